This design comes from an exercise in tuning for small area on the open sky130 flow, not from production work. At most, simulation tests tie the RTL to the original design; equivalence was not proved. Order is by start time. A run may have started before the one above it ended, and the first run may already hold edits. Some runs may be left out. An edit can pass the tests and still lose a function that they never use. Only the layout flow was run in runs 1 and 3; the RTL was not checked for function there. In runs 16 to 18 the design's own scripts or RTL, not TritonCTS, make the clock network. No driver is modelled on the clock port, so clock power and skew are understated where the tree is cut down; a real chip needs a root buffer or a tree. Power is estimated from default activity; no workload was simulated.

===== run.sh =====
#!/bin/bash
# synth_recipe.tcl (not shown) runs the flow's synth.tcl, then flattens the netlist and writes it again
# the make line also repeats each setting of config.mk as NAME=value (left out here)
make -C /OpenROAD-flow-scripts/flow DESIGN_CONFIG=/design/flow/config.mk WORK_HOME=/design/flow/orfs CLKGATE_MAP_FILE= SYNTH_SCRIPT=/design/flow/synth_recipe.tcl finish

===== config.mk =====
export PLATFORM = sky130hd
export DESIGN_NAME = rom_module
export DESIGN_NICKNAME = rom_module
export VERILOG_FILES = /design/flow/design.v
export SDC_FILE = /design/flow/constraint.sdc
export NUM_CORES = 4
export LEC_CHECK = 0
export ABC_AREA = 1
export CAP_MARGIN = 20
export CORE_MARGIN = 2
export CORE_UTILIZATION = 40
export SLEW_MARGIN = 20

===== constraint.sdc =====
create_clock -name core_clock -period 8.0 [get_ports {clk}]
set_input_delay 1.6000 -clock core_clock [delete_from_list [all_inputs] [get_ports {clk}]]
set_output_delay 1.6000 -clock core_clock [all_outputs]
set_load 0.01 [all_outputs]

===== design.v =====
`timescale 1ns / 1ps
module divFreq(clk, rst, clk_out, tick);  
input clk;
input rst;
output reg clk_out;
output tick;
parameter freq = 100000000;
parameter freq_out = 30;
localparam max_count = freq/(2*freq_out);
reg [$clog2(max_count+1)-1:0] count;  
assign tick = (count == (max_count)) && !clk_out;
always @(posedge clk) begin
	if (rst) begin
		count = 'd0;
		clk_out = 0;
	end
	else if(count == (max_count)) begin
		clk_out = ~clk_out;
		count = 0;
	end
	else
	count=count+1;
end
endmodule
`timescale 1ns / 1ps
module rom_module(clk, rst, data, enable, sel, selec);
input clk;
input rst;
input [1:0] sel;
input selec;
wire [8:0] dataM;
wire [8:0] dataF;
output[8:0] data;
output enable;
reg [8:0] data0;
reg [8:0] data1;
reg [8:0] data2;
reg [8:0] data3;
reg [8:0] data4;
reg [8:0] data5;
reg [5:0] init; 
reg [5:0] init1;
reg [5:0] init2;
reg [4:0] char;
reg [4:0] char1;
reg [4:0] char2;
reg [4:0] char3;
reg [4:0] char4;
reg [4:0] char5;
wire tick;
divFreq #(.freq(240), .freq_out(30)) d1(clk, rst, enable, tick);
parameter A = 9'b101000001;  parameter B = 9'b101000010;  parameter C = 9'b101000011;  parameter D = 9'b101000100;
parameter E = 9'b101000101;  parameter F = 9'b101000110;  parameter G = 9'b101000111;  parameter H = 9'b101001000;
parameter I = 9'b101001001;  parameter J = 9'b101001010;  parameter K = 9'b101001011;  parameter L = 9'b101001100;
parameter M = 9'b101001101;  parameter N = 9'b101001110;  parameter O = 9'b101001111;  parameter P = 9'b101010000;
parameter Q = 9'b101010001;  parameter R = 9'b101010010;  parameter S = 9'b101010011;  parameter T = 9'b101010100;
parameter U = 9'b101010101;  parameter V = 9'b101010110;  parameter W = 9'b101010111;  parameter X = 9'b101011000;
parameter Y = 9'b101011001;  parameter Z = 9'b101011010;
parameter a = 9'b101100001;  parameter b = 9'b101100010;  parameter c = 9'b101100011;  parameter d = 9'b101100100;
parameter e = 9'b101100101;  parameter f = 9'b101100110;  parameter g = 9'b101100111;  parameter h = 9'b101101000;
parameter i = 9'b101101001;  parameter j = 9'b101101010;  parameter k = 9'b101101011;  parameter l = 9'b101101100;
parameter m = 9'b101101101;  parameter n = 9'b101101110;  parameter o = 9'b101101111;  parameter p = 9'b101110000;
parameter q = 9'b101110001;  parameter r = 9'b101110010;  parameter s = 9'b101110011;  parameter t = 9'b101110100;
parameter u = 9'b101110101;  parameter v = 9'b101110110;  parameter w = 9'b101110111;  parameter x = 9'b101111000;
parameter y = 9'b101111001;  parameter z = 9'b101111010;
parameter alpha = 9'b111100000; parameter omega = 9'b111110100; parameter theta = 9'b111110010; parameter hashtag = 9'b100100011;
parameter pi = 9'b111110111; parameter kanji = 9'b110110111; parameter emoji = 9'b111101111;
parameter es = 9'b100100000; parameter c1 = 9'b000111000;
parameter c2 = 9'b000001110; parameter clear = 9'b000000001; parameter enter = 9'b011000000;
wire [5:0] rom_addr = init+char;
reg [8:0] rom_q;
always @* begin
	case (rom_addr)
		6'd0: rom_q = c1;
		6'd1: rom_q = c2;
		6'd2: rom_q = clear;
		6'd3: rom_q = es;
		6'd4: rom_q = es;
		6'd5: rom_q = es;
		6'd6: rom_q = es;
		6'd7: rom_q = es;
		6'd8: rom_q = es;
		6'd9: rom_q = es;
		6'd10: rom_q = es;
		6'd11: rom_q = P;
		6'd12: rom_q = r;
		6'd13: rom_q = i;
		6'd14: rom_q = m;
		6'd15: rom_q = e;
		6'd16: rom_q = r;
		6'd17: rom_q = o;
		6'd18: rom_q = es;
		6'd19: rom_q = S;
		6'd20: rom_q = e;
		6'd21: rom_q = g;
		6'd22: rom_q = u;
		6'd23: rom_q = n;
		6'd24: rom_q = d;
		6'd25: rom_q = o;
		6'd26: rom_q = es;
		6'd27: rom_q = T;
		6'd28: rom_q = e;
		6'd29: rom_q = r;
		6'd30: rom_q = c;
		6'd31: rom_q = e;
		6'd32: rom_q = r;
		6'd33: rom_q = o;
		6'd34: rom_q = es;
		6'd35: rom_q = hashtag;
		6'd36: rom_q = hashtag;
		6'd37: rom_q = hashtag;
		6'd38: rom_q = hashtag;
		6'd39: rom_q = es;
		6'd40: rom_q = es;
		6'd41: rom_q = es;
		6'd42: rom_q = es;
		6'd43: rom_q = es;
		6'd44: rom_q = es;
		6'd45: rom_q = es;
		6'd46: rom_q = es;
		default: rom_q = 9'd0;
	endcase
end
always @(posedge clk)begin
	if (rst) begin
		init = 0;
		char = 0;
		data0 <= 0;
	end
	else if (tick) begin
	data0 <= rom_q;
	if (init<'d46)begin
		if (char<'d18)begin
			char = char + 1;
		end 
		else begin
			char = 0;
			init = init + 1;
			data0 <= clear;
		end
	end
	else begin
		init = 0;
	end
end
	end
wire [5:0] rom1_addr = init1+char1;
reg [8:0] rom1_q;
always @* begin
	case (rom1_addr)
		6'd0: rom1_q = c1;
		6'd1: rom1_q = c2;
		6'd2: rom1_q = clear;
		6'd3: rom1_q = es;
		6'd4: rom1_q = es;
		6'd5: rom1_q = es;
		6'd6: rom1_q = es;
		6'd7: rom1_q = es;
		6'd8: rom1_q = es;
		6'd9: rom1_q = es;
		6'd10: rom1_q = es;
		6'd11: rom1_q = P;
		6'd12: rom1_q = r;
		6'd13: rom1_q = i;
		6'd14: rom1_q = m;
		6'd15: rom1_q = e;
		6'd16: rom1_q = r;
		6'd17: rom1_q = o;
		6'd18: rom1_q = es;
		6'd19: rom1_q = S;
		6'd20: rom1_q = e;
		6'd21: rom1_q = g;
		6'd22: rom1_q = u;
		6'd23: rom1_q = n;
		6'd24: rom1_q = d;
		6'd25: rom1_q = o;
		6'd26: rom1_q = es;
		6'd27: rom1_q = T;
		6'd28: rom1_q = e;
		6'd29: rom1_q = r;
		6'd30: rom1_q = c;
		6'd31: rom1_q = e;
		6'd32: rom1_q = r;
		6'd33: rom1_q = o;
		6'd34: rom1_q = es;
		6'd35: rom1_q = hashtag;
		6'd36: rom1_q = hashtag;
		6'd37: rom1_q = hashtag;
		6'd38: rom1_q = hashtag;
		6'd39: rom1_q = hashtag;
		6'd40: rom1_q = es;
		6'd41: rom1_q = es;
		6'd42: rom1_q = es;
		6'd43: rom1_q = es;
		6'd44: rom1_q = es;
		6'd45: rom1_q = es;
		6'd46: rom1_q = es;
		6'd47: rom1_q = es;
		default: rom1_q = 9'd0;
	endcase
end
always @(posedge clk)begin
	if (rst) begin
		init1 = 0;
		char1 = 0;
		data1 <= 0;
	end
	else if (tick) begin
	data1 <= rom1_q;
	if (init1<'d40)begin
		if (char1<'d18)begin
			char1 = char1 + 1;
		end 
		else begin
			char1 = 0;
			init1 = init1 + 1;
			data1 <= clear;
		end
	end
	else begin
		init1 = 0;
	end
end
	end
wire [5:0] rom2_addr = init2+char2;
reg [8:0] rom2_q;
always @* begin
	case (rom2_addr)
		6'd0: rom2_q = c1;
		6'd1: rom2_q = c2;
		6'd2: rom2_q = clear;
		6'd3: rom2_q = es;
		6'd4: rom2_q = es;
		6'd5: rom2_q = es;
		6'd6: rom2_q = es;
		6'd7: rom2_q = es;
		6'd8: rom2_q = es;
		6'd9: rom2_q = es;
		6'd10: rom2_q = es;
		6'd11: rom2_q = P;
		6'd12: rom2_q = r;
		6'd13: rom2_q = i;
		6'd14: rom2_q = m;
		6'd15: rom2_q = e;
		6'd16: rom2_q = r;
		6'd17: rom2_q = o;
		6'd18: rom2_q = es;
		6'd19: rom2_q = S;
		6'd20: rom2_q = e;
		6'd21: rom2_q = g;
		6'd22: rom2_q = u;
		6'd23: rom2_q = n;
		6'd24: rom2_q = d;
		6'd25: rom2_q = o;
		6'd26: rom2_q = es;
		6'd27: rom2_q = T;
		6'd28: rom2_q = e;
		6'd29: rom2_q = r;
		6'd30: rom2_q = c;
		6'd31: rom2_q = e;
		6'd32: rom2_q = r;
		6'd33: rom2_q = o;
		6'd34: rom2_q = es;
		6'd35: rom2_q = hashtag;
		6'd36: rom2_q = hashtag;
		6'd37: rom2_q = hashtag;
		6'd38: rom2_q = hashtag;
		6'd39: rom2_q = es;
		6'd40: rom2_q = es;
		6'd41: rom2_q = es;
		6'd42: rom2_q = es;
		6'd43: rom2_q = es;
		6'd44: rom2_q = es;
		6'd45: rom2_q = es;
		6'd46: rom2_q = es;
		default: rom2_q = 9'd0;
	endcase
end
always @(posedge clk)begin
	if (rst) begin
		init2 = 0;
		char2 = 0;
		data2 <= 0;
	end
	else if (tick) begin
	data2 <= rom2_q;
	if (init2<'d46)begin
		if (char2<'d18)begin
			char2 = char2 + 1;
		end 
		else begin
			char2 = 0;
			init2 = init2 + 1;
			data2<=clear;
		end
	end
	else begin
		init2 = 0;
	end
end
	end
wire [4:0] rom3_addr = char3;
reg [8:0] rom3_q;
always @* begin
	case (rom3_addr)
		5'd0: rom3_q = c1;
		5'd1: rom3_q = c2;
		5'd2: rom3_q = clear;
		5'd3: rom3_q = A;
		5'd4: rom3_q = r;
		5'd5: rom3_q = r;
		5'd6: rom3_q = i;
		5'd7: rom3_q = b;
		5'd8: rom3_q = a;
		5'd9: rom3_q = es;
		5'd10: rom3_q = enter;
		5'd11: rom3_q = A;
		5'd12: rom3_q = b;
		5'd13: rom3_q = a;
		5'd14: rom3_q = j;
		5'd15: rom3_q = o;
		5'd16: rom3_q = es;
		5'd17: rom3_q = hashtag;
		5'd18: rom3_q = hashtag;
		5'd19: rom3_q = hashtag;
		5'd20: rom3_q = hashtag;
		default: rom3_q = 9'd0;
	endcase
end
always @(posedge clk)begin
	if (rst) begin
		char3 = 0;
		data3 <= 0;
	end
	else if (tick) begin
	data3 <= rom3_q;
		if (char3<'d20)begin
			char3 = char3 + 1;
		end 
		else begin
			char3 = 0;
			data3<=clear;
		end
	end
	end
wire [4:0] rom4_addr = char4;
reg [8:0] rom4_q;
always @* begin
	case (rom4_addr)
		5'd0: rom4_q = c1;
		5'd1: rom4_q = c2;
		5'd2: rom4_q = clear;
		5'd3: rom4_q = A;
		5'd4: rom4_q = r;
		5'd5: rom4_q = r;
		5'd6: rom4_q = i;
		5'd7: rom4_q = b;
		5'd8: rom4_q = a;
		5'd9: rom4_q = es;
		5'd10: rom4_q = enter;
		5'd11: rom4_q = A;
		5'd12: rom4_q = b;
		5'd13: rom4_q = a;
		5'd14: rom4_q = j;
		5'd15: rom4_q = o;
		5'd16: rom4_q = es;
		5'd17: rom4_q = hashtag;
		5'd18: rom4_q = hashtag;
		default: rom4_q = 9'd0;
	endcase
end
always @(posedge clk)begin
	if (rst) begin
		char4 = 0;
		data4 <= 0;
	end
	else if (tick) begin
	data4 <= rom4_q;
		if (char4<'d18)begin
			char4 = char4 + 1;
		end 
		else begin
			char4 = 0;
			data4<=clear;
		end
	end
	end
wire [4:0] rom5_addr = char5;
reg [8:0] rom5_q;
always @* begin
	case (rom5_addr)
		5'd0: rom5_q = c1;
		5'd1: rom5_q = c2;
		5'd2: rom5_q = clear;
		5'd3: rom5_q = A;
		5'd4: rom5_q = r;
		5'd5: rom5_q = r;
		5'd6: rom5_q = i;
		5'd7: rom5_q = b;
		5'd8: rom5_q = a;
		5'd9: rom5_q = es;
		5'd10: rom5_q = enter;
		5'd11: rom5_q = A;
		5'd12: rom5_q = b;
		5'd13: rom5_q = a;
		5'd14: rom5_q = j;
		5'd15: rom5_q = o;
		5'd16: rom5_q = es;
		default: rom5_q = 9'd0;
	endcase
end
always @(posedge clk)begin
	if (rst) begin
		char5 = 0;
		data5 <= 0;
	end
	else if (tick) begin
	data5 <= rom5_q;
		if (char5<'d16)begin
			char5 = char5 + 1;
		end 
		else begin
			char5 = 0;
			data5<=clear;
		end
	end
	end
assign dataM = (sel == 2'b00) ? data0:
					(sel == 2'b01) ? data1:
					(sel == 2'b10) ? data2:
					data2;
assign dataF = (sel == 2'b00) ? data3:
					(sel == 2'b01) ? data4:
					(sel == 2'b10) ? data5:
					data5;
assign data = (selec == 1'b0) ? dataM:
					dataF;
endmodule 	

==> results of run 1 <==
==> cell usage after synthesis (2+ instances only) <==
cell / number / area share
a211oi_1: 2 / 0.0018
a21oi_1: 92 / 0.055
a221oi_1: 8 / 0.0084
a31oi_1: 6 / 0.0045
a32o_1: 8 / 0.0096
buf_1: 2 / 0.00090
buf_2: 16 / 0.0096
buf_4: 2 / 0.0018
clkbuf_1: 15 / 0.0068
clkinv_1: 2 / 0.00090
dfxtp_1: 130 / 0.31
fa_1: 3 / 0.0072
ha_1: 68 / 0.10
inv_1: 137 / 0.062
inv_2: 5 / 0.0023
nand2_1: 359 / 0.16
nand2_2: 5 / 0.0038
nand3_1: 125 / 0.075
nand3b_1: 2 / 0.0018
nand4_1: 11 / 0.0083
nor2_1: 117 / 0.053
nor2_2: 6 / 0.0045
nor2_4: 3 / 0.0041
nor3_1: 25 / 0.015
nor4_1: 2 / 0.0015
o211ai_1: 10 / 0.0090
o21ai_0: 62 / 0.037
o21ai_1: 3 / 0.0018
o21ai_2: 2 / 0.0021
or2_0: 2 / 0.0015
xnor2_1: 3 / 0.0032
xor2_1: 11 / 0.012
==> flip-flops by register name, indices dropped and copies added, names as in the netlist, 8 cells and up <==
register	cells
data3	9
data4	9
data5	9
rom3_q	9
rom4_q	9
rom5_q	9
data0	8
data1	8
data2	8
==> worst max-delay path: cells and delay by family <==
| family | cells | cell delay (ps) |
|---|---|---|
| AOI/OAI and AO/OA | 1 | 270 |
| buffers and inverters | 3 | 1380 |
| and+or+nand+nor | 2 | 1080 |
==> power breakdown <==
part	switching, mW	internal (mW)
logic	0.0768	0.0436
clock network	0.315	0.405
registers	0.0125	0.667
total	0.404	1.12
==> per-layer routing <==
metal | GRT usage | vias up | routed length (um)
met5 | 0 | - | 0
met4 | 0.06238 | 0 | 393
met3 | 0.02975 | 23 | 670
met2 | 0.3032 | 152 | 8974
met1 | 0.2469 | 3519 | 9649
li1 | - | 4111 | -
==> metrics by stage <==
step / hold slack [ps] / power [mW] / cells
final: 431.4 / 1.520 / 1541
after global routing: 459.1 / 1.581 / 1541
after CTS: 433.2 / 1.537 / 1541
after detailed placement: 428.4 / 0.8140 / 1509
after global placement: 422.0 / 0.8138 / 1509
after floorplan: 413.8 / 0.7810 / 1258
==> how the worst max path moves through the flow <==
stage,to,slack (ps),cells past startpoint
floorplan,data[2],3650,6
global placement,data[0],2150,6
detailed placement,data[0],2060,6
CTS,data[0],2060,6
global route,data[2],1850,6
finish,data[0],2070,6
==> layout make-up <==
cell class / instances / area, um^2
Clock buffer: 18 / 429.2
Clock inverter: 14 / 120.1
Inverter: 145 / 546.8
Sequential cell: 130 / 2603
Multi-Input combinational cell: 947 / 5012
Tap cell: 270 / 337.8
Timing Repair Buffer: 17 / 157.7
Fill cell: 2126 / 11160
==> cells by family after synthesis <==
kind of cell	count (synthesis)	share of synthesized area
AND/OR/NAND/NOR	663	0.3397
flip-flops	130	0.3124
XOR/XNOR	15	0.01667
AO/OA/AOI/OAI	198	0.1359
adder cells (fa/ha/maj)	71	0.1093
buffers and inverters	181	0.08605
==> flow_metrics.env, run 1 <==
export IMPL_status="complete, no violations"
export IMPL_arrival_ps=4330
export IMPL_cpMostUsedCell="clkdlybuf4s50_1"
export IMPL_min_period_ps=5925
export IMPL_crit_required_ps=6400
export IMPL_slowest_stage="nor2_1"
export IMPL_cts_sinks=130
export IMPL_start_kind="primary input"
export IMPL_r2r_setup_slack_ps=4870
export IMPL_diodes=0
export IMPL_maxCapViolations=0
export IMPL_wl_per_cell_um=12.78
export IMPL_ys_seq_elements=130
export IMPL_crit_path_max_incr_delay_ps=940
export IMPL_final_area_um2=9206
export IMPL_synth_edff_count=0
export IMPL_crit_type="in -> out"
export IMPL_r2r_end="rom4_q[0]"
export IMPL_coreArea_um2=20360
export IMPL_finalCritPeriodShare=0.7406
export IMPL_hp_start="rom3_q[0]"
export IMPL_grt_pass1_vias=7112
export IMPL_syn_nets=1334
export IMPL_setup_tns_ps=0
export IMPL_rsz0062_at_grt="false"
export IMPL_path_max_fanout=19
export IMPL_hold_viol_final=0
export IMPL_grt_max_degree=55
export IMPL_cts_htree_levels=4
export IMPL_crit_chain="clkdlybuf4s50_1 > nor2_1 > nand2_1 > a32o_1 > inv_1 > clkdlybuf4s50_1"
export IMPL_r2r_cells=14
export IMPL_area_growth_pct=10.50
export IMPL_grt_pass1_wl_um=33730
export IMPL_placed_area_um2=8657
export IMPL_routed_wl_um=19690
export IMPL_tightest_slew_ps=1040
export IMPL_grt_overflow=0
export IMPL_drcViolationCount=0
export IMPL_hpwl_um=14340
export IMPL_slew_violations=0
export IMPL_pin_count=15
export IMPL_utilization=0.4521
export IMPL_via_per_inst=5.065
export IMPL_final_setup_worst_slack_ps=2075
export IMPL_nNetsFinal=1334
export IMPL_cts_setup_buffers=0
export IMPL_place_ws_ps=2061
export IMPL_num_rows=52
export IMPL_max_freq_ghz=0.1688
export IMPL_gp_congestion=0.8506
export IMPL_clk_latency_ps=420
export IMPL_fp_dieH_um=148.3
export IMPL_drt_iter0_drc=392
export IMPL_avgSynthCellArea_um2=6.623
export IMPL_mostFrequentLayoutCell="nand2_1"
export IMPL_postCtsHoldBufs=0
export IMPL_synth_async_reset_ratio=0
export IMPL_drive_above_1_share=0.04957
export IMPL_clk_path_buf_depth=2
export IMPL_crit_start="sel[1]"
export IMPL_p_leak_nw=4.144
export IMPL_yosys_cell_types_count=46
export IMPL_min_delay_path_depth=2
export IMPL_yosys_most_used_dff="dfxtp_1"
export IMPL_antenna_found_initial=0
export IMPL_root_buffer="clkbuf_16"
export IMPL_powerDensity_nw_per_um2=165.1
export IMPL_track_usage=0.1844
export IMPL_antenna_left=0
export IMPL_crit_path_end_kind="primary output"
export IMPL_hp_class="reg -> reg"
export IMPL_setup_viol=0
export IMPL_cts_made_buffers=17
export IMPL_cts_tree="yes"
export IMPL_seq_area_frac_synth=0.3124
export IMPL_initial_core_util=0.4091
export IMPL_die_area_um2=22000
export IMPL_ys_warn_count=2
export IMPL_layout_common_cells="nand2_1 (359), inv_1 (137), dfxtp_1 (130), nand3_1 (125), nor2_1 (117)"
export IMPL_worst_ir_drop_vdd_mv=0.1406
export IMPL_hold_end="data3[0]"
export IMPL_finClkSkew_ps=14.68
export IMPL_drt_pass1_iter_count=5
export IMPL_fp_dieW_um=148.3
export IMPL_vias=7805
export IMPL_io_buffers=14
export IMPL_synth_cell_area_um2=8332
export IMPL_clkTransAtPathRegs_ps=60
export IMPL_worst_r2r_startpoint="d1.count[0]"
export IMPL_cts_resized=0
export IMPL_syn_inst=1258
export IMPL_slew_headroom=0.3043
==> run 2, diff against run 1 <==
==> design.v (replaced) <==
`timescale 1ns / 1ps
module divFreq(clk, rst, clk_out, tick);
input clk;
input rst;
output reg clk_out;
output tick;
parameter freq = 100000000;
parameter freq_out = 30;
localparam max_count = freq/(2*freq_out);
reg [$clog2(max_count+1)-1:0] count;
assign tick = (count == max_count) && !clk_out;
always @(posedge clk) begin
	if (rst) begin
		count <= 0;
		clk_out <= 1'b0;
	end else if (count == max_count) begin
		clk_out <= ~clk_out;
		count <= 0;
	end else
		count <= count + 1'b1;
end
endmodule
`timescale 1ns / 1ps
module rom_module(clk, rst, data, enable, sel, selec);
input clk;
input rst;
input [1:0] sel;
input selec;
output [8:0] data;
output enable;
wire tick;
divFreq #(.freq(240), .freq_out(30)) d1(clk, rst, enable, tick);
reg started;
always @(posedge clk)
	if (rst) started <= 1'b0;
	else if (tick) started <= 1'b1;
reg [5:0] aA, aB;
reg [4:0] cA, cB;
wire zA = (cA == 5'd0);
wire zB = (cB == 5'd0);
always @(posedge clk) begin
	if (rst) begin
		aA <= 6'd63; cA <= 5'd0;
	end else if (tick) begin
		if (zA && aA == 6'd45) aA <= 6'd63;
		else if (cA == 5'd18) begin aA <= aA - 6'd17; cA <= 5'd0; end
		else begin aA <= aA + 1'b1; cA <= cA + 1'b1; end
	end
end
always @(posedge clk) begin
	if (rst) begin
		aB <= 6'd63; cB <= 5'd0;
	end else if (tick) begin
		if (zB && aB == 6'd39) aB <= 6'd63;
		else if (cB == 5'd18) begin aB <= aB - 6'd17; cB <= 5'd0; end
		else begin aB <= aB + 1'b1; cB <= cB + 1'b1; end
	end
end
reg [4:0] f1, f2, f3;
always @(posedge clk) begin
	if (rst) begin
		f1 <= 5'd0; f2 <= 5'd0; f3 <= 5'd0;
	end else if (tick) begin
		f1 <= (f1 == 5'd20) ? 5'd0 : f1 + 1'b1;
		f2 <= (f2 == 5'd18) ? 5'd0 : f2 + 1'b1;
		f3 <= (f3 == 5'd16) ? 5'd0 : f3 + 1'b1;
	end
end
wire nB = (sel == 2'b01);
wire [5:0] ma = nB ? aB : aA;
wire mz = nB ? zB : zA;
reg [8:0] mq;
always @* begin
	case (ma)
		6'd0: mq = 9'h038;
		6'd1: mq = 9'h00E;
		6'd2: mq = 9'h001;
		6'd11: mq = 9'h150;  
		6'd12: mq = 9'h172;  
		6'd13: mq = 9'h169;  
		6'd14: mq = 9'h16D;  
		6'd15: mq = 9'h165;  
		6'd16: mq = 9'h172;  
		6'd17: mq = 9'h16F;  
		6'd19: mq = 9'h153;  
		6'd20: mq = 9'h165;  
		6'd21: mq = 9'h167;  
		6'd22: mq = 9'h175;  
		6'd23: mq = 9'h16E;  
		6'd24: mq = 9'h164;  
		6'd25: mq = 9'h16F;  
		6'd27: mq = 9'h154;  
		6'd28: mq = 9'h165;  
		6'd29: mq = 9'h172;  
		6'd30: mq = 9'h163;  
		6'd31: mq = 9'h165;  
		6'd32: mq = 9'h172;  
		6'd33: mq = 9'h16F;  
		6'd35, 6'd36, 6'd37, 6'd38: mq = 9'h123;  
		6'd39: mq = nB ? 9'h123 : 9'h120;
		6'd47: mq = nB ? 9'h120 : 9'h000;
		6'd3, 6'd4, 6'd5, 6'd6, 6'd7, 6'd8, 6'd9, 6'd10, 6'd18, 6'd26, 6'd34,
		6'd40, 6'd41, 6'd42, 6'd43, 6'd44, 6'd45, 6'd46: mq = 9'h120;
		default: mq = 9'h000;
	endcase
end
wire [8:0] mword = mz ? ((ma == 6'd63) ? 9'h120 : 9'h001) : mq;
wire [4:0] fc = (sel == 2'b00) ? f1 : (sel == 2'b01) ? f2 : f3;
reg [8:0] fq;
always @* begin
	case (fc)
		5'd0: fq = 9'h001;
		5'd1: fq = 9'h038;
		5'd2: fq = 9'h00E;
		5'd3: fq = 9'h001;
		5'd4: fq = 9'h141;  
		5'd5: fq = 9'h172;  
		5'd6: fq = 9'h172;  
		5'd7: fq = 9'h169;  
		5'd8: fq = 9'h162;  
		5'd9: fq = 9'h161;  
		5'd10: fq = 9'h120;
		5'd11: fq = 9'h0C0;
		5'd12: fq = 9'h141;  
		5'd13: fq = 9'h162;  
		5'd14: fq = 9'h161;  
		5'd15: fq = 9'h16A;  
		5'd16: fq = 9'h16F;  
		5'd17: fq = 9'h120;
		5'd18, 5'd19, 5'd20: fq = 9'h123;  
		default: fq = 9'h000;
	endcase
end
assign data = started ? (selec ? fq : mword) : 9'h000;
endmodule
==> run 2 against run 1 <==
Net effect: wire length shrank 58%; sequential share of layout area shrank 6.1 points; synthesized cell count is 57% lower; first-iteration DRC count is 60% lower; area after synthesis shrank 58%; power decreased by 68%; final area fell by 59%; via count shrank 57%; register-to-register slack improved by 360 ps; count of clock-buffer cells in the layout fell by 13; critical path type unchanged; highest routed layer unchanged.
==> flow_metrics.env, run 2 <==
export IMPL_status="complete, no violations"
export IMPL_power_mw=0.4869
export IMPL_utilization=0.4419
export IMPL_drt_iter0_drc=157
export IMPL_via_per_inst=5.116
export IMPL_wl_per_cell_um=12.56
export IMPL_slew_violations=0
export IMPL_grt_overflow=0
export IMPL_coreArea_um2=8593
export IMPL_synth_top_area_frac=0.2408
export IMPL_setup_viol=0
export IMPL_pwr_share_clk=0.300
export IMPL_finClkSkew_ps=9.032
export IMPL_hpwl_um=6535
export IMPL_path_delay_family="buffers and inverters"
export IMPL_initial_core_util=0.4064
export IMPL_cp_num_cells=15
export IMPL_diodes=0
export IMPL_max_freq_ghz=0.1628
export IMPL_intPower_mw=0.3195
export IMPL_syn_inst=544
export IMPL_r2r_setup_slack_ps=5230
export IMPL_seq_area_um2=840.8
export IMPL_mostFrequentLayoutCell="nand2_1"
export IMPL_root_buffer="clkbuf_8"
export IMPL_arrival_ps=4540
export IMPL_avgSynthCellArea_um2=6.419
export IMPL_wl_met2_um=3684
export IMPL_synth_async_reset_ratio=0
export IMPL_cts_resized=0
export IMPL_placed_area_um2=3705
export IMPL_crit_required_ps=6400
export IMPL_setup_tns_ps=0
export IMPL_multiInputGateArea_um2=2303
export IMPL_finalCritPeriodShare=0.7679
export IMPL_final_area_um2=3797
export IMPL_grt_max_degree=24
export IMPL_vias=3392
export IMPL_hold_viol_final=0
export IMPL_io_buffers=14
export IMPL_postCtsHoldBufs=0
export IMPL_drcViolationCount=0
export IMPL_r2r_end="cB[3]"
export IMPL_dr_wl_met3_um=236
export IMPL_antenna_left=0
export IMPL_met1_length_um=4297
export IMPL_drt_pass1_iter_count=5
export IMPL_synthTopCellsByCount="nand2_1 (122), inv_1 (67), nor2_1 (61), dfxtp_1 (42), nand3_1 (36)"
export IMPL_crit_path_end_kind="primary output"
export IMPL_critical_path_buf_inv_count=4
export IMPL_track_usage=0.1783
export IMPL_rsz0062_at_grt="false"
export IMPL_fp_dieW_um=97.44
export IMPL_ys_warn_count=2
export IMPL_p_switching_mw=0.1674
export IMPL_num_fill_cells=940
export IMPL_top_layer="met4"
export IMPL_hp_class="reg -> reg"
export IMPL_min_period_ps=6143
export IMPL_num_rows=34
export IMPL_yosys_area_top_type="dfxtp_1"
export IMPL_r2r_cells=11
export IMPL_clkTransAtPathRegs_ps=80
export IMPL_worst_ir_drop_vdd_mv=0.09758
export IMPL_slowest_stage="clkdlybuf4s50_1"
export IMPL_clk_path_buf_depth=2
export IMPL_powerDensity_nw_per_um2=128.2
export IMPL_cts_sinks=42
export IMPL_cp_endpoint="data[1]"
export IMPL_seq_area_frac_synth=0.2408
export IMPL_maxCapViolations=0
export IMPL_worst_r2r_startpoint="d1.count[0]"
export IMPL_crit_type="in -> out"
export IMPL_cts_htree_levels=2
export IMPL_pwr_share_comb=0.236
export IMPL_holdWs_ps=454.6
export IMPL_drive_above_1_share=0.1027
export IMPL_p_leak_nw=1.792
export IMPL_synth_edff_count=0
export IMPL_ys_seq_elements=42
export IMPL_slew_headroom=0.4792
export IMPL_tightest_slew_ps=771.2
export IMPL_yosys_cell_types_count=41
export IMPL_cts_made_buffers=5
export IMPL_crit_chain="clkdlybuf4s50_1 > nand2_4 > o221ai_2 > inv_1 > ha_1 > inv_1 > nor2_1 > nor2_1 > o21ai_0 > o211ai_1 > nand2_1 > nand2_1 > nand2_1 > nor2_1 > clkdlybuf4s50_1"
export IMPL_area_growth_pct=8.742
export IMPL_synth_area_leaders="dfxtp_1 (24%), nand2_1 (13%), ha_1 (9.0%)"
export IMPL_switching_share=0.3438
export IMPL_crit_start="sel[0]"
export IMPL_nNetsFinal=586
export IMPL_sequentialPowerShare=0.465
export IMPL_antenna_found_initial=0
export IMPL_path_max_fanout=19
export IMPL_routed_wl_um=8327
export IMPL_reg_top3="aA: 6 flops, aB: 6 flops"
export IMPL_cts_setup_buffers=0
export IMPL_clk_latency_ps=300
export IMPL_gp_congestion=0.9015
export IMPL_synth_most_common_cell="nand2_1"
export IMPL_layout_common_cells="nand2_1 (122), inv_1 (67), nor2_1 (61), dfxtp_1 (42), nand3_1 (36)"
export IMPL_grt_pass1_wl_um=14430
export IMPL_grt_pass1_vias=3181
export IMPL_pin_count=15
export IMPL_cts_tree="yes"
export IMPL_start_kind="primary input"
export IMPL_yosys_most_used_dff="dfxtp_1"
export IMPL_fp_dieH_um=97.44
export IMPL_crit_path_max_incr_delay_ps=790
export IMPL_syn_nets=576
export IMPL_synth_cell_area_um2=3492
export IMPL_die_area_um2=9494
==> run 2: cell count changes after synthesis, sizes merged, moves of 31 or more <==
cell   previous run  this run
a21oi            93        31
dfxtp           130        42
ha               68        25
inv             143        74
nand2           364       142
nand3           125        39
nor2            127        72
o21ai            67        36
==> run 2: power groups by stage <==
stage               clock (mW)  sequential, mW  combinational [mW]
finish                   0.146           0.226               0.115
global route             0.162           0.228               0.132
CTS                      0.154           0.226               0.115
detailed placement           0           0.231               0.114
global placement             0           0.231               0.112
floorplan                    0           0.228              0.0909
==> run 2: logic make-up (layout without fill, tap and decap cells) <==
logic type,Yosys count,in the layout,synth area share
simple gates,289,289,0.3819
compound gates,88,88,0.1462
buf+inv,86,97,0.09960
flops,42,42,0.2408
fa+ha+maj,27,27,0.1010
xor+xnor,11,11,0.02759
mux,1,1,0.002866
==> run 2: worst min-delay path by stage <==
| stage | startpoint | slack (ps) | depth (start not counted) | endpoint |
|---|---|---|---|---|
| global placement | d1.count[0] | 430 | 1 | d1.count[0] |
| finish | d1.count[0] | 450 | 1 | d1.count[0] |
| floorplan | d1.count[0] | 420 | 1 | d1.count[0] |
| detailed placement | d1.count[0] | 450 | 1 | d1.count[0] |
| CTS | d1.count[0] | 460 | 1 | d1.count[0] |
| global route | d1.count[0] | 480 | 1 | d1.count[0] |
==> run 2: per-stage QoR <==
step	cells	setup WS, ps
floorplan	544	3256
global placement	655	1935
detailed placement	655	1881
CTS	663	1872
global route	663	1591
finish	663	1857
==> run 2: area by class of cell <==
class / count / share of cell area
multi-input combinational: 416 / 0.6066
timing repair buffer: 15 / 0.03888
clock buffer: 5 / 0.01812
clock inverter: 3 / 0.006260
sequential: 42 / 0.2214
tap: 108 / 0.03558
inverter: 74 / 0.07315
==> run 2: routing by layer <==
layer | vias to the layer above | global-route usage
met1 | 1534 | 0.2491
met3 | 10 | 0.02158
met5 | - | 0
li1 | 1785 | -
met2 | 63 | 0.2928
met4 | 0 | 0.04487
==> run 3, diff against run 2 <==
==> design.v (replaced) <==
`timescale 1ns / 1ps
module divFreq(clk, rst, clk_out, tick);
input clk;
input rst;
output reg clk_out;
output tick;
parameter freq = 100000000;
parameter freq_out = 30;
localparam max_count = freq/(2*freq_out);
reg [$clog2(max_count+1)-1:0] count;
assign tick = (count == max_count) && !clk_out;
always @(posedge clk) begin
	if (rst) begin
		count <= 0;
		clk_out <= 1'b0;
	end else if (count == max_count) begin
		clk_out <= ~clk_out;
		count <= 0;
	end else
		count <= count + 1'b1;
end
endmodule
`timescale 1ns / 1ps
module rom_module(clk, rst, data, enable, sel, selec);
input clk;
input rst;
input [1:0] sel;
input selec;
output [8:0] data;
output enable;
wire tick;
divFreq #(.freq(240), .freq_out(30)) d1(clk, rst, enable, tick);
reg started;
always @(posedge clk)
	if (rst) started <= 1'b0;
	else if (tick) started <= 1'b1;
reg [5:0] aA;
reg [4:0] cA;
wire zA = (cA == 5'd0);
always @(posedge clk) begin
	if (rst) begin
		aA <= 6'd63; cA <= 5'd0;
	end else if (tick) begin
		if (zA && aA == 6'd45) aA <= 6'd63;
		else if (cA == 5'd30) begin aA <= aA - 6'd17; cA <= 5'd0; end
		else begin aA <= aA + 1'b1; cA <= {cA[3:0], ~(cA[4] ^ cA[2])}; end
	end
end
reg [5:0] aB;
reg [4:0] cB;
wire zB = (cB == 5'd0);
always @(posedge clk) begin
	if (rst) begin
		aB <= 6'd63; cB <= 5'd0;
	end else if (tick) begin
		if (zB && aB == 6'd39) aB <= 6'd63;
		else if (cB == 5'd30) begin aB <= aB - 6'd17; cB <= 5'd0; end
		else begin aB <= aB + 1'b1; cB <= {cB[3:0], ~(cB[4] ^ cB[2])}; end
	end
end
wire nB = (sel == 2'b01);
wire [5:0] ma = nB ? aB : aA;
wire mz = nB ? zB : zA;
wire m0 = (ma == 6'd63);
reg [4:0] f1, f2, f3;
always @(posedge clk) begin
	if (rst) begin
		f1 <= 5'd0; f2 <= 5'd0; f3 <= 5'd0;
	end else if (tick) begin
		f1 <= (f1 == 5'd27) ? 5'd0 : {f1[3:0], ~(f1[4] ^ f1[2])};
		f2 <= (f2 == 5'd30) ? 5'd0 : {f2[3:0], ~(f2[4] ^ f2[2])};
		f3 <= (f3 == 5'd23) ? 5'd0 : {f3[3:0], ~(f3[4] ^ f3[2])};
	end
end
wire [4:0] fc = (sel == 2'b00) ? f1 : (sel == 2'b01) ? f2 : f3;
wire [5:0] ad = selec ? {1'b0, fc} : ma;
reg [8:0] q;
always @* begin
	case ({selec, ad})
		7'd64: q = 9'h001;
		7'd65: q = 9'h038;
		7'd67: q = 9'h00E;
		7'd71: q = 9'h001;
		7'd78: q = 9'h141;
		7'd92: q = 9'h172;
		7'd89: q = 9'h172;
		7'd82: q = 9'h169;
		7'd68: q = 9'h162;
		7'd72: q = 9'h161;
		7'd81: q = 9'h120;
		7'd66: q = 9'h0C0;
		7'd69: q = 9'h141;
		7'd74: q = 9'h162;
		7'd85: q = 9'h161;
		7'd75: q = 9'h16A;
		7'd87: q = 9'h16F;
		7'd79: q = 9'h120;
		7'd94: q = 9'h123;
		7'd93: q = 9'h123;
		7'd91: q = 9'h123;
		7'd0: q = 9'h038;
		7'd1: q = 9'h00E;
		7'd2: q = 9'h001;
		7'd3: q = 9'h120;
		7'd4: q = 9'h120;
		7'd5: q = 9'h120;
		7'd6: q = 9'h120;
		7'd7: q = 9'h120;
		7'd8: q = 9'h120;
		7'd9: q = 9'h120;
		7'd10: q = 9'h120;
		7'd11: q = 9'h150;
		7'd12: q = 9'h172;
		7'd13: q = 9'h169;
		7'd14: q = 9'h16D;
		7'd15: q = 9'h165;
		7'd16: q = 9'h172;
		7'd17: q = 9'h16F;
		7'd18: q = 9'h120;
		7'd19: q = 9'h153;
		7'd20: q = 9'h165;
		7'd21: q = 9'h167;
		7'd22: q = 9'h175;
		7'd23: q = 9'h16E;
		7'd24: q = 9'h164;
		7'd25: q = 9'h16F;
		7'd26: q = 9'h120;
		7'd27: q = 9'h154;
		7'd28: q = 9'h165;
		7'd29: q = 9'h172;
		7'd30: q = 9'h163;
		7'd31: q = 9'h165;
		7'd32: q = 9'h172;
		7'd33: q = 9'h16F;
		7'd34: q = 9'h120;
		7'd35: q = 9'h123;
		7'd36: q = 9'h123;
		7'd37: q = 9'h123;
		7'd38: q = 9'h123;
		7'd39: q = nB ? 9'h123 : 9'h120;
		7'd40: q = 9'h120;
		7'd41: q = 9'h120;
		7'd42: q = 9'h120;
		7'd43: q = 9'h120;
		7'd44: q = 9'h120;
		7'd45: q = 9'h120;
		7'd46: q = 9'h120;
		7'd47: q = nB ? 9'h120 : 9'h000;
		default: q = 9'h000;
	endcase
end
assign data = !started ? 9'h000 : (!selec && mz) ? (m0 ? 9'h120 : 9'h001) : q;
endmodule
==> flow/run.sh (new file) <==
#!/bin/bash
# Own layout flow: the standard layout, except that synthesis maps the
# logic with a stronger area script for ABC (flow/abc_deep.script) in place
# of ORFS's abc_area.script. Everything else, including the registers and
# their names, is the standard synthesis and layout.
set -euo pipefail
W=$(pwd)
cat > "$W/own_synth.tcl" <<EOT
proc abc {args} {
  set i [lsearch -exact \$args -script]
  if {\$i >= 0} { lset args [expr {\$i + 1}] {$W/flow/abc_deep.script} }
  yosys abc {*}\$args
}
source {$W/synth_recipe.tcl}
EOT
bash "$W/standard.sh" SYNTH_SCRIPT="$W/own_synth.tcl" finish > "$W/flow_run.log" 2>&1
==> flow/abc_deep.script (new file) <==
strash
&get -n
&deepsyn -J 50 -T 120
&put
dch -f
map -a
==> standard.sh (new file) <==
#!/bin/bash
# synth_recipe.tcl (not shown) runs the flow's synth.tcl, then flattens the netlist and writes it again
# the make line also repeats each setting of config.mk as NAME=value (left out here)
make -C /OpenROAD-flow-scripts/flow DESIGN_CONFIG=/design/flow/config.mk WORK_HOME=/design/flow/orfs CLKGATE_MAP_FILE= SYNTH_SCRIPT=/design/flow/synth_recipe.tcl "${@:-finish}"
removed: run.sh
==> run 3 against run 2 <==
Net effect: synthesized cell count shrank 31%; fmax shrank 16%; power grew 11%; critical path type unchanged; combinational power grew 22%; wire length shrank 23%; register-to-register slack gained 320 ps; hold slack gained 2.5 ps; final area shrank 24%; count of clock-buffer cells in the layout grew 1; clock skew grew 1.2 ps; final cell count shrank 28%; sequential cell count is the same.
==> flow_metrics.env, run 3 <==
export IMPL_status="complete, no violations"
export IMPL_syn_nets=392
export IMPL_crit_chain="clkdlybuf4s50_1 > clkinv_1 > nand2_1 > clkinv_1 > nand2_1 > o22ai_1 > a31oi_1 > clkinv_1 > nor2_1 > nor2_1 > clkinv_1 > o21ai_0 > a32oi_1 > clkinv_1 > a221oi_1 > nand2_1 > nor4_1 > a31oi_1 > clkdlybuf4s50_1"
export IMPL_hpwl_um=5162
export IMPL_yosys_cell_types_count=33
export IMPL_setup_tns_ps=0
export IMPL_synth_area_leaders="dfxtp_1 (33%), clkinv_1 (12%), nor2_1 (8.3%)"
export IMPL_arrival_ps=5740
export IMPL_area_growth_pct=13.93
export IMPL_initial_core_util=0.4074
export IMPL_powerDensity_nw_per_um2=186.5
export IMPL_seq_area_frac_synth=0.3307
export IMPL_avgSynthCellArea_um2=6.744
export IMPL_nNetsFinal=414
export IMPL_cts_made_buffers=5
export IMPL_synth_top_area_frac=0.3307
export IMPL_hold_end="d1.count[0]"
export IMPL_coreArea_um2=6241
export IMPL_clkTransAtPathRegs_ps=80
export IMPL_hp_class="reg -> reg"
export IMPL_layout_common_cells="clkinv_1 (84), nor2_1 (56), dfxtp_1 (42), nand2_1 (39), o21ai_0 (30)"
export IMPL_reg_top3="aA: 6 flops, aB: 6 flops"
export IMPL_clk_latency_ps=300
export IMPL_drt_iter0_drc=182
export IMPL_die_area_um2=7010
export IMPL_cts_htree_levels=2
export IMPL_num_rows=29
export IMPL_min_period_ps=7342
export IMPL_min_delay_path_depth=1
export IMPL_wl_per_cell_um=13.43
export IMPL_start_kind="primary input"
export IMPL_hold_viol_final=0
export IMPL_drt_pass1_iter_count=5
export IMPL_yosys_area_top_type="dfxtp_1"
export IMPL_synthTopCellsByCount="clkinv_1 (84), nor2_1 (56), dfxtp_1 (42), nand2_1 (39), o21ai_0 (30)"
export IMPL_cts_sinks=42
export IMPL_syn_inst=377
export IMPL_path_delay_family="buffers and inverters"
export IMPL_r2r_cells=10
export IMPL_finalCritPeriodShare=0.9177
export IMPL_cts_resized=0
export IMPL_rsz0062_at_grt="false"
export IMPL_finClkSkew_ps=10.27
export IMPL_maxCapViolations=0
export IMPL_antenna_found_initial=0
export IMPL_fp_dieW_um=83.73
export IMPL_synth_most_common_cell="clkinv_1"
export IMPL_critical_path_buf_inv_count=7
export IMPL_drcViolationCount=0
export IMPL_cpMostUsedCell="clkinv_1"
export IMPL_drive_above_1_share=0.03250
export IMPL_p_leak_nw=0.9856
export IMPL_worst_ir_drop_vdd_mv=0.09469
export IMPL_pin_count=15
export IMPL_hp_start="d1.count[0]"
export IMPL_power_mw=0.5401
export IMPL_crit_path_end_kind="primary output"
export IMPL_path_max_fanout=8
export IMPL_r2r_setup_slack_ps=5550
export IMPL_synth_edff_count=0
export IMPL_setup_viol=0
export IMPL_worst_r2r_startpoint="d1.count[0]"
export IMPL_grt_pass1_wl_um=11410
export IMPL_io_buffers=14
export IMPL_root_buffer="clkbuf_8"
export IMPL_max_freq_ghz=0.1362
export IMPL_grt_pass1_vias=2597
export IMPL_cts_tree="yes"
export IMPL_antenna_left=0
export IMPL_crit_type="in -> out"
export IMPL_track_usage=0.1978
export IMPL_fp_dieH_um=83.73
export IMPL_clk_path_buf_depth=2
export IMPL_cts_setup_buffers=0
export IMPL_synth_async_reset_ratio=0
export IMPL_synth_cell_area_um2=2542
export IMPL_crit_path_max_incr_delay_ps=560
export IMPL_gp_congestion=0.9559
export IMPL_slew_headroom=0.5950
export IMPL_crit_required_ps=6400
export IMPL_routed_wl_um=6405
export IMPL_r2r_end="cB[4]"
export IMPL_diodes=0
export IMPL_ys_warn_count=2
export IMPL_slowest_stage="clkdlybuf4s50_1"
export IMPL_postCtsHoldBufs=0
export IMPL_slew_violations=0
export IMPL_tightest_slew_ps=602.0
export IMPL_vias=2616
export IMPL_grt_max_degree=24
export IMPL_via_per_inst=5.484
export IMPL_mostFrequentLayoutCell="clkinv_1"
export IMPL_grt_overflow=0
export IMPL_ys_seq_elements=42
export IMPL_yosys_most_used_dff="dfxtp_1"
==> run 3: changes by cell type after synthesis, moves of 10 or more <==
cell / before / now
clkinv_1: 0 / 84
ha_1: 25 / 8
inv_1: 67 / 0
nand2_1: 122 / 39
nand2_2: 18 / 0
nand3_1: 36 / 10
nor2_2: 10 / 0
o22ai_1: 5 / 24
==> run 3: worst max path at each step <==
stage,from,end,slack [ps],cells past startpoint
6_report,sel[1],data[6],660,19
4_1_cts,sel[1],data[6],700,19
3_5_place_dp,sel[1],data[6],730,19
5_1_grt,sel[1],data[6],190,19
3_3_place_gp,sel[1],data[6],870,19
2_1_floorplan,sel[1],data[6],2330,17
==> run 3: kinds of logic (layout without fill, tap and decap cells) <==
| family | Yosys count | in the layout | synth area share |
|---|---|---|---|
| AOI/OAI and AO/OA | 110 | 110 | 0.2653 |
| xor gates and xnor gates | 5 | 5 | 0.01722 |
| adders and majority gates | 10 | 10 | 0.05512 |
| buffers and inverters | 84 | 107 | 0.1240 |
| DFF | 42 | 42 | 0.3307 |
| and+or+nand+nor | 126 | 126 | 0.2077 |
==> run 3: final cells by class <==
type                       instances  area, um^2
multi-input combinational        251        1386
sequential                        42       840.8
tap                               77       96.34
fill                             675        3344
inverter                          84       315.3
clock buffer                       6       72.57
clock inverter                     2       37.54
timing repair buffer              15       147.6
==> run 3: through the flow <==
stage / hold WS, ps / util / instance area, um^2 / instances / worst slack, ps
after global routing: 486.0 / 0.4641 / 2897 / 477 / 189.7
after global placement: 435.1 / 0.4465 / 2786 / 469 / 865.1
after CTS: 465.8 / 0.4641 / 2897 / 477 / 701.9
after detailed placement: 448.5 / 0.4465 / 2786 / 469 / 726.2
final: 457.1 / 0.4641 / 2897 / 477 / 658.2
after floorplan: 421.2 / - / 2542 / 377 / 2329
==> run 3: report_power, final <==
part           internal (mW)  switching, mW  leakage, nW
Sequential             0.221         0.0100        0.340
Combinational         0.0497         0.0906        0.594
Clock                 0.0932         0.0760       0.0514
==> run 3: worst register-to-register path, stage by stage, from the launching register on <==
cell,delay [ps]
dfxtp_1,330
clkinv_1,50
ha_1,130
nand2_1,70
nor2_1,270
clkinv_1,290
nor2_1,530
nand2_1,280
nor2_1,180
clkinv_1,120
o22ai_1,120
==> run 3: per-layer routing <==
layer	track usage	vias to the layer above	share of wire
met2	0.3215	82	0.46
met4	0.08358	0	0.015
met1	0.2623	1185	0.48
met5	0	-	0
li1	-	1337	-
met3	0.02868	12	0.043
==> run 4, diff against run 3 <==
==> design.v (replaced) <==
`timescale 1ns / 1ps
module divFreq(clk, rst, clk_out, tick);
input clk;
input rst;
output reg clk_out;
output tick;
parameter freq = 100000000;
parameter freq_out = 30;
localparam max_count = freq/(2*freq_out);
reg [$clog2(max_count+1)-1:0] count;
assign tick = (count == max_count) && !clk_out;
always @(posedge clk) begin
	if (rst) begin
		count <= 0;
		clk_out <= 1'b0;
	end else if (count == max_count) begin
		clk_out <= ~clk_out;
		count <= 0;
	end else
		count <= count + 1'b1;
end
endmodule
`timescale 1ns / 1ps
module rom_module(clk, rst, data, enable, sel, selec);
input clk;
input rst;
input [1:0] sel;
input selec;
output [8:0] data;
output enable;
wire tick;
divFreq #(.freq(240), .freq_out(30)) d1(clk, rst, enable, tick);
reg started;
always @(posedge clk)
	if (rst) started <= 1'b0;
	else if (tick) started <= 1'b1;
reg [5:0] aA;
reg [4:0] cA;
wire zA = (cA == 5'd0);
always @(posedge clk) begin
	if (rst) begin
		aA <= 6'd0; cA <= 5'd0;
	end else if (tick) begin
		if (zA) begin
			if (aA == 6'd46) aA <= 6'd0;
			else cA <= 5'd1;
		end else if (cA == 5'd30) begin
			aA <= aA - 6'd16; cA <= 5'd0;
		end else begin
			aA <= aA + 1'b1; cA <= {cA[3:0], ~(cA[4] ^ cA[2])};
		end
	end
end
reg [5:0] aB;
reg [4:0] cB;
wire zB = (cB == 5'd0);
always @(posedge clk) begin
	if (rst) begin
		aB <= 6'd0; cB <= 5'd0;
	end else if (tick) begin
		if (zB) begin
			if (aB == 6'd40) aB <= 6'd0;
			else cB <= 5'd1;
		end else if (cB == 5'd30) begin
			aB <= aB - 6'd16; cB <= 5'd0;
		end else begin
			aB <= aB + 1'b1; cB <= {cB[3:0], ~(cB[4] ^ cB[2])};
		end
	end
end
wire nB = (sel == 2'b01);
wire [5:0] ma = nB ? aB : aA;
wire mz = nB ? zB : zA;
wire m0 = (ma == 6'd0);
reg [8:0] mq;
always @* begin
	case (ma)
		6'd0: mq = 9'h038;
		6'd1: mq = 9'h00E;
		6'd2: mq = 9'h001;
		6'd3: mq = 9'h120;
		6'd4: mq = 9'h120;
		6'd5: mq = 9'h120;
		6'd6: mq = 9'h120;
		6'd7: mq = 9'h120;
		6'd8: mq = 9'h120;
		6'd9: mq = 9'h120;
		6'd10: mq = 9'h120;
		6'd11: mq = 9'h150;
		6'd12: mq = 9'h172;
		6'd13: mq = 9'h169;
		6'd14: mq = 9'h16D;
		6'd15: mq = 9'h165;
		6'd16: mq = 9'h172;
		6'd17: mq = 9'h16F;
		6'd18: mq = 9'h120;
		6'd19: mq = 9'h153;
		6'd20: mq = 9'h165;
		6'd21: mq = 9'h167;
		6'd22: mq = 9'h175;
		6'd23: mq = 9'h16E;
		6'd24: mq = 9'h164;
		6'd25: mq = 9'h16F;
		6'd26: mq = 9'h120;
		6'd27: mq = 9'h154;
		6'd28: mq = 9'h165;
		6'd29: mq = 9'h172;
		6'd30: mq = 9'h163;
		6'd31: mq = 9'h165;
		6'd32: mq = 9'h172;
		6'd33: mq = 9'h16F;
		6'd34: mq = 9'h120;
		6'd35: mq = 9'h123;
		6'd36: mq = 9'h123;
		6'd37: mq = 9'h123;
		6'd38: mq = 9'h123;
		6'd39: mq = nB ? 9'h123 : 9'h120;
		6'd40: mq = 9'h120;
		6'd41: mq = 9'h120;
		6'd42: mq = 9'h120;
		6'd43: mq = 9'h120;
		6'd44: mq = 9'h120;
		6'd45: mq = 9'h120;
		6'd46: mq = 9'h120;
		6'd47: mq = nB ? 9'h120 : 9'h000;
		default: mq = 9'h000;
	endcase
end
wire [8:0] mword = mz ? (m0 ? 9'h120 : 9'h001) : mq;
reg [4:0] f1, f2, f3;
always @(posedge clk) begin
	if (rst) begin
		f1 <= 5'd0; f2 <= 5'd0; f3 <= 5'd0;
	end else if (tick) begin
		f1 <= (f1 == 5'd27) ? 5'd0 : {f1[3:0], ~(f1[4] ^ f1[2])};
		f2 <= (f2 == 5'd30) ? 5'd0 : {f2[3:0], ~(f2[4] ^ f2[2])};
		f3 <= (f3 == 5'd23) ? 5'd0 : {f3[3:0], ~(f3[4] ^ f3[2])};
	end
end
wire [4:0] fc = (sel == 2'b00) ? f1 : (sel == 2'b01) ? f2 : f3;
reg [8:0] fq;
always @* begin
	case (fc)
		5'd0: fq = 9'h001;
		5'd1: fq = 9'h038;
		5'd3: fq = 9'h00E;
		5'd7: fq = 9'h001;
		5'd14: fq = 9'h141;
		5'd28: fq = 9'h172;
		5'd25: fq = 9'h172;
		5'd18: fq = 9'h169;
		5'd4: fq = 9'h162;
		5'd8: fq = 9'h161;
		5'd17: fq = 9'h120;
		5'd2: fq = 9'h0C0;
		5'd5: fq = 9'h141;
		5'd10: fq = 9'h162;
		5'd21: fq = 9'h161;
		5'd11: fq = 9'h16A;
		5'd23: fq = 9'h16F;
		5'd15: fq = 9'h120;
		5'd30: fq = 9'h123;
		5'd29: fq = 9'h123;
		5'd27: fq = 9'h123;
		default: fq = 9'h000;
	endcase
end
assign data = started ? (selec ? fq : mword) : 9'h000;
endmodule
==> flow/run.sh (replaced) <==
#!/bin/bash
# Own layout flow: the standard layout (standard.sh) with three changes:
#  - synthesis maps the logic with a stronger area script for ABC
#    (flow/abc_area.script) in place of ORFS's abc_area.script;
#  - synthesis leaves half/full adders to ABC instead of extracting them
#    into fixed adder cells first;
#  - the port buffers are the smallest buffer, sky130_fd_sc_hd__buf_1.
# Registers, their names and cells come from the standard synthesis; the
# rest of the layout is the standard flow. Each tool's full output is in
# orfs/logs/ and the whole run's output in flow_run.log.
set -euo pipefail
W=$(pwd)
cat > "$W/own_synth.tcl" <<EOT
proc abc {args} {
  set i [lsearch -exact \$args -script]
  if {\$i >= 0} { lset args [expr {\$i + 1}] {$W/flow/abc_area.script} }
  yosys abc {*}\$args
}
proc extract_fa {args} {}
source {$W/synth_recipe.tcl}
EOT
bash "$W/standard.sh" SYNTH_SCRIPT="$W/own_synth.tcl" \
  BUFFER_PORTS_ARGS="-buffer_cell sky130_fd_sc_hd__buf_1" finish > "$W/flow_run.log" 2>&1
==> flow/abc_area.script (new file) <==
strash
&get -n
&deepsyn -J 50 -T 120
&dch -f
&nf -p -R 1000 -F 8 -C 32
&put
removed: flow/abc_deep.script
==> run 4 against run 3 <==
Net effect: critical path type unchanged; synthesized cell count shrank 25%; sequential cell count is the same; clock skew shrank 7.5 ps; non-clock buffer count grew 2; highest routed layer unchanged; first-iteration DRC count shrank 35%; final area shrank 13%; largest cell class unchanged.
==> flow_metrics.env, run 4 <==
export IMPL_clk_latency_ps=290
export IMPL_synth_mux_area_frac=0.02719
export IMPL_grt_pass1_vias=1981
export IMPL_crit_required_ps=6400
export IMPL_drt_iter0_drc=119
export IMPL_ys_seq_elements=42
export IMPL_r2r_setup_slack_ps=5810
export IMPL_start_kind="primary input"
export IMPL_synth_top_area_frac=0.3729
export IMPL_grt_pass1_wl_um=9197
export IMPL_cts_sinks=42
export IMPL_max_freq_ghz=0.1560
export IMPL_io_buffers=14
export IMPL_synth_top_family_by_area="compound AO/OA/AOI/OAI gates"
export IMPL_fp_dieH_um=79.08
export IMPL_dp_cells=371
export IMPL_cts_tree="yes"
export IMPL_routed_wl_um=5372
export IMPL_cts_setup_buffers=0
export IMPL_cts_htree_levels=2
export IMPL_seq_area_frac_synth=0.3729
export IMPL_hold_end="d1.count[0]"
export IMPL_diodes=0
export IMPL_synth_xor_area_share=0.02719
export IMPL_cts_resized=0
export IMPL_arrival_ps=4810
export IMPL_finalCritPeriodShare=0.8013
export IMPL_nNetsFinal=311
export IMPL_layout_common_cells="dfxtp_1 (42), nor2_1 (41), nand2_1 (26), a22o_1 (22), a21oi_1 (20)"
export IMPL_powerDensity_nw_per_um2=203.5
export IMPL_antenna_found_initial=0
export IMPL_r2r_end="aA[5]"
export IMPL_holdWs_ps=461.6
export IMPL_synth_area_leaders="dfxtp_1 (37%), a22o_1 (8.5%), nor2_1 (6.8%)"
export IMPL_syn_nets=287
export IMPL_drt_pass1_iter_count=5
export IMPL_yosys_most_used_dff="dfxtp_1"
export IMPL_grt_max_degree=19
export IMPL_synth_async_reset_ratio=0
export IMPL_synthSimpleGateAreaFrac=0.2719
export IMPL_setup_tns_ps=0
export IMPL_clk_path_buf_depth=2
export IMPL_reg_top3="aA: 6 flops, aB: 6 flops"
export IMPL_track_usage=0.1824
export IMPL_syn_inst=282
export IMPL_hpwl_um=3986
export IMPL_finClkSkew_ps=2.804
export IMPL_slew_violations=0
export IMPL_yosys_cell_types_count=46
export IMPL_clkTransAtPathRegs_ps=80
export IMPL_wl_per_cell_um=14.21
export IMPL_hp_start="d1.count[0]"
export IMPL_vias=2171
export IMPL_min_period_ps=6411
export IMPL_num_rows=27
export IMPL_avgSynthCellArea_um2=7.995
export IMPL_yosys_area_top_type="dfxtp_1"
export IMPL_postCtsHoldBufs=0
export IMPL_via_per_inst=5.743
export IMPL_synth_compound_area_frac=0.2891
export IMPL_crit_path_end_kind="primary output"
export IMPL_coreArea_um2=5473
export IMPL_r2r_cells=10
export IMPL_min_delay_path_depth=1
export IMPL_mostFrequentLayoutCell="dfxtp_1"
export IMPL_synthTopCellsByCount="dfxtp_1 (42), nor2_1 (41), nand2_1 (26), a22o_1 (22), a21oi_1 (20)"
export IMPL_synth_cell_area_um2=2255
export IMPL_antenna_left=0
export IMPL_tightest_slew_ps=904.5
export IMPL_placed_area_um2=2420
export IMPL_setup_viol=0
export IMPL_fp_dieW_um=79.08
export IMPL_crit_type="in -> out"
export IMPL_worst_r2r_startpoint="d1.count[0]"
export IMPL_synth_edff_count=0
export IMPL_synth_most_common_cell="dfxtp_1"
export IMPL_ys_warn_count=2
export IMPL_die_area_um2=6253
export IMPL_pin_count=15
export IMPL_path_max_fanout=16
export IMPL_grt_overflow=0
export IMPL_maxCapViolations=0
export IMPL_initial_core_util=0.4120
export IMPL_p_leak_nw=0.9032
export IMPL_root_buffer="clkbuf_8"
export IMPL_area_growth_pct=12.32
export IMPL_drive_above_1_share=0.03268
export IMPL_synth_adder_area_share=0
export IMPL_hp_class="reg -> reg"
export IMPL_drcViolationCount=0
export IMPL_gp_congestion=0.8901
export IMPL_worst_ir_drop_vdd_mv=0.1352
export IMPL_crit_start="sel[1]"
export IMPL_final_area_um2=2532
export IMPL_slew_headroom=0.3906
export IMPL_final_cells=378
export IMPL_cts_made_buffers=5
export IMPL_rsz0062_at_grt="false"
export IMPL_status="complete, no violations"
export IMPL_hold_viol_final=0
-- run 4: cell count changes after synthesis, sizes merged, moves of 5 or more --
cell	before	now
nor3	11	16
nor2	56	41
a22oi	7	2
a22o	1	22
clkinv	84	7
or2	0	5
nand2	39	26
nand2b	0	5
nor2b	0	5
mux2i	0	5
o22ai	24	2
o21ai	30	15
ha	8	0
-- run 4: worst max path at each step --
stage	endpoint	depth (start not counted)
after floorplan	data[3]	11
after global placement	data[0]	15
after detailed placement	data[0]	15
after CTS	data[0]	15
after global routing	data[0]	15
final	data[0]	15
-- run 4: final cells by class --
| class | count | area [um^2] |
|---|---|---|
| Timing Repair Buffer | 17 | 75.07 |
| Fill cell | 581 | 2940 |
| Multi-Input combinational cell | 233 | 1388 |
| Sequential cell | 42 | 840.8 |
| Tap cell | 72 | 90.09 |
| Inverter | 7 | 26.28 |
| Clock buffer | 6 | 82.58 |
| Clock inverter | 1 | 30.03 |
-- run 4: worst max-delay path: stages --
cell      delay [ps]
buf_1            240
nor2b_1           80
buf_4            200
o21ai_0          720
nand2_1          270
a21oi_1          210
a311o_1          200
nor4_1            80
a211oi_1         320
o211a_1          220
nand2b_1         120
nor2_1            50
nor4_1           260
a21oi_1           80
buf_1            140
-- run 4: kinds of logic after synthesis --
family	count (synthesis)
simple gates	127
compound gates	93
flops	42
xor+xnor	7
buf+inv	7
mux	6
-- run 4: through the flow --
step	setup WS, ps	utilization	power, mW
after CTS	1643	0.4627	0.5217
after detailed placement	1659	0.4422	0.3511
after floorplan	1939	-	0.3194
after global routing	1166	0.4627	0.5504
final	1589	0.4627	0.5155
after global placement	1711	0.4422	0.3504
-- run 4: layer usage --
metal  vias to the layer above  track usage  share of wire
met5                         -            0              0
li1                       1110            -              -
met2                        59       0.2949           0.45
met4                         0      0.03103         0.0069
met3                         5      0.04205          0.047
met1                       997       0.2516           0.50
-- run 4: power breakdown --
group	internal [mW]	switching, mW	leakage (nW)
Combinational	0.0373	0.0642	0.507
Clock	0.0998	0.0698	0.0573
Sequential	0.227	0.0169	0.339
==> run 5, diff against run 4 <==
--- a/config.mk
+++ b/config.mk
@@ -10,3 +10,4 @@
 export CORE_MARGIN = 2
 export CORE_UTILIZATION = 40
+export CTS_BUF_LIST = sky130_fd_sc_hd__clkbuf_4
 export SLEW_MARGIN = 20
==> run 5 against run 4 <==
Net effect: critical path depth unchanged; critical endpoint unchanged; global-route usage decreased by 0.19 points; combinational power about the same; first-iteration DRC count decreased by 11%; worst setup slack improved by 20 ps; wire length decreased by 0.11%.
==> flow_metrics.env, run 5 <==
export IMPL_synth_cell_area_um2=2255
export IMPL_clk_latency_ps=340
export IMPL_path_max_fanout=16
export IMPL_clk_path_buf_depth=2
export IMPL_vias=2172
export IMPL_via_per_inst=5.746
export IMPL_num_fill_cells=592
export IMPL_layout_common_cells="dfxtp_1 (42), nor2_1 (41), nand2_1 (26), a22o_1 (22), a21oi_1 (20)"
export IMPL_pwr_share_comb=0.214
export IMPL_cts_made_buffers=5
export IMPL_drcViolationCount=0
export IMPL_arrival_ps=4790
export IMPL_slew_violations=0
export IMPL_min_period_ps=6391
export IMPL_crit_required_ps=6400
export IMPL_ys_seq_elements=42
export IMPL_reg_top3="aA: 6 flops, aB: 6 flops"
export IMPL_finalCritPeriodShare=0.7988
export IMPL_yosys_most_used_dff="dfxtp_1"
export IMPL_synth_top_area_frac=0.3729
export IMPL_crit_path_end_kind="primary output"
export IMPL_grt_pass1_vias=1975
export IMPL_wl_per_cell_um=14.20
export IMPL_mostFrequentLayoutCell="dfxtp_1"
export IMPL_synth_async_reset_ratio=0
export IMPL_final_cells=378
export IMPL_yosys_cell_types_count=46
export IMPL_p_leak_nw=0.8847
export IMPL_num_rows=27
export IMPL_utilization=0.4552
export IMPL_maxCapViolations=0
export IMPL_cts_htree_levels=2
export IMPL_root_buffer="clkbuf_4"
export IMPL_max_freq_ghz=0.1565
export IMPL_area_growth_pct=10.49
export IMPL_synthTopCellsByCount="dfxtp_1 (42), nor2_1 (41), nand2_1 (26), a22o_1 (22), a21oi_1 (20)"
export IMPL_intPower_mw=0.3280
export IMPL_cts_tree="yes"
export IMPL_cts_sinks=42
export IMPL_drt_iter0_drc=106
export IMPL_seq_area_frac_synth=0.3729
export IMPL_syn_inst=282
export IMPL_grt_max_degree=19
export IMPL_dp_cells=371
export IMPL_drive_above_1_share=0.02941
export IMPL_synth_most_common_cell="dfxtp_1"
export IMPL_status="complete, no violations"
export IMPL_cts_setup_buffers=0
export IMPL_grt_overflow=0
export IMPL_fp_dieW_um=79.08
export IMPL_antenna_found_initial=0
export IMPL_fp_dieH_um=79.08
export IMPL_pwr_share_clk=0.271
export IMPL_drt_pass1_iter_count=5
export IMPL_switching_share=0.3092
export IMPL_p_switching_mw=0.1469
export IMPL_finClkSkew_ps=9.113
export IMPL_hpwl_um=3986
export IMPL_start_kind="primary input"
export IMPL_pin_count=15
export IMPL_powerDensity_nw_per_um2=190.6
export IMPL_avgSynthCellArea_um2=7.995
export IMPL_nNetsFinal=311
export IMPL_synth_edff_count=0
export IMPL_setup_tns_ps=0
export IMPL_synth_area_leaders="dfxtp_1 (37%), a22o_1 (8.5%), nor2_1 (6.8%)"
export IMPL_ys_warn_count=2
export IMPL_hold_viol_final=0
export IMPL_setup_viol=0
export IMPL_antenna_left=0
export IMPL_initial_core_util=0.4120
export IMPL_routed_wl_um=5366
export IMPL_grt_pass1_wl_um=9108
export IMPL_slew_headroom=0.4028
export IMPL_yosys_area_top_type="dfxtp_1"
export IMPL_postCtsHoldBufs=0
export IMPL_cts_resized=0
export IMPL_worst_ir_drop_vdd_mv=0.1284
export IMPL_dr_wl_met3_um=203
export IMPL_coreArea_um2=5473
export IMPL_holdWs_ps=472.9
export IMPL_hp_class="reg -> reg"
export IMPL_syn_nets=287
export IMPL_rsz0062_at_grt="false"
export IMPL_io_buffers=14
export IMPL_top_layer="met3"
export IMPL_die_area_um2=6253
export IMPL_track_usage=0.1804
export IMPL_met1_length_um=2692
export IMPL_sequentialPowerShare=0.515
export IMPL_clkTransAtPathRegs_ps=120
export IMPL_diodes=0
export IMPL_crit_type="in -> out"
export IMPL_tightest_slew_ps=886.4
export IMPL_wl_met2_um=2469
export IMPL_gp_congestion=0.8901
==> run 5: cell counts after synthesis <==
No cell type changed its count.
==> run 5: final cells by class <==
cell class | count | area [um^2] | share of cell area
multi-input combinational | 233 | 1388 | 0.5570
sequential | 42 | 840.8 | 0.3375
tap | 72 | 90.09 | 0.03616
timing repair buffer | 17 | 75.07 | 0.03014
clock buffer | 5 | 37.54 | 0.01507
clock inverter | 2 | 33.78 | 0.01356
inverter | 7 | 26.28 | 0.01055
==> run 5: metal layers <==
| metal | GRT usage | vias to the layer above |
|---|---|---|
| met5 | 0 | - |
| met4 | 0.04138 | 0 |
| met3 | 0.03182 | 0 |
| met2 | 0.2958 | 43 |
| met1 | 0.2474 | 1019 |
| li1 | - | 1110 |
==> run 5: critical path, cell delays in order <==
cell,delay (ps)
buf_1,230
nor2b_1,80
buf_4,200
o21ai_0,710
nand2_1,270
a21oi_1,200
a311o_1,200
nor4_1,80
a211oi_1,320
o211a_1,220
nand2b_1,120
nor2_1,50
nor4_1,260
a21oi_1,80
buf_1,140
==> run 5: path summary, 6_finish.rpt <==
path	from	end	slack [ps]	cells past startpoint
worst min register to register	d1.count[0]	d1.count[0]	470	1
worst min-delay path	d1.count[0]	d1.count[0]	470	1
worst max register to register	d1.count[0]	aA[5]	5800	10
worst max-delay path	sel[1]	data[0]	1610	15
==> run 5: power by group through the flow <==
stage	Combinational (mW)	Sequential [mW]	Clock, mW
after floorplan	0.0737	0.246	0
after detailed placement	0.102	0.249	0
after global placement	0.101	0.249	0
final	0.102	0.244	0.129
after global routing	0.116	0.247	0.144
after CTS	0.102	0.245	0.134
==> run 5: cells by family (layout without fill, tap and decap cells) <==
group	after synthesis	after routing	synth area share
AO/OA/AOI/OAI	93	93	0.2891
AND/OR/NAND/NOR	127	127	0.2719
XOR/XNOR	7	7	0.02719
multiplexers	6	6	0.02719
buffers and inverters	7	31	0.01166
flip-flops	42	42	0.3729
==> run 5: through the flow <==
step / setup slack (ps) / cell area (um^2) / power (mW)
6_report: 1609 / 2491 / 0.4749
4_1_cts: 1643 / 2491 / 0.4803
5_1_grt: 1166 / 2491 / 0.5075
3_3_place_gp: 1711 / 2420 / 0.3504
3_5_place_dp: 1659 / 2420 / 0.3511
2_1_floorplan: 1939 / 2255 / 0.3194
==> run 6, diff against run 5 <==
--- a/flow/run.sh
+++ b/flow/run.sh
@@ -5,5 +5,6 @@
 #  - synthesis leaves half/full adders to ABC instead of extracting them
 #    into fixed adder cells first;
-#  - the port buffers are the smallest buffer, sky130_fd_sc_hd__buf_1.
+#  - the port buffers are the smallest buffer, sky130_fd_sc_hd__buf_1;
+#  - clock tree synthesis adds no dummy loads to balance the tree.
 # Registers, their names and cells come from the standard synthesis; the
 # rest of the layout is the standard flow. Each tool's full output is in
@@ -21,3 +22,4 @@
 EOT
 bash "$W/standard.sh" SYNTH_SCRIPT="$W/own_synth.tcl" \
-  BUFFER_PORTS_ARGS="-buffer_cell sky130_fd_sc_hd__buf_1" finish > "$W/flow_run.log" 2>&1
+  BUFFER_PORTS_ARGS="-buffer_cell sky130_fd_sc_hd__buf_1" \
+  CTS_ARGS="-sink_clustering_enable -repair_clock_nets -dont_use_dummy_load" finish > "$W/flow_run.log" 2>&1
--- a/config.mk
+++ b/config.mk
@@ -10,4 +10,3 @@
 export CORE_MARGIN = 2
 export CORE_UTILIZATION = 40
-export CTS_BUF_LIST = sky130_fd_sc_hd__clkbuf_4
 export SLEW_MARGIN = 20
==> run 6 against run 5 <==
Net effect: power fell by 1.8%; die area did not move; final cell count fell by 0.53%; sequential share of layout area barely moved; first-iteration DRC count rose by 8.5%; critical path type unchanged; critical endpoint unchanged; largest power group unchanged; highest routed layer is now met4.
==> flow_metrics.env, run 6 <==
export IMPL_root_buffer="clkbuf_8"
export IMPL_synth_cell_area_um2=2255
export IMPL_drt_pass1_iter_count=4
export IMPL_min_delay_path_depth=1
export IMPL_max_freq_ghz=0.1562
export IMPL_grt_pass1_wl_um=9149
export IMPL_crit_type="in -> out"
export IMPL_yosys_area_top_type="dfxtp_1"
export IMPL_initial_core_util=0.4120
export IMPL_layout_common_cells="dfxtp_1 (42), nor2_1 (41), nand2_1 (26), a22o_1 (22), a21oi_1 (20)"
export IMPL_yosys_cell_types_count=46
export IMPL_cts_htree_levels=2
export IMPL_nNetsFinal=311
export IMPL_start_kind="primary input"
export IMPL_fp_dieW_um=79.08
export IMPL_setup_tns_ps=0
export IMPL_r2r_setup_slack_ps=5830
export IMPL_finClkSkew_ps=10.44
export IMPL_ys_seq_elements=42
export IMPL_drive_above_1_share=0.02632
export IMPL_setup_viol=0
export IMPL_area_growth_pct=10.38
export IMPL_worst_ir_drop_vdd_mv=0.1321
export IMPL_seq_area_frac_synth=0.3729
export IMPL_dp_cells=371
export IMPL_grt_overflow=0
export IMPL_ys_warn_count=2
export IMPL_cts_setup_buffers=0
export IMPL_mostFrequentLayoutCell="dfxtp_1"
export IMPL_min_period_ps=6403
export IMPL_hpwl_um=3986
export IMPL_rsz0062_at_grt="false"
export IMPL_powerDensity_nw_per_um2=187.4
export IMPL_num_fill_cells=588
export IMPL_drt_iter0_drc=115
export IMPL_synth_area_leaders="dfxtp_1 (37%), a22o_1 (8.5%), nor2_1 (6.8%)"
export IMPL_grt_pass1_vias=1978
export IMPL_arrival_ps=4800
export IMPL_r2r_cells=10
export IMPL_crit_start="sel[1]"
export IMPL_crit_path_end_kind="primary output"
export IMPL_p_leak_nw=0.8819
export IMPL_coreArea_um2=5473
export IMPL_cts_resized=0
export IMPL_slew_headroom=0.3959
export IMPL_clkTransAtPathRegs_ps=70
export IMPL_syn_nets=287
export IMPL_final_area_um2=2489
export IMPL_tightest_slew_ps=896.6
export IMPL_wl_per_cell_um=14.28
export IMPL_placed_area_um2=2420
export IMPL_power_mw=0.4664
export IMPL_diodes=0
export IMPL_cts_made_buffers=5
export IMPL_synth_most_common_cell="dfxtp_1"
export IMPL_cts_sinks=42
export IMPL_drcViolationCount=0
export IMPL_gp_congestion=0.8901
export IMPL_avgSynthCellArea_um2=7.995
export IMPL_final_cells=376
export IMPL_num_rows=27
export IMPL_via_per_inst=5.769
export IMPL_synth_edff_count=0
export IMPL_track_usage=0.1814
export IMPL_r2r_end="aA[5]"
export IMPL_synthTopCellsByCount="dfxtp_1 (42), nor2_1 (41), nand2_1 (26), a22o_1 (22), a21oi_1 (20)"
export IMPL_io_buffers=14
export IMPL_yosys_most_used_dff="dfxtp_1"
export IMPL_hold_viol_final=0
export IMPL_vias=2169
export IMPL_antenna_left=0
export IMPL_status="complete, no violations"
export IMPL_slew_violations=0
export IMPL_clk_path_buf_depth=2
export IMPL_die_area_um2=6253
export IMPL_maxCapViolations=0
export IMPL_worst_r2r_startpoint="d1.count[0]"
export IMPL_syn_inst=282
export IMPL_postCtsHoldBufs=0
export IMPL_grt_max_degree=19
export IMPL_hp_class="reg -> reg"
export IMPL_synth_async_reset_ratio=0
export IMPL_crit_required_ps=6400
export IMPL_fp_dieH_um=79.08
export IMPL_path_max_fanout=16
export IMPL_cp_endpoint="data[0]"
export IMPL_utilization=0.4547
export IMPL_reg_top3="aA: 6 flops, aB: 6 flops"
export IMPL_routed_wl_um=5368
export IMPL_clk_latency_ps=290
export IMPL_synth_top_area_frac=0.3729
export IMPL_pin_count=15
export IMPL_finalCritPeriodShare=0.8004
export IMPL_antenna_found_initial=0
export IMPL_cts_tree="yes"
run 6: cell counts after synthesis:
No cell type changed its count.
run 6: worst max-delay path: stages:
cell and delay (ps):
buf_1 240, nor2b_1 80, buf_4 200, o21ai_0 720, nand2_1 270, a21oi_1 210
a311o_1 200, nor4_1 80, a211oi_1 320, o211a_1 220, nand2b_1 120, nor2_1 50
nor4_1 260, a21oi_1 80, buf_1 140
run 6: worst min path at each step:
stage,startpoint,to,slack [ps]
after CTS,d1.count[0],d1.count[0],470
final,d1.count[0],d1.count[0],460
after global routing,d1.clk_out,d1.clk_out,510
after global placement,d1.count[0],d1.count[0],450
after floorplan,d1.count[0],d1.count[0],430
after detailed placement,d1.count[0],d1.count[0],450
run 6: power by group:
part           total [mW]  switching [mW]  internal (mW)
clock network       0.121          0.0645         0.0563
logic               0.101          0.0640         0.0373
registers           0.244          0.0168          0.228
run 6: per-layer routing:
metal	routed length (um)	track usage	up-vias
met5	0	0	-
met4	19	0.03103	0
met3	242	0.04205	4
met2	2427	0.2924	52
met1	2679	0.2509	1005
li1	-	-	1108
run 6: final cells by class:
cell class,count,area (um^2),area share
Inverter,7,26.28,0.01056
Multi-Input combinational cell,233,1388,0.5576
Clock buffer,5,68.82,0.02765
Timing Repair Buffer,17,75.07,0.03017
Sequential cell,42,840.8,0.3379
Tap cell,72,90.09,0.03620
run 6: cells by family after synthesis:
logic type,count (synthesis),synth area share
AOI/OAI and AO/OA,93,0.2891
xor gates and xnor gates,7,0.02719
buffers and inverters,7,0.01166
DFF,42,0.3729
muxes,6,0.02719
and+or+nand+nor,127,0.2719
run 6: through the flow:
step                      worst slack (ps)  hold WS (ps)
final                                 1597         459.9
after global routing                  1166         508.7
after CTS                             1643         468.9
after detailed placement              1659         450.5
after global placement                1711         446.7
after floorplan                       1939         426.9
==> run 7, diff against run 6 <==
--- a/flow/run.sh
+++ b/flow/run.sh
@@ -23,3 +23,3 @@
 bash "$W/standard.sh" SYNTH_SCRIPT="$W/own_synth.tcl" \
   BUFFER_PORTS_ARGS="-buffer_cell sky130_fd_sc_hd__buf_1" \
-  CTS_ARGS="-sink_clustering_enable -repair_clock_nets -dont_use_dummy_load" finish > "$W/flow_run.log" 2>&1
+  CTS_ARGS="-sink_clustering_enable -repair_clock_nets -dont_use_dummy_load -buf_list sky130_fd_sc_hd__clkbuf_4 -sink_clustering_size 10" finish > "$W/flow_run.log" 2>&1
==> run 7 against run 6 <==
Net effect: still clean; utilization down 0.57 points; hold slack improved by 8.8 ps; sequential share of layout area up 0.43 points; critical path depth stayed put; first-iteration DRC count is 20% lower; final area fell by 1.3%; area after synthesis did not move; non-clock buffer count unchanged; critical endpoint unchanged.
==> flow_metrics.env, run 7 <==
export IMPL_status="complete, no violations"
export IMPL_arrival_ps=4810
export IMPL_worst_r2r_startpoint="d1.count[0]"
export IMPL_path_max_fanout=16
export IMPL_cts_htree_levels=2
export IMPL_max_freq_ghz=0.1560
export IMPL_root_buffer="clkbuf_4"
export IMPL_fp_dieW_um=79.08
export IMPL_crit_required_ps=6400
export IMPL_crit_path_end_kind="primary output"
export IMPL_switching_share=0.3260
export IMPL_setup_viol=0
export IMPL_r2r_setup_slack_ps=5820
export IMPL_clk_path_buf_depth=2
export IMPL_utilization=0.4490
export IMPL_coreArea_um2=5473
export IMPL_synth_most_common_cell="dfxtp_1"
export IMPL_cts_tree="yes"
export IMPL_synth_cell_area_um2=2255
export IMPL_clkTransAtPathRegs_ps=110
export IMPL_p_leak_nw=0.8690
export IMPL_rsz0062_at_grt="false"
export IMPL_pwr_share_comb=0.233
export IMPL_wl_per_cell_um=14.27
export IMPL_hold_viol_final=0
export IMPL_finClkSkew_ps=18.09
export IMPL_syn_inst=282
export IMPL_min_period_ps=6410
export IMPL_hold_end="d1.count[0]"
export IMPL_reg_top3="aA: 6 flops, aB: 6 flops"
export IMPL_antenna_left=0
export IMPL_cts_sinks=42
export IMPL_powerDensity_nw_per_um2=177.7
export IMPL_min_delay_path_depth=1
export IMPL_start_kind="primary input"
export IMPL_mostFrequentLayoutCell="dfxtp_1"
export IMPL_synthTopCellsByCount="dfxtp_1 (42), nor2_1 (41), nand2_1 (26), a22o_1 (22), a21oi_1 (20)"
export IMPL_hp_start="d1.count[0]"
export IMPL_antenna_found_initial=0
export IMPL_crit_start="sel[1]"
export IMPL_grt_overflow=0
export IMPL_tightest_slew_ps=904.5
export IMPL_ys_warn_count=2
export IMPL_synth_area_leaders="dfxtp_1 (37%), a22o_1 (8.5%), nor2_1 (6.8%)"
export IMPL_pin_count=15
export IMPL_hpwl_um=3986
export IMPL_gp_congestion=0.8901
export IMPL_synth_async_reset_ratio=0
export IMPL_slew_headroom=0.3906
export IMPL_r2r_end="aA[5]"
export IMPL_synth_top_area_frac=0.3729
export IMPL_drt_iter0_drc=92
export IMPL_avgSynthCellArea_um2=7.995
export IMPL_via_per_inst=5.787
export IMPL_yosys_cell_types_count=46
export IMPL_synth_edff_count=0
export IMPL_routed_wl_um=5367
export IMPL_drt_pass1_iter_count=6
export IMPL_grt_max_degree=19
export IMPL_area_growth_pct=8.990
export IMPL_slew_violations=0
export IMPL_grt_pass1_wl_um=9101
export IMPL_worst_ir_drop_vdd_mv=0.1207
export IMPL_clk_latency_ps=340
export IMPL_die_area_um2=6253
export IMPL_intPower_mw=0.2942
export IMPL_num_rows=27
export IMPL_drcViolationCount=0
export IMPL_r2r_cells=10
export IMPL_vias=2176
export IMPL_yosys_area_top_type="dfxtp_1"
export IMPL_nNetsFinal=311
export IMPL_finalCritPeriodShare=0.8013
export IMPL_crit_type="in -> out"
export IMPL_num_fill_cells=592
export IMPL_io_buffers=14
export IMPL_postCtsHoldBufs=0
export IMPL_drive_above_1_share=0.02632
export IMPL_grt_pass1_vias=1969
export IMPL_layout_common_cells="dfxtp_1 (42), nor2_1 (41), nand2_1 (26), a22o_1 (22), a21oi_1 (20)"
export IMPL_hp_class="reg -> reg"
export IMPL_seq_area_frac_synth=0.3729
export IMPL_setup_tns_ps=0
export IMPL_cts_resized=0
export IMPL_maxCapViolations=0
export IMPL_fp_dieH_um=79.08
export IMPL_p_switching_mw=0.1423
export IMPL_diodes=0
export IMPL_syn_nets=287
export IMPL_sequentialPowerShare=0.560
export IMPL_pwr_share_clk=0.208
export IMPL_initial_core_util=0.4120
export IMPL_cts_made_buffers=5
export IMPL_yosys_most_used_dff="dfxtp_1"
export IMPL_cts_setup_buffers=0
export IMPL_ys_seq_elements=42
export IMPL_track_usage=0.1804
[run 7: cell counts after synthesis]
No cell type changed its count.
[run 7: cell families after synthesis]
group / count (synthesis) / synth area share
XOR/XNOR: 7 / 0.02719
flip-flops: 42 / 0.3729
AND/OR/NAND/NOR: 127 / 0.2719
multiplexers: 6 / 0.02719
AO/OA/AOI/OAI: 93 / 0.2891
buffers and inverters: 7 / 0.01166
[run 7: cell type report]
| cell class | count | area, um^2 | share of cell area |
|---|---|---|---|
| Sequential cell | 42 | 840.8 | 0.3422 |
| Timing Repair Buffer | 17 | 75.07 | 0.03055 |
| Tap cell | 72 | 90.09 | 0.03666 |
| Inverter | 7 | 26.28 | 0.01069 |
| Multi-Input combinational cell | 233 | 1388 | 0.5647 |
| Clock buffer | 5 | 37.54 | 0.01527 |
[run 7: worst max path at each step]
| stage | cells after the start | endpoint | slack [ps] |
|---|---|---|---|
| finish | 15 | data[0] | 1590 |
| global route | 15 | data[0] | 1170 |
| CTS | 15 | data[0] | 1640 |
| detailed placement | 15 | data[0] | 1660 |
| global placement | 15 | data[0] | 1710 |
| floorplan | 11 | data[3] | 1940 |
[run 7: per-stage QoR]
stage	hold WS [ps]	setup slack, ps	std cells	total power, mW	instance area [um^2]
after global routing	514.6	1166	376	0.4690	2457
after CTS	478.5	1643	376	0.4426	2457
after floorplan	426.9	1939	282	0.3194	2255
after detailed placement	450.5	1659	371	0.3511	2420
after global placement	446.7	1711	371	0.3504	2420
final	468.7	1590	376	0.4366	2457
[run 7: worst max-delay path, stage by stage]
cell	delay (ps)
buf_1	240
nor2b_1	80
buf_4	200
o21ai_0	720
nand2_1	270
a21oi_1	210
a311o_1	200
nor4_1	80
a211oi_1	320
o211a_1	220
nand2b_1	120
nor2_1	50
nor4_1	260
a21oi_1	80
buf_1	140
[run 7: layer usage]
layer  vias to the layer above  global-route usage  routed length [um]
li1                       1108                   -                   -
met4                         0             0.04655                  60
met1                      1008              0.2481                2693
met3                         7             0.02841                 220
met2                        53              0.2949                2393
met5                         -                   0                   0
[run 7: power by group through the flow]
| stage | registers (mW) | logic [mW] | clock network [mW] |
|---|---|---|---|
| global route | 0.247 | 0.116 | 0.106 |
| CTS | 0.245 | 0.102 | 0.0959 |
| detailed placement | 0.249 | 0.102 | 0 |
| finish | 0.244 | 0.102 | 0.0906 |
| global placement | 0.249 | 0.101 | 0 |
| floorplan | 0.246 | 0.0737 | 0 |
==> run 8, diff against run 7 <==
--- a/flow/run.sh
+++ b/flow/run.sh
@@ -23,3 +23,3 @@
 bash "$W/standard.sh" SYNTH_SCRIPT="$W/own_synth.tcl" \
   BUFFER_PORTS_ARGS="-buffer_cell sky130_fd_sc_hd__buf_1" \
-  CTS_ARGS="-sink_clustering_enable -repair_clock_nets -dont_use_dummy_load -buf_list sky130_fd_sc_hd__clkbuf_4 -sink_clustering_size 10" finish > "$W/flow_run.log" 2>&1
+  CTS_ARGS="-sink_clustering_enable -repair_clock_nets -dont_use_dummy_load -buf_list sky130_fd_sc_hd__clkbuf_4 -sink_clustering_size 8" finish > "$W/flow_run.log" 2>&1
==> run 8 against run 7 <==
Net effect: sequential share of layout area unchanged; area after synthesis is the same; synthesized cell count unchanged; die area is the same; still clean.
==> flow_metrics.env, run 8 <==
export IMPL_clk_path_buf_depth=2
export IMPL_fp_dieH_um=79.08
export IMPL_vias=2176
export IMPL_synth_area_leaders="dfxtp_1 (37%), a22o_1 (8.5%), nor2_1 (6.8%)"
export IMPL_crit_path_max_incr_delay_ps=720
export IMPL_slew_violations=0
export IMPL_pin_count=15
export IMPL_setup_viol=0
export IMPL_maxCapViolations=0
export IMPL_rsz0062_at_grt="false"
export IMPL_synth_edff_count=0
export IMPL_yosys_area_top_type="dfxtp_1"
export IMPL_min_delay_path_depth=1
export IMPL_drcViolationCount=0
export IMPL_track_usage=0.1804
export IMPL_cts_setup_buffers=0
export IMPL_worst_r2r_startpoint="d1.count[0]"
export IMPL_grt_pass1_vias=1969
export IMPL_mostFrequentLayoutCell="dfxtp_1"
export IMPL_hpwl_um=3986
export IMPL_grt_max_degree=19
export IMPL_initial_core_util=0.4120
export IMPL_finalCritPeriodShare=0.8013
export IMPL_status="complete, no violations"
export IMPL_slowest_stage="o21ai_0"
export IMPL_root_buffer="clkbuf_4"
export IMPL_max_freq_ghz=0.1560
export IMPL_drt_pass1_iter_count=6
export IMPL_wl_per_cell_um=14.27
export IMPL_postCtsHoldBufs=0
export IMPL_arrival_ps=4810
export IMPL_r2r_setup_slack_ps=5820
export IMPL_diodes=0
export IMPL_met1_length_um=2693
export IMPL_top_layer="met4"
export IMPL_syn_inst=282
export IMPL_min_period_ps=6410
export IMPL_final_setup_worst_slack_ps=1590
export IMPL_syn_nets=287
export IMPL_num_rows=27
export IMPL_synthTopCellsByCount="dfxtp_1 (42), nor2_1 (41), nand2_1 (26), a22o_1 (22), a21oi_1 (20)"
export IMPL_crit_type="in -> out"
export IMPL_drt_iter0_drc=92
export IMPL_die_area_um2=6253
export IMPL_tightest_slew_ps=904.5
export IMPL_fp_dieW_um=79.08
export IMPL_coreArea_um2=5473
export IMPL_layout_common_cells="dfxtp_1 (42), nor2_1 (41), nand2_1 (26), a22o_1 (22), a21oi_1 (20)"
export IMPL_cts_htree_levels=2
export IMPL_cts_tree="yes"
export IMPL_antenna_found_initial=0
export IMPL_ys_warn_count=2
export IMPL_num_fill_cells=592
export IMPL_power_mw=0.4366
export IMPL_grt_overflow=0
export IMPL_hp_class="reg -> reg"
export IMPL_synth_most_common_cell="dfxtp_1"
export IMPL_finClkSkew_ps=18.09
export IMPL_routed_wl_um=5367
export IMPL_cts_resized=0
export IMPL_hold_end="d1.count[0]"
export IMPL_synth_async_reset_ratio=0
export IMPL_drive_above_1_share=0.02632
export IMPL_r2r_end="aA[5]"
export IMPL_dr_wl_met3_um=220
export IMPL_via_per_inst=5.787
export IMPL_ys_seq_elements=42
export IMPL_worst_ir_drop_vdd_mv=0.1207
export IMPL_hp_start="d1.count[0]"
export IMPL_crit_required_ps=6400
export IMPL_crit_path_end_kind="primary output"
export IMPL_cts_sinks=42
export IMPL_hold_viol_final=0
export IMPL_reg_top3="aA: 6 flops, aB: 6 flops"
export IMPL_nNetsFinal=311
export IMPL_cts_made_buffers=5
export IMPL_synth_cell_area_um2=2255
export IMPL_place_ws_ps=1659
export IMPL_multiInputGateArea_um2=1388
export IMPL_synth_top_area_frac=0.3729
export IMPL_slew_headroom=0.3906
export IMPL_powerDensity_nw_per_um2=177.7
export IMPL_setup_tns_ps=0
export IMPL_r2r_cells=10
export IMPL_avgSynthCellArea_um2=7.995
export IMPL_clk_latency_ps=340
export IMPL_yosys_most_used_dff="dfxtp_1"
export IMPL_seq_area_um2=840.8
export IMPL_area_growth_pct=8.990
export IMPL_crit_chain="buf_1 > nor2b_1 > buf_4 > o21ai_0 > nand2_1 > a21oi_1 > a311o_1 > nor4_1 > a211oi_1 > o211a_1 > nand2b_1 > nor2_1 > nor4_1 > a21oi_1 > buf_1"
export IMPL_grt_pass1_wl_um=9101
export IMPL_antenna_left=0
export IMPL_gp_congestion=0.8901
export IMPL_yosys_cell_types_count=46
export IMPL_clkTransAtPathRegs_ps=110
export IMPL_p_leak_nw=0.8690
export IMPL_start_kind="primary input"
export IMPL_io_buffers=14
export IMPL_seq_area_frac_synth=0.3729
export IMPL_wl_met2_um=2393
export IMPL_path_max_fanout=16
## run 8: cell counts after synthesis
No cell type changed its count.
## run 8: how the worst max path moves through the flow
| stage | slack (ps) | endpoint | cells past startpoint | from |
|---|---|---|---|---|
| floorplan | 1940 | data[3] | 11 | sel[0] |
| global placement | 1710 | data[0] | 15 | sel[1] |
| detailed placement | 1660 | data[0] | 15 | sel[1] |
| CTS | 1640 | data[0] | 15 | sel[1] |
| global route | 1170 | data[0] | 15 | sel[1] |
| finish | 1590 | data[0] | 15 | sel[1] |
## run 8: layer usage
layer	vias up	GRT usage
met5	-	0
met4	0	0.04655
met3	7	0.02841
met2	53	0.2949
met1	1008	0.2481
li1	1108	-
## run 8: kinds of logic after synthesis
logic type | synth area share
buffers and inverters | 0.01166
AOI/OAI and AO/OA | 0.2891
DFF | 0.3729
muxes | 0.02719
xor gates and xnor gates | 0.02719
and+or+nand+nor | 0.2719
## run 8: area by class of cell
type,instances,area share
clock buffers,5,0.01527
inverters,7,0.01069
multi-input cells,233,0.5647
flip-flops and latches,42,0.3422
well taps,72,0.03666
repair buffers,17,0.03055
## run 8: worst max-delay path, delay by kind of cell
| kind | cells | cell delay (ps) |
|---|---|---|
| buffers and inverters | 3 | 580 |
| AND/OR/NAND/NOR | 6 | 860 |
| AO/OA/AOI/OAI | 6 | 1750 |
## run 8: through the flow
step	hold slack [ps]	instance area, um^2	instances	utilization
after global routing	514.6	2457	376	0.4490
after global placement	446.7	2420	371	0.4422
final	468.7	2457	376	0.4490
after detailed placement	450.5	2420	371	0.4422
after CTS	478.5	2457	376	0.4490
after floorplan	426.9	2255	282	-
## run 8: power breakdown
part	internal, mW	total, mW	switching, mW	leakage (nW)
clock	0.0295	0.0906	0.0611	0.0230
sequential	0.228	0.244	0.0169	0.339
combinational	0.0373	0.102	0.0643	0.507
total	0.294	0.437	0.142	0.869
==> run 9, diff against run 8 <==
--- a/flow/run.sh
+++ b/flow/run.sh
@@ -23,3 +23,3 @@
 bash "$W/standard.sh" SYNTH_SCRIPT="$W/own_synth.tcl" \
   BUFFER_PORTS_ARGS="-buffer_cell sky130_fd_sc_hd__buf_1" \
-  CTS_ARGS="-sink_clustering_enable -repair_clock_nets -dont_use_dummy_load -buf_list sky130_fd_sc_hd__clkbuf_4 -sink_clustering_size 8" finish > "$W/flow_run.log" 2>&1
+  CTS_ARGS="-sink_clustering_enable -repair_clock_nets -dont_use_dummy_load" finish > "$W/flow_run.log" 2>&1
--- a/config.mk
+++ b/config.mk
@@ -7,6 +7,7 @@
 export LEC_CHECK = 0
 export ABC_AREA = 1
-export CAP_MARGIN = 20
+export CAP_MARGIN = 0
 export CORE_MARGIN = 2
 export CORE_UTILIZATION = 40
-export SLEW_MARGIN = 20
+export GPL_TIMING_DRIVEN = 0
+export SLEW_MARGIN = 0
==> run 9 against run 8 <==
Net effect: still clean on timing, DRC and antenna; synthesized cell count is the same; fmax decreased by 9.3%; register-to-register slack got worse by 450 ps; largest cell class unchanged; largest power group unchanged; highest routed layer unchanged.
==> flow_metrics.env, run 9 <==
export IMPL_drcViolationCount=0
export IMPL_holdWs_ps=470.5
export IMPL_crit_required_ps=6400
export IMPL_syn_nets=287
export IMPL_clk_latency_ps=300
export IMPL_avgSynthCellArea_um2=7.995
export IMPL_reg_top3="aA: 6 flops, aB: 6 flops"
export IMPL_min_period_ps=7064
export IMPL_diodes=0
export IMPL_cts_tree="yes"
export IMPL_synth_area_leaders="dfxtp_1 (37%), a22o_1 (8.5%), nor2_1 (6.8%)"
export IMPL_io_buffers=14
export IMPL_grt_util_met1=0.2407
export IMPL_tightest_slew_ps=1174
export IMPL_setup_viol=0
export IMPL_hp_class="reg -> reg"
export IMPL_coreArea_um2=5473
export IMPL_syn_inst=282
export IMPL_use_met2=0.2797
export IMPL_multiInputGateArea_um2=1390
export IMPL_grt_pass1_wl_um=8859
export IMPL_arrival_ps=5460
export IMPL_via_per_inst=5.692
export IMPL_fp_dieH_um=79.08
export IMPL_num_rows=27
export IMPL_final_area_um2=2469
export IMPL_mostFrequentLayoutCell="dfxtp_1"
export IMPL_gp_congestion=0.9048
export IMPL_routed_wl_um=5198
export IMPL_synth_async_reset_ratio=0
export IMPL_cts_made_buffers=5
export IMPL_cts_resized=0
export IMPL_path_max_fanout=16
export IMPL_num_fill_cells=583
export IMPL_finClkSkew_ps=27.37
export IMPL_initial_core_util=0.4120
export IMPL_p_leak_nw=0.8667
export IMPL_cts_setup_buffers=0
export IMPL_antenna_found_initial=0
export IMPL_slew_violations=0
export IMPL_placed_area_um2=2397
export IMPL_drive_above_1_share=0.01993
export IMPL_cts_htree_levels=2
export IMPL_status="complete, no violations"
export IMPL_seq_area_frac_synth=0.3729
export IMPL_layout_common_cells="dfxtp_1 (42), nor2_1 (40), nand2_1 (26), a22o_1 (22), a21oi_1 (20)"
export IMPL_slew_headroom=0.2154
export IMPL_place_ws_ps=946.9
export IMPL_hold_viol_final=0
export IMPL_final_setup_worst_slack_ps=935.8
export IMPL_nNetsFinal=308
export IMPL_cts_sinks=42
export IMPL_synth_edff_count=0
export IMPL_grt_overflow=0
export IMPL_pin_count=15
export IMPL_drt_pass1_iter_count=5
export IMPL_postCtsHoldBufs=0
export IMPL_start_kind="primary input"
export IMPL_ys_seq_elements=42
export IMPL_yosys_most_used_dff="dfxtp_1"
export IMPL_track_usage=0.1745
export IMPL_synth_most_common_cell="dfxtp_1"
export IMPL_grt_max_degree=23
export IMPL_seq_area_um2=840.8
export IMPL_clk_path_buf_depth=2
export IMPL_antenna_left=0
export IMPL_area_growth_pct=9.490
export IMPL_finalCritPeriodShare=0.8830
export IMPL_maxCapViolations=0
export IMPL_worst_ir_drop_vdd_mv=0.1092
export IMPL_vias=2123
export IMPL_max_freq_ghz=0.1416
export IMPL_globalRouteMet3Util=0.03636
export IMPL_wl_per_cell_um=13.94
export IMPL_yosys_cell_types_count=46
export IMPL_synthTopCellsByCount="dfxtp_1 (42), nor2_1 (41), nand2_1 (26), a22o_1 (22), a21oi_1 (20)"
export IMPL_powerDensity_nw_per_um2=188.6
export IMPL_crit_type="in -> out"
export IMPL_hpwl_um=3798
export IMPL_rsz0062_at_grt="false"
export IMPL_clkTransAtPathRegs_ps=70
export IMPL_crit_path_end_kind="primary output"
export IMPL_root_buffer="clkbuf_8"
export IMPL_grt_pass1_vias=1917
export IMPL_die_area_um2=6253
export IMPL_setup_tns_ps=0
export IMPL_grt_busiest_layer="met2"
export IMPL_yosys_area_top_type="dfxtp_1"
export IMPL_drt_iter0_drc=110
export IMPL_synth_top_area_frac=0.3729
export IMPL_ys_warn_count=2
export IMPL_synth_cell_area_um2=2255
export IMPL_fp_dieW_um=79.08
run 9: layer usage:
layer	routed length (um)	part of all wire	vias to the layer above
met2	2308	0.44	37
met5	0	0	-
met3	187	0.036	6
li1	-	-	1101
met4	50	0.0096	0
met1	2651	0.51	979
run 9: report_power, final:
part	switching (mW)	total, mW	internal (mW)
registers	0.0170	0.245	0.228
clock network	0.0668	0.123	0.0563
logic	0.0635	0.0979	0.0345
total	0.147	0.466	0.318
run 9: critical path, stage by stage:
cell	delay (ps)
buf_1	160
nor2b_1	930
mux2i_1	780
o21ai_0	290
a21oi_1	200
a311o_1	210
nor4_1	70
a211oi_1	310
o211a_1	220
nand2b_1	130
nor2_1	60
nor4_1	280
a21oi_1	70
buf_1	140
run 9: kinds of logic (layout without fill, tap and decap cells):
logic type	after synthesis	count (layout)	share of synthesized area
AO/OA/AOI/OAI	93	93	0.2891
multiplexers	6	6	0.02719
XOR/XNOR	7	7	0.02719
AND/OR/NAND/NOR	127	127	0.2719
flip-flops	42	42	0.3729
buffers and inverters	7	26	0.01166
run 9: worst paths after layout:
check | start | endpoint | slack (ps) | depth (start not counted)
worst max-delay path | sel[1] | data[0] | 940 | 14
worst min-delay path | d1.count[0] | d1.count[0] | 470 | 1
worst max register to register | d1.count[0] | aB[5] | 5370 | 10
worst min register to register | d1.count[0] | d1.count[0] | 470 | 1
run 9: through the flow:
step           instances    util  power, mW
2_1_floorplan        282       -     0.3194
3_3_place_gp         368  0.4380     0.3457
3_5_place_dp         368  0.4380     0.3466
4_1_cts              373  0.4506     0.4693
5_1_grt              373  0.4511     0.4948
6_report             373  0.4511     0.4657
run 9: cell type report:
type / count / area share
clock buffer: 5 / 0.02788
inverter: 7 / 0.01064
multi-input combinational: 233 / 0.5631
sequential: 42 / 0.3406
tap: 72 / 0.03649
timing repair buffer: 14 / 0.02129
==> run 10, diff against run 9 <==
--- a/config.mk
+++ b/config.mk
@@ -7,7 +7,7 @@
 export LEC_CHECK = 0
 export ABC_AREA = 1
-export CAP_MARGIN = 0
+export CAP_MARGIN = 20
 export CORE_MARGIN = 2
 export CORE_UTILIZATION = 40
 export GPL_TIMING_DRIVEN = 0
-export SLEW_MARGIN = 0
+export SLEW_MARGIN = 20
==> run 10 against run 9 <==
Net effect: power fell by 0.19%; final area is 0.10% higher; critical endpoint unchanged; worst setup slack better by 310 ps; clock power about the same; via count rose by 1.2%; clock skew is 2.2 ps lower; register-to-register slack got worse by 20 ps; wire length down 1.2%; combinational power is 0.4% lower; final cell count is the same; sequential power is essentially flat.
==> flow_metrics.env, run 10 <==
export IMPL_drcViolationCount=0
export IMPL_setup_tns_ps=0
export IMPL_hp_class="reg -> reg"
export IMPL_grt_pass1_wl_um=8838
export IMPL_arrival_ps=5160
export IMPL_ys_warn_count=2
export IMPL_hold_viol_final=0
export IMPL_seq_area_frac_synth=0.3729
export IMPL_coreArea_um2=5473
export IMPL_sequentialPowerShare=0.526
export IMPL_synth_edff_count=0
export IMPL_dr_wl_met3_um=198
export IMPL_antenna_found_initial=0
export IMPL_fp_dieH_um=79.08
export IMPL_final_setup_worst_slack_ps=1243
export IMPL_yosys_area_top_type="dfxtp_1"
export IMPL_p_switching_mw=0.1464
export IMPL_cts_made_buffers=5
export IMPL_cts_setup_buffers=0
export IMPL_yosys_most_used_dff="dfxtp_1"
export IMPL_via_per_inst=5.761
export IMPL_die_area_um2=6253
export IMPL_syn_inst=282
export IMPL_clkTransAtPathRegs_ps=70
export IMPL_gp_congestion=0.9048
export IMPL_crit_path_end_kind="primary output"
export IMPL_ys_seq_elements=42
export IMPL_yosys_cell_types_count=46
export IMPL_nNetsFinal=308
export IMPL_wl_met2_um=2268
export IMPL_pin_count=15
export IMPL_max_freq_ghz=0.1480
export IMPL_layout_common_cells="dfxtp_1 (42), nor2_1 (40), nand2_1 (26), a22o_1 (22), a21oi_1 (20)"
export IMPL_worst_ir_drop_vdd_mv=0.1241
export IMPL_pwr_share_clk=0.264
export IMPL_diodes=0
export IMPL_grt_max_degree=23
export IMPL_clk_latency_ps=300
export IMPL_crit_type="in -> out"
export IMPL_mostFrequentLayoutCell="dfxtp_1"
export IMPL_maxCapViolations=0
export IMPL_slew_headroom=0.3736
export IMPL_switching_share=0.3150
export IMPL_dp_cells=368
export IMPL_tightest_slew_ps=929.7
export IMPL_setup_viol=0
export IMPL_cts_resized=0
export IMPL_syn_nets=287
export IMPL_powerDensity_nw_per_um2=188.1
export IMPL_top_layer="met4"
export IMPL_intPower_mw=0.3184
export IMPL_num_fill_cells=569
export IMPL_fp_dieW_um=79.08
export IMPL_hpwl_um=3786
export IMPL_final_cells=373
export IMPL_io_buffers=14
export IMPL_area_growth_pct=9.600
export IMPL_antenna_left=0
export IMPL_synthTopCellsByCount="dfxtp_1 (42), nor2_1 (41), nand2_1 (26), a22o_1 (22), a21oi_1 (20)"
export IMPL_crit_required_ps=6400
export IMPL_drt_pass1_iter_count=5
export IMPL_rsz0062_at_grt="false"
export IMPL_start_kind="primary input"
export IMPL_cts_htree_levels=2
export IMPL_synth_async_reset_ratio=0
export IMPL_min_period_ps=6757
export IMPL_track_usage=0.1737
export IMPL_finalCritPeriodShare=0.8447
export IMPL_clk_path_buf_depth=2
export IMPL_synth_area_leaders="dfxtp_1 (37%), a22o_1 (8.5%), nor2_1 (6.8%)"
export IMPL_holdWs_ps=471.7
export IMPL_drive_above_1_share=0.02326
export IMPL_grt_pass1_vias=1943
export IMPL_met1_length_um=2625
export IMPL_grt_overflow=0
export IMPL_avgSynthCellArea_um2=7.995
export IMPL_postCtsHoldBufs=0
export IMPL_drt_iter0_drc=92
export IMPL_root_buffer="clkbuf_8"
export IMPL_pwr_share_comb=0.210
export IMPL_place_ws_ps=934.8
export IMPL_synth_most_common_cell="dfxtp_1"
export IMPL_synth_cell_area_um2=2255
export IMPL_routed_wl_um=5134
export IMPL_wl_per_cell_um=13.76
export IMPL_slew_violations=0
export IMPL_initial_core_util=0.4120
export IMPL_reg_top3="aA: 6 flops, aB: 6 flops"
export IMPL_status="complete, no violations"
export IMPL_cts_sinks=42
export IMPL_synth_top_area_frac=0.3729
export IMPL_vias=2149
export IMPL_num_rows=27
export IMPL_path_max_fanout=16
export IMPL_finClkSkew_ps=25.18
export IMPL_cts_tree="yes"
export IMPL_p_leak_nw=0.8678
## run 10: cell count changes in the layout (fill, tap and decap cells not counted)
| cell | delta |
|---|---|
| nor2b_1 | -1 |
| nor2b_2 | +1 |
## run 10: through the flow
step           cell area [um^2]  power [mW]  utilization
2_1_floorplan              2255      0.3194            -
3_3_place_gp               2397      0.3457       0.4380
3_5_place_dp               2400      0.3469       0.4385
4_1_cts                    2469      0.4681       0.4511
5_1_grt                    2471      0.4939       0.4515
6_report                   2471      0.4648       0.4515
## run 10: area by class of cell
cell class	instances	area, um^2	area share
timing repair buffer	14	52.55	0.02127
tap	72	90.09	0.03646
clock buffer	5	68.82	0.02785
sequential	42	840.8	0.3403
multi-input combinational	233	1393	0.5635
inverter	7	26.28	0.01063
## run 10: cell families after synthesis
| logic type | Yosys count | synth area share |
|---|---|---|
| multiplexers | 6 | 0.02719 |
| XOR/XNOR | 7 | 0.02719 |
| buffers and inverters | 7 | 0.01166 |
| AND/OR/NAND/NOR | 127 | 0.2719 |
| flip-flops | 42 | 0.3729 |
| AO/OA/AOI/OAI | 93 | 0.2891 |
## run 10: path summary, 6_finish.rpt
kind	startpoint	to	slack, ps	depth (start not counted)
worst max-delay path	sel[1]	data[0]	1240	14
worst min-delay path	d1.count[0]	d1.count[0]	470	1
worst max register to register	d1.count[0]	aB[5]	5350	10
worst min register to register	d1.count[0]	d1.count[0]	470	1
## run 10: per-layer routing
metal  track usage  vias up
met2        0.2805       45
met3       0.03295        5
met1        0.2405      992
li1              -     1107
met4       0.03966        0
met5             0        -
## run 10: power groups by stage
stage	clock network [mW]	registers, mW	logic [mW]
2_1_floorplan	0	0.246	0.0737
3_3_place_gp	0	0.249	0.0965
3_5_place_dp	0	0.249	0.0976
4_1_cts	0.126	0.244	0.0979
5_1_grt	0.135	0.247	0.112
6_report	0.123	0.245	0.0975
## run 10: worst max-delay path: stages
cell and delay (ps):
buf_1 160, nor2b_2 590, mux2i_1 780, o21ai_0 290
a21oi_1 190, a311o_1 220, nor4_1 80, a211oi_1 340
o211a_1 230, nand2b_1 130, nor2_1 60, nor4_1 280
a21oi_1 80, buf_1 140
==> run 11, diff against run 10 <==
==> design.v (replaced) <==
`timescale 1ns / 1ps
module divFreq(clk, rst, clk_out, tick);
input clk;
input rst;
output reg clk_out;
output tick;
parameter freq = 100000000;
parameter freq_out = 30;
localparam max_count = freq/(2*freq_out);
reg [$clog2(max_count+1)-1:0] count;
assign tick = (count == max_count) && !clk_out;
always @(posedge clk) begin
	if (rst) begin
		count <= 0;
		clk_out <= 1'b0;
	end else if (count == max_count) begin
		clk_out <= ~clk_out;
		count <= 0;
	end else
		count <= count + 1'b1;
end
endmodule
`timescale 1ns / 1ps
module rom_module(clk, rst, data, enable, sel, selec);
input clk;
input rst;
input [1:0] sel;
input selec;
output [8:0] data;
output enable;
wire tick;
divFreq #(.freq(240), .freq_out(30)) d1(clk, rst, enable, tick);
reg started;
always @(posedge clk)
	if (rst) started <= 1'b0;
	else if (tick) started <= 1'b1;
reg [5:0] aA;
reg [4:0] cA;
wire zA = (cA == 5'd0);
always @(posedge clk) begin
	if (rst) begin
		aA <= 6'd21; cA <= 5'd0;
	end else if (tick) begin
		if (zA) begin
			if (aA == 6'd3) aA <= 6'd21;
			else cA <= 5'd1;
		end else if (cA == 5'd30) begin
			aA <= aA - 6'd16; cA <= 5'd0;
		end else begin
			aA <= aA + 1'b1; cA <= {cA[3:0], ~(cA[4] ^ cA[2])};
		end
	end
end
reg [5:0] aB;
reg [4:0] cB;
wire zB = (cB == 5'd0);
always @(posedge clk) begin
	if (rst) begin
		aB <= 6'd21; cB <= 5'd0;
	end else if (tick) begin
		if (zB) begin
			if (aB == 6'd61) aB <= 6'd21;
			else cB <= 5'd1;
		end else if (cB == 5'd30) begin
			aB <= aB - 6'd16; cB <= 5'd0;
		end else begin
			aB <= aB + 1'b1; cB <= {cB[3:0], ~(cB[4] ^ cB[2])};
		end
	end
end
wire nB = (sel == 2'b01);
wire [5:0] ma = nB ? aB : aA;
wire mz = nB ? zB : zA;
wire m0 = (ma == 6'd21);
reg [8:0] mq;
always @* begin
	case (ma)
		6'd21: mq = 9'h038;
		6'd22: mq = 9'h00E;
		6'd23: mq = 9'h001;
		6'd24: mq = 9'h120;
		6'd25: mq = 9'h120;
		6'd26: mq = 9'h120;
		6'd27: mq = 9'h120;
		6'd28: mq = 9'h120;
		6'd29: mq = 9'h120;
		6'd30: mq = 9'h120;
		6'd31: mq = 9'h120;
		6'd32: mq = 9'h150;
		6'd33: mq = 9'h172;
		6'd34: mq = 9'h169;
		6'd35: mq = 9'h16D;
		6'd36: mq = 9'h165;
		6'd37: mq = 9'h172;
		6'd38: mq = 9'h16F;
		6'd39: mq = 9'h120;
		6'd40: mq = 9'h153;
		6'd41: mq = 9'h165;
		6'd42: mq = 9'h167;
		6'd43: mq = 9'h175;
		6'd44: mq = 9'h16E;
		6'd45: mq = 9'h164;
		6'd46: mq = 9'h16F;
		6'd47: mq = 9'h120;
		6'd48: mq = 9'h154;
		6'd49: mq = 9'h165;
		6'd50: mq = 9'h172;
		6'd51: mq = 9'h163;
		6'd52: mq = 9'h165;
		6'd53: mq = 9'h172;
		6'd54: mq = 9'h16F;
		6'd55: mq = 9'h120;
		6'd56: mq = 9'h123;
		6'd57: mq = 9'h123;
		6'd58: mq = 9'h123;
		6'd59: mq = 9'h123;
		6'd60: mq = nB ? 9'h123 : 9'h120;
		6'd61: mq = 9'h120;
		6'd62: mq = 9'h120;
		6'd63: mq = 9'h120;
		6'd0: mq = 9'h120;
		6'd1: mq = 9'h120;
		6'd2: mq = 9'h120;
		6'd3: mq = 9'h120;
		6'd4: mq = nB ? 9'h120 : 9'h000;
		default: mq = 9'h000;
	endcase
end
wire [8:0] mword = mz ? (m0 ? 9'h120 : 9'h001) : mq;
reg [4:0] f1, f2, f3;
always @(posedge clk) begin
	if (rst) begin
		f1 <= 5'd17; f2 <= 5'd17; f3 <= 5'd17;
	end else if (tick) begin
		f1 <= (f1 == 5'd16) ? 5'd17 : {f1[3:0], ~(f1[4] ^ f1[2])};
		f2 <= (f2 == 5'd12) ? 5'd17 : {f2[3:0], ~(f2[4] ^ f2[2])};
		f3 <= (f3 == 5'd19) ? 5'd17 : {f3[3:0], ~(f3[4] ^ f3[2])};
	end
end
wire [4:0] fc = (sel == 2'b00) ? f1 : (sel == 2'b01) ? f2 : f3;
reg [8:0] fq;
always @* begin
	case (fc)
		5'd17: fq = 9'h001;
		5'd2: fq = 9'h038;
		5'd5: fq = 9'h00E;
		5'd10: fq = 9'h001;
		5'd21: fq = 9'h141;
		5'd11: fq = 9'h172;
		5'd23: fq = 9'h172;
		5'd15: fq = 9'h169;
		5'd30: fq = 9'h162;
		5'd29: fq = 9'h161;
		5'd27: fq = 9'h120;
		5'd22: fq = 9'h0C0;
		5'd13: fq = 9'h141;
		5'd26: fq = 9'h162;
		5'd20: fq = 9'h161;
		5'd9: fq = 9'h16A;
		5'd19: fq = 9'h16F;
		5'd6: fq = 9'h120;
		5'd12: fq = 9'h123;
		5'd24: fq = 9'h123;
		5'd16: fq = 9'h123;
		default: fq = 9'h000;
	endcase
end
assign data = started ? (selec ? fq : mword) : 9'h000;
endmodule
==> flow/abc_area.script (replaced) <==
strash
&get -n
&deepsyn -J 50 -T 1000
&put
dch -f
amap -F 4 -A 8
==> run 11 against run 10 <==
Net effect: power increased by 7.0%; sequential power grew 2%; wire length up 0.12%; final cell count increased by 3.5%; count of clock-buffer cells in the layout is the same; synthesized cell count rose by 5.3%; critical path depth is 1 higher.
==> flow_metrics.env, run 11 <==
export IMPL_mostFrequentLayoutCell="clkinv_1"
export IMPL_postCtsHoldBufs=0
export IMPL_gp_congestion=0.9224
export IMPL_drt_iter0_drc=139
export IMPL_setup_tns_ps=0
export IMPL_crit_required_ps=6400
export IMPL_grt_max_degree=21
export IMPL_area_growth_pct=9.526
export IMPL_crit_chain="buf_1 > nor2b_1 > clkinv_1 > o22ai_1 > nor2_1 > nor2_1 > a32oi_1 > nor2_1 > or2_0 > o311a_1 > nor4_1 > nor4_1 > a21oi_1 > o21ai_0 > buf_1"
export IMPL_power_mw=0.4974
export IMPL_hold_viol_final=0
export IMPL_syn_nets=302
export IMPL_io_buffers=14
export IMPL_worst_ir_drop_vdd_mv=0.1222
export IMPL_powerDensity_nw_per_um2=207.1
export IMPL_cts_made_buffers=5
export IMPL_start_kind="primary input"
export IMPL_synthTopCellsByCount="clkinv_1 (57), nor2_1 (47), dfxtp_1 (42), o22ai_1 (25), o21ai_0 (17)"
export IMPL_initial_core_util=0.4214
export IMPL_min_period_ps=7125
export IMPL_track_usage=0.1707
export IMPL_drcViolationCount=0
export IMPL_slew_headroom=0.4314
export IMPL_antenna_left=0
export IMPL_rsz0062_at_grt="false"
export IMPL_grt_pass1_vias=1918
export IMPL_crit_path_max_incr_delay_ps=690
export IMPL_cts_sinks=42
export IMPL_synth_area_leaders="dfxtp_1 (38%), clkinv_1 (9.8%), nor2_1 (8.0%)"
export IMPL_synth_most_common_cell="clkinv_1"
export IMPL_syn_inst=297
export IMPL_synth_edff_count=0
export IMPL_avgSynthCellArea_um2=7.385
export IMPL_synth_top_area_frac=0.3833
export IMPL_die_area_um2=6092
export IMPL_utilization=0.4615
export IMPL_fp_dieW_um=78.05
export IMPL_path_delay_family="simple AND/OR/NAND/NOR gates"
export IMPL_routed_wl_um=5140
export IMPL_cts_resized=0
export IMPL_cts_htree_levels=2
export IMPL_antenna_found_initial=0
export IMPL_yosys_area_top_type="dfxtp_1"
export IMPL_fp_dieH_um=78.05
export IMPL_setup_viol=0
export IMPL_clk_path_buf_depth=2
export IMPL_crit_path_end_kind="primary output"
export IMPL_clk_latency_ps=280
export IMPL_p_leak_nw=0.7553
export IMPL_cts_setup_buffers=0
export IMPL_grt_overflow=0
export IMPL_num_rows=26
export IMPL_nNetsFinal=323
export IMPL_diodes=0
export IMPL_max_freq_ghz=0.1404
export IMPL_layout_common_cells="clkinv_1 (57), nor2_1 (47), dfxtp_1 (42), o22ai_1 (25), o21ai_0 (17)"
export IMPL_slowest_stage="nor2b_1"
export IMPL_finalCritPeriodShare=0.8906
export IMPL_cts_tree="yes"
export IMPL_path_max_fanout=13
export IMPL_via_per_inst=5.769
export IMPL_wl_per_cell_um=13.32
export IMPL_vias=2227
export IMPL_slew_violations=0
export IMPL_ys_warn_count=2
export IMPL_synth_cell_area_um2=2193
export IMPL_finClkSkew_ps=11.82
export IMPL_yosys_cell_types_count=37
export IMPL_coreArea_um2=5205
export IMPL_ys_seq_elements=42
export IMPL_tightest_slew_ps=851.1
export IMPL_hpwl_um=3961
export IMPL_status="complete, no violations"
export IMPL_synth_async_reset_ratio=0
export IMPL_drive_above_1_share=0.01582
export IMPL_pin_count=15
export IMPL_yosys_most_used_dff="dfxtp_1"
export IMPL_maxCapViolations=0
export IMPL_root_buffer="clkbuf_8"
export IMPL_hp_class="reg -> reg"
export IMPL_drt_pass1_iter_count=5
export IMPL_arrival_ps=5520
export IMPL_reg_top3="aA: 6 flops, aB: 6 flops"
export IMPL_critical_path_buf_inv_count=3
export IMPL_grt_pass1_wl_um=8576
export IMPL_clkTransAtPathRegs_ps=70
export IMPL_seq_area_frac_synth=0.3833
export IMPL_cpMostUsedCell="nor2_1"
export IMPL_crit_type="in -> out"
==> run 11: final cells by class <==
cell class / count / area [um^2]
Clock buffer: 5 / 68.82
Fill cell: 558 / 2803
Inverter: 57 / 214.0
Multi-Input combinational cell: 198 / 1139
Sequential cell: 42 / 840.8
Tap cell: 70 / 87.58
Timing Repair Buffer: 14 / 52.55
==> run 11: kinds of logic (layout without fill, tap and decap cells) <==
group | after synthesis | after routing | synth area share
buf+inv | 57 | 76 | 0.09755
flops | 42 | 42 | 0.3833
simple gates | 96 | 96 | 0.1997
compound gates | 102 | 102 | 0.3195
==> run 11: routing by layer <==
| metal | vias up | GRT usage | wire length, um |
|---|---|---|---|
| li1 | 1155 | - | - |
| met1 | 1000 | 0.2361 | 2583 |
| met2 | 68 | 0.2707 | 2275 |
| met3 | 4 | 0.02874 | 250 |
| met4 | 0 | 0.05789 | 31 |
| met5 | - | 0 | 0 |
==> run 11: per-stage QoR <==
step | std cells | setup slack (ps) | cell area (um^2) | hold WS, ps
5_1_grt | 386 | 398.9 | 2402 | 438.7
4_1_cts | 386 | 961.3 | 2402 | 425.0
6_report | 386 | 875.4 | 2402 | 423.0
3_3_place_gp | 381 | 1053 | 2333 | 411.2
2_1_floorplan | 297 | 1883 | 2193 | 400.6
3_5_place_dp | 381 | 966.6 | 2333 | 413.6
==> run 11: power breakdown <==
group | internal (mW) | leakage (nW) | switching, mW | total (mW)
registers | 0.234 | 0.340 | 0.0148 | 0.249
clock network | 0.0562 | 0.0359 | 0.0626 | 0.119
logic | 0.0411 | 0.379 | 0.0884 | 0.129
total | 0.332 | 0.755 | 0.166 | 0.497
==> run 11: worst reg2reg max path, cell delays in order, from the launching register on <==
cell      delay (ps)
dfxtp_1          310
clkinv_1          60
nand3_1           80
nor2_1           150
clkinv_1         220
nor3_1           280
and2_0           230
nand2_1           90
nor2_1           150
nand2_1           90
o21ai_0          140
o221ai_1         210
a211oi_1         250
==> run 11: path summary, 6_finish.rpt <==
path / cells past startpoint / startpoint / to / slack [ps]
setup / recovery: 15 / sel[1] / data[2] / 880
hold / removal: 1 / d1.count[0] / d1.count[0] / 420
setup reg to reg: 12 / d1.count[0] / aB[5] / 5630
hold reg to reg: 1 / d1.count[0] / d1.count[0] / 420
==> run 12, diff against run 11 <==
--- a/flow/run.sh
+++ b/flow/run.sh
@@ -1,4 +1,4 @@
 #!/bin/bash
-# Own layout flow: the standard layout (standard.sh) with three changes:
+# Own layout flow: the standard layout (standard.sh) with these changes:
 #  - synthesis maps the logic with a stronger area script for ABC
 #    (flow/abc_area.script) in place of ORFS's abc_area.script;
==> run 12 against run 11 <==
Net effect: non-clock buffer count unchanged; combinational power hardly changed; still clean; sequential power hardly changed.
==> flow_metrics.env, run 12 <==
export IMPL_vias=2227
export IMPL_io_buffers=14
export IMPL_layout_common_cells="clkinv_1 (57), nor2_1 (47), dfxtp_1 (42), o22ai_1 (25), o21ai_0 (17)"
export IMPL_drive_above_1_share=0.01582
export IMPL_initial_core_util=0.4214
export IMPL_clk_path_buf_depth=2
export IMPL_gp_congestion=0.9224
export IMPL_setup_viol=0
export IMPL_grt_pass1_wl_um=8576
export IMPL_critical_path_buf_inv_count=3
export IMPL_start_kind="primary input"
export IMPL_crit_type="in -> out"
export IMPL_reg_top3="aA: 6 flops, aB: 6 flops"
export IMPL_yosys_cell_types_count=37
export IMPL_cts_made_buffers=5
export IMPL_min_period_ps=7125
export IMPL_syn_inst=297
export IMPL_crit_path_end_kind="primary output"
export IMPL_maxCapViolations=0
export IMPL_hp_class="reg -> reg"
export IMPL_worst_ir_drop_vdd_mv=0.1222
export IMPL_ys_warn_count=2
export IMPL_synthTopCellsByCount="clkinv_1 (57), nor2_1 (47), dfxtp_1 (42), o22ai_1 (25), o21ai_0 (17)"
export IMPL_drt_pass1_iter_count=5
export IMPL_synth_edff_count=0
export IMPL_path_delay_family="simple AND/OR/NAND/NOR gates"
export IMPL_syn_nets=302
export IMPL_grt_overflow=0
export IMPL_cpMostUsedCell="nor2_1"
export IMPL_fp_dieW_um=78.05
export IMPL_grt_max_degree=21
export IMPL_cts_resized=0
export IMPL_cts_setup_buffers=0
export IMPL_num_fill_cells=558
export IMPL_crit_path_max_incr_delay_ps=690
export IMPL_clk_latency_ps=280
export IMPL_slew_headroom=0.4314
export IMPL_routed_wl_um=5140
export IMPL_synth_area_leaders="dfxtp_1 (38%), clkinv_1 (9.8%), nor2_1 (8.0%)"
export IMPL_synth_cell_area_um2=2193
export IMPL_coreArea_um2=5205
export IMPL_max_freq_ghz=0.1404
export IMPL_drt_iter0_drc=139
export IMPL_synth_top_area_frac=0.3833
export IMPL_powerDensity_nw_per_um2=207.1
export IMPL_die_area_um2=6092
export IMPL_cts_sinks=42
export IMPL_yosys_most_used_dff="dfxtp_1"
export IMPL_grt_pass1_vias=1918
export IMPL_hold_viol_final=0
export IMPL_num_rows=26
export IMPL_cts_tree="yes"
export IMPL_antenna_left=0
export IMPL_yosys_area_top_type="dfxtp_1"
export IMPL_nNetsFinal=323
export IMPL_diodes=0
export IMPL_avgSynthCellArea_um2=7.385
export IMPL_clkTransAtPathRegs_ps=70
export IMPL_crit_required_ps=6400
export IMPL_p_leak_nw=0.7553
export IMPL_r2r_setup_slack_ps=5630
export IMPL_slew_violations=0
export IMPL_fp_dieH_um=78.05
export IMPL_slowest_stage="nor2b_1"
export IMPL_setup_tns_ps=0
export IMPL_finalCritPeriodShare=0.8906
export IMPL_pin_count=15
export IMPL_drcViolationCount=0
export IMPL_tightest_slew_ps=851.1
export IMPL_path_max_fanout=13
export IMPL_track_usage=0.1707
export IMPL_antenna_found_initial=0
export IMPL_area_growth_pct=9.526
export IMPL_mostFrequentLayoutCell="clkinv_1"
export IMPL_via_per_inst=5.769
export IMPL_postCtsHoldBufs=0
export IMPL_cts_htree_levels=2
export IMPL_ys_seq_elements=42
export IMPL_holdWs_ps=423.0
export IMPL_hpwl_um=3961
export IMPL_rsz0062_at_grt="false"
export IMPL_synth_most_common_cell="clkinv_1"
export IMPL_root_buffer="clkbuf_8"
export IMPL_crit_chain="buf_1 > nor2b_1 > clkinv_1 > o22ai_1 > nor2_1 > nor2_1 > a32oi_1 > nor2_1 > or2_0 > o311a_1 > nor4_1 > nor4_1 > a21oi_1 > o21ai_0 > buf_1"
export IMPL_synth_async_reset_ratio=0
export IMPL_power_mw=0.4974
export IMPL_seq_area_frac_synth=0.3833
export IMPL_arrival_ps=5520
export IMPL_finClkSkew_ps=11.82
export IMPL_status="complete, no violations"
export IMPL_wl_per_cell_um=13.32
-- run 12: cell counts after synthesis --
Identical to the previous run, type by type.
-- run 12: cells by family (layout without fill, tap and decap cells) --
kind of cell,after synthesis,after routing,synth area share
compound gates,102,102,0.3195
simple gates,96,96,0.1997
flops,42,42,0.3833
buf+inv,57,76,0.09755
-- run 12: worst paths after layout --
| kind | cells past startpoint | start | end |
|---|---|---|---|
| worst max-delay path | 15 | sel[1] | data[2] |
| worst min-delay path | 1 | d1.count[0] | d1.count[0] |
| worst max register to register | 12 | d1.count[0] | aB[5] |
| worst min register to register | 1 | d1.count[0] | d1.count[0] |
-- run 12: cell type report --
type	instances	area, um^2	share of cell area
sequential	42	840.8	0.3500
tap	70	87.58	0.03646
multi-input combinational	198	1139	0.4740
inverter	57	214.0	0.08906
clock buffer	5	68.82	0.02865
timing repair buffer	14	52.55	0.02188
-- run 12: metal layers --
layer / vias up / share of wire / GRT usage
li1: 1155 / - / -
met1: 1000 / 0.50 / 0.2361
met2: 68 / 0.44 / 0.2707
met3: 4 / 0.049 / 0.02874
met4: 0 / 0.0060 / 0.05789
met5: - / 0 / 0
-- run 12: power breakdown --
part	internal [mW]	switching, mW
combinational	0.0411	0.0884
clock	0.0562	0.0626
sequential	0.234	0.0148
-- run 12: per-stage QoR --
stage | worst slack [ps] | std cells | instance area [um^2] | util
after CTS | 961.3 | 386 | 2402 | 0.4615
after global routing | 398.9 | 386 | 2402 | 0.4615
after detailed placement | 966.6 | 381 | 2333 | 0.4483
final | 875.4 | 386 | 2402 | 0.4615
after floorplan | 1883 | 297 | 2193 | -
after global placement | 1053 | 381 | 2333 | 0.4483
==> run 13, diff against run 12 <==
--- a/design.v
+++ b/design.v
@@ -40,8 +40,8 @@
 always @(posedge clk) begin
 	if (rst) begin
-		aA <= 6'd21; cA <= 5'd0;
+		aA <= 6'd12; cA <= 5'd0;
 	end else if (tick) begin
 		if (zA) begin
-			if (aA == 6'd3) aA <= 6'd21;
+			if (aA == 6'd58) aA <= 6'd12;
 			else cA <= 5'd1;
 		end else if (cA == 5'd30) begin
@@ -57,8 +57,8 @@
 always @(posedge clk) begin
 	if (rst) begin
-		aB <= 6'd21; cB <= 5'd0;
+		aB <= 6'd12; cB <= 5'd0;
 	end else if (tick) begin
 		if (zB) begin
-			if (aB == 6'd61) aB <= 6'd21;
+			if (aB == 6'd52) aB <= 6'd12;
 			else cB <= 5'd1;
 		end else if (cB == 5'd30) begin
@@ -72,56 +72,56 @@
 wire [5:0] ma = nB ? aB : aA;
 wire mz = nB ? zB : zA;
-wire m0 = (ma == 6'd21);
+wire m0 = (ma == 6'd12);
 reg [8:0] mq;
 always @* begin
 	case (ma)
-		6'd21: mq = 9'h038;
-		6'd22: mq = 9'h00E;
-		6'd23: mq = 9'h001;
-		6'd24: mq = 9'h120;
-		6'd25: mq = 9'h120;
-		6'd26: mq = 9'h120;
-		6'd27: mq = 9'h120;
-		6'd28: mq = 9'h120;
-		6'd29: mq = 9'h120;
+		6'd12: mq = 9'h038;
+		6'd13: mq = 9'h00E;
+		6'd14: mq = 9'h001;
+		6'd15: mq = 9'h120;
+		6'd16: mq = 9'h120;
+		6'd17: mq = 9'h120;
+		6'd18: mq = 9'h120;
+		6'd19: mq = 9'h120;
+		6'd20: mq = 9'h120;
+		6'd21: mq = 9'h120;
+		6'd22: mq = 9'h120;
+		6'd23: mq = 9'h150;
+		6'd24: mq = 9'h172;
+		6'd25: mq = 9'h169;
+		6'd26: mq = 9'h16D;
+		6'd27: mq = 9'h165;
+		6'd28: mq = 9'h172;
+		6'd29: mq = 9'h16F;
 		6'd30: mq = 9'h120;
-		6'd31: mq = 9'h120;
-		6'd32: mq = 9'h150;
-		6'd33: mq = 9'h172;
-		6'd34: mq = 9'h169;
-		6'd35: mq = 9'h16D;
-		6'd36: mq = 9'h165;
-		6'd37: mq = 9'h172;
-		6'd38: mq = 9'h16F;
-		6'd39: mq = 9'h120;
-		6'd40: mq = 9'h153;
-		6'd41: mq = 9'h165;
-		6'd42: mq = 9'h167;
-		6'd43: mq = 9'h175;
-		6'd44: mq = 9'h16E;
-		6'd45: mq = 9'h164;
-		6'd46: mq = 9'h16F;
-		6'd47: mq = 9'h120;
-		6'd48: mq = 9'h154;
-		6'd49: mq = 9'h165;
-		6'd50: mq = 9'h172;
-		6'd51: mq = 9'h163;
-		6'd52: mq = 9'h165;
-		6'd53: mq = 9'h172;
-		6'd54: mq = 9'h16F;
+		6'd31: mq = 9'h153;
+		6'd32: mq = 9'h165;
+		6'd33: mq = 9'h167;
+		6'd34: mq = 9'h175;
+		6'd35: mq = 9'h16E;
+		6'd36: mq = 9'h164;
+		6'd37: mq = 9'h16F;
+		6'd38: mq = 9'h120;
+		6'd39: mq = 9'h154;
+		6'd40: mq = 9'h165;
+		6'd41: mq = 9'h172;
+		6'd42: mq = 9'h163;
+		6'd43: mq = 9'h165;
+		6'd44: mq = 9'h172;
+		6'd45: mq = 9'h16F;
+		6'd46: mq = 9'h120;
+		6'd47: mq = 9'h123;
+		6'd48: mq = 9'h123;
+		6'd49: mq = 9'h123;
+		6'd50: mq = 9'h123;
+		6'd51: mq = nB ? 9'h123 : 9'h120;
+		6'd52: mq = 9'h120;
+		6'd53: mq = 9'h120;
+		6'd54: mq = 9'h120;
 		6'd55: mq = 9'h120;
-		6'd56: mq = 9'h123;
-		6'd57: mq = 9'h123;
-		6'd58: mq = 9'h123;
-		6'd59: mq = 9'h123;
-		6'd60: mq = nB ? 9'h123 : 9'h120;
-		6'd61: mq = 9'h120;
-		6'd62: mq = 9'h120;
-		6'd63: mq = 9'h120;
-		6'd0: mq = 9'h120;
-		6'd1: mq = 9'h120;
-		6'd2: mq = 9'h120;
-		6'd3: mq = 9'h120;
-		6'd4: mq = nB ? 9'h120 : 9'h000;
+		6'd56: mq = 9'h120;
+		6'd57: mq = 9'h120;
+		6'd58: mq = 9'h120;
+		6'd59: mq = nB ? 9'h120 : 9'h000;
 		default: mq = 9'h000;
 	endcase
==> run 13 against run 12 <==
Net effect: still clean; worst setup slack worse by 320 ps; sequential share of layout area is 0.26 points higher; non-clock buffer count stayed put; global-route usage is 0.34 points higher; final cell count is 1.8% higher; fmax is 4.3% lower; synthesized cell count is 2.4% higher; final area is 0.73% lower; critical endpoint is now data[0]; highest routed layer unchanged.
==> flow_metrics.env, run 13 <==
export IMPL_syn_inst=304
export IMPL_switching_share=0.3316
export IMPL_p_switching_mw=0.1636
export IMPL_fp_dieH_um=77.76
export IMPL_drt_pass1_iter_count=4
export IMPL_postCtsHoldBufs=0
export IMPL_cts_tree="yes"
export IMPL_clk_latency_ps=300
export IMPL_drcViolationCount=0
export IMPL_met1_length_um=2627
export IMPL_synth_edff_count=0
export IMPL_setup_tns_ps=0
export IMPL_finClkSkew_ps=17.62
export IMPL_crit_required_ps=6400
export IMPL_tightest_slew_ps=939.1
export IMPL_area_growth_pct=9.603
export IMPL_grt_overflow=0
export IMPL_pin_count=15
export IMPL_grt_pass1_vias=1882
export IMPL_clk_path_buf_depth=2
export IMPL_place_ws_ps=692.3
export IMPL_drt_iter0_drc=135
export IMPL_holdWs_ps=434.2
export IMPL_r2r_setup_slack_ps=5500
export IMPL_path_max_fanout=13
export IMPL_cts_setup_buffers=0
export IMPL_via_per_inst=5.511
export IMPL_intPower_mw=0.3297
export IMPL_p_leak_nw=0.7463
export IMPL_synth_area_leaders="dfxtp_1 (39%), clkinv_1 (10%), nor2_1 (8.6%)"
export IMPL_final_setup_worst_slack_ps=557.5
export IMPL_pwr_share_clk=0.248
export IMPL_nNetsFinal=330
export IMPL_slew_violations=0
export IMPL_synthTopCellsByCount="clkinv_1 (60), nor2_1 (50), dfxtp_1 (42), o22ai_1 (29), o21ai_0 (26)"
export IMPL_drive_above_1_share=0.01548
export IMPL_synth_most_common_cell="clkinv_1"
export IMPL_worst_ir_drop_vdd_mv=0.08150
export IMPL_synth_async_reset_ratio=0
export IMPL_wl_met2_um=2193
export IMPL_yosys_area_top_type="dfxtp_1"
export IMPL_io_buffers=14
export IMPL_vias=2166
export IMPL_yosys_cell_types_count=28
export IMPL_setup_viol=0
export IMPL_routed_wl_um=5129
export IMPL_reg_top3="aA: 6 flops, aB: 6 flops"
export IMPL_cts_htree_levels=2
export IMPL_status="complete, no violations"
export IMPL_utilization=0.4611
export IMPL_hold_viol_final=0
export IMPL_crit_type="in -> out"
export IMPL_layout_common_cells="clkinv_1 (60), nor2_1 (50), dfxtp_1 (42), o22ai_1 (29), o21ai_0 (26)"
export IMPL_cts_resized=0
export IMPL_cts_made_buffers=5
export IMPL_synth_top_area_frac=0.3864
export IMPL_initial_core_util=0.4207
export IMPL_powerDensity_nw_per_um2=206.8
export IMPL_num_fill_cells=537
export IMPL_seq_area_frac_synth=0.3864
export IMPL_coreArea_um2=5172
export IMPL_avgSynthCellArea_um2=7.157
export IMPL_grt_max_degree=24
export IMPL_ys_seq_elements=42
export IMPL_grt_pass1_wl_um=8487
export IMPL_final_cells=393
export IMPL_min_period_ps=7442
export IMPL_antenna_found_initial=0
export IMPL_mostFrequentLayoutCell="clkinv_1"
export IMPL_fp_dieW_um=77.76
export IMPL_pwr_share_comb=0.237
export IMPL_sequentialPowerShare=0.515
export IMPL_antenna_left=0
export IMPL_root_buffer="clkbuf_8"
export IMPL_yosys_most_used_dff="dfxtp_1"
export IMPL_track_usage=0.1741
export IMPL_synth_cell_area_um2=2176
export IMPL_top_layer="met4"
export IMPL_clkTransAtPathRegs_ps=70
export IMPL_hpwl_um=3933
export IMPL_arrival_ps=5840
export IMPL_maxCapViolations=0
export IMPL_gp_congestion=0.9116
export IMPL_start_kind="primary input"
export IMPL_syn_nets=309
export IMPL_num_rows=26
export IMPL_finalCritPeriodShare=0.9303
export IMPL_slew_headroom=0.3739
export IMPL_max_freq_ghz=0.1344
export IMPL_diodes=0
export IMPL_cts_sinks=42
export IMPL_dr_wl_met3_um=257
export IMPL_hp_class="reg -> reg"
export IMPL_wl_per_cell_um=13.05
export IMPL_dp_cells=388
export IMPL_rsz0062_at_grt="false"
export IMPL_die_area_um2=6046
export IMPL_ys_warn_count=2
export IMPL_crit_path_end_kind="primary output"
==> run 13: cell type report <==
type / instances / area (um^2) / area share
Clock buffer: 5 / 68.82 / 0.02886
Inverter: 60 / 225.2 / 0.09444
Multi-Input combinational cell: 202 / 1110 / 0.4654
Sequential cell: 42 / 840.8 / 0.3526
Tap cell: 70 / 87.58 / 0.03673
Timing Repair Buffer: 14 / 52.55 / 0.02204
==> run 13: final timing paths <==
kind                 end  depth (start not counted)   startpoint
min reg2reg  d1.count[0]                          1  d1.count[0]
max reg2reg        f1[3]                          7  d1.count[0]
min          d1.count[0]                          1  d1.count[0]
max              data[0]                         16       sel[1]
==> run 13: power by group through the flow <==
stage / combinational (mW) / sequential [mW] / clock [mW]
finish: 0.117 / 0.254 / 0.122
detailed placement: 0.116 / 0.258 / 0
floorplan: 0.0885 / 0.254 / 0
global placement: 0.116 / 0.258 / 0
global route: 0.134 / 0.258 / 0.136
CTS: 0.117 / 0.254 / 0.125
==> run 13: cell families after synthesis <==
kind of cell           Yosys count  share of synthesized area
AND/OR/NAND/NOR                 94                     0.1846
AO/OA/AOI/OAI                  108                     0.3255
buffers and inverters           60                     0.1035
flip-flops                      42                     0.3864
==> run 13: per-layer routing <==
layer | up-vias | GRT usage
li1 | 1155 | -
met1 | 954 | 0.2367
met2 | 48 | 0.2750
met3 | 9 | 0.03488
met4 | 0 | 0.05893
met5 | - | 0
==> run 13: through the flow <==
stage               total power [mW]  cell area, um^2
floorplan                     0.3424             2176
global placement              0.3739             2316
detailed placement            0.3745             2316
CTS                           0.4957             2385
global route                  0.5276             2385
finish                        0.4933             2385
==> run 13: critical path, stage by stage <==
cell	delay (ps)
buf_1	150
nor2b_1	730
clkinv_1	470
o22ai_1	450
nor2_1	130
a211oi_1	270
o21ai_0	190
nor2_1	160
nor2_1	70
o21ai_0	400
o211ai_1	190
nor2_1	160
o22ai_1	130
o2111a_1	260
o41ai_1	260
buf_1	190
==> run 14, diff against run 13 <==
--- a/flow/run.sh
+++ b/flow/run.sh
@@ -23,3 +23,3 @@
 bash "$W/standard.sh" SYNTH_SCRIPT="$W/own_synth.tcl" \
   BUFFER_PORTS_ARGS="-buffer_cell sky130_fd_sc_hd__buf_1" \
-  CTS_ARGS="-sink_clustering_enable -repair_clock_nets -dont_use_dummy_load" finish > "$W/flow_run.log" 2>&1
+  CTS_ARGS="-repair_clock_nets -dont_use_dummy_load -root_buf sky130_fd_sc_hd__clkbuf_16 -buf_list sky130_fd_sc_hd__clkbuf_16" finish > "$W/flow_run.log" 2>&1
==> run 14 against run 13 <==
Net effect: still clean on timing, DRC and antenna; via count is 0.97% lower; fmax increased by 0.26%; die area unchanged; hold slack got worse by 2.8 ps; clock skew decreased by 3.3 ps; first-iteration DRC count is 8.1% lower; critical endpoint unchanged.
==> flow_metrics.env, run 14 <==
export IMPL_status="complete, no violations"
export IMPL_layout_common_cells="clkinv_1 (60), nor2_1 (50), dfxtp_1 (42), o22ai_1 (29), o21ai_0 (26)"
export IMPL_crit_start="sel[1]"
export IMPL_finClkSkew_ps=14.27
export IMPL_cts_sinks=42
export IMPL_vias=2145
export IMPL_p_switching_mw=0.1682
export IMPL_start_kind="primary input"
export IMPL_drive_above_1_share=0.01548
export IMPL_drt_iter0_drc=124
export IMPL_sequentialPowerShare=0.461
export IMPL_reg_top3="aA: 6 flops, aB: 6 flops"
export IMPL_switching_share=0.3047
export IMPL_maxCapViolations=0
export IMPL_grt_overflow=0
export IMPL_cts_made_buffers=5
export IMPL_cts_tree="yes"
export IMPL_max_freq_ghz=0.1347
export IMPL_wl_per_cell_um=13.17
export IMPL_pin_count=15
export IMPL_yosys_area_top_type="dfxtp_1"
export IMPL_clkTransAtPathRegs_ps=50
export IMPL_seq_area_frac_synth=0.3864
export IMPL_cts_htree_levels=2
export IMPL_r2r_cells=7
export IMPL_slew_headroom=0.3736
export IMPL_crit_chain="buf_1 > nor2b_1 > clkinv_1 > o22ai_1 > nor2_1 > a211oi_1 > o21ai_0 > nor2_1 > nor2_1 > o21ai_0 > o211ai_1 > nor2_1 > o22ai_1 > o2111a_1 > o41ai_1 > buf_1"
export IMPL_nNetsFinal=330
export IMPL_fp_dieW_um=77.76
export IMPL_syn_inst=304
export IMPL_via_per_inst=5.458
export IMPL_track_usage=0.1762
export IMPL_finalCritPeriodShare=0.9279
export IMPL_num_fill_cells=525
export IMPL_ys_warn_count=2
export IMPL_slowest_stage="nor2b_1"
export IMPL_antenna_found_initial=0
export IMPL_synth_top_area_frac=0.3864
export IMPL_clk_path_buf_depth=2
export IMPL_root_buffer="clkbuf_16"
export IMPL_synth_cell_area_um2=2176
export IMPL_synth_most_common_cell="clkinv_1"
export IMPL_crit_type="in -> out"
export IMPL_mostFrequentLayoutCell="clkinv_1"
export IMPL_p_leak_nw=0.7719
export IMPL_clk_latency_ps=280
export IMPL_initial_core_util=0.4207
export IMPL_min_period_ps=7423
export IMPL_slew_violations=0
export IMPL_yosys_most_used_dff="dfxtp_1"
export IMPL_hpwl_um=3933
export IMPL_arrival_ps=5820
export IMPL_powerDensity_nw_per_um2=226.1
export IMPL_synth_area_leaders="dfxtp_1 (39%), clkinv_1 (10%), nor2_1 (8.6%)"
export IMPL_hp_class="reg -> reg"
export IMPL_antenna_left=0
export IMPL_syn_nets=309
export IMPL_hold_viol_final=0
export IMPL_worst_ir_drop_vdd_mv=0.1189
export IMPL_die_area_um2=6046
export IMPL_fp_dieH_um=77.76
export IMPL_cts_setup_buffers=0
export IMPL_crit_required_ps=6400
export IMPL_pwr_share_comb=0.211
export IMPL_setup_tns_ps=0
export IMPL_grt_pass1_vias=1910
export IMPL_cpMostUsedCell="nor2_1"
export IMPL_grt_max_degree=24
export IMPL_num_rows=26
export IMPL_path_max_fanout=13
export IMPL_area_growth_pct=12.19
export IMPL_synthTopCellsByCount="clkinv_1 (60), nor2_1 (50), dfxtp_1 (42), o22ai_1 (29), o21ai_0 (26)"
export IMPL_routed_wl_um=5174
export IMPL_gp_congestion=0.9116
export IMPL_crit_path_end_kind="primary output"
export IMPL_r2r_setup_slack_ps=5500
export IMPL_crit_path_max_incr_delay_ps=720
export IMPL_pwr_share_clk=0.327
export IMPL_grt_pass1_wl_um=8638
export IMPL_yosys_cell_types_count=28
export IMPL_postCtsHoldBufs=0
export IMPL_drt_pass1_iter_count=4
export IMPL_avgSynthCellArea_um2=7.157
export IMPL_synth_edff_count=0
export IMPL_synth_async_reset_ratio=0
export IMPL_tightest_slew_ps=939.6
export IMPL_cts_resized=0
export IMPL_r2r_end="f1[3]"
export IMPL_drcViolationCount=0
export IMPL_worst_r2r_startpoint="d1.count[0]"
export IMPL_cp_endpoint="data[0]"
export IMPL_power_mw=0.5520
export IMPL_coreArea_um2=5172
export IMPL_ys_seq_elements=42
export IMPL_intPower_mw=0.3838
export IMPL_rsz0062_at_grt="false"
export IMPL_io_buffers=14
export IMPL_setup_viol=0
export IMPL_diodes=0
run 14: area by class of cell:
class	instances	area, um^2	share of cell area
well taps	70	87.58	0.03588
repair buffers	14	52.55	0.02153
inverters	60	225.2	0.09226
clock buffers	5	125.1	0.05126
flip-flops and latches	42	840.8	0.3444
multi-input cells	202	1110	0.4546
run 14: routing by layer:
layer	vias up	track usage	part of all wire
li1	1148	-	-
met1	943	0.2370	0.51
met2	48	0.2853	0.44
met3	6	0.03488	0.041
met4	0	0.05179	0.0087
met5	-	0	0
run 14: power groups by stage:
stage                     clock [mW]  sequential (mW)  combinational, mW
after floorplan                    0            0.254             0.0885
after global placement             0            0.258              0.116
after detailed placement           0            0.258              0.116
after CTS                      0.185            0.254              0.117
after global routing           0.196            0.258              0.134
final                          0.181            0.255              0.117
run 14: cell families (layout without fill, tap and decap cells):
| family | after synthesis | count (layout) | synth area share |
|---|---|---|---|
| AND/OR/NAND/NOR | 94 | 94 | 0.1846 |
| buffers and inverters | 60 | 79 | 0.1035 |
| AO/OA/AOI/OAI | 108 | 108 | 0.3255 |
| flip-flops | 42 | 42 | 0.3864 |
run 14: stage by stage:
stage	utilization	hold slack (ps)	setup WS (ps)	instance area (um^2)	instances
floorplan	-	400.6	1562	2176	304
global placement	0.4478	414.4	647.4	2316	388
detailed placement	0.4478	419.8	692.3	2316	388
CTS	0.4719	428.9	671.0	2441	393
global route	0.4719	457.9	56.70	2441	393
finish	0.4719	431.4	577.1	2441	393
run 14: critical path, delay by kind of cell:
family                 cells  cell delay [ps]
buffers and inverters      3              810
and+or+nand+nor            5             1250
AOI/OAI and AO/OA          8             2140
run 14: how the worst min path moves through the flow:
stage,from,slack [ps],cells after the start,endpoint
detailed placement,d1.count[0],420,1,d1.count[0]
CTS,d1.count[0],430,1,d1.count[0]
global placement,d1.count[0],410,1,d1.count[0]
finish,d1.count[0],430,1,d1.count[0]
floorplan,d1.count[0],400,1,d1.count[0]
global route,d1.count[0],460,1,d1.count[0]
==> run 15, diff against run 14 <==
--- a/flow/run.sh
+++ b/flow/run.sh
@@ -23,3 +23,3 @@
 bash "$W/standard.sh" SYNTH_SCRIPT="$W/own_synth.tcl" \
   BUFFER_PORTS_ARGS="-buffer_cell sky130_fd_sc_hd__buf_1" \
-  CTS_ARGS="-repair_clock_nets -dont_use_dummy_load -root_buf sky130_fd_sc_hd__clkbuf_16 -buf_list sky130_fd_sc_hd__clkbuf_16" finish > "$W/flow_run.log" 2>&1
+  CTS_ARGS="-sink_clustering_enable -repair_clock_nets -dont_use_dummy_load -root_buf sky130_fd_sc_hd__clkbuf_16 -buf_list sky130_fd_sc_hd__clkbuf_16 -sink_clustering_size 50 -sink_clustering_max_diameter 500" finish > "$W/flow_run.log" 2>&1
==> run 15 against run 14 <==
Net effect: final area stayed put; still clean on timing, DRC and antenna; critical path type unchanged; fmax unchanged; non-clock buffer count stayed put; clock skew is the same.
==> flow_metrics.env, run 15 <==
export IMPL_status="complete, no violations"
export IMPL_avgSynthCellArea_um2=7.157
export IMPL_root_buffer="clkbuf_16"
export IMPL_utilization=0.4719
export IMPL_power_mw=0.5520
export IMPL_synth_most_common_cell="clkinv_1"
export IMPL_initial_core_util=0.4207
export IMPL_pin_count=15
export IMPL_gp_congestion=0.9116
export IMPL_setup_tns_ps=0
export IMPL_finClkSkew_ps=14.27
export IMPL_yosys_area_top_type="dfxtp_1"
export IMPL_cts_made_buffers=5
export IMPL_ys_seq_elements=42
export IMPL_clk_path_buf_depth=2
export IMPL_clk_latency_ps=280
export IMPL_routed_wl_um=5174
export IMPL_rsz0062_at_grt="false"
export IMPL_vias=2145
export IMPL_layout_common_cells="clkinv_1 (60), nor2_1 (50), dfxtp_1 (42), o22ai_1 (29), o21ai_0 (26)"
export IMPL_drive_above_1_share=0.01548
export IMPL_drt_iter0_drc=124
export IMPL_track_usage=0.1762
export IMPL_grt_max_degree=24
export IMPL_seq_area_um2=840.8
export IMPL_synth_edff_count=0
export IMPL_synthTopCellsByCount="clkinv_1 (60), nor2_1 (50), dfxtp_1 (42), o22ai_1 (29), o21ai_0 (26)"
export IMPL_die_area_um2=6046
export IMPL_yosys_cell_types_count=28
export IMPL_reg_top3="aA: 6 flops, aB: 6 flops"
export IMPL_synth_top_area_frac=0.3864
export IMPL_slew_violations=0
export IMPL_cts_setup_buffers=0
export IMPL_grt_pass1_vias=1910
export IMPL_hold_viol_final=0
export IMPL_syn_inst=304
export IMPL_powerDensity_nw_per_um2=226.1
export IMPL_setup_viol=0
export IMPL_fp_dieH_um=77.76
export IMPL_coreArea_um2=5172
export IMPL_maxCapViolations=0
export IMPL_nNetsFinal=330
export IMPL_worst_ir_drop_vdd_mv=0.1189
export IMPL_antenna_found_initial=0
export IMPL_crit_type="in -> out"
export IMPL_fp_dieW_um=77.76
export IMPL_cts_resized=0
export IMPL_syn_nets=309
export IMPL_cts_tree="yes"
export IMPL_drcViolationCount=0
export IMPL_finalCritPeriodShare=0.9279
export IMPL_io_buffers=14
export IMPL_synth_async_reset_ratio=0
export IMPL_yosys_most_used_dff="dfxtp_1"
export IMPL_start_kind="primary input"
export IMPL_clkTransAtPathRegs_ps=50
export IMPL_wl_per_cell_um=13.17
export IMPL_num_rows=26
export IMPL_synth_cell_area_um2=2176
export IMPL_cts_htree_levels=2
export IMPL_p_leak_nw=0.7719
export IMPL_grt_overflow=0
export IMPL_slew_headroom=0.3736
export IMPL_path_max_fanout=13
export IMPL_placed_area_um2=2316
export IMPL_synth_area_leaders="dfxtp_1 (39%), clkinv_1 (10%), nor2_1 (8.6%)"
export IMPL_drt_pass1_iter_count=4
export IMPL_ys_warn_count=2
export IMPL_via_per_inst=5.458
export IMPL_hp_class="reg -> reg"
export IMPL_diodes=0
export IMPL_max_freq_ghz=0.1347
export IMPL_hpwl_um=3933
export IMPL_tightest_slew_ps=939.6
export IMPL_area_growth_pct=12.19
export IMPL_seq_area_frac_synth=0.3864
export IMPL_multiInputGateArea_um2=1110
export IMPL_num_fill_cells=525
export IMPL_mostFrequentLayoutCell="clkinv_1"
export IMPL_antenna_left=0
export IMPL_arrival_ps=5820
export IMPL_crit_path_end_kind="primary output"
export IMPL_min_period_ps=7423
export IMPL_crit_required_ps=6400
export IMPL_final_area_um2=2441
export IMPL_cts_sinks=42
export IMPL_grt_pass1_wl_um=8638
export IMPL_postCtsHoldBufs=0
==> run 15: cell counts after synthesis <==
Identical to the previous run, type by type.
==> run 15: path summary, 6_finish.rpt <==
check,from,end,slack (ps),cells past startpoint
worst max-delay path,sel[1],data[0],580,16
worst min-delay path,d1.count[0],d1.count[0],430,1
worst max register to register,d1.count[0],f1[3],5500,7
worst min register to register,d1.count[0],d1.count[0],430,1
==> run 15: routing by layer <==
layer	part of all wire	global-route usage
met2	0.44	0.2853
met3	0.041	0.03488
met5	0	0
met4	0.0087	0.05179
met1	0.51	0.2370
==> run 15: cell families (layout without fill, tap and decap cells) <==
group,Yosys count,after routing,synth area share
and+or+nand+nor,94,94,0.1846
buffers and inverters,60,79,0.1035
AOI/OAI and AO/OA,108,108,0.3255
DFF,42,42,0.3864
==> run 15: cell type report <==
type,instances,share of cell area
flip-flops and latches,42,0.3444
clock buffers,5,0.05126
repair buffers,14,0.02153
inverters,60,0.09226
well taps,70,0.03588
multi-input cells,202,0.4546
==> run 15: power by group <==
group	switching [mW]	total [mW]	internal, mW
clock network	0.0707	0.181	0.110
registers	0.0199	0.255	0.235
logic	0.0776	0.117	0.0390
==> run 15: worst max-delay path, stage by stage <==
cell and delay, ps:
buf_1 150, nor2b_1 720, clkinv_1 470, o22ai_1 430, nor2_1 130, a211oi_1 270, o21ai_0 200, nor2_1 160
nor2_1 70, o21ai_0 400, o211ai_1 190, nor2_1 170, o22ai_1 130, o2111a_1 260, o41ai_1 260, buf_1 190
==> run 15: metrics by stage <==
step | setup slack, ps | instances | hold slack, ps
floorplan | 1562 | 304 | 400.6
global placement | 647.4 | 388 | 414.4
detailed placement | 692.3 | 388 | 419.8
CTS | 671.0 | 393 | 428.9
global route | 56.70 | 393 | 457.9
finish | 577.1 | 393 | 431.4
==> run 16, diff against run 15 <==
--- a/flow/run.sh
+++ b/flow/run.sh
@@ -6,5 +6,6 @@
 #    into fixed adder cells first;
 #  - the port buffers are the smallest buffer, sky130_fd_sc_hd__buf_1;
-#  - clock tree synthesis adds no dummy loads to balance the tree.
+#  - clock tree synthesis adds no dummy loads to balance the tree, and
+#    flow/post_cts.tcl then replaces its small tree by one clock buffer.
 # Registers, their names and cells come from the standard synthesis; the
 # rest of the layout is the standard flow. Each tool's full output is in
@@ -23,3 +24,5 @@
 bash "$W/standard.sh" SYNTH_SCRIPT="$W/own_synth.tcl" \
   BUFFER_PORTS_ARGS="-buffer_cell sky130_fd_sc_hd__buf_1" \
-  CTS_ARGS="-sink_clustering_enable -repair_clock_nets -dont_use_dummy_load -root_buf sky130_fd_sc_hd__clkbuf_16 -buf_list sky130_fd_sc_hd__clkbuf_16 -sink_clustering_size 50 -sink_clustering_max_diameter 500" finish > "$W/flow_run.log" 2>&1
+  CTS_ARGS="-sink_clustering_enable -repair_clock_nets -dont_use_dummy_load" \
+  POST_CTS_TCL="$W/flow/post_cts.tcl" FLOW_CLOCK_PORT=clk FLOW_CLOCK_GROUPS=3 \
+  FLOW_CLOCK_BUF=sky130_fd_sc_hd__clkbuf_8 finish > "$W/flow_run.log" 2>&1
==> flow/post_cts.tcl (new file) <==
# Runs at the end of the CTS step (ORFS POST_CTS_TCL hook), before the step
# writes its database. The design has only a few dozen flip-flops, so the
# two-level tree TritonCTS builds (a root buffer and four leaf buffers) is
# replaced by one level: the flip-flops are split into FLOW_CLOCK_GROUPS
# equal groups by x position, and each group gets its own clock buffer,
# placed at the group's centre and driven by the clock port. Every
# flip-flop is then one buffer from the clock port, each buffer driving the
# same number of flip-flops.
set block [ord::get_db_block]
set db [ord::get_db]
set clk_net [$block findNet $::env(FLOW_CLOCK_PORT)]
set groups $::env(FLOW_CLOCK_GROUPS)

set sinks {}
foreach inst [$block getInsts] {
  if { ![[$inst getMaster] isSequential] } { continue }
  set it [$inst findITerm CLK]
  if { $it == "NULL" } { continue }
  set box [$inst getBBox]
  lappend sinks [list [expr { ([$box xMin] + [$box xMax]) / 2 }] \
    [expr { ([$box yMin] + [$box yMax]) / 2 }] $it]
}
set sinks [lsort -integer -index 0 $sinks]
set n [llength $sinks]
puts "post_cts: $n clock sinks in $groups groups"

# remove the CTS buffers and their nets
set old_nets {}
foreach inst [$block getInsts] {
  set m [[$inst getMaster] getName]
  if { [string match "clkbuf_*" [$inst getName]] && [string match "sky130_fd_sc_hd__clkbuf_*" $m] } {
    foreach it [$inst getITerms] {
      set net [$it getNet]
      if { $net != "NULL" && [$net getName] != [$clk_net getName] } { lappend old_nets $net }
      $it disconnect
    }
    puts "post_cts: removing [$inst getName] ($m)"
    odb::dbInst_destroy $inst
  }
}
foreach net [lsort -unique $old_nets] {
  foreach it [$net getITerms] { $it disconnect }
  odb::dbNet_destroy $net
}

set master [$db findMaster $::env(FLOW_CLOCK_BUF)]
for { set g 0 } { $g < $groups } { incr g } {
  set lo [expr { ($g * $n) / $groups }]
  set hi [expr { (($g + 1) * $n) / $groups - 1 }]
  set buf [odb::dbInst_create $block $master clkbuf_0_${g}_clk]
  set net [odb::dbNet_create $block clknet_0_${g}_clk]
  $net setSigType CLOCK
  [$buf findITerm A] connect $clk_net
  [$buf findITerm X] connect $net
  set sx 0
  set sy 0
  foreach s [lrange $sinks $lo $hi] {
    lassign $s x y it
    $it disconnect
    $it connect $net
    set sx [expr { $sx + $x }]
    set sy [expr { $sy + $y }]
  }
  set k [expr { $hi - $lo + 1 }]
  $buf setLocation [expr { $sx / $k }] [expr { $sy / $k }]
  $buf setPlacementStatus PLACED
  puts "post_cts: [$buf getName] drives $k flip-flops"
}

detailed_placement
check_placement -verbose
estimate_parasitics -placement
report_clock_skew
report_check_types -max_slew -max_capacitance
==> run 16 against run 15 <==
Net effect: register-to-register slack is essentially flat; worst setup slack lost 41 ps; combinational power is essentially flat; clock power shrank 51%; critical path depth is the same; utilization shrank 1.6 points; die area is the same.
==> flow_metrics.env, run 16 <==
export IMPL_fp_dieH_um=77.76
export IMPL_reg_top3="aA: 6 flops, aB: 6 flops"
export IMPL_drt_iter0_drc=130
export IMPL_path_max_fanout=13
export IMPL_setup_viol=0
export IMPL_ys_warn_count=2
export IMPL_vias=2164
export IMPL_arrival_ps=5860
export IMPL_initial_core_util=0.4207
export IMPL_coreArea_um2=5172
export IMPL_status="complete, no violations"
export IMPL_yosys_most_used_dff="dfxtp_1"
export IMPL_grt_pass1_wl_um=8473
export IMPL_start_kind="primary input"
export IMPL_avgSynthCellArea_um2=7.157
export IMPL_synth_area_leaders="dfxtp_1 (39%), clkinv_1 (10%), nor2_1 (8.6%)"
export IMPL_synthTopCellsByCount="clkinv_1 (60), nor2_1 (50), dfxtp_1 (42), o22ai_1 (29), o21ai_0 (26)"
export IMPL_grt_pass1_vias=1855
export IMPL_powerDensity_nw_per_um2=194.9
export IMPL_synth_most_common_cell="clkinv_1"
export IMPL_ys_seq_elements=42
export IMPL_cts_sinks=42
export IMPL_crit_required_ps=6400
export IMPL_area_growth_pct=8.338
export IMPL_drcViolationCount=0
export IMPL_via_per_inst=5.535
export IMPL_num_rows=26
export IMPL_layout_common_cells="clkinv_1 (60), nor2_1 (50), dfxtp_1 (42), o22ai_1 (29), o21ai_0 (26)"
export IMPL_setup_tns_ps=0
export IMPL_finClkSkew_ps=6.912
export IMPL_antenna_left=0
export IMPL_crit_path_end_kind="primary output"
export IMPL_drive_above_1_share=0.009346
export IMPL_finalCritPeriodShare=0.9330
export IMPL_yosys_area_top_type="dfxtp_1"
export IMPL_utilization=0.4557
export IMPL_clk_latency_ps=150
export IMPL_routed_wl_um=5141
export IMPL_worst_ir_drop_vdd_mv=0.1090
export IMPL_hold_viol_final=0
export IMPL_synth_async_reset_ratio=0
export IMPL_synth_top_area_frac=0.3864
export IMPL_slew_violations=0
export IMPL_num_fill_cells=541
export IMPL_mostFrequentLayoutCell="clkinv_1"
export IMPL_antenna_found_initial=0
export IMPL_clkTransAtPathRegs_ps=90
export IMPL_die_area_um2=6046
export IMPL_tightest_slew_ps=993.5
export IMPL_crit_path_max_incr_delay_ps=720
export IMPL_diodes=0
export IMPL_crit_chain="buf_1 > nor2b_1 > clkinv_1 > o22ai_1 > nor2_1 > a211oi_1 > o21ai_0 > nor2_1 > nor2_1 > o21ai_0 > o211ai_1 > nor2_1 > o22ai_1 > o2111a_1 > o41ai_1 > buf_1"
export IMPL_syn_nets=309
export IMPL_fp_dieW_um=77.76
export IMPL_hp_class="reg -> reg"
export IMPL_syn_inst=304
export IMPL_grt_max_degree=24
export IMPL_maxCapViolations=0
export IMPL_slew_headroom=0.3377
export IMPL_synth_edff_count=0
export IMPL_synth_cell_area_um2=2176
export IMPL_yosys_cell_types_count=28
export IMPL_slowest_stage="nor2b_1"
export IMPL_nNetsFinal=328
export IMPL_io_buffers=14
export IMPL_hpwl_um=3933
export IMPL_path_delay_family="compound AO/OA/AOI/OAI gates"
export IMPL_cpMostUsedCell="nor2_1"
export IMPL_p_leak_nw=0.7319
export IMPL_max_freq_ghz=0.1340
export IMPL_crit_type="in -> out"
export IMPL_grt_overflow=0
export IMPL_track_usage=0.1699
export IMPL_min_period_ps=7464
export IMPL_drt_pass1_iter_count=5
export IMPL_rsz0062_at_grt="false"
export IMPL_gp_congestion=0.9116
export IMPL_critical_path_buf_inv_count=3
export IMPL_seq_area_frac_synth=0.3864
export IMPL_pin_count=15
export IMPL_wl_per_cell_um=13.15
## run 16: cell counts after synthesis
Identical to the previous run, type by type.
## run 16: area by class of cell
type                    count  area, um^2  share of cell area
plain buffers               3       41.29             0.01752
flip-flops and latches     42       840.8              0.3567
inverters                  60       225.2             0.09554
multi-input cells         202        1110              0.4708
repair buffers             14       52.55             0.02229
well taps                  70       87.58             0.03716
## run 16: cells by family after synthesis
family | count (synthesis) | share of synthesized area
AO/OA/AOI/OAI | 108 | 0.3255
AND/OR/NAND/NOR | 94 | 0.1846
buffers and inverters | 60 | 0.1035
flip-flops | 42 | 0.3864
## run 16: worst paths after layout
kind	start	end	slack, ps	cells past startpoint
worst max-delay path	sel[1]	data[0]	540	16
worst min-delay path	d1.count[0]	d1.count[0]	440	1
worst max register to register	d1.count[0]	f1[3]	5510	7
worst min register to register	d1.count[0]	d1.count[0]	440	1
## run 16: metrics by stage
step,area [um^2],power [mW],setup WS (ps),cells,hold WS (ps)
floorplan,2176,0.3424,1562,304,400.6
global placement,2316,0.3739,647.4,388,414.4
detailed placement,2316,0.3745,692.3,388,419.8
global route,2357,0.4932,56.70,391,465.1
finish,2357,0.4594,535.7,391,437.2
## run 16: layer usage
| metal | track usage | wire, um |
|---|---|---|
| met5 | 0 | 0 |
| met4 | 0.02500 | 28 |
| met3 | 0.02442 | 210 |
| met2 | 0.2905 | 2311 |
| met1 | 0.2317 | 2590 |
## run 16: report_power, final
group          switching [mW]  total, mW  internal [mW]
sequential             0.0201      0.254          0.234
clock                  0.0538     0.0884         0.0346
combinational          0.0777      0.117         0.0390
total                   0.152      0.459          0.308
==> run 17, diff against run 16 <==
--- a/flow/run.sh
+++ b/flow/run.sh
@@ -7,5 +7,6 @@
 #  - the port buffers are the smallest buffer, sky130_fd_sc_hd__buf_1;
 #  - clock tree synthesis adds no dummy loads to balance the tree, and
-#    flow/post_cts.tcl then replaces its small tree by one clock buffer.
+#    flow/post_cts.tcl then replaces its two-level tree by one level of
+#    three buffers, each driving a third of the flip-flops.
 # Registers, their names and cells come from the standard synthesis; the
 # rest of the layout is the standard flow. Each tool's full output is in
==> flow/abc_area.script (replaced) <==
strash
&get -n
&deepsyn -J 50 -T 1000
&put
dch -f
amap -F 4 -A 8 -m
strash
dch -f
amap -F 4 -A 8 -m
==> run 17 against run 16 <==
Net effect: still clean; via count up 0.92%; critical path depth up 3; clock power down 1%; clock skew up 0.88 ps; critical path type unchanged; largest power group unchanged; highest routed layer unchanged.
==> flow_metrics.env, run 17 <==
export IMPL_crit_required_ps=6400
export IMPL_synth_cell_area_um2=2153
export IMPL_fp_dieH_um=77.37
export IMPL_syn_nets=308
export IMPL_num_fill_cells=561
export IMPL_synth_area_leaders="dfxtp_1 (39%), nor2_1 (9.6%), clkinv_1 (9.1%)"
export IMPL_crit_chain="buf_1 > nor2b_2 > clkinv_1 > o22ai_1 > clkinv_1 > nand2_1 > o21ai_0 > o21bai_1 > nor2_1 > nor2_1 > o21ai_0 > clkinv_1 > or3_1 > o21a_1 > o21ai_0 > nor2_1 > nor4_1 > o31ai_1 > buf_1"
export IMPL_status="complete, no violations"
export IMPL_clk_latency_ps=150
export IMPL_holdWs_ps=420.3
export IMPL_setup_tns_ps=0
export IMPL_hpwl_um=3898
export IMPL_crit_path_end_kind="primary output"
export IMPL_diodes=0
export IMPL_io_buffers=14
export IMPL_crit_start="sel[1]"
export IMPL_path_max_fanout=13
export IMPL_worst_ir_drop_vdd_mv=0.1201
export IMPL_finalCritPeriodShare=0.9136
export IMPL_pin_count=15
export IMPL_grt_overflow=0
export IMPL_syn_inst=303
export IMPL_yosys_most_used_dff="dfxtp_1"
export IMPL_drive_above_1_share=0.01250
export IMPL_antenna_found_initial=0
export IMPL_p_leak_nw=0.7540
export IMPL_min_period_ps=7309
export IMPL_hp_class="reg -> reg"
export IMPL_max_freq_ghz=0.1368
export IMPL_ys_seq_elements=42
export IMPL_finClkSkew_ps=7.793
export IMPL_via_per_inst=5.600
export IMPL_crit_path_max_incr_delay_ps=470
export IMPL_coreArea_um2=5140
export IMPL_slowest_stage="nor2b_2"
export IMPL_wl_per_cell_um=13.20
export IMPL_yosys_cell_types_count=29
export IMPL_drt_iter0_drc=125
export IMPL_synthTopCellsByCount="nor2_1 (55), clkinv_1 (52), dfxtp_1 (42), o22ai_1 (28), o21ai_0 (25)"
export IMPL_synth_top_area_frac=0.3905
export IMPL_drcViolationCount=0
export IMPL_gp_congestion=0.8211
export IMPL_hp_start="d1.count[0]"
export IMPL_slew_violations=0
export IMPL_yosys_area_top_type="dfxtp_1"
export IMPL_place_ws_ps=488.5
export IMPL_mostFrequentLayoutCell="nor2_1"
export IMPL_final_cells=390
export IMPL_avgSynthCellArea_um2=7.107
export IMPL_start_kind="primary input"
export IMPL_critical_path_buf_inv_count=5
export IMPL_track_usage=0.1778
export IMPL_final_setup_worst_slack_ps=690.9
export IMPL_grt_max_degree=26
export IMPL_hold_viol_final=0
export IMPL_path_delay_family="simple AND/OR/NAND/NOR gates"
export IMPL_vias=2184
export IMPL_die_area_um2=5986
export IMPL_maxCapViolations=0
export IMPL_reg_top3="aA: 6 flops, aB: 6 flops"
export IMPL_nNetsFinal=327
export IMPL_synth_async_reset_ratio=0
export IMPL_fp_dieW_um=77.37
export IMPL_ys_warn_count=2
export IMPL_routed_wl_um=5148
export IMPL_power_mw=0.4579
export IMPL_clkTransAtPathRegs_ps=80
export IMPL_cts_sinks=42
export IMPL_rsz0062_at_grt="false"
export IMPL_grt_pass1_vias=1951
export IMPL_synth_edff_count=0
export IMPL_setup_viol=0
export IMPL_drt_pass1_iter_count=5
export IMPL_powerDensity_nw_per_um2=195.9
export IMPL_worst_r2r_startpoint="d1.count[0]"
export IMPL_grt_pass1_wl_um=8783
export IMPL_synth_most_common_cell="nor2_1"
export IMPL_num_rows=26
export IMPL_seq_area_frac_synth=0.3905
export IMPL_antenna_left=0
export IMPL_arrival_ps=5710
export IMPL_area_growth_pct=8.541
export IMPL_tightest_slew_ps=940.1
export IMPL_slew_headroom=0.3733
export IMPL_dp_cells=387
export IMPL_layout_common_cells="nor2_1 (55), clkinv_1 (52), dfxtp_1 (42), o22ai_1 (28), o21ai_0 (25)"
export IMPL_initial_core_util=0.4189
export IMPL_crit_type="in -> out"
-- run 17: changes by cell type in the layout (fill, tap and decap cells not counted), moves of 2 or more --
cell,delta
nand2_1,+5
nand3_1,-3
o211ai_1,-3
o41ai_1,-2
a31oi_1,+3
clkinv_1,-8
nor3_1,+2
nor2_1,+5
a211oi_1,-3
o31ai_1,+2
o221ai_1,+2
-- run 17: cell type report --
| class | count | area (um^2) | area share |
|---|---|---|---|
| plain buffers | 3 | 41.29 | 0.01767 |
| inverters | 52 | 195.2 | 0.08351 |
| multi-input cells | 209 | 1120 | 0.4791 |
| flip-flops and latches | 42 | 840.8 | 0.3597 |
| well taps | 70 | 87.58 | 0.03747 |
| repair buffers | 14 | 52.55 | 0.02248 |
-- run 17: worst paths after layout --
kind                               endpoint  slack [ps]  cells after the start
worst max-delay path                data[0]         690                     19
worst min-delay path            d1.count[0]         420                      1
worst max register to register        f1[0]        5610                      7
worst min register to register  d1.count[0]         420                      1
-- run 17: logic make-up (layout without fill, tap and decap cells) --
logic type / Yosys count / after routing / synth area share
AOI/OAI and AO/OA: 104 / 104 / 0.3120
buffers and inverters: 52 / 69 / 0.09065
DFF: 42 / 42 / 0.3905
and+or+nand+nor: 105 / 105 / 0.2069
-- run 17: metal layers --
layer	part of all wire	global-route usage	routed length [um]
met1	0.49	0.2329	2526
met2	0.46	0.3017	2362
met3	0.036	0.02674	183
met4	0.015	0.05536	76
met5	0	0	0
-- run 17: report_power, final --
part           total [mW]  internal, mW  switching, mW
clock network      0.0875        0.0346         0.0529
logic               0.117        0.0387         0.0787
registers           0.253         0.234         0.0188
-- run 17: per-stage QoR --
stage,utilization,instance area (um^2)
finish,0.4547,2337
global route,0.4547,2337
detailed placement,0.4462,2293
global placement,0.4462,2293
floorplan,-,2153
==> run 18, diff against run 17 <==
--- a/flow/run.sh
+++ b/flow/run.sh
@@ -26,4 +26,4 @@
   BUFFER_PORTS_ARGS="-buffer_cell sky130_fd_sc_hd__buf_1" \
   CTS_ARGS="-sink_clustering_enable -repair_clock_nets -dont_use_dummy_load" \
-  POST_CTS_TCL="$W/flow/post_cts.tcl" FLOW_CLOCK_PORT=clk FLOW_CLOCK_GROUPS=3 \
-  FLOW_CLOCK_BUF=sky130_fd_sc_hd__clkbuf_8 finish > "$W/flow_run.log" 2>&1
+  POST_CTS_TCL="$W/flow/post_cts.tcl" FLOW_CLOCK_PORT=clk FLOW_CLOCK_GROUPS=4 \
+  FLOW_CLOCK_BUF=sky130_fd_sc_hd__clkbuf_4 finish > "$W/flow_run.log" 2>&1
==> run 18 against run 17 <==
Net effect: still clean; global-route usage is 0.15 points higher; via count up 0.60%; sequential share of layout area up 0.17 points; register-to-register slack is essentially flat.
==> flow_metrics.env, run 18 <==
export IMPL_hpwl_um=3898
export IMPL_crit_start="sel[1]"
export IMPL_worst_ir_drop_vdd_mv=0.1019
export IMPL_crit_required_ps=6400
export IMPL_utilization=0.4525
export IMPL_drt_pass1_iter_count=7
export IMPL_synth_top_family_by_area="compound AO/OA/AOI/OAI gates"
export IMPL_seq_area_frac_synth=0.3905
export IMPL_max_freq_ghz=0.1375
export IMPL_antenna_left=0
export IMPL_diodes=0
export IMPL_antenna_found_initial=0
export IMPL_tightest_slew_ps=938.2
export IMPL_final_cells=391
export IMPL_final_area_um2=2326
export IMPL_clkTransAtPathRegs_ps=100
export IMPL_yosys_area_top_type="dfxtp_1"
export IMPL_wl_per_cell_um=13.35
export IMPL_synth_xor_area_share=0
export IMPL_r2r_setup_slack_ps=5610
export IMPL_crit_path_end_kind="primary output"
export IMPL_synth_top_area_frac=0.3905
export IMPL_worst_r2r_startpoint="d1.count[0]"
export IMPL_vias=2197
export IMPL_pwr_share_clk=0.173
export IMPL_layout_common_cells="nor2_1 (55), clkinv_1 (52), dfxtp_1 (42), o22ai_1 (28), o21ai_0 (25)"
export IMPL_reg_top3="aA: 6 flops, aB: 6 flops"
export IMPL_yosys_cell_types_count=29
export IMPL_critical_path_buf_inv_count=5
export IMPL_syn_nets=308
export IMPL_synth_async_reset_ratio=0
export IMPL_slew_headroom=0.3745
export IMPL_min_period_ps=7275
export IMPL_finalCritPeriodShare=0.9093
export IMPL_nNetsFinal=328
export IMPL_finClkSkew_ps=16.90
export IMPL_grt_overflow=0
export IMPL_crit_path_max_incr_delay_ps=460
export IMPL_intPower_mw=0.2970
export IMPL_sequentialPowerShare=0.565
export IMPL_track_usage=0.1793
export IMPL_dp_cells=387
export IMPL_maxCapViolations=0
export IMPL_avgSynthCellArea_um2=7.107
export IMPL_pwr_share_comb=0.262
export IMPL_path_delay_family="simple AND/OR/NAND/NOR gates"
export IMPL_slowest_stage="nor2b_2"
export IMPL_num_rows=26
export IMPL_hold_end="d1.count[0]"
export IMPL_synth_mux_area_frac=0
export IMPL_fp_dieH_um=77.37
export IMPL_hold_viol_final=0
export IMPL_crit_type="in -> out"
export IMPL_mostFrequentLayoutCell="nor2_1"
export IMPL_r2r_end="cB[1]"
export IMPL_crit_chain="buf_1 > nor2b_2 > clkinv_1 > o22ai_1 > clkinv_1 > nand2_1 > o21ai_0 > o21bai_1 > nor2_1 > nor2_1 > o21ai_0 > clkinv_1 > or3_1 > o21a_1 > o21ai_0 > nor2_1 > nor4_1 > o31ai_1 > buf_1"
export IMPL_ys_seq_elements=42
export IMPL_pin_count=15
export IMPL_io_buffers=14
export IMPL_drive_above_1_share=0.01558
export IMPL_grt_pass1_vias=1974
export IMPL_p_leak_nw=0.7509
export IMPL_initial_core_util=0.4189
export IMPL_clk_latency_ps=170
export IMPL_synth_compound_area_frac=0.3120
export IMPL_p_switching_mw=0.1512
export IMPL_coreArea_um2=5140
export IMPL_via_per_inst=5.619
export IMPL_ys_warn_count=2
export IMPL_grt_pass1_wl_um=8887
export IMPL_gp_congestion=0.8211
export IMPL_rsz0062_at_grt="false"
export IMPL_r2r_cells=7
export IMPL_synth_edff_count=0
export IMPL_setup_viol=0
export IMPL_yosys_most_used_dff="dfxtp_1"
export IMPL_area_growth_pct=8.019
export IMPL_status="complete, no violations"
export IMPL_synth_area_leaders="dfxtp_1 (39%), nor2_1 (9.6%), clkinv_1 (9.1%)"
export IMPL_synth_cell_area_um2=2153
export IMPL_switching_share=0.3373
export IMPL_synth_adder_area_share=0
export IMPL_grt_max_degree=26
export IMPL_synth_most_common_cell="nor2_1"
export IMPL_synthTopCellsByCount="nor2_1 (55), clkinv_1 (52), dfxtp_1 (42), o22ai_1 (28), o21ai_0 (25)"
export IMPL_drt_iter0_drc=163
export IMPL_slew_violations=0
export IMPL_die_area_um2=5986
export IMPL_routed_wl_um=5221
export IMPL_hp_start="d1.count[0]"
export IMPL_path_max_fanout=13
export IMPL_synthSimpleGateAreaFrac=0.2069
export IMPL_cts_sinks=42
export IMPL_hp_class="reg -> reg"
export IMPL_start_kind="primary input"
export IMPL_arrival_ps=5670
export IMPL_setup_tns_ps=0
export IMPL_syn_inst=303
export IMPL_min_delay_path_depth=1
export IMPL_fp_dieW_um=77.37
export IMPL_placed_area_um2=2293
export IMPL_powerDensity_nw_per_um2=192.7
export IMPL_drcViolationCount=0
==> run 18: worst register-to-register path, cell delays in order, from the launching register on <==
cell	delay (ps)
dfxtp_1	320
clkinv_1	70
nand3_1	90
nor2_1	240
clkinv_1	210
nor2_1	610
clkinv_1	490
o22ai_1	280
==> run 18: area by class of cell <==
cell class                 instances  area (um^2)
fill                             571         2814
multi-input combinational        209         1120
sequential                        42        840.8
inverter                          52        195.2
tap                               70        87.58
timing repair buffer              14        52.55
buffer                             4        30.03
==> run 18: cells by family (layout without fill, tap and decap cells) <==
family                 Yosys count  in the layout
DFF                             42             42
and+or+nand+nor                105            105
AOI/OAI and AO/OA              104            104
buffers and inverters           52             70
==> run 18: how the worst max path moves through the flow <==
stage / to / slack, ps / depth (start not counted)
floorplan: data[0] / 1510 / 17
global placement: data[0] / 460 / 19
detailed placement: data[0] / 490 / 19
global route: data[0] / 330 / 19
finish: data[0] / 730 / 19
==> run 18: per-stage QoR <==
stage	power, mW	setup WS, ps	hold slack [ps]
final	0.4483	725.5	424.7
after global routing	0.4793	333.4	470.3
after detailed placement	0.3720	488.5	410.9
after global placement	0.3718	458.3	408.9
after floorplan	0.3412	1512	400.6
==> run 18: metal layers <==
layer | vias up | wire length (um) | GRT usage
met5 | - | 0 | 0
met4 | 0 | 73 | 0.04464
met3 | 7 | 231 | 0.02674
met2 | 60 | 2477 | 0.3139
met1 | 998 | 2439 | 0.2314
li1 | 1132 | - | -
==> run 18: power groups by stage <==
stage	registers (mW)	logic [mW]	clock network, mW
after floorplan	0.253	0.0882	0
after global placement	0.257	0.115	0
after detailed placement	0.257	0.115	0
after global routing	0.257	0.133	0.0894
final	0.253	0.118	0.0776

[what the ideal ports hide]
No port has a modelled driver above. Below, the same layouts with a new extraction and two added sets of constraints.
Step 1 sets driving cells, clkbuf_16 on the clock port and buf_2 on the other inputs (assumed; they add their load-dependent delay and slew).
Step 2 also shifts input and output timing later by t, the mid clock arrival at the registers, as if the neighbouring blocks saw the same clock.
a / b / c = ideal / step 1 / step 2; a / b = the first two.
run	t, ns	setup WS [ns]	hold WS [ns]	worst setup path after step 2	worst slew at a driven data input, ns
run 1	0.459	2.075 / 2.045 / 2.045	0.431 / 0.431 / 0.431	input to output	0.07
run 2	0.323	1.857 / 1.803 / 1.803	0.455 / 0.455 / 0.455	input to output	0.05
run 3	0.323	0.658 / 0.636 / 0.636	0.457 / 0.457 / 0.457	input to output	0.03
run 4	0.314	1.589 / 1.565 / 1.565	0.462 / 0.462 / 0.462	input to output	0.03
run 5	0.358	1.609 / 1.585 / 1.585	0.473 / 0.473 / 0.473	input to output	0.03
run 6	0.306	1.597 / 1.572 / 1.572	0.460 / 0.460 / 0.460	input to output	0.03
run 7	0.357	1.590 / 1.565 / 1.565	0.469 / 0.469 / 0.469	input to output	0.03
run 8	0.357	1.590 / 1.565 / 1.565	0.469 / 0.469 / 0.469	input to output	0.03
run 9	0.314	0.936 / 0.916 / 0.916	0.471 / 0.471 / 0.471	input to output	0.03
run 10	0.311	1.243 / 1.223 / 1.223	0.472 / 0.472 / 0.472	input to output	0.03
run 11	0.303	0.875 / 0.851 / 0.851	0.423 / 0.423 / 0.423	input to output	0.03
run 12	0.303	0.875 / 0.851 / 0.851	0.423 / 0.423 / 0.423	input to output	0.03
run 13	0.312	0.558 / 0.538 / 0.538	0.434 / 0.434 / 0.434	input to output	0.03
run 14	0.303	0.577 / 0.558 / 0.558	0.431 / 0.431 / 0.431	input to output	0.03
run 15	0.303	0.577 / 0.558 / 0.558	0.431 / 0.431 / 0.431	input to output	0.03
run 16	0.186	0.536 / 0.516 / 0.516	0.437 / 0.437 / 0.437	input to output	0.03
run 17	0.190	0.691 / 0.670 / 0.670	0.420 / 0.420 / 0.420	input to output	0.03
run 18	0.206	0.725 / 0.705 / 0.705	0.425 / 0.425 / 0.425	input to output	0.03
After both steps every run listed still meets setup and hold. The setup slack of run 2, which loses most, moves by -0.054 ns with the drivers and by -0.054 ns with both steps.
